Source: an optimization exercise on an open RTL-to-GDS flow (aim: a short achievable clock period and few clock cycles per item). Production flows keep margins and buffers that such runs may drop. Function was checked by simulation only, so behaviour that the tests miss may differ from the original. Order is by start time. A run may have started before the one above it ended, and the first run may already hold edits. Some runs may be left out. An edit can pass the tests and still lose a function that they never use. The flow treats the clock pin as an ideal source, which a real chip does not have. No activity file was given, so power comes from the tool's default toggle rates.

`flow/constraint.sdc`:
```
create_clock -name core_clock -period 14.0 [get_ports {CLK}]
set_input_delay 2.8000 -clock core_clock [delete_from_list [all_inputs] [get_ports {CLK}]]
set_output_delay 2.8000 -clock core_clock [all_outputs]
set_load 0.01 [all_outputs]
```
`flow/config.mk`:
```
export PLATFORM = sky130hd
export DESIGN_NAME = risc_v
export DESIGN_NICKNAME = risc_v
export VERILOG_FILES = /design/flow/design.v
export SDC_FILE = /design/flow/constraint.sdc
export NUM_CORES = 8
export LEC_CHECK = 0
export CAP_MARGIN = 20
export CORE_MARGIN = 2
export CORE_UTILIZATION = 30
export SETUP_SLACK_MARGIN = 0.5
export SLEW_MARGIN = 20
```
`flow/design.v`:
```
module PC #(parameter width = 32 )
           (
            input wire [width-1 : 0] PCNext ,
            input wire CLK ,
	          input wire RST ,
	          output reg [width-1 : 0] PC 
    );
  always @(posedge CLK or negedge RST)
  begin
   if(!RST)
     begin
       PC <= 32'b0 ;
     end
   else
	    begin
		     PC <= PCNext ;
		  end
	 end	
endmodule
module PCPlus4 (PC, PCPlus4);
	input  wire  [31:0] PC;
	output wire  [31:0] PCPlus4 ;
	assign PCPlus4 = PC + 4;
endmodule
module PCTargt (PC,ImmExt ,PCTargt);
	input  wire  [31:0] PC;
  input  wire  [31:0] ImmExt;
	output wire  [31:0] PCTargt ;
	assign PCTargt = PC + ImmExt;
endmodule
 module alu
   (
   input     wire  [31:0]  SrcA,
   input     wire  [31:0]  SrcB,
   input     wire  [2:0]   ALUControl,
   output    reg   [31:0]  ALUResult,
   output    wire          Zero
   );
 always @(*)  
   begin
   case(ALUControl)
	 3'b000: begin   
           ALUResult = SrcA+SrcB; 
           end
	 3'b001: begin   
           ALUResult = SrcA-SrcB; 
           end
	 3'b010: begin   
           ALUResult = SrcA&SrcB;
           end
	 3'b011: begin   
           ALUResult = SrcA|SrcB; 
           end
	 3'b101: begin   
           if(SrcA < SrcB)
           begin
				   ALUResult = 32'b1;
           end 
				   else
           begin
				   ALUResult = 0;
           end
	         end
    default:begin
            ALUResult = 0;
            end         
    endcase	
  end
  assign Zero = (ALUResult == 0 ) ? 1'b1 :1'b0;  
endmodule
module ALU_Decoder 
 (
  input   wire    [2:0]     funct3,
  input   wire              funct7,
  input   wire    [1:0]     ALUOP,
  input   wire              OP,
  output  reg     [2:0]     ALUControl
 );
  localparam    [2:0]    add           = 3'b000,
                         sub           = 3'b001,
                         less_than     = 3'b101,
                         OR            = 3'b011,
                         AND           = 3'b010;
  always@(*)
  begin
    case(ALUOP)
      2'b00: begin
             ALUControl = add;
             end 
      2'b01: begin
             ALUControl = sub;
             end
      2'b10: begin
             if (funct3 == 3'b000)
             begin
             if( {OP,funct7} == 2'b11 )
             begin
             ALUControl = sub;
             end
             else
             begin
             ALUControl = add;
             end
             end
             else if (funct3 == 3'b010)
             begin
             ALUControl = less_than;
             end
             else if (funct3 == 3'b110)
             begin
             ALUControl = OR;
             end
             else  
             begin
             ALUControl = AND;
             end
             end
    default: begin
             ALUControl = add;
             end 
   endcase
 end     
endmodule
module control_decode  (
 input   wire     [6:0]       OP,
 output  reg                  Branch,
 output  reg                  Jump, 
 output  reg                  ALUSrc,
 output  reg                  RegWrite,
 output  reg                  MemWrite,
 output  reg      [1:0]       ResultSrc, 
 output  reg      [1:0]       ALUOp,
 output  reg      [1:0]       ImmSrc
);
parameter   [6:0]   lw    = 7'b0000011,
                    sw    = 7'b0100011,
					R     = 7'b0110011,
					I     = 7'b0010011,
					jal   = 7'b1101111,
                    beq   = 7'b1100011;
always @ (*)
begin
 case(OP)
  lw      : {RegWrite,ImmSrc,ALUSrc,MemWrite,ResultSrc,Branch,ALUOp,Jump} = 11'b 1_00_1_0_01_0_00_0;          
  sw      : {RegWrite,ImmSrc,ALUSrc,MemWrite,ResultSrc,Branch,ALUOp,Jump} = 11'b 0_01_1_1_00_0_00_0;
  R       : {RegWrite,ImmSrc,ALUSrc,MemWrite,ResultSrc,Branch,ALUOp,Jump} = 11'b 1_00_0_0_00_0_10_0;
  beq     : {RegWrite,ImmSrc,ALUSrc,MemWrite,ResultSrc,Branch,ALUOp,Jump} = 11'b 0_10_0_0_00_1_01_0;
  I       : {RegWrite,ImmSrc,ALUSrc,MemWrite,ResultSrc,Branch,ALUOp,Jump} = 11'b 1_00_1_0_00_0_10_0;
  jal     : {RegWrite,ImmSrc,ALUSrc,MemWrite,ResultSrc,Branch,ALUOp,Jump} = 11'b 1_11_0_0_10_0_00_1;
  default : {RegWrite,ImmSrc,ALUSrc,MemWrite,ResultSrc,Branch,ALUOp,Jump} = 11'b 0_00_0_0_00_0_00_0;
  endcase            
 end 
endmodule
module Control_Unit 
(
 input   wire     [6:0]        OP,
 input   wire                  Zero,
 input   wire     [2:0]        funct3,
 input   wire                  funct7,
 output  wire                  PCSrc,
 output  wire                  ALUSrc,
 output  wire                  RegWrite,
 output  wire                  MemWrite,
 output  wire      [1:0]       ResultSrc, 
 output  wire      [2:0]       ALUControl,
 output  wire      [1:0]       ImmSrc
);
wire                            Branch_c,Jump_c;
wire               [1:0]        ALUOp_c;  
control_decode  U0_control_decode(
  .OP(OP),
  .Branch(Branch_c),
  .Jump(Jump_c), 
  .ALUSrc(ALUSrc),
  .RegWrite(RegWrite),
  .MemWrite(MemWrite),
  .ResultSrc(ResultSrc), 
  .ALUOp(ALUOp_c),
  .ImmSrc(ImmSrc)
);
ALU_Decoder U0_ALU_Decoder(
  .funct3(funct3),
  .funct7(funct7),
  .ALUOP(ALUOp_c),
  .OP(OP[5]),
  .ALUControl(ALUControl)
);
assign PCSrc = ( ( Zero & Branch_c) | (Jump_c) ) ? 1'b1 : 1'b0 ;
endmodule
module Extend #(parameter width = 32)(
    input wire  [31 : 7] INSTR ,
	 input wire [1 : 0] IMMSrc ,
	 output reg [31 : 0] IMMExt
    );
	 always @(*)
	 begin
	   case(IMMSrc)
		  2'b00 : begin 
		         IMMExt = {{20{INSTR[31]}} , INSTR[31 : 20]} ;
		       end
		  2'b01 : begin 
		         IMMExt = {{20{INSTR[31]}} , INSTR[31 : 25] , INSTR[11 : 7]} ;
		       end
		  2'b10 : begin
		         IMMExt = {{20{INSTR[31]}}, INSTR[7], INSTR[30 : 25], INSTR[11 : 8], 1'b0} ;
		       end
		  2'b11 : begin 
		         IMMExt = {{12{INSTR[31]}}, INSTR[19 : 12], INSTR[20], INSTR[30 : 21], 1'b0} ;
		       end
                 default : IMMExt =32'b0;
		endcase
	 end
endmodule
module mux_2x1 #(parameter width = 32)
          (
            input  wire [width-1 : 0] RD2 ,
	          input  wire [width-1 : 0] ImmExt ,
	          input  wire ALUSrc ,
	          output wire [width-1 : 0] SrcB 
    );
  assign SrcB = ALUSrc ? ImmExt : RD2 ;
endmodule
module mux_3x1 #(parameter N =32 )
				(
					input [N-1:0] ALUResult,
					input [N-1:0] ReadData,
					input [N-1:0] PCPlus4,
					input [1:0] ResultSrc,
					output reg [N-1:0] Result
				);
				always @(*)
				 begin
					case (ResultSrc)
					 2'b00   : Result = ALUResult;
					 2'b01   : Result = ReadData;
					 2'b10   : Result = PCPlus4;
					 default : Result = 0;
					endcase
				 end
endmodule
module Register_File( 
    input  wire [4:0]    A1,
    input  wire [4:0]    A2,
    input  wire [4:0]    A3,
    input  wire [31:0]   WD3,
    input  wire          CLK,
    input  wire          RST,
    input  wire          WE3,
    output wire [31:0]   RD1,
    output wire [31:0]   RD2
  );
reg [31:0] MEM [31:0];
integer i ;
always@(posedge CLK or negedge RST)
begin
     if(!RST)
        begin
         for(i=0;i<=31;i=i+1)
          begin
            MEM[i] <= 0 ;
          end
        end
      else if(WE3)
        begin
         MEM[A3] <= WD3 ;     
        end
end 
assign RD1 = MEM[A1];
assign RD2 = MEM[A2];
endmodule
module risc_v  
(
 input   wire                        CLK,
 input   wire                        RST,
 output  wire     [31:0]             PC,
 input   wire     [31:0]             Instr,
 output  wire                        MemWrite,
 output  wire     [31:0]             DataAdr,
 output  wire     [31:0]             WriteData,
 input   wire     [31:0]             ReadData
);
 wire      [6:0]       OP_c;
 wire                  Zero_c;
 wire      [2:0]       funct3_c;
 wire                  funct7_c;
 wire                  PCSrc_c;
 wire                  ALUSrc_c;
 wire                  RegWrite_c;
 wire                  MemWrite_c;
 wire       [1:0]      ResultSrc_c;
 wire       [2:0]      ALUControl_c;
 wire       [1:0]      ImmSrc_c;
 wire       [31:0]     PC_c;
 wire       [31:0]     PCNext_c;
 wire       [31:0]     RD2_c;
 wire       [31:0]     ImmExt_c;
 wire       [31:0]     PCPlus_c;
 wire       [31:0]     PCTargt_c;
 wire       [31:0]     ALU_Result_c;   
 wire       [31:0]     Result_c; 
 wire       [31:0]     RD1_c;
 wire       [31:0]     SrcB_c;
Control_Unit U0_Control_Unit (
    .OP(Instr[6:0]),
    .Zero(Zero_c),
    .funct3(Instr[14:12]),
    .funct7(Instr[30]),
    .PCSrc(PCSrc_c),
    .ALUSrc(ALUSrc_c),
    .RegWrite(RegWrite_c),
    .MemWrite(MemWrite_c),
    .ResultSrc(ResultSrc_c),
    .ALUControl(ALUControl_c),
    .ImmSrc(ImmSrc_c)
);
PC U0_PC(
    .PCNext(PCNext_c),
    .CLK(CLK),
    .RST(RST),
    .PC(PC_c) 
);
PCPlus4 U0_PCPlus4(
    .PC(PC_c),
    .PCPlus4(PCPlus_c)
);
PCTargt U0_PCTargt(
    .PC(PC_c),
    .ImmExt(ImmExt_c),
    .PCTargt(PCTargt_c)
);
mux_2x1 U0_mux_2x1(
    .RD2(RD2_c),
    .ImmExt(ImmExt_c),
    .ALUSrc(ALUSrc_c),
    .SrcB(SrcB_c) 
);
mux_2x1 U1_mux_2x1(
    .RD2(PCPlus_c),
    .ImmExt(PCTargt_c),
    .ALUSrc(PCSrc_c),
    .SrcB(PCNext_c) 
);
assign PC = PC_c;
Register_File U0_Register_File( 
    .A1(Instr[19:15]),
    .A2(Instr[24:20]),
    .A3(Instr[11:7]),
    .WD3(Result_c),
    .CLK(CLK),
    .RST(RST),
    .WE3(RegWrite_c),
    .RD1(RD1_c),
    .RD2(RD2_c)   
);
mux_3x1 U0_mux_3x1(
    .ALUResult(ALU_Result_c),
    .ReadData(ReadData),
    .PCPlus4(PCPlus_c),
    .ResultSrc(ResultSrc_c),
    .Result(Result_c)
);
Extend U0_Extend(
    .INSTR(Instr[31:7]),
    .IMMSrc(ImmSrc_c),
    .IMMExt(ImmExt_c)
);
alu  U0_alu(
    .SrcA(RD1_c),
    .SrcB(SrcB_c),
    .ALUControl(ALUControl_c),
    .ALUResult(ALU_Result_c),
    .Zero(Zero_c)
);
assign MemWrite  = MemWrite_c;
assign DataAdr   = ALU_Result_c;
assign WriteData = RD2_c;
endmodule
```
`flow/run.sh`:
```
#!/bin/bash
# synth_recipe.tcl (not shown) runs the flow's synth.tcl, then flattens the netlist and writes it again
# the make line also repeats each setting of config.mk as NAME=value (left out here)
make -C /OpenROAD-flow-scripts/flow DESIGN_CONFIG=/design/flow/config.mk WORK_HOME=/design/flow/orfs CLKGATE_MAP_FILE= SYNTH_SCRIPT=/design/flow/synth_recipe.tcl finish
```
==> impl_metrics.json, run 1 <==
{
  "fp.dieW_um": 437,
  "grt_pass1_vias": 54300,
  "synth_area_leaders": "dfrtp_1, o21ai_0, a22oi_1",
  "routed_wl_um": 310000,
  "multi_input_area_mm2": 0.0286,
  "synth-seq-cells": 1056,
  "fin_crit_ps": 13390,
  "fp.coreArea_mm2": 0.187,
  "row_count": 159,
  "clockBufferDepth": 3,
  "pwr-share-seq_pct": 41.5,
  "hp-class": "reg -> reg",
  "intPower_w": 0.00561,
  "grt_usage_pct": 31.3,
  "path_delay_family": "compound AO/OA/AOI/OAI gates",
  "maxCapViolCount": 0,
  "crit_chain": "clkdlybuf4s50_1 > or3_1 > nor2_4 > buf_4 > a22o_1 > a221oi_1 > nand4_1 > o32a_1 > mux2i_1 > ha_1 > nand2_1 > o21ai_0 > o31ai_1 > buf_4 > a2111oi_1 > o211ai_1 > a2111oi_0 > o31a_1 > o41ai_1 > a22oi_1 > inv_1 > clkdlybuf4s50_1",
  "ctsResizeCount": 0,
  "cts_root_buf": "clkbuf_16",
  "grt_max_degree": 176,
  "slowest_stage": "clkdlybuf4s50_1",
  "drive_gt1_share_pct": 9.63,
  "cts_sinks": 1056,
  "clk_latency_ps": 820,
  "crit_buf_inv": 5,
  "overflow": 0,
  "path_clk_slew_ps": 60,
  "synth-edff-count": 0,
  "area_delta_synth_final_pct": 18.1,
  "cts_buffers": 118,
  "stdcell_count": 8893,
  "worstPathMaxFanout": 16,
  "cts_max_level": 3,
  "seqCellArea_mm2": 0.0264,
  "die-area_mm2": 0.191,
  "rsz0062_at_grt": "false",
  "io_buffers": 162,
  "wire_per_inst_um": 34.8,
  "arrival_ps": 10590,
  "start_util_pct": 30.1,
  "synth_cells": 6325,
  "setup_viol": 0,
  "holdBufCountCts": 0,
  "ys_warn_count": 8,
  "synth_flop_cell": "dfrtp_1",
  "final_common_cell": "dfrtp_1",
  "power_w": 0.00800,
  "antenna_left": 0,
  "mostFrequentLayoutCells": "dfrtp_1, nand2_1, o21ai_0",
  "comb_power_share_pct": 15.1,
  "ir_drop_mv": 0.100,
  "setup_ws_ps": 614,
  "synth_top_area_share_pct": 46.9,
  "final_area_mm2": 0.0665,
  "setup-tns-final_ps": 0,
  "gp_congestion": 1.03,
  "place_ws_ps": 956,
  "synth_area_mm2": 0.0563,
  "via_per_inst": 6.55,
  "power_leakage_nw": 28.3,
  "power_switching_w": 0.00240,
  "dpl.hpwl_um": 196000,
  "drv_slew": 0,
  "max_freq_mhz": 74.7,
  "crit_type": "in -> out",
  "grt_pass1_wl_um": 429000,
  "finalHoldViolations": 0,
  "max_stage_delay_ps": 790,
  "sw_frac_of_total_pct": 29.9,
  "yosys.area.top_type": "dfrtp_1",
  "synth.avg_cell_area_um2": 8.91,
  "fillers": 18900,
  "max_slew_margin_pct": 10.9,
  "dpl.cell_count": 8651,
  "outcome": "no timing/DRC/antenna violations",
  "worstSetupStartpointType": "input pin",
  "post-cts-setup-buffers": 0,
  "place_area_mm2": 0.0620,
  "route.detailed.drc": 0,
  "powerDensity_mw_per_mm2": 120,
  "first_pass_iters": 11,
  "cts_tree": "done",
  "critPathCaptureType": "output pin",
  "worst_pin_slew_ps": 1340,
  "die_h_um": 437,
  "ys_seq_area_share_pct": 46.9,
  "clkPwrFrac_pct": 43.4,
  "synthArstFlopShare_pct": 100,
  "io_pins": 163,
  "cp.required_ps": 11200,
  "vias": 58300,
  "fin_worst_skew_ps": 65.6,
  "grt_antenna_before_repair": 21,
  "min_period_over_period_pct": 95.6,
  "synth.distinct_cells": 80,
  "final_nets": 6481,
  "drt_iter0_drc": 10300
}
## routing by layer
layer  track usage [%]  up-vias  part of all wire [%]
li1                  -    23200                     -
met1              39.2    28000                    37
met2              44.4     5298                    40
met3              14.0     1740                    15
met4              17.8       26                   7.8
met5             0.857        -                  0.15
## worst register-to-register path, delay by kind of cell, from the launching register on
kind | cells | cell delay (ps)
fa+ha+maj | 1 | 260
flops | 1 | 410
compound gates | 7 | 3370
simple gates | 7 | 2190
mux | 2 | 680
buf+inv | 2 | 540
xor+xnor | 1 | 170
## power groups by stage
stage / logic [W] / registers, W / clock network (W)
global placement: 0.00115 / 0.00337 / 0
CTS: 0.00117 / 0.00331 / 0.00347
global route: 0.00129 / 0.00333 / 0.00359
finish: 0.00121 / 0.00332 / 0.00347
floorplan: 0.000636 / 0.00332 / 0
detailed placement: 0.00117 / 0.00337 / 0
## synthesized netlist by cell type (all sizes together), types with 32 or more instances
| cell | count |
|---|---|
| dfrtp | 1056 |
| nand2 | 778 |
| o21ai | 711 |
| nor2 | 577 |
| a21oi | 563 |
| clkbuf | 529 |
| a22oi | 458 |
| a221oi | 281 |
| a22o | 258 |
| nand3 | 147 |
| ha | 130 |
| inv | 108 |
| nand4 | 102 |
| xor2 | 43 |
| o21a | 42 |
| nor3 | 38 |
| mux2i | 37 |
| or4 | 36 |
| a21o | 35 |
| buf | 34 |
| xnor2 | 34 |
| o211ai | 32 |
| o32a | 32 |
## area by class of cell
type	instances	area share [%]
timing repair buffer	400	5.48
inverter	108	0.609
sequential	1056	39.7
clock buffer	162	5.06
clock inverter	59	1.39
antenna	15	0.0564
multi-input combinational	4598	43.0
tap	2495	4.69
## kinds of logic after synthesis
family,Yosys count,share of synthesized area (%)
flip-flops,1056,46.9
XOR/XNOR,77,1.20
AND/OR/NAND/NOR,1816,13.9
buffers and inverters,671,4.54
AO/OA/AOI/OAI,2522,29.5
adder cells (fa/ha/maj),133,2.99
multiplexers,50,0.944
## flip-flops by register name, summed over array words and instances (netlist names)
name and cells:
U0_PC.PC 32, U0_Register_File.MEM 1024
## worst paths after layout
kind	from	cells past startpoint	to	slack, ps
min in group asynchronous	RST	1	U0_PC.PC[3]$_DFF_PN0_	2040
min reg2reg	U0_Register_File.MEM[25][15]$_DFFE_PN0P_	2	U0_Register_File.MEM[25][15]$_DFFE_PN0P_	510
max in group asynchronous	RST	4	U0_Register_File.MEM[26][24]$_DFFE_PN0P_	9290
max	Instr[20]	22	DataAdr[31]	610
min	U0_Register_File.MEM[25][15]$_DFFE_PN0P_	2	U0_Register_File.MEM[25][15]$_DFFE_PN0P_	510
max reg2reg	U0_Register_File.MEM[22][1]$_DFFE_PN0P_	20	U0_PC.PC[26]$_DFF_PN0_	6290
## stage by stage
stage	utilization, %	hold WS [ps]
floorplan	-	467
global placement	33.1	487
detailed placement	33.1	495
CTS	35.4	508
global route	35.5	537
finish	35.5	510
Testbench counts, summed over its fixed seeds: cycles 70,638, instructions 70,638.
==> inputs of run 2 (changes only) <==
==> flow/design.v (replaced) <==
module risc_v
(
 input   wire                        CLK,
 input   wire                        RST,
 output  wire     [31:0]             PC,
 input   wire     [31:0]             Instr,
 output  wire                        MemWrite,
 output  wire     [31:0]             DataAdr,
 output  wire     [31:0]             WriteData,
 input   wire     [31:0]             ReadData
);
  reg  [31:0] pc_f;
  reg  [31:0] ir_d;
  reg  [31:0] pc_d;
  reg         v_d;
  reg  [31:0] a_e, b_e, imm_e, tgt_e;
  reg         we_e, lw_e, sw_e, br_e, bimm_e, sub_e;
  reg  [1:0]  rsel_e;             
  reg         fam_e, faw_e, fbm_e, fbw_e;
  reg  [4:0]  rd_e;
  reg  [31:0] res_m, wd_m;
  reg         we_m, lw_m, sw_m;
  reg  [4:0]  rd_m;
  reg  [31:0] val_w;
  reg         we_w;
  reg  [4:0]  rd_w;
  reg  [31:0] rf [0:31];
  wire [6:0] op_d  = ir_d[6:0];
  wire [4:0] rd_d  = ir_d[11:7];
  wire [2:0] f3_d  = ir_d[14:12];
  wire [4:0] rs1_d = ir_d[19:15];
  wire [4:0] rs2_d = ir_d[24:20];
  wire is_lw_d  = (op_d == 7'b0000011);
  wire is_sw_d  = (op_d == 7'b0100011);
  wire is_r_d   = (op_d == 7'b0110011);
  wire is_i_d   = (op_d == 7'b0010011);
  wire is_br_d  = (op_d == 7'b1100011);
  wire is_jal_d = (op_d == 7'b1101111);
  wire same_d   = (rs1_d == rs2_d);
  wire use1_d = is_lw_d | is_sw_d | is_r_d | is_i_d | (is_br_d & ~same_d);
  wire use2_d = is_sw_d | is_r_d | (is_br_d & ~same_d);
  wire wr_d   = is_lw_d | is_r_d | is_i_d | is_jal_d;
  wire [31:0] immI_d = {{20{ir_d[31]}}, ir_d[31:20]};
  wire [31:0] immS_d = {{20{ir_d[31]}}, ir_d[31:25], ir_d[11:7]};
  wire [31:0] immB_d = {{20{ir_d[31]}}, ir_d[7], ir_d[30:25], ir_d[11:8], 1'b0};
  wire [31:0] immJ_d = {{12{ir_d[31]}}, ir_d[19:12], ir_d[20], ir_d[30:21], 1'b0};
  wire [31:0] tgt_d = pc_d + (is_jal_d ? immJ_d : immB_d);
  wire [31:0] rf1_d = (we_w && rd_w == rs1_d) ? val_w : rf[rs1_d];
  wire [31:0] rf2_d = (we_w && rd_w == rs2_d) ? val_w : rf[rs2_d];
  wire [31:0] A  = fam_e ? res_m : faw_e ? val_w : a_e;
  wire [31:0] Bv = fbm_e ? res_m : fbw_e ? val_w : b_e;
  wire [31:0] B  = bimm_e ? imm_e : Bv;
  wire [31:0] Bx = B ^ {32{sub_e}};
  wire [32:0] sum_e = {1'b0, A} + {1'b0, Bx} + {32'b0, sub_e};
  reg  [31:0] res_e;
  always @(*) begin
    case (rsel_e)
      2'd0: res_e = sum_e[31:0];
      2'd1: res_e = {31'b0, ~sum_e[32]};
      2'd2: res_e = A | B;
      default: res_e = A & B;
    endcase
  end
  wire taken_e = br_e & (A == Bv);
  wire stall = v_d & lw_e &
               ((use1_d & (rs1_d == rd_e)) | (use2_d & (rs2_d == rd_e)));
  wire kill_d  = taken_e;
  wire redir_d = v_d & ~kill_d & (is_jal_d | (is_br_d & same_d));
  wire go_d    = v_d & ~kill_d & ~stall;
  assign PC = pc_f;
  always @(posedge CLK or negedge RST) begin
    if (!RST) begin
      pc_f <= 32'b0;
      ir_d <= 32'b0;
      pc_d <= 32'b0;
      v_d  <= 1'b0;
    end else begin
      if (taken_e)      pc_f <= tgt_e;
      else if (redir_d) pc_f <= tgt_d;
      else if (!stall)  pc_f <= pc_f + 32'd4;
      if (taken_e | redir_d) v_d <= 1'b0;
      else if (!stall) begin
        v_d  <= 1'b1;
        ir_d <= Instr;
        pc_d <= pc_f;
      end
    end
  end
  always @(posedge CLK or negedge RST) begin
    if (!RST) begin
      a_e <= 32'b0; b_e <= 32'b0; imm_e <= 32'b0; tgt_e <= 32'b0;
      we_e <= 1'b0; lw_e <= 1'b0; sw_e <= 1'b0; br_e <= 1'b0;
      bimm_e <= 1'b0; sub_e <= 1'b0; rsel_e <= 2'd0;
      fam_e <= 1'b0; faw_e <= 1'b0; fbm_e <= 1'b0; fbw_e <= 1'b0;
      rd_e <= 5'b0;
    end else begin
      a_e   <= is_jal_d ? pc_d : rf1_d;
      b_e   <= rf2_d;
      imm_e <= is_jal_d ? 32'd4 : is_sw_d ? immS_d : immI_d;
      tgt_e <= tgt_d;
      rd_e  <= rd_d;
      we_e  <= go_d & wr_d;
      lw_e  <= go_d & is_lw_d;
      sw_e  <= go_d & is_sw_d;
      br_e  <= go_d & is_br_d & ~same_d;
      bimm_e <= ~is_r_d;
      if ((is_r_d | is_i_d) && f3_d == 3'b000) begin
        sub_e  <= is_r_d & ir_d[30];
        rsel_e <= 2'd0;
      end else if ((is_r_d | is_i_d) && f3_d == 3'b010) begin
        sub_e  <= 1'b1;
        rsel_e <= 2'd1;
      end else if ((is_r_d | is_i_d) && f3_d == 3'b110) begin
        sub_e  <= 1'b0;
        rsel_e <= 2'd2;
      end else if (is_r_d | is_i_d) begin
        sub_e  <= 1'b0;
        rsel_e <= 2'd3;
      end else begin
        sub_e  <= 1'b0;
        rsel_e <= 2'd0;
      end
      fam_e <= use1_d & we_e & (rd_e == rs1_d);
      faw_e <= use1_d & ~(we_e & (rd_e == rs1_d)) & we_m & (rd_m == rs1_d);
      fbm_e <= use2_d & we_e & (rd_e == rs2_d);
      fbw_e <= use2_d & ~(we_e & (rd_e == rs2_d)) & we_m & (rd_m == rs2_d);
    end
  end
  always @(posedge CLK or negedge RST) begin
    if (!RST) begin
      res_m <= 32'b0; wd_m <= 32'b0;
      we_m <= 1'b0; lw_m <= 1'b0; sw_m <= 1'b0; rd_m <= 5'b0;
    end else begin
      res_m <= res_e;
      wd_m  <= Bv;
      we_m  <= we_e;
      lw_m  <= lw_e;
      sw_m  <= sw_e;
      rd_m  <= rd_e;
    end
  end
  assign MemWrite  = sw_m;
  assign DataAdr   = res_m;
  assign WriteData = wd_m;
  always @(posedge CLK or negedge RST) begin
    if (!RST) begin
      val_w <= 32'b0; we_w <= 1'b0; rd_w <= 5'b0;
    end else begin
      val_w <= lw_m ? ReadData : res_m;
      we_w  <= we_m;
      rd_w  <= rd_m;
    end
  end
  integer i;
  always @(posedge CLK or negedge RST) begin
    if (!RST) begin
      for (i = 0; i < 32; i = i + 1) rf[i] <= 32'b0;
    end else if (we_w) begin
      rf[rd_w] <= val_w;
    end
  end
endmodule
==> impl_metrics.json, run 2 <==
{
  "io_pins": 163,
  "synth_flop_cell": "dfrtp_1",
  "routed_wl_um": 320000,
  "max_slew_margin_pct": 15.8,
  "clkPwrFrac_pct": 41.5,
  "row_count": 175,
  "slowest_stage": "fa_1",
  "pwr-share-seq_pct": 45.8,
  "ys_warn_count": 2,
  "powerDensity_mw_per_mm2": 125,
  "clockBufferDepth": 3,
  "dpl.hpwl_um": 185000,
  "critPathCaptureType": "flip-flop",
  "grt_antenna_before_repair": 20,
  "worstPathMaxFanout": 32,
  "synth_commonest_cells": "dfrtp_1, mux2_2, clkbuf_1, a221oi_1, a22o_1",
  "power_leakage_nw": 35.7,
  "io_buffers": 162,
  "rsz0062_at_grt": "false",
  "reg2reg_depth": 16,
  "finalHoldViolations": 0,
  "drt_iter0_drc": 10900,
  "ir_drop_mv": 0.102,
  "grt_pass1_vias": 56400,
  "fin_worst_skew_ps": 60.5,
  "hold_ws_ps": 359,
  "antenna_left": 0,
  "outcome": "no timing/DRC/antenna violations",
  "die_h_um": 483,
  "final_nets": 5863,
  "fin_crit_ps": 5250,
  "cts_max_level": 4,
  "die-area_mm2": 0.233,
  "via_per_inst": 6.57,
  "final_common_cell": "dfrtp_1",
  "yosysMostFrequentCell": "dfrtp_1",
  "ctsResizeCount": 0,
  "fp.coreArea_mm2": 0.228,
  "path_clk_slew_ps": 60,
  "first_pass_iters": 11,
  "synth.avg_cell_area_um2": 11.9,
  "r2r_start": "fbw_e$_DFF_PN0_",
  "top_register": "rf",
  "hp-class": "reg -> reg",
  "r2r-end": "res_m[30]$_DFF_PN0_",
  "crit_chain": "buf_4 > mux2_2 > o21a_1 > o21ai_0 > nor2_1 > a21o_1 > fa_1 > a21oi_1 > o211a_1 > o31ai_1 > a31o_1 > a2111o_1 > o41ai_2 > o21ai_0 > xnor2_1 > o21ai_1",
  "vias": 58300,
  "clk_latency_ps": 850,
  "power_switching_w": 0.00283,
  "max_freq_mhz": 191,
  "synth_area_mm2": 0.0689,
  "synthArstFlopShare_pct": 100,
  "cp.required_ps": 14660,
  "area_delta_synth_final_pct": 15.1,
  "holdBufCountCts": 0,
  "synth_top_area_share_pct": 49.3,
  "synth_cells": 5784,
  "maxCapViolCount": 0,
  "whs_path_depth": 0,
  "synth_area_leaders": "dfrtp_1, mux2_2, a221oi_1",
  "cts_buffers": 151,
  "cts_sinks": 1356,
  "crit_path_frequent_cell": "o21ai_0",
  "min_period_over_period_pct": 37.5,
  "min_from": "sw_e$_DFF_PN0_",
  "drive_gt1_share_pct": 29.5,
  "synth.distinct_cells": 80,
  "max_stage_delay_ps": 470,
  "grt_usage_pct": 26.4,
  "intPower_w": 0.00705,
  "start_util_pct": 30.2,
  "cts_tree": "done",
  "gp_congestion": 0.955,
  "fillers": 22200,
  "min_to": "sw_m$_DFF_PN0_",
  "route.detailed.drc": 0,
  "wire_per_inst_um": 36.1,
  "cts_root_buf": "clkbuf_16",
  "rrSetupSlack_ps": 8750,
  "yosys.area.top_type": "dfrtp_1",
  "setup_viol": 0,
  "worst_pin_slew_ps": 1260,
  "synth-seq-cells": 1356,
  "drv_slew": 0,
  "grt_max_degree": 184,
  "fp.dieW_um": 483,
  "grt_pass1_wl_um": 442000,
  "synth-edff-count": 0,
  "comb_power_share_pct": 12.7,
  "setup-tns-final_ps": 0,
  "sw_frac_of_total_pct": 28.6,
  "ys_seq_area_share_pct": 49.3,
  "worstSetupStartpointType": "flip-flop",
  "mostFrequentLayoutCells": "dfrtp_1, mux2_2, a221oi_1",
  "largest_register_ffs": 1024,
  "post-cts-setup-buffers": 0,
  "overflow": 0,
  "crit_type": "reg -> reg",
  "arrival_ps": 5910
}
[run 2: critical path: cells and delay by family, from the launching register on]
kind	cells	cell delay [ps]
xor gates and xnor gates	1	180
and+or+nand+nor	1	140
muxes	1	430
buffers and inverters	1	460
DFF	1	340
adders and majority gates	1	470
AOI/OAI and AO/OA	11	3050
[run 2: cell type report]
type,instances,area (um^2),area share (%)
Timing Repair Buffer,344,3030,3.83
Clock inverter,39,528,0.667
Tap cell,3009,3760,4.75
Antenna cell,9,22.5,0.0284
Clock buffer,233,4530,5.72
Sequential cell,1356,34000,42.9
Inverter,92,345,0.436
Multi-Input combinational cell,3788,33000,41.7
[run 2: worst max path at each step]
| stage | depth (start not counted) | to | slack [ps] | startpoint |
|---|---|---|---|---|
| floorplan | 17 | pc_f[17]$_DFFE_PN0P_ | 9900 | ir_d[4]$_DFFE_PN0P_ |
| global placement | 4 | rf[8][18]$_DFFE_PN0P_ | 8080 | RST |
| detailed placement | 4 | rf[8][18]$_DFFE_PN0P_ | 7930 | RST |
| CTS | 15 | res_m[30]$_DFF_PN0_ | 8790 | val_w[0]$_DFF_PN0_ |
| global route | 4 | b_e[24]$_DFF_PN0_ | 8460 | RST |
| finish | 16 | res_m[30]$_DFF_PN0_ | 8750 | fbw_e$_DFF_PN0_ |
[run 2: kinds of logic (layout without fill, tap and decap cells)]
logic type                 Yosys count  after routing  synth area share, %
AOI/OAI and AO/OA                 1493           1493                 16.6
DFF                               1356           1356                 49.3
muxes                             1262           1262                 21.0
and+or+nand+nor                    765            765                 5.56
buffers and inverters              640            708                 3.77
xor gates and xnor gates           173            173                 2.20
adders and majority gates           95             95                 1.64
other                                0              9                    0
[run 2: stage by stage]
stage	setup slack [ps]	power (W)	utilization (%)	cells	area (um^2)
6_report	8750	0.00988	34.8	8870	79200
5_1_grt	8460	0.0102	34.8	8863	79200
4_1_cts	8790	0.00984	34.8	8861	79100
3_5_place_dp	7930	0.00579	32.5	8589	74100
3_3_place_gp	8080	0.00577	32.5	8589	74100
2_1_floorplan	9900	0.00516	-	5784	68900
[run 2: layer usage]
metal	up-vias	global-route usage [%]	part of all wire, %
li1	22000	-	-
met1	29500	33.9	38
met2	5224	35.9	39
met3	1564	11.6	15
met4	28	16.1	7.8
met5	-	0.776	0.10
[run 2: power by group through the flow]
stage,logic [W],clock network (W),registers [W]
finish,0.00125,0.00410,0.00453
global route,0.00133,0.00427,0.00455
CTS,0.00122,0.00411,0.00451
detailed placement,0.00121,0,0.00458
global placement,0.00120,0,0.00457
floorplan,0.000759,0,0.00440
Testbench counts for the RTL of run 2, summed over its fixed seeds: cycles 80,925, instructions 70,638.
==> inputs of run 3 (changes only) <==
==> flow/design.v (replaced) <==
module risc_v
(
 input   wire                        CLK,
 input   wire                        RST,
 output  wire     [31:0]             PC,
 input   wire     [31:0]             Instr,
 output  wire                        MemWrite,
 output  wire     [31:0]             DataAdr,
 output  wire     [31:0]             WriteData,
 input   wire     [31:0]             ReadData
);
  reg         rst_q;              
  reg  [31:0] pc_f;
  reg  [31:0] pc_o;               
  reg         v_d;
  reg  [31:0] pc_d;
  reg  [31:0] ir_d;
  reg  [31:0] rs1oh_d, rs2oh_d;
  reg  [31:0] immop_d;            
  reg         lw_d, sw_d, r_d, jal_d, brd_d, wr_d, use1_d, use2_d;
  reg         sub_d, ssum_d, slt_d, sor_d, sand_d;
  reg         stall;              
  reg  [31:0] a_e, b_e, bb_e, tgt_e;
  reg         we_e, lw_e, sw_e, br_e;
  reg         sub_e, ssum_e, slt_e, sor_e, sand_e;
  reg  [4:0]  rd_e;
  reg  [31:0] res_m, wd_m;
  reg  [31:0] res_o;              
  reg         we_m, lw_m, sw_m;
  reg  [4:0]  rd_m;
  reg  [31:0] val_w;
  reg         we_w;
  reg  [4:0]  rd_w;
  reg  [31:0] rfv;
  wire [1023:0] rf;               
  wire [6:0] op_f   = Instr[6:0];
  wire [2:0] f3_f   = Instr[14:12];
  wire [4:0] rs1_f  = Instr[19:15];
  wire [4:0] rs2_f  = Instr[24:20];
  wire lw_f   = (op_f == 7'b0000011);
  wire sw_f   = (op_f == 7'b0100011);
  wire r_f    = (op_f == 7'b0110011);
  wire i_f    = (op_f == 7'b0010011);
  wire br_f   = (op_f == 7'b1100011);
  wire jal_f  = (op_f == 7'b1101111);
  wire same_f = (rs1_f == rs2_f);
  wire alu_f  = r_f | i_f;
  wire brd_f  = br_f & ~same_f;
  wire beqs_f = br_f & same_f;
  wire use1_f = lw_f | sw_f | alu_f | brd_f;
  wire use2_f = sw_f | r_f | brd_f;
  wire wr_f   = lw_f | alu_f | jal_f;
  wire sub_f  = alu_f & ((f3_f == 3'b000) ? (r_f & Instr[30]) : (f3_f == 3'b010));
  wire ssum_f = ~alu_f | (f3_f == 3'b000);
  wire slt_f  = alu_f & (f3_f == 3'b010);
  wire sor_f  = alu_f & (f3_f == 3'b110);
  wire sand_f = alu_f & (f3_f != 3'b000) & (f3_f != 3'b010) & (f3_f != 3'b110);
  wire [31:0] immI_f  = {{20{Instr[31]}}, Instr[31:20]};
  wire [31:0] immS_f  = {{20{Instr[31]}}, Instr[31:25], Instr[11:7]};
  wire [31:0] immop_f = jal_f ? 32'd4 : sw_f ? immS_f : immI_f;
  wire [31:0] rs1oh_f = 32'b1 << rs1_f;
  wire [31:0] rs2oh_f = 32'b1 << rs2_f;
  wire [20:0] immJ_f = {Instr[31], Instr[19:12], Instr[20], Instr[30:21], 1'b0};
  wire [20:0] immB_f = {{9{Instr[31]}}, Instr[7], Instr[30:25], Instr[11:8], 1'b0};
  wire [10:0] hip_f, him_f;
  wire [21:0] loJ_f, loB_f;
  wire [31:0] p4_f;
  incdec11 u_hif (.a(pc_f[31:21]), .p(hip_f), .m(him_f));
  ksadd #(.N(21), .L(5)) u_tj (.a(pc_f[20:0]), .b(immJ_f), .ci(1'b0), .s(loJ_f));
  ksadd #(.N(21), .L(5)) u_tb (.a(pc_f[20:0]), .b(immB_f), .ci(1'b0), .s(loB_f));
  inc4     u_p4  (.a(pc_f), .s(p4_f));
  wire [4:0] rd_d  = ir_d[11:7];
  wire [4:0] rs1_d = ir_d[19:15];
  wire [4:0] rs2_d = ir_d[24:20];
  wire [31:0] immB_d = {{20{ir_d[31]}}, ir_d[7], ir_d[30:25], ir_d[11:8], 1'b0};
  wire [31:0] tgt_d;
  add32 u_tgtd (.a(pc_d), .b(immB_d), .s(tgt_d));
  wire [31:0] sel1_d = rs1oh_d & rfv;
  wire [31:0] sel2_d = rs2oh_d & rfv;
  reg  [31:0] rr1_d, rr2_d;
  integer k;
  always @(*) begin
    rr1_d = 32'b0;
    rr2_d = 32'b0;
    for (k = 0; k < 32; k = k + 1) begin
      rr1_d = rr1_d | ({32{sel1_d[k]}} & rf[32*k +: 32]);
      rr2_d = rr2_d | ({32{sel2_d[k]}} & rf[32*k +: 32]);
    end
  end
  wire [31:0] wv_m  = lw_m ? ReadData : res_m;
  wire [31:0] rf1_d = (we_m && rd_m == rs1_d) ? wv_m :
                      (we_w && rd_w == rs1_d) ? val_w : rr1_d;
  wire [31:0] rf2_d = (we_m && rd_m == rs2_d) ? wv_m :
                      (we_w && rd_w == rs2_d) ? val_w : rr2_d;
  wire fa_d = use1_d & we_e & (rd_e == rs1_d);
  wire fb_d = use2_d & we_e & (rd_e == rs2_d);
  wire [32:0] sum_e;
  add32c u_adde (.a(a_e), .b(bb_e), .ci(sub_e), .s(sum_e));
  wire [31:0] res_e, reso_e;
  resmux u_res  (.ssum(ssum_e), .sor(sor_e), .sand(sand_e), .slt(slt_e),
                 .sum(sum_e), .a(a_e), .b(bb_e), .r(res_e));
  resmux u_reso (.ssum(ssum_e), .sor(sor_e), .sand(sand_e), .slt(slt_e),
                 .sum(sum_e), .a(a_e), .b(bb_e), .r(reso_e));
  wire taken_e = br_e & (a_e == b_e);
  wire go_d    = v_d & ~taken_e & ~stall;
  wire stall_n = rst_q & go_d & lw_d &
                 ((use1_f & (rs1_f == rd_d)) | (use2_f & (rs2_f == rd_d)));
  assign PC = pc_o;
  wire [31:0] early_f = ~rst_q ? 32'b0 : taken_e ? tgt_e : stall ? pc_f : p4_f;
  wire        ok_f    = rst_q & ~taken_e & ~stall;
  wire [31:0] next_f, nexto_f;
  fsel u_fsel (.loJ(loJ_f[20:0]), .loB(loB_f[20:0]), .cJ(loJ_f[21]), .cB(loB_f[21]), .s(Instr[31]),
               .selj(ok_f & jal_f), .selb(ok_f & beqs_f),
               .hi0(pc_f[31:21]), .hip(hip_f), .him(him_f), .early(early_f), .nxt(next_f));
  fsel u_fselo (.loJ(loJ_f[20:0]), .loB(loB_f[20:0]), .cJ(loJ_f[21]), .cB(loB_f[21]), .s(Instr[31]),
                .selj(ok_f & jal_f), .selb(ok_f & beqs_f),
                .hi0(pc_f[31:21]), .hip(hip_f), .him(him_f), .early(early_f), .nxt(nexto_f));
  always @(posedge CLK or negedge RST) begin
    if (!RST) begin
      rst_q <= 1'b0;
      v_d   <= 1'b0;
      stall <= 1'b0;
    end else begin
      rst_q <= 1'b1;
      stall <= stall_n;
      if (!rst_q || taken_e) v_d <= 1'b0;
      else if (!stall)       v_d <= 1'b1;
    end
  end
  always @(posedge CLK) begin
    pc_f <= next_f;
    pc_o <= nexto_f;
    if (!stall) begin
      pc_d    <= pc_f;
      ir_d    <= Instr;
      rs1oh_d <= rs1oh_f;
      rs2oh_d <= rs2oh_f;
      immop_d <= immop_f;
      lw_d    <= lw_f;
      sw_d    <= sw_f;
      r_d     <= r_f;
      jal_d   <= jal_f;
      brd_d   <= brd_f;
      wr_d    <= wr_f;
      use1_d  <= use1_f;
      use2_d  <= use2_f;
      sub_d   <= sub_f;
      ssum_d  <= ssum_f;
      slt_d   <= slt_f;
      sor_d   <= sor_f;
      sand_d  <= sand_f;
    end
  end
  always @(posedge CLK or negedge RST) begin
    if (!RST) begin
      we_e <= 1'b0; lw_e <= 1'b0; sw_e <= 1'b0; br_e <= 1'b0;
    end else begin
      we_e  <= go_d & wr_d;
      lw_e  <= go_d & lw_d;
      sw_e  <= go_d & sw_d;
      br_e  <= go_d & brd_d;
    end
  end
  always @(posedge CLK) begin
    a_e    <= fa_d ? res_e : jal_d ? pc_d : rf1_d;
    b_e    <= fb_d ? res_e : rf2_d;
    bb_e   <= (r_d ? (fb_d ? res_e : rf2_d) : immop_d) ^ {32{sub_d}};
    tgt_e  <= tgt_d;
    rd_e   <= rd_d;
    sub_e  <= sub_d;
    ssum_e <= ssum_d;
    slt_e  <= slt_d;
    sor_e  <= sor_d;
    sand_e <= sand_d;
  end
  always @(posedge CLK or negedge RST) begin
    if (!RST) begin
      we_m <= 1'b0; lw_m <= 1'b0; sw_m <= 1'b0;
    end else begin
      we_m  <= we_e;
      lw_m  <= lw_e;
      sw_m  <= sw_e;
    end
  end
  always @(posedge CLK) begin
    res_m <= res_e;
    res_o <= reso_e;
    wd_m  <= b_e;
    rd_m  <= rd_e;
  end
  assign MemWrite  = sw_m;
  assign DataAdr   = res_o;
  assign WriteData = wd_m;
  always @(posedge CLK or negedge RST) begin
    if (!RST) we_w <= 1'b0;
    else      we_w <= we_m;
  end
  always @(posedge CLK) begin
    val_w <= wv_m;
    rd_w  <= rd_m;
  end
  genvar gi;
  generate
    for (gi = 0; gi < 32; gi = gi + 1) begin : x
      reg [31:0] q;
      always @(posedge CLK) begin
        if (we_w && rd_w == gi) q <= val_w;
      end
      assign rf[32*gi +: 32] = q;
    end
  endgenerate
  always @(posedge CLK or negedge RST) begin
    if (!RST)      rfv <= 32'b0;
    else if (we_w) rfv[rd_w] <= 1'b1;
  end
endmodule
module ksadd #(parameter N = 32, parameter L = 5)
(
  input  wire [N-1:0] a,
  input  wire [N-1:0] b,
  input  wire         ci,
  output wire [N:0]   s
);
  wire [N-1:0] p = a ^ b;
  wire [N-1:0] g = a & b;
  wire [N*(L+1)-1:0] G, P;
  assign G[N-1:0] = g;
  assign P[N-1:0] = p;
  genvar l, i;
  generate
    for (l = 0; l < L; l = l + 1) begin : lev
      for (i = 0; i < N; i = i + 1) begin : bit_
        if (i >= (1 << l)) begin : pr
          assign G[(l+1)*N+i] = G[l*N+i] | (P[l*N+i] & G[l*N+i-(1<<l)]);
          assign P[(l+1)*N+i] = P[l*N+i] & P[l*N+i-(1<<l)];
        end else begin : pa
          assign G[(l+1)*N+i] = G[l*N+i];
          assign P[(l+1)*N+i] = P[l*N+i];
        end
      end
    end
  endgenerate
  wire [N-1:0] GL = G[L*N+N-1:L*N];
  wire [N-1:0] PL = P[L*N+N-1:L*N];
  wire [N:0]   c  = {GL | (PL & {N{ci}}), ci};
  assign s = {c[N], p ^ c[N-1:0]};
endmodule
module add32c (input wire [31:0] a, input wire [31:0] b, input wire ci, output wire [32:0] s);
  ksadd #(.N(32), .L(5)) u (.a(a), .b(b), .ci(ci), .s(s));
endmodule
module add32 (input wire [31:0] a, input wire [31:0] b, output wire [31:0] s);
  wire [32:0] t;
  ksadd #(.N(32), .L(5)) u (.a(a), .b(b), .ci(1'b0), .s(t));
  assign s = t[31:0];
endmodule
module resmux
(
  input  wire        ssum,
  input  wire        sor,
  input  wire        sand,
  input  wire        slt,
  input  wire [32:0] sum,
  input  wire [31:0] a,
  input  wire [31:0] b,
  output wire [31:0] r
);
  assign r = ({32{ssum}} & sum[31:0]) |
             ({32{sor}}  & (a | b)) |
             ({32{sand}} & (a & b)) |
             {31'b0, slt & ~sum[32]};
endmodule
module inc4 (input wire [31:0] a, output wire [31:0] s);
  assign s = a + 32'd4;
endmodule
module incdec11 (input wire [10:0] a, output wire [10:0] p, output wire [10:0] m);
  assign p = a + 11'd1;
  assign m = a - 11'd1;
endmodule
module fsel
(
  input  wire [20:0] loJ,
  input  wire [20:0] loB,
  input  wire        cJ,
  input  wire        cB,
  input  wire        s,
  input  wire        selj,
  input  wire        selb,
  input  wire [10:0] hi0,
  input  wire [10:0] hip,
  input  wire [10:0] him,
  input  wire [31:0] early,
  output wire [31:0] nxt
);
  wire        ne   = ~selj & ~selb;
  wire [10:0] x1   = s ? hi0 : hip;
  wire [10:0] x0   = s ? him : hi0;
  wire [10:0] h0   = ne ? early[31:21] : x0;
  wire        cany = (selj & cJ) | (selb & cB);
  assign nxt[20:0]  = ({21{selj}} & loJ) | ({21{selb}} & loB) | ({21{ne}} & early[20:0]);
  assign nxt[31:21] = cany ? x1 : h0;
endmodule
==> flow/flow/run.sh (new file) <==
#!/bin/bash
# Layout flow: the standard ORFS flow (standard.sh), unchanged synthesis,
# with two changes to how the layout is made:
#  - the ports are buffered with sky130_fd_sc_hd__buf_8 instead of the default pick;
#  - timing repair (repair_timing after CTS and after global routing) asks for
#    SETUP_SLACK_MARGIN ns of setup slack, so that it works on paths well inside
#    the 14 ns clock. The clock, the SDC and every constraint stay the design's.
# Each step's full output goes to a log file in the folder this runs in; ORFS's
# own per-step logs are under orfs/logs/.
set -euo pipefail
bash standard.sh synth > synth.log 2>&1
bash standard.sh SETUP_SLACK_MARGIN=10 "BUFFER_PORTS_ARGS=-buffer_cell sky130_fd_sc_hd__buf_8" finish > layout.log 2>&1
==> flow/standard.sh (new file) <==
#!/bin/bash
# synth_recipe.tcl (not shown) runs the flow's synth.tcl, then flattens the netlist and writes it again
# the make line also repeats each setting of config.mk as NAME=value (left out here)
make -C /OpenROAD-flow-scripts/flow DESIGN_CONFIG=/design/flow/config.mk WORK_HOME=/design/flow/orfs CLKGATE_MAP_FILE= SYNTH_SCRIPT=/design/flow/synth_recipe.tcl "${@:-finish}"
--- a/flow/config.mk
+++ b/flow/config.mk
@@ -8,5 +8,6 @@
 export CAP_MARGIN = 20
 export CORE_MARGIN = 2
 export CORE_UTILIZATION = 30
-export SETUP_SLACK_MARGIN = 0.5
 export SLEW_MARGIN = 20
+export SYNTH_HIERARCHICAL = 1
+export SYNTH_MINIMUM_KEEP_SIZE = 0
removed: flow/run.sh
==> impl_metrics.json, run 3 <==
{
  "highest_layer": "met5",
  "power_leakage_nw": 29.0,
  "mostFrequentLayoutCells": "edfxtp_1, a22oi_1, a221oi_1",
  "synth_area_mm2": 0.0708,
  "rrSetupSlack_ps": 9900,
  "outcome": "no timing/DRC/antenna violations",
  "slowest_stage": "o211ai_2",
  "grt_antenna_before_repair": 15,
  "cp.required_ps": 14730,
  "route.detailed.drc": 0,
  "grt_usage_pct": 25.6,
  "cts_max_level": 4,
  "top_register": "x.q",
  "routed_wl_um": 321000,
  "crit_chain": "buf_16 > ha_4 > a21o_1 > a21o_1 > a211oi_2 > a21oi_2 > o211ai_2 > a31oi_4 > a21o_4 > a22oi_2 > buf_6 > clkbuf_16 > o21ai_1 > o22ai_1",
  "finalHoldViolations": 0,
  "max_stage_delay_ps": 260,
  "synth.avg_cell_area_um2": 12.6,
  "cts_sinks": 1550,
  "powerDensity_mw_per_mm2": 121,
  "worstSetupStartpointType": "input pin",
  "max_freq_mhz": 223,
  "area_delta_synth_final_pct": 17.3,
  "path_clk_slew_ps": 70,
  "final_area_mm2": 0.0830,
  "antenna_left": 0,
  "synth_cells": 5631,
  "maxCapViolCount": 0,
  "final_nets": 5864,
  "grt_max_degree": 89,
  "reg2reg_depth": 11,
  "drt_iter0_drc": 13800,
  "min_period_over_period_pct": 32.0,
  "clk_latency_ps": 850,
  "crit_path_frequent_cell": "a21o_1",
  "place_area_mm2": 0.0767,
  "clockBufferDepth": 3,
  "max_slew_margin_pct": 12.9,
  "vias": 58500,
  "dr_wl_met2_um": 125000,
  "cts_tree": "done",
  "rsz0062_at_grt": "true",
  "io_pins": 163,
  "gp_congestion": 0.965,
  "place_ws_ps": 7960,
  "power_w": 0.0101,
  "wirelength_met1_um": 118000,
  "min_to": "sand_e$_DFF_P_",
  "cts_buffers": 155,
  "route.met3.wl_um": 56300,
  "crit_type": "in -> reg",
  "fillers": 22600,
  "wire_per_inst_um": 35.8,
  "via_per_inst": 6.53,
  "seqCellArea_mm2": 0.0431,
  "worstPathMaxFanout": 20,
  "cts_root_buf": "clkbuf_16",
  "largest_register_ffs": 1024,
  "setup_ws_ps": 9530,
  "drive_gt1_share_pct": 18.4,
  "arrival_ps": 5200,
  "row_count": 178,
  "setup-tns-final_ps": 0,
  "die-area_mm2": 0.240,
  "final_common_cell": "edfxtp_1",
  "fin_crit_ps": 4470,
  "dpl.hpwl_um": 177000,
  "min_from": "sand_d$_DFFE_PN_",
  "whs_path_depth": 0,
  "grt_pass1_vias": 54000,
  "worst_pin_slew_ps": 1310,
  "drv_slew": 0,
  "start_util_pct": 30.1,
  "hp-class": "reg -> reg",
  "fp.dieW_um": 490,
  "die_h_um": 490,
  "fin_worst_skew_ps": 53.9,
  "first_pass_iters": 9,
  "r2r_start": "a_e[19]$_DFF_P_",
  "grt_pass1_wl_um": 433000,
  "io_buffers": 162,
  "overflow": 0,
  "fp.coreArea_mm2": 0.235,
  "setup_viol": 0,
  "r2r-end": "pc_o[29]$_DFF_P_",
  "multi_input_area_mm2": 0.0264,
  "ir_drop_mv": 0.0974,
  "ys_warn_count": 7,
  "critPathCaptureType": "flip-flop"
}
run 3: cell type report:
class / instances / area share [%]
tap: 3150 / 4.75
multi-input combinational: 3536 / 31.9
clock inverter: 104 / 1.40
clock buffer: 185 / 4.97
timing repair buffer: 314 / 4.56
sequential: 1550 / 51.9
inverter: 122 / 0.556
antenna: 2 / 0.00603
run 3: per-layer routing:
metal  up-vias  GRT usage [%]
met3      1433           11.2
met1     28500           34.2
met5         -              0
li1      22500              -
met4        14           13.3
met2      5996           34.7
run 3: worst max-delay path: cells and delay by family:
family          cells  cell delay (ps)
compound gates     10             1720
buf+inv             3              440
fa+ha+maj           1              230
run 3: repair_timing:
item	CTS	global route
cloned	5	1
pin swaps	17	23
buffers inserted	22	19
gates resized for setup	134	46
hold buffers	0	0
endpoints found under the setup margin	170	155
run 3: stage by stage:
step	hold slack, ps	instances	util [%]
2_1_floorplan	323	5642	-
3_3_place_gp	338	8625	32.6
3_5_place_dp	337	8625	32.6
4_1_cts	354	8941	35.2
5_1_grt	375	8961	35.3
6_report	348	8963	35.3
run 3: where the power goes:
group / internal, W / switching (W) / total (W)
logic: 0.000196 / 0.000288 / 0.000484
registers: 0.00502 / 0.000102 / 0.00513
clock network: 0.00248 / 0.00196 / 0.00444
total: 0.00770 / 0.00235 / 0.0101
run 3: how the worst max path moves through the flow:
stage                  endpoint  startpoint  slack, ps
6_report       pc_f[23]$_DFF_P_   Instr[31]       9530
5_1_grt        pc_f[28]$_DFF_P_   Instr[31]       9470
4_1_cts        pc_f[24]$_DFF_P_   Instr[20]       9680
3_5_place_dp   pc_f[31]$_DFF_P_   Instr[31]       7960
3_3_place_gp   pc_o[31]$_DFF_P_   Instr[31]       7990
2_1_floorplan  pc_f[22]$_DFF_P_   Instr[20]       9240
Testbench counts for the RTL of run 3, summed over its fixed seeds: cycles 75,646, instructions 70,638.
==> inputs of run 4 (changes only) <==
--- a/flow/design.v
+++ b/flow/design.v
@@ -19,12 +19,21 @@
   reg  [31:0] immop_d;            
   reg         lw_d, sw_d, r_d, jal_d, brd_d, wr_d, use1_d, use2_d;
   reg         sub_d, ssum_d, slt_d, sor_d, sand_d;
-  reg         stall;              
-  reg  [31:0] a_e, b_e, bb_e, tgt_e;
+  reg  [31:0] p4_d;               
+  reg         pt_d;               
+  reg  [63:0] bht;                
+  reg  [31:0] a_e, b_e, bb_e;
   reg         we_e, lw_e, sw_e, br_e;
-  reg         sub_e, ssum_e, slt_e, sor_e, sand_e;
+  reg         pt_e;
+  reg         stall;              
+  reg         xm_e, xl_e, ym_e, ymn_e, yl_e, bm_e, bl_e, am_e;
+  reg         ci_e, si_e, sltn_e;
+  reg  [31:0] rtgt_e;             
+  reg  [5:0]  idx_e;
+  reg         ssum_e, slt_e, sor_e, sand_e;
   reg  [4:0]  rd_e;
   reg  [31:0] res_m, wd_m;
+  reg  [31:0] res_mn;             
   reg  [31:0] res_o;              
   reg         we_m, lw_m, sw_m;
   reg  [4:0]  rd_m;
@@ -66,8 +75,8 @@
   wire [21:0] loJ_f, loB_f;
   wire [31:0] p4_f;
   incdec11 u_hif (.a(pc_f[31:21]), .p(hip_f), .m(him_f));
-  ksadd #(.N(21), .L(5)) u_tj (.a(pc_f[20:0]), .b(immJ_f), .ci(1'b0), .s(loJ_f));
-  ksadd #(.N(21), .L(5)) u_tb (.a(pc_f[20:0]), .b(immB_f), .ci(1'b0), .s(loB_f));
+  ksadd #(.N(21), .L(5)) u_tj (.a(pc_f[20:0]), .b(immJ_f), .ci(1'b0), .si(1'b0), .s(loJ_f));
+  ksadd #(.N(21), .L(5)) u_tb (.a(pc_f[20:0]), .b(immB_f), .ci(1'b0), .si(1'b0), .s(loB_f));
   inc4     u_p4  (.a(pc_f), .s(p4_f));
   wire [4:0] rd_d  = ir_d[11:7];
   wire [4:0] rs1_d = ir_d[19:15];
@@ -92,34 +101,52 @@
                       (we_w && rd_w == rs1_d) ? val_w : rr1_d;
   wire [31:0] rf2_d = (we_m && rd_m == rs2_d) ? wv_m :
                       (we_w && rd_w == rs2_d) ? val_w : rr2_d;
-  wire fa_d = use1_d & we_e & (rd_e == rs1_d);
-  wire fb_d = use2_d & we_e & (rd_e == rs2_d);
+  wire ealu_d = we_e & ~lw_e;
+  wire ma_d   = use1_d & ealu_d & (rd_e == rs1_d);
+  wire la_d   = use1_d & lw_e   & (rd_e == rs1_d);
+  wire mb_d   = use2_d & ealu_d & (rd_e == rs2_d);
+  wire lb_d   = use2_d & lw_e   & (rd_e == rs2_d);
+  wire mbY_d  = mb_d & r_d;                   
+  wire lbY_d  = lb_d & r_d;
+  wire inva_d = sub_d & lbY_d & ~la_d;        
+  wire zero_d = sub_d & lbY_d & la_d;         
+  wire invb_d = sub_d & ~lbY_d;               
+  wire [31:0] Xe_e = xm_e ? res_m : a_e;
+  wire [31:0] X_e  = xl_e ? ReadData : Xe_e;
+  wire [31:0] Ye_e = ymn_e ? res_mn : ym_e ? res_m : bb_e;
+  wire [31:0] Y_e  = yl_e ? ReadData : Ye_e;
+  wire [31:0] Bq_e = bm_e ? res_m : b_e;
+  wire [31:0] Bv_e = bl_e ? ReadData : Bq_e;
+  wire [31:0] Aq_e = am_e ? res_m : a_e;
   wire [32:0] sum_e;
-  add32c u_adde (.a(a_e), .b(bb_e), .ci(sub_e), .s(sum_e));
-  wire [31:0] res_e, reso_e;
-  resmux u_res  (.ssum(ssum_e), .sor(sor_e), .sand(sand_e), .slt(slt_e),
-                 .sum(sum_e), .a(a_e), .b(bb_e), .r(res_e));
-  resmux u_reso (.ssum(ssum_e), .sor(sor_e), .sand(sand_e), .slt(slt_e),
-                 .sum(sum_e), .a(a_e), .b(bb_e), .r(reso_e));
-  wire taken_e = br_e & (a_e == b_e);
+  add32c u_adde (.a(X_e), .b(Y_e), .ci(ci_e), .si(si_e), .s(sum_e));
+  wire [31:0] res_e, resn_e, reso_e;
+  resmux #(.INV(0)) u_res  (.ssum(ssum_e), .sor(sor_e), .sand(sand_e), .slt(slt_e), .sltn(sltn_e),
+                            .sum(sum_e), .a(X_e), .b(Y_e), .r(res_e));
+  resmux #(.INV(1)) u_resn (.ssum(ssum_e), .sor(sor_e), .sand(sand_e), .slt(slt_e), .sltn(sltn_e),
+                            .sum(sum_e), .a(X_e), .b(Y_e), .r(resn_e));
+  resmux #(.INV(0)) u_reso (.ssum(ssum_e), .sor(sor_e), .sand(sand_e), .slt(slt_e), .sltn(sltn_e),
+                            .sum(sum_e), .a(X_e), .b(Y_e), .r(reso_e));
+  wire eq_e    = (Aq_e == Bq_e);
+  wire taken_e = br_e & (eq_e ^ pt_e);    
   wire go_d    = v_d & ~taken_e & ~stall;
-  wire stall_n = rst_q & go_d & lw_d &
-                 ((use1_f & (rs1_f == rd_d)) | (use2_f & (rs2_f == rd_d)));
+  wire stall_n = rst_q & go_d & lw_d & brd_f & ((rs1_f == rd_d) | (rs2_f == rd_d));
   assign PC = pc_o;
-  wire [31:0] early_f = ~rst_q ? 32'b0 : taken_e ? tgt_e : stall ? pc_f : p4_f;
+  wire        pred_f  = bht[pc_f[7:2]];
+  wire [31:0] early_f = ~rst_q ? 32'b0 : taken_e ? rtgt_e : stall ? pc_f : p4_f;
   wire        ok_f    = rst_q & ~taken_e & ~stall;
   wire [31:0] next_f, nexto_f;
   fsel u_fsel (.loJ(loJ_f[20:0]), .loB(loB_f[20:0]), .cJ(loJ_f[21]), .cB(loB_f[21]), .s(Instr[31]),
-               .selj(ok_f & jal_f), .selb(ok_f & beqs_f),
+               .selj(ok_f & jal_f), .selb(ok_f & (beqs_f | (brd_f & pred_f))),
                .hi0(pc_f[31:21]), .hip(hip_f), .him(him_f), .early(early_f), .nxt(next_f));
   fsel u_fselo (.loJ(loJ_f[20:0]), .loB(loB_f[20:0]), .cJ(loJ_f[21]), .cB(loB_f[21]), .s(Instr[31]),
-                .selj(ok_f & jal_f), .selb(ok_f & beqs_f),
+                .selj(ok_f & jal_f), .selb(ok_f & (beqs_f | (brd_f & pred_f))),
                 .hi0(pc_f[31:21]), .hip(hip_f), .him(him_f), .early(early_f), .nxt(nexto_f));
   always @(posedge CLK or negedge RST) begin
     if (!RST) begin
       rst_q <= 1'b0;
-      v_d   <= 1'b0;
       stall <= 1'b0;
+      v_d   <= 1'b0;
     end else begin
       rst_q <= 1'b1;
       stall <= stall_n;
@@ -132,6 +159,8 @@
     pc_o <= nexto_f;
     if (!stall) begin
       pc_d    <= pc_f;
+      p4_d    <= p4_f;
+      pt_d    <= brd_f & pred_f;
       ir_d    <= Instr;
       rs1oh_d <= rs1oh_f;
       rs2oh_d <= rs2oh_f;
@@ -162,14 +191,26 @@
     end
   end
   always @(posedge CLK) begin
-    a_e    <= fa_d ? res_e : jal_d ? pc_d : rf1_d;
-    b_e    <= fb_d ? res_e : rf2_d;
-    bb_e   <= (r_d ? (fb_d ? res_e : rf2_d) : immop_d) ^ {32{sub_d}};
-    tgt_e  <= tgt_d;
+    a_e    <= jal_d ? pc_d : (rf1_d ^ {32{inva_d}});
+    b_e    <= rf2_d;
+    bb_e   <= (r_d ? rf2_d : immop_d) ^ {32{invb_d}};
+    rtgt_e <= pt_d ? p4_d : tgt_d;
+    xm_e   <= ma_d;               
+    xl_e   <= la_d;
+    ym_e   <= mbY_d & ~invb_d;
+    ymn_e  <= mbY_d & invb_d;
+    yl_e   <= lbY_d;
+    bm_e   <= mb_d;
+    bl_e   <= lb_d;
+    am_e   <= ma_d;
+    ci_e   <= invb_d;
+    si_e   <= inva_d;
+    sltn_e <= ~inva_d;
+    pt_e   <= pt_d;
+    idx_e  <= pc_d[7:2];
     rd_e   <= rd_d;
-    sub_e  <= sub_d;
-    ssum_e <= ssum_d;
-    slt_e  <= slt_d;
+    ssum_e <= ssum_d & ~zero_d;
+    slt_e  <= slt_d & ~zero_d;
     sor_e  <= sor_d;
     sand_e <= sand_d;
   end
@@ -184,8 +225,9 @@
   end
   always @(posedge CLK) begin
     res_m <= res_e;
+    res_mn <= resn_e;
     res_o <= reso_e;
-    wd_m  <= b_e;
+    wd_m  <= Bv_e;
     rd_m  <= rd_e;
   end
   assign MemWrite  = sw_m;
@@ -210,6 +252,10 @@
     end
   endgenerate
   always @(posedge CLK or negedge RST) begin
+    if (!RST)      bht <= 64'b0;
+    else if (br_e) bht[idx_e] <= eq_e;
+  end
+  always @(posedge CLK or negedge RST) begin
     if (!RST)      rfv <= 32'b0;
     else if (we_w) rfv[rd_w] <= 1'b1;
   end
@@ -219,6 +265,7 @@
   input  wire [N-1:0] a,
   input  wire [N-1:0] b,
   input  wire         ci,
+  input  wire         si,             
   output wire [N:0]   s
 );
   wire [N-1:0] p = a ^ b;
@@ -231,43 +278,64 @@
     for (l = 0; l < L; l = l + 1) begin : lev
       for (i = 0; i < N; i = i + 1) begin : bit_
         if (i >= (1 << l)) begin : pr
-          assign G[(l+1)*N+i] = G[l*N+i] | (P[l*N+i] & G[l*N+i-(1<<l)]);
-          assign P[(l+1)*N+i] = P[l*N+i] & P[l*N+i-(1<<l)];
+          if (l % 2 == 0) begin : a_
+            pg_aoi c (.g(G[l*N+i]), .p(P[l*N+i]), .gj(G[l*N+i-(1<<l)]), .pj(P[l*N+i-(1<<l)]),
+                      .gn(G[(l+1)*N+i]), .pn(P[(l+1)*N+i]));
+          end else begin : o_
+            pg_oai c (.gn(G[l*N+i]), .pn(P[l*N+i]), .gjn(G[l*N+i-(1<<l)]), .pjn(P[l*N+i-(1<<l)]),
+                      .g(G[(l+1)*N+i]), .p(P[(l+1)*N+i]));
+          end
         end else begin : pa
-          assign G[(l+1)*N+i] = G[l*N+i];
-          assign P[(l+1)*N+i] = P[l*N+i];
+          pg_inv c (.g(G[l*N+i]), .p(P[l*N+i]), .gn(G[(l+1)*N+i]), .pn(P[(l+1)*N+i]));
         end
       end
     end
   endgenerate
-  wire [N-1:0] GL = G[L*N+N-1:L*N];
-  wire [N-1:0] PL = P[L*N+N-1:L*N];
+  wire [N-1:0] GL = (L % 2 == 0) ? G[L*N+N-1:L*N] : ~G[L*N+N-1:L*N];
+  wire [N-1:0] PL = (L % 2 == 0) ? P[L*N+N-1:L*N] : ~P[L*N+N-1:L*N];
   wire [N:0]   c  = {GL | (PL & {N{ci}}), ci};
-  assign s = {c[N], p ^ c[N-1:0]};
+  assign s = {c[N], (p ^ {N{si}}) ^ c[N-1:0]};
+endmodule
+module pg_aoi (input wire g, input wire p, input wire gj, input wire pj,
+               output wire gn, output wire pn);
+  assign gn = ~(g | (p & gj));
+  assign pn = ~(p & pj);
+endmodule
+module pg_oai (input wire gn, input wire pn, input wire gjn, input wire pjn,
+               output wire g, output wire p);
+  assign g = ~(gn & (pn | gjn));
+  assign p = ~(pn | pjn);
+endmodule
+module pg_inv (input wire g, input wire p, output wire gn, output wire pn);
+  assign gn = ~g;
+  assign pn = ~p;
 endmodule
-module add32c (input wire [31:0] a, input wire [31:0] b, input wire ci, output wire [32:0] s);
-  ksadd #(.N(32), .L(5)) u (.a(a), .b(b), .ci(ci), .s(s));
+module add32c (input wire [31:0] a, input wire [31:0] b, input wire ci, input wire si,
+               output wire [32:0] s);
+  ksadd #(.N(32), .L(5)) u (.a(a), .b(b), .ci(ci), .si(si), .s(s));
 endmodule
 module add32 (input wire [31:0] a, input wire [31:0] b, output wire [31:0] s);
   wire [32:0] t;
-  ksadd #(.N(32), .L(5)) u (.a(a), .b(b), .ci(1'b0), .s(t));
+  ksadd #(.N(32), .L(5)) u (.a(a), .b(b), .ci(1'b0), .si(1'b0), .s(t));
   assign s = t[31:0];
 endmodule
-module resmux
+module resmux #(parameter INV = 0)
 (
   input  wire        ssum,
   input  wire        sor,
   input  wire        sand,
   input  wire        slt,
+  input  wire        sltn,
   input  wire [32:0] sum,
   input  wire [31:0] a,
   input  wire [31:0] b,
   output wire [31:0] r
 );
-  assign r = ({32{ssum}} & sum[31:0]) |
-             ({32{sor}}  & (a | b)) |
-             ({32{sand}} & (a & b)) |
-             {31'b0, slt & ~sum[32]};
+  wire [31:0] t = ({32{ssum}} & sum[31:0]) |
+                  ({32{sor}}  & (a | b)) |
+                  ({32{sand}} & (a & b)) |
+                  {31'b0, slt & (sum[32] ^ sltn)};
+  assign r = INV ? ~t : t;
 endmodule
 module inc4 (input wire [31:0] a, output wire [31:0] s);
   assign s = a + 32'd4;
==> impl_metrics.json, run 4 <==
{
  "outcome": "no timing/DRC/antenna violations",
  "grt_pass1_vias": 67100,
  "drv_slew": 0,
  "final_common_cell": "edfxtp_1",
  "grt_usage_pct": 25.3,
  "top_register": "x.q",
  "largestRegisters": "x.q: 1024 flops, bht: 64 flops",
  "fp.dieW_um": 533,
  "area_delta_synth_final_pct": 23.1,
  "grt_antenna_before_repair": 18,
  "fp.coreArea_mm2": 0.279,
  "io_pins": 163,
  "die-area_mm2": 0.284,
  "dpl.cell_count": 10900,
  "first_pass_iters": 9,
  "highest_layer": "met5",
  "max_freq_mhz": 234,
  "synth.avg_cell_area_um2": 11.4,
  "slowest_stage": "dfrtp_2",
  "route.met3.wl_um": 57200,
  "path_clk_slew_ps": 60,
  "final_nets": 7711,
  "critPathCaptureType": "output pin",
  "grt_pass1_wl_um": 517000,
  "fin_crit_ps": 4270,
  "crit_type": "reg -> out",
  "largest_register_ffs": 1024,
  "dpl.hpwl_um": 218000,
  "crit_chain": "buf_8",
  "maxCapViolCount": 0,
  "routed_wl_um": 378000,
  "synth_cells": 7362,
  "cts_root_buf": "clkbuf_16",
  "overflow": 0,
  "antenna_left": 0,
  "path_delay_family": "flip-flops",
  "wirelength_met1_um": 142000,
  "route.detailed.drc": 0,
  "cp.required_ps": 11200,
  "cts_sinks": 1695,
  "max_stage_delay_ps": 480,
  "powerDensity_mw_per_mm2": 110,
  "rsz0062_at_grt": "true",
  "clockBufferDepth": 3,
  "worstPathMaxFanout": 1,
  "fin_worst_skew_ps": 85.4,
  "start_util_pct": 30.1,
  "finalHoldViolations": 0,
  "ys_warn_count": 7,
  "cts_tree": "done",
  "setup_ws_ps": 9730,
  "gp_congestion": 0.967,
  "crit_buf_inv": 1,
  "setup-tns-final_ps": 0,
  "vias": 71000,
  "cts_buffers": 175,
  "io_buffers": 162,
  "worst_pin_slew_ps": 1440,
  "hp-class": "reg -> reg",
  "cts_max_level": 4,
  "row_count": 194,
  "dr_wl_met2_um": 152000,
  "via_per_inst": 6.22,
  "die_h_um": 533,
  "place_area_mm2": 0.0917,
  "power_leakage_nw": 35.7,
  "min_period_over_period_pct": 30.5,
  "clk_latency_ps": 880,
  "holdBufCountCts": 0,
  "max_slew_margin_pct": 3.17,
  "drive_gt1_share_pct": 28.4,
  "worstSetupStartpointType": "flip-flop",
  "arrival_ps": 1470,
  "grt_max_degree": 176,
  "wire_per_inst_um": 33.1,
  "mostFrequentLayoutCells": "edfxtp_1, a22oi_1, nand2_1",
  "drt_iter0_drc": 13800,
  "place_ws_ps": 7990,
  "final_area_mm2": 0.103,
  "ir_drop_mv": 0.117,
  "stdcell_count": 11400,
  "setup_viol": 0,
  "synth_area_mm2": 0.0840
}
==> run 4: path summary, 6_finish.rpt <==
path,startpoint,to,slack (ps),cells after the start
setup / recovery,sw_m$_DFF_PN0_,MemWrite,9730,1
hold / removal,sw_e$_DFF_PN0_,sw_m$_DFF_PN0_,330,0
setup reg to reg,rd_w[3]$_DFF_P_,a_e[3]$_DFF_P_,9870,9
hold reg to reg,sw_e$_DFF_PN0_,sw_m$_DFF_PN0_,330,0
max in group asynchronous,RST,lw_m$_DFF_PN0_,11270,1
min in group asynchronous,RST,bht[22]$_DFFE_PN0P_,2010,1
==> run 4: cell type report <==
cell class,count,area (um^2)
diodes,7,17.5
clock buffers,222,4710
clock inverters,107,1320
fillers,26600,175000
inverters,375,1510
multi-input cells,4782,38900
flip-flops and latches,1695,46600
well taps,3724,4660
repair buffers,497,5690
==> run 4: per-stage QoR <==
stage | hold WS [ps] | utilization [%] | total power, W
after floorplan | 323 | - | 0.00608
after global placement | 332 | 32.9 | 0.00638
after detailed placement | 327 | 32.9 | 0.00640
after CTS | 329 | 36.2 | 0.0113
after global routing | 348 | 37.1 | 0.0117
final | 330 | 37.1 | 0.0114
==> run 4: repair_timing <==
| item | CTS | global route |
|---|---|---|
| pin swaps | 111 | 175 |
| cloned | 13 | 5 |
| setup endpoints to repair | 311 | 276 |
| gates resized for setup | 479 | 376 |
| setup buffers | 118 | 58 |
==> run 4: routing by layer <==
metal | global-route usage [%] | vias up
li1 | - | 28300
met1 | 33.5 | 34700
met2 | 35.5 | 6418
met3 | 9.31 | 1526
met4 | 13.8 | 4
met5 | 0.0833 | -
==> run 4: power breakdown <==
part	internal, W	leakage [nW]	switching (W)
Clock	0.00282	2.93	0.00216
Combinational	0.000339	16.7	0.000530
Sequential	0.00546	16.0	0.000112
Testbench counts for the RTL of run 4, summed over its fixed seeds: cycles 73,725, instructions 70,638.
==> inputs of run 5 (changes only) <==
--- a/flow/design.v
+++ b/flow/design.v
@@ -18,6 +18,8 @@
   reg  [31:0] rs1oh_d, rs2oh_d;
   reg  [31:0] immop_d;            
   reg         lw_d, sw_d, r_d, jal_d, brd_d, wr_d, use1_d, use2_d;
+  reg         fe1_d, fe2_d, fm1_d, fm2_d, fw1_d, fw2_d;
+  reg         vsel_d;             
   reg         sub_d, ssum_d, slt_d, sor_d, sand_d;
   reg  [31:0] p4_d;               
   reg         pt_d;               
@@ -25,6 +27,7 @@
   reg  [31:0] a_e, b_e, bb_e;
   reg         we_e, lw_e, sw_e, br_e;
   reg         pt_e;
+  reg         upd_e, out_e;       
   reg         stall;              
   reg         xm_e, xl_e, ym_e, ymn_e, yl_e, bm_e, bl_e, am_e;
   reg         ci_e, si_e, sltn_e;
@@ -97,51 +100,93 @@
     end
   end
   wire [31:0] wv_m  = lw_m ? ReadData : res_m;
-  wire [31:0] rf1_d = (we_m && rd_m == rs1_d) ? wv_m :
-                      (we_w && rd_w == rs1_d) ? val_w : rr1_d;
-  wire [31:0] rf2_d = (we_m && rd_m == rs2_d) ? wv_m :
-                      (we_w && rd_w == rs2_d) ? val_w : rr2_d;
-  wire ealu_d = we_e & ~lw_e;
-  wire ma_d   = use1_d & ealu_d & (rd_e == rs1_d);
-  wire la_d   = use1_d & lw_e   & (rd_e == rs1_d);
-  wire mb_d   = use2_d & ealu_d & (rd_e == rs2_d);
-  wire lb_d   = use2_d & lw_e   & (rd_e == rs2_d);
+  wire [31:0] rf1_d = fm1_d ? wv_m : fw1_d ? val_w : rr1_d;
+  wire [31:0] rf2_d = fm2_d ? wv_m : fw2_d ? val_w : rr2_d;
+  wire ma_d   = use1_d & ~lw_e & fe1_d;
+  wire la_d   = use1_d & lw_e  & fe1_d;
+  wire mb_d   = use2_d & ~lw_e & fe2_d;
+  wire lb_d   = use2_d & lw_e  & fe2_d;
   wire mbY_d  = mb_d & r_d;                   
   wire lbY_d  = lb_d & r_d;
   wire inva_d = sub_d & lbY_d & ~la_d;        
   wire zero_d = sub_d & lbY_d & la_d;         
   wire invb_d = sub_d & ~lbY_d;               
   wire [31:0] Xe_e = xm_e ? res_m : a_e;
-  wire [31:0] X_e  = xl_e ? ReadData : Xe_e;
+  wire [31:0] X_e, xa_e, xb_e;
+  nandv u_xa (.a(ReadData), .b({32{xl_e}}), .y(xa_e));
+  nandv u_xb (.a(Xe_e), .b({32{~xl_e}}), .y(xb_e));
+  nandv u_xc (.a(xa_e), .b(xb_e), .y(X_e));
   wire [31:0] Ye_e = ymn_e ? res_mn : ym_e ? res_m : bb_e;
-  wire [31:0] Y_e  = yl_e ? ReadData : Ye_e;
+  wire [31:0] Y_e, ya_e, yb_e;
+  nandv u_ya (.a(ReadData), .b({32{yl_e}}), .y(ya_e));
+  nandv u_yb (.a(Ye_e), .b({32{~yl_e}}), .y(yb_e));
+  nandv u_yc (.a(ya_e), .b(yb_e), .y(Y_e));
   wire [31:0] Bq_e = bm_e ? res_m : b_e;
   wire [31:0] Bv_e = bl_e ? ReadData : Bq_e;
   wire [31:0] Aq_e = am_e ? res_m : a_e;
   wire [32:0] sum_e;
-  add32c u_adde (.a(X_e), .b(Y_e), .ci(ci_e), .si(si_e), .s(sum_e));
+  wire [31:0] po_e;
+  wire [32:0] co_e;
+  add32c u_adde (.a(X_e), .b(Y_e), .ci(ci_e), .si(si_e), .s(sum_e), .po(po_e), .co(co_e));
   wire [31:0] res_e, resn_e, reso_e;
   resmux #(.INV(0)) u_res  (.ssum(ssum_e), .sor(sor_e), .sand(sand_e), .slt(slt_e), .sltn(sltn_e),
-                            .sum(sum_e), .a(X_e), .b(Y_e), .r(res_e));
+                            .po(po_e), .c(co_e), .a(X_e), .b(Y_e), .r(res_e));
   resmux #(.INV(1)) u_resn (.ssum(ssum_e), .sor(sor_e), .sand(sand_e), .slt(slt_e), .sltn(sltn_e),
-                            .sum(sum_e), .a(X_e), .b(Y_e), .r(resn_e));
+                            .po(po_e), .c(co_e), .a(X_e), .b(Y_e), .r(resn_e));
   resmux #(.INV(0)) u_reso (.ssum(ssum_e), .sor(sor_e), .sand(sand_e), .slt(slt_e), .sltn(sltn_e),
-                            .sum(sum_e), .a(X_e), .b(Y_e), .r(reso_e));
+                            .po(po_e), .c(co_e), .a(X_e), .b(Y_e), .r(reso_e));
   wire eq_e    = (Aq_e == Bq_e);
   wire taken_e = br_e & (eq_e ^ pt_e);    
+  wire        e1_d   = fe1_d;
+  wire        e2_d   = fe2_d;
+  wire        efast  = ~lw_e & ~xl_e & ~yl_e & (ssum_e | sor_e | sand_e);
+  wire        ok1_d  = e1_d ? efast : fm1_d ? ~lw_m : fw1_d;
+  wire        ok2_d  = e2_d ? efast : fm2_d ? ~lw_m : fw2_d;
+  wire        dres_d = ok1_d & ok2_d;
+  wire        ee_d   = e1_d | e2_d;                
+  wire [31:0] vE_d   = vsel_d ? res_m : val_w;     
+  wire        eqR_d  = (fm1_d == fm2_d) | (res_m == val_w);
+  wire        eqE_d;
+  fasteq u_feq (.x(Xe_e), .y(Ye_e), .ci(ci_e), .ssum(ssum_e), .sor(sor_e), .sand(sand_e),
+                .v(vE_d), .eq(eqE_d));
+  wire        eq_d   = ee_d ? eqE_d : eqR_d;
+  wire [31:0] rtgt_d = pt_d ? p4_d : tgt_d;
   wire go_d    = v_d & ~taken_e & ~stall;
+  wire mie_d   = go_d & brd_d & dres_d & ~pt_d;            
+  wire min_d   = go_d & brd_d & dres_d & pt_d;             
+  wire misR_d  = eqR_d ? mie_d : min_d;
+  wire mieX_d  = ee_d ? mie_d : misR_d;
+  wire minX_d  = ee_d ? min_d : misR_d;
+  wire mis_d   = eqE_d ? mieX_d : minX_d;
   wire stall_n = rst_q & go_d & lw_d & brd_f & ((rs1_f == rd_d) | (rs2_f == rd_d));
+  wire [4:0] rs1_n = stall ? rs1_d : rs1_f;
+  wire [4:0] rs2_n = stall ? rs2_d : rs2_f;
+  wire fe1_n = go_d & wr_d & (rd_d == rs1_f);
+  wire fe2_n = go_d & wr_d & (rd_d == rs2_f);
+  wire fm1_n = we_e & (rd_e == rs1_n);
+  wire fm2_n = we_e & (rd_e == rs2_n);
+  wire fw1_n = we_m & (rd_m == rs1_n);
+  wire fw2_n = we_m & (rd_m == rs2_n);
+  wire vsel_n = fe1_n ? fm2_n : fm1_n;
   assign PC = pc_o;
   wire        pred_f  = bht[pc_f[7:2]];
   wire [31:0] early_f = ~rst_q ? 32'b0 : taken_e ? rtgt_e : stall ? pc_f : p4_f;
-  wire        ok_f    = rst_q & ~taken_e & ~stall;
+  wire        sj0_f   = rst_q & ~stall & jal_f;
+  wire        sb0_f   = rst_q & ~stall & (beqs_f | (brd_f & pred_f));
+  wire        selj_f  = sj0_f & ~taken_e;
+  wire        selb_f  = sb0_f & ~taken_e;
   wire [31:0] next_f, nexto_f;
+  wire        eqE1_d, eqE2_d;
+  fasteq u_feq1 (.x(Xe_e), .y(Ye_e), .ci(ci_e), .ssum(ssum_e), .sor(sor_e), .sand(sand_e),
+                 .v(vE_d), .eq(eqE1_d));
+  fasteq u_feq2 (.x(Xe_e), .y(Ye_e), .ci(ci_e), .ssum(ssum_e), .sor(sor_e), .sand(sand_e),
+                 .v(vE_d), .eq(eqE2_d));
   fsel u_fsel (.loJ(loJ_f[20:0]), .loB(loB_f[20:0]), .cJ(loJ_f[21]), .cB(loB_f[21]), .s(Instr[31]),
-               .selj(ok_f & jal_f), .selb(ok_f & (beqs_f | (brd_f & pred_f))),
-               .hi0(pc_f[31:21]), .hip(hip_f), .him(him_f), .early(early_f), .nxt(next_f));
+               .selj0(selj_f), .selb0(selb_f), .eq(eqE1_d), .mie(mieX_d), .min(minX_d), .rt(rtgt_d),
+               .hi0(pc_f[31:21]), .hip(hip_f), .him(him_f), .early0(early_f), .nxt(next_f));
   fsel u_fselo (.loJ(loJ_f[20:0]), .loB(loB_f[20:0]), .cJ(loJ_f[21]), .cB(loB_f[21]), .s(Instr[31]),
-                .selj(ok_f & jal_f), .selb(ok_f & (beqs_f | (brd_f & pred_f))),
-                .hi0(pc_f[31:21]), .hip(hip_f), .him(him_f), .early(early_f), .nxt(nexto_f));
+                .selj0(selj_f), .selb0(selb_f), .eq(eqE2_d), .mie(mieX_d), .min(minX_d), .rt(rtgt_d),
+                .hi0(pc_f[31:21]), .hip(hip_f), .him(him_f), .early0(early_f), .nxt(nexto_f));
   always @(posedge CLK or negedge RST) begin
     if (!RST) begin
       rst_q <= 1'b0;
@@ -150,11 +195,18 @@
     end else begin
       rst_q <= 1'b1;
       stall <= stall_n;
-      if (!rst_q || taken_e) v_d <= 1'b0;
+      if (!rst_q || taken_e || mis_d) v_d <= 1'b0;
       else if (!stall)       v_d <= 1'b1;
     end
   end
   always @(posedge CLK) begin
+    fe1_d <= fe1_n;
+    fe2_d <= fe2_n;
+    fm1_d <= fm1_n;
+    fm2_d <= fm2_n;
+    fw1_d <= fw1_n;
+    fw2_d <= fw2_n;
+    vsel_d <= vsel_n;
     pc_f <= next_f;
     pc_o <= nexto_f;
     if (!stall) begin
@@ -182,19 +234,21 @@
   end
   always @(posedge CLK or negedge RST) begin
     if (!RST) begin
-      we_e <= 1'b0; lw_e <= 1'b0; sw_e <= 1'b0; br_e <= 1'b0;
+      we_e <= 1'b0; lw_e <= 1'b0; sw_e <= 1'b0; br_e <= 1'b0; upd_e <= 1'b0;
     end else begin
       we_e  <= go_d & wr_d;
       lw_e  <= go_d & lw_d;
       sw_e  <= go_d & sw_d;
-      br_e  <= go_d & brd_d;
+      br_e  <= go_d & brd_d & ~dres_d;
+      upd_e <= go_d & brd_d & dres_d;
     end
   end
   always @(posedge CLK) begin
     a_e    <= jal_d ? pc_d : (rf1_d ^ {32{inva_d}});
     b_e    <= rf2_d;
     bb_e   <= (r_d ? rf2_d : immop_d) ^ {32{invb_d}};
-    rtgt_e <= pt_d ? p4_d : tgt_d;
+    rtgt_e <= rtgt_d;
+    out_e  <= eq_d;
     xm_e   <= ma_d;               
     xl_e   <= la_d;
     ym_e   <= mbY_d & ~invb_d;
@@ -216,14 +270,16 @@
   end
   always @(posedge CLK or negedge RST) begin
     if (!RST) begin
-      we_m <= 1'b0; lw_m <= 1'b0; sw_m <= 1'b0;
+      we_m <= 1'b0; lw_m <= 1'b0;
     end else begin
       we_m  <= we_e;
       lw_m  <= lw_e;
-      sw_m  <= sw_e;
     end
   end
   always @(posedge CLK) begin
+    sw_m <= sw_e & rst_q;
+  end
+  always @(posedge CLK) begin
     res_m <= res_e;
     res_mn <= resn_e;
     res_o <= reso_e;
@@ -254,6 +310,7 @@
   always @(posedge CLK or negedge RST) begin
     if (!RST)      bht <= 64'b0;
     else if (br_e) bht[idx_e] <= eq_e;
+    else if (upd_e) bht[idx_e] <= out_e;
   end
   always @(posedge CLK or negedge RST) begin
     if (!RST)      rfv <= 32'b0;
@@ -266,35 +323,51 @@
   input  wire [N-1:0] b,
   input  wire         ci,
   input  wire         si,             
-  output wire [N:0]   s
+  output wire [N:0]   s,
+  output wire [N-1:0] po,             
+  output wire [N:0]   co              
 );
-  wire [N-1:0] p = a ^ b;
-  wire [N-1:0] g = a & b;
-  wire [N*(L+1)-1:0] G, P;
-  assign G[N-1:0] = g;
-  assign P[N-1:0] = p;
+  wire [N-1:0] p, gn, tn;
+  xorv #(.N(N)) ux (.a(a), .b(b), .y(p));
+  gtn  #(.N(N)) ug (.a(a), .b(b), .gn(gn), .tn(tn));
+  wire [N*(L+1)-1:0] G, T;
+  assign G[N-1:0] = gn;
+  assign T[N-1:0] = tn;
   genvar l, i;
   generate
     for (l = 0; l < L; l = l + 1) begin : lev
       for (i = 0; i < N; i = i + 1) begin : bit_
         if (i >= (1 << l)) begin : pr
-          if (l % 2 == 0) begin : a_
-            pg_aoi c (.g(G[l*N+i]), .p(P[l*N+i]), .gj(G[l*N+i-(1<<l)]), .pj(P[l*N+i-(1<<l)]),
-                      .gn(G[(l+1)*N+i]), .pn(P[(l+1)*N+i]));
-          end else begin : o_
-            pg_oai c (.gn(G[l*N+i]), .pn(P[l*N+i]), .gjn(G[l*N+i-(1<<l)]), .pjn(P[l*N+i-(1<<l)]),
-                      .g(G[(l+1)*N+i]), .p(P[(l+1)*N+i]));
+          if (l % 2 == 0) begin : o_
+            pg_oai c (.gn(G[l*N+i]), .pn(T[l*N+i]), .gjn(G[l*N+i-(1<<l)]), .pjn(T[l*N+i-(1<<l)]),
+                      .g(G[(l+1)*N+i]), .p(T[(l+1)*N+i]));
+          end else begin : a_
+            pg_aoi c (.g(G[l*N+i]), .p(T[l*N+i]), .gj(G[l*N+i-(1<<l)]), .pj(T[l*N+i-(1<<l)]),
+                      .gn(G[(l+1)*N+i]), .pn(T[(l+1)*N+i]));
           end
         end else begin : pa
-          pg_inv c (.g(G[l*N+i]), .p(P[l*N+i]), .gn(G[(l+1)*N+i]), .pn(P[(l+1)*N+i]));
+          pg_inv c (.g(G[l*N+i]), .p(T[l*N+i]), .gn(G[(l+1)*N+i]), .pn(T[(l+1)*N+i]));
         end
       end
     end
   endgenerate
-  wire [N-1:0] GL = (L % 2 == 0) ? G[L*N+N-1:L*N] : ~G[L*N+N-1:L*N];
-  wire [N-1:0] PL = (L % 2 == 0) ? P[L*N+N-1:L*N] : ~P[L*N+N-1:L*N];
-  wire [N:0]   c  = {GL | (PL & {N{ci}}), ci};
-  assign s = {c[N], (p ^ {N{si}}) ^ c[N-1:0]};
+  wire [N-1:0] GL = (L % 2 == 1) ? G[L*N+N-1:L*N] : ~G[L*N+N-1:L*N];
+  wire [N-1:0] TL = (L % 2 == 1) ? T[L*N+N-1:L*N] : ~T[L*N+N-1:L*N];
+  wire [N:0]   c  = {GL | (TL & {N{ci}}), ci};
+  assign po = p ^ {N{si}};
+  assign co = c;
+  assign s  = {c[N], po ^ c[N-1:0]};
+endmodule
+module xorv #(parameter N = 32) (input wire [N-1:0] a, input wire [N-1:0] b, output wire [N-1:0] y);
+  assign y = a ^ b;
+endmodule
+module gtn #(parameter N = 32) (input wire [N-1:0] a, input wire [N-1:0] b,
+                                output wire [N-1:0] gn, output wire [N-1:0] tn);
+  assign gn = ~(a & b);
+  assign tn = ~(a | b);
+endmodule
+module nandv #(parameter N = 32) (input wire [N-1:0] a, input wire [N-1:0] b, output wire [N-1:0] y);
+  assign y = ~(a & b);
 endmodule
 module pg_aoi (input wire g, input wire p, input wire gj, input wire pj,
                output wire gn, output wire pn);
@@ -311,14 +384,66 @@
   assign pn = ~p;
 endmodule
 module add32c (input wire [31:0] a, input wire [31:0] b, input wire ci, input wire si,
-               output wire [32:0] s);
-  ksadd #(.N(32), .L(5)) u (.a(a), .b(b), .ci(ci), .si(si), .s(s));
+               output wire [32:0] s, output wire [31:0] po, output wire [32:0] co);
+  ksadd #(.N(32), .L(5)) u (.a(a), .b(b), .ci(ci), .si(si), .s(s), .po(po), .co(co));
 endmodule
 module add32 (input wire [31:0] a, input wire [31:0] b, output wire [31:0] s);
   wire [32:0] t;
   ksadd #(.N(32), .L(5)) u (.a(a), .b(b), .ci(1'b0), .si(1'b0), .s(t));
   assign s = t[31:0];
 endmodule
+module fasteq
+(
+  input  wire [31:0] x,
+  input  wire [31:0] y,
+  input  wire        ci,
+  input  wire        ssum,
+  input  wire        sor,
+  input  wire        sand,
+  input  wire [31:0] v,
+  output wire        eq
+);
+  wire [31:0] p, g, o, gn, tn;
+  xorv u_p (.a(x), .b(y), .y(p));
+  gtn  u_g (.a(x), .b(y), .gn(gn), .tn(tn));
+  assign g = ~gn;
+  assign o = ~tn;
+  wire [31:0] z   = p ^ v;                                    
+  wire [31:0] k   = {g[30:0] | (p[30:0] & ~v[30:0]), ci};     
+  wire [31:0] b   = ({32{ssum}} & (z ~^ k)) | ({32{sor}} & (o ~^ v)) | ({32{sand}} & (g ~^ v));
+  and32 u_and (.a(b), .y(eq));
+endmodule
+module and32 (input wire [31:0] a, output wire y);
+  wire [15:0] n1;
+  wire [7:0]  n2;
+  wire [3:0]  n3;
+  wire [1:0]  n4;
+  genvar i;
+  generate
+    for (i = 0; i < 16; i = i + 1) begin : l1
+      nand2m c (.a(a[2*i+1:2*i]), .y(n1[i]));
+    end
+    for (i = 0; i < 8; i = i + 1) begin : l2
+      nor2m c (.a(n1[2*i+1:2*i]), .y(n2[i]));
+    end
+    for (i = 0; i < 4; i = i + 1) begin : l3
+      nand2m c (.a(n2[2*i+1:2*i]), .y(n3[i]));
+    end
+    for (i = 0; i < 2; i = i + 1) begin : l4
+      nor2m c (.a(n3[2*i+1:2*i]), .y(n4[i]));
+    end
+  endgenerate
+  and2m c5 (.a(n4), .y(y));
+endmodule
+module nand2m (input wire [1:0] a, output wire y);
+  assign y = ~&a;
+endmodule
+module nor2m (input wire [1:0] a, output wire y);
+  assign y = ~|a;
+endmodule
+module and2m (input wire [1:0] a, output wire y);
+  assign y = &a;
+endmodule
 module resmux #(parameter INV = 0)
 (
   input  wire        ssum,
@@ -326,20 +451,34 @@
   input  wire        sand,
   input  wire        slt,
   input  wire        sltn,
-  input  wire [32:0] sum,
+  input  wire [31:0] po,
+  input  wire [32:0] c,
   input  wire [31:0] a,
   input  wire [31:0] b,
   output wire [31:0] r
 );
-  wire [31:0] t = ({32{ssum}} & sum[31:0]) |
-                  ({32{sor}}  & (a | b)) |
-                  ({32{sand}} & (a & b)) |
-                  {31'b0, slt & (sum[32] ^ sltn)};
-  assign r = INV ? ~t : t;
+  wire [31:0] rest = ({32{sor}} & (a | b)) | ({32{sand}} & (a & b));
+  wire [31:0] d1, d0, sel;
+  assign d1[31:1]  = ssum ? ~po[31:1] : rest[31:1];
+  assign d0[31:1]  = ssum ?  po[31:1] : rest[31:1];
+  assign sel[31:1] = c[31:1];
+  wire   r0 = rest[0] | (ssum & (po[0] ^ c[0]));
+  assign d1[0]  = r0 | (slt & ~sltn);
+  assign d0[0]  = r0 | (slt & sltn);
+  assign sel[0] = c[32];
+  genvar i;
+  generate
+    for (i = 0; i < 32; i = i + 1) begin : b_
+      mux1 m (.s(sel[i]), .a(INV ? ~d1[i] : d1[i]), .b(INV ? ~d0[i] : d0[i]), .y(r[i]));
+    end
+  endgenerate
 endmodule
 module inc4 (input wire [31:0] a, output wire [31:0] s);
   assign s = a + 32'd4;
 endmodule
+module mux1 (input wire s, input wire a, input wire b, output wire y);
+  assign y = s ? a : b;
+endmodule
 module incdec11 (input wire [10:0] a, output wire [10:0] p, output wire [10:0] m);
   assign p = a + 11'd1;
   assign m = a - 11'd1;
@@ -351,19 +490,33 @@
   input  wire        cJ,
   input  wire        cB,
   input  wire        s,
-  input  wire        selj,
-  input  wire        selb,
+  input  wire        selj0,
+  input  wire        selb0,
+  input  wire        eq,
+  input  wire        mie,
+  input  wire        min,
+  input  wire [31:0] rt,
   input  wire [10:0] hi0,
   input  wire [10:0] hip,
   input  wire [10:0] him,
-  input  wire [31:0] early,
+  input  wire [31:0] early0,
   output wire [31:0] nxt
 );
-  wire        ne   = ~selj & ~selb;
+  wire        misl, mish;
+  mux1 u_ml (.s(eq), .a(mie), .b(min), .y(misl));
+  mux1 u_mh (.s(eq), .a(mie), .b(min), .y(mish));
+  wire        seljl = selj0 & ~misl;
+  wire        selbl = selb0 & ~misl;
+  wire        nel   = ~seljl & ~selbl;
+  wire        seljh = selj0 & ~mish;
+  wire        selbh = selb0 & ~mish;
+  wire        neh   = ~seljh & ~selbh;
+  wire [20:0] earlyl = misl ? rt[20:0] : early0[20:0];
+  wire [10:0] earlyh = mish ? rt[31:21] : early0[31:21];
   wire [10:0] x1   = s ? hi0 : hip;
   wire [10:0] x0   = s ? him : hi0;
-  wire [10:0] h0   = ne ? early[31:21] : x0;
-  wire        cany = (selj & cJ) | (selb & cB);
-  assign nxt[20:0]  = ({21{selj}} & loJ) | ({21{selb}} & loB) | ({21{ne}} & early[20:0]);
+  wire [10:0] h0   = neh ? earlyh : x0;
+  wire        cany = (seljh & cJ) | (selbh & cB);
+  assign nxt[20:0]  = ({21{seljl}} & loJ) | ({21{selbl}} & loB) | ({21{nel}} & earlyl);
   assign nxt[31:21] = cany ? x1 : h0;
 endmodule
--- a/flow/config.mk
+++ b/flow/config.mk
@@ -7,7 +7,7 @@
 export LEC_CHECK = 0
 export CAP_MARGIN = 20
 export CORE_MARGIN = 2
-export CORE_UTILIZATION = 30
+export CORE_UTILIZATION = 55
 export SLEW_MARGIN = 20
 export SYNTH_HIERARCHICAL = 1
 export SYNTH_MINIMUM_KEEP_SIZE = 0
==> impl_metrics.json, run 5 <==
{
  "cts_tree": "done",
  "fp.dieW_um": 427,
  "cts_sinks": 1704,
  "die_h_um": 427,
  "ir_drop_mv": 0.115,
  "arrival_ps": 1380,
  "gp_congestion": 1.01,
  "area_delta_synth_final_pct": 16.0,
  "fp.coreArea_mm2": 0.178,
  "grt_antenna_before_repair": 13,
  "mostFrequentLayoutCells": "edfxtp_1, nand2_1, xor2_1",
  "final_nets": 9518,
  "io_buffers": 162,
  "drive_gt1_share_pct": 26.2,
  "via_per_inst": 7.10,
  "io_pins": 163,
  "fin_worst_skew_ps": 68.3,
  "worstSetupStartpointType": "flip-flop",
  "routed_wl_um": 426000,
  "clk_latency_ps": 880,
  "start_util_pct": 55.2,
  "grt_usage_pct": 45.0,
  "max_slew_margin_pct": 12.7,
  "crit_cells": 1,
  "rsz0062_at_grt": "true",
  "overflow": 0,
  "ys_warn_count": 7,
  "dpl.hpwl_um": 259000,
  "vias": 84300,
  "crit_chain": "buf_8",
  "holdBufCountCts": 0,
  "max_stage_delay_ps": 400,
  "cts_buffers": 182,
  "first_pass_iters": 15,
  "setup_viol": 0,
  "hp-class": "reg -> reg",
  "critPathCaptureType": "output pin",
  "reg2reg_depth": 9,
  "outcome": "no timing/DRC/antenna violations",
  "route.detailed.drc": 0,
  "clockBufferDepth": 3,
  "place_ws_ps": 8300,
  "drv_slew": 0,
  "powerDensity_mw_per_mm2": 104,
  "worst_pin_slew_ps": 1300,
  "synth_area_mm2": 0.0983,
  "crit_buf_inv": 1,
  "fin_crit_ps": 4180,
  "final_common_cell": "edfxtp_1",
  "grt_max_degree": 180,
  "synth_cells": 9179,
  "finalHoldViolations": 0,
  "top_register": "x.q",
  "maxCapViolCount": 0,
  "path_delay_family": "flip-flops",
  "largest_register_ffs": 1024,
  "worstPathMaxFanout": 1,
  "min_period_over_period_pct": 29.9,
  "power_leakage_nw": 44.0,
  "max_freq_mhz": 239,
  "grt_pass1_vias": 78400,
  "whs_path_depth": 0,
  "path_clk_slew_ps": 70,
  "cts_root_buf": "clkbuf_16",
  "slowest_stage": "dfxtp_4",
  "setup_ws_ps": 9820,
  "cts_max_level": 4,
  "drt_iter0_drc": 15900,
  "wire_per_inst_um": 35.9,
  "grt_pass1_wl_um": 579000,
  "row_count": 155,
  "largestRegisters": "x.q: 1024 flops, bht: 64 flops",
  "cp.required_ps": 11200,
  "crit_type": "reg -> out",
  "hold_ws_ps": 386,
  "antenna_left": 0,
  "setup-tns-final_ps": 0,
  "synth.avg_cell_area_um2": 10.7,
  "die-area_mm2": 0.182
}
==> run 5: power breakdown <==
| group | leakage, nW | internal (W) | switching [W] |
|---|---|---|---|
| combinational | 24.9 | 0.000478 | 0.000766 |
| sequential | 16.1 | 0.00548 | 0.0000855 |
| clock | 3.00 | 0.00288 | 0.00217 |
==> run 5: final cells by class <==
| class | instances | area, um^2 |
|---|---|---|
| antenna | 14 | 35.0 |
| clock buffer | 228 | 4880 |
| clock inverter | 112 | 1280 |
| fill | 14100 | 63900 |
| inverter | 470 | 1770 |
| multi-input combinational | 6448 | 50400 |
| sequential | 1704 | 46900 |
| tap | 2355 | 2950 |
| timing repair buffer | 538 | 5940 |
| timing repair inverter | 1 | 5.00 |
==> run 5: timing repair <==
action / 4_1_cts / 5_1_grt
pin swaps: 15 / 99
setup endpoints to repair: 238 / 283
gates cloned: 12 / 18
setup buffers: 22 / 111
resized for setup: 224 / 289
==> run 5: per-layer routing <==
metal  wire, um  part of all wire [%]  track usage, %
met1     150000                    35            56.6
met3      65400                    15            17.9
met4      34900                   8.2            27.6
met5        244                 0.057           0.317
met2     176000                    41            64.6
==> run 5: worst paths after layout <==
check                                   start                  to  slack [ps]
max                           pc_o[3]$_DFF_P_               PC[3]        9820
min in group asynchronous                 RST  rfv[4]$_DFFE_PN0P_        1990
max reg2reg                rfv[9]$_DFFE_PN0P_      a_e[5]$_DFF_P_        9860
max in group asynchronous                 RST      lw_m$_DFF_PN0_       11370
min reg2reg                   rd_m[3]$_DFF_P_     rd_w[3]$_DFF_P_         390
min                           rd_m[3]$_DFF_P_     rd_w[3]$_DFF_P_         390
==> run 5: stage by stage <==
stage	power (W)	utilization [%]	cell area, um^2	instances
5_1_grt	0.0121	64.1	114000	11900
4_1_cts	0.0118	62.8	112000	11700
2_1_floorplan	0.00641	-	99800	9198
3_3_place_gp	0.00680	58.7	104000	11400
3_5_place_dp	0.00682	58.7	104000	11400
6_report	0.0119	64.1	114000	11900
Testbench counts for the RTL of run 5, summed over its fixed seeds: cycles 73,139, instructions 70,638.
==> inputs of run 6 (changes only) <==
--- a/flow/design.v
+++ b/flow/design.v
@@ -15,11 +15,12 @@
   reg         v_d;
   reg  [31:0] pc_d;
   reg  [31:0] ir_d;
-  reg  [31:0] rs1oh_d, rs2oh_d;
+  reg  [31:0] erv1_d, erv2_d;     
   reg  [31:0] immop_d;            
   reg         lw_d, sw_d, r_d, jal_d, brd_d, wr_d, use1_d, use2_d;
-  reg         fe1_d, fe2_d, fm1_d, fm2_d, fw1_d, fw2_d;
-  reg         vsel_d;             
+  reg         fe1_d, fe2_d, fm1_d, fm2_d, fw1_d, fw2_d, fx1_d, fx2_d, fy1_d, fy2_d;
+  reg         vm_d, vw_d, vx_d, vr1_d, vr2_d;
+  reg  [12:0] pr_d;
   reg         sub_d, ssum_d, slt_d, sor_d, sand_d;
   reg  [31:0] p4_d;               
   reg         pt_d;               
@@ -43,6 +44,10 @@
   reg  [31:0] val_w;
   reg         we_w;
   reg  [4:0]  rd_w;
+  reg  [31:0] val_x;
+  reg         we_x;
+  reg  [4:0]  rd_x;
+  reg  [31:0] val_y;
   reg  [31:0] rfv;
   wire [1023:0] rf;               
   wire [6:0] op_f   = Instr[6:0];
@@ -70,8 +75,6 @@
   wire [31:0] immI_f  = {{20{Instr[31]}}, Instr[31:20]};
   wire [31:0] immS_f  = {{20{Instr[31]}}, Instr[31:25], Instr[11:7]};
   wire [31:0] immop_f = jal_f ? 32'd4 : sw_f ? immS_f : immI_f;
-  wire [31:0] rs1oh_f = 32'b1 << rs1_f;
-  wire [31:0] rs2oh_f = 32'b1 << rs2_f;
   wire [20:0] immJ_f = {Instr[31], Instr[19:12], Instr[20], Instr[30:21], 1'b0};
   wire [20:0] immB_f = {{9{Instr[31]}}, Instr[7], Instr[30:25], Instr[11:8], 1'b0};
   wire [10:0] hip_f, him_f;
@@ -87,21 +90,9 @@
   wire [31:0] immB_d = {{20{ir_d[31]}}, ir_d[7], ir_d[30:25], ir_d[11:8], 1'b0};
   wire [31:0] tgt_d;
   add32 u_tgtd (.a(pc_d), .b(immB_d), .s(tgt_d));
-  wire [31:0] sel1_d = rs1oh_d & rfv;
-  wire [31:0] sel2_d = rs2oh_d & rfv;
-  reg  [31:0] rr1_d, rr2_d;
-  integer k;
-  always @(*) begin
-    rr1_d = 32'b0;
-    rr2_d = 32'b0;
-    for (k = 0; k < 32; k = k + 1) begin
-      rr1_d = rr1_d | ({32{sel1_d[k]}} & rf[32*k +: 32]);
-      rr2_d = rr2_d | ({32{sel2_d[k]}} & rf[32*k +: 32]);
-    end
-  end
   wire [31:0] wv_m  = lw_m ? ReadData : res_m;
-  wire [31:0] rf1_d = fm1_d ? wv_m : fw1_d ? val_w : rr1_d;
-  wire [31:0] rf2_d = fm2_d ? wv_m : fw2_d ? val_w : rr2_d;
+  wire [31:0] rf1_d = fm1_d ? wv_m : fw1_d ? val_w : fx1_d ? val_x : fy1_d ? val_y : erv1_d;
+  wire [31:0] rf2_d = fm2_d ? wv_m : fw2_d ? val_w : fx2_d ? val_x : fy2_d ? val_y : erv2_d;
   wire ma_d   = use1_d & ~lw_e & fe1_d;
   wire la_d   = use1_d & lw_e  & fe1_d;
   wire mb_d   = use2_d & ~lw_e & fe2_d;
@@ -140,12 +131,27 @@
   wire        e1_d   = fe1_d;
   wire        e2_d   = fe2_d;
   wire        efast  = ~lw_e & ~xl_e & ~yl_e & (ssum_e | sor_e | sand_e);
-  wire        ok1_d  = e1_d ? efast : fm1_d ? ~lw_m : fw1_d;
-  wire        ok2_d  = e2_d ? efast : fm2_d ? ~lw_m : fw2_d;
+  wire        ok1_d  = e1_d ? efast : ~(fm1_d & lw_m) & ~fy1_d;
+  wire        ok2_d  = e2_d ? efast : ~(fm2_d & lw_m) & ~fy2_d;
   wire        dres_d = ok1_d & ok2_d;
   wire        ee_d   = e1_d | e2_d;                
-  wire [31:0] vE_d   = vsel_d ? res_m : val_w;     
-  wire        eqR_d  = (fm1_d == fm2_d) | (res_m == val_w);
+  wire [31:0] vE_d   = ({32{vm_d}} & res_m) | ({32{vw_d}} & val_w) | ({32{vx_d}} & val_x) |
+                       ({32{vr1_d}} & erv1_d) | ({32{vr2_d}} & erv2_d);
+  wire [12:0] peq_d;
+  eq32 u_e0  (.a(res_m),  .b(val_w),  .eq(peq_d[0]));     
+  eq32 u_e1  (.a(res_m),  .b(val_x),  .eq(peq_d[1]));     
+  eq32 u_e2  (.a(res_m),  .b(erv2_d), .eq(peq_d[2]));     
+  eq32 u_e3  (.a(val_w),  .b(res_m),  .eq(peq_d[3]));     
+  eq32 u_e4  (.a(val_w),  .b(val_x),  .eq(peq_d[4]));     
+  eq32 u_e5  (.a(val_w),  .b(erv2_d), .eq(peq_d[5]));     
+  eq32 u_e6  (.a(val_x),  .b(res_m),  .eq(peq_d[6]));     
+  eq32 u_e7  (.a(val_x),  .b(val_w),  .eq(peq_d[7]));     
+  eq32 u_e8  (.a(val_x),  .b(erv2_d), .eq(peq_d[8]));     
+  eq32 u_e9  (.a(erv1_d), .b(res_m),  .eq(peq_d[9]));     
+  eq32 u_e10 (.a(erv1_d), .b(val_w),  .eq(peq_d[10]));    
+  eq32 u_e11 (.a(erv1_d), .b(val_x),  .eq(peq_d[11]));    
+  eq32 u_e12 (.a(erv1_d), .b(erv2_d), .eq(peq_d[12]));    
+  wire        eqR_d  = |(pr_d & peq_d);
   wire        eqE_d;
   fasteq u_feq (.x(Xe_e), .y(Ye_e), .ci(ci_e), .ssum(ssum_e), .sor(sor_e), .sand(sand_e),
                 .v(vE_d), .eq(eqE_d));
@@ -167,7 +173,34 @@
   wire fm2_n = we_e & (rd_e == rs2_n);
   wire fw1_n = we_m & (rd_m == rs1_n);
   wire fw2_n = we_m & (rd_m == rs2_n);
-  wire vsel_n = fe1_n ? fm2_n : fm1_n;
+  wire fx1_n = we_w & (rd_w == rs1_n);
+  wire fx2_n = we_w & (rd_w == rs2_n);
+  wire fy1_n = stall & we_x & (rd_x == rs1_d);
+  wire fy2_n = stall & we_x & (rd_x == rs2_d);
+  wire s1m_n = fm1_n;
+  wire s1w_n = ~fm1_n & fw1_n;
+  wire s1x_n = ~fm1_n & ~fw1_n & fx1_n;
+  wire s1r_n = ~fm1_n & ~fw1_n & ~fx1_n & ~fy1_n;
+  wire s2m_n = fm2_n;
+  wire s2w_n = ~fm2_n & fw2_n;
+  wire s2x_n = ~fm2_n & ~fw2_n & fx2_n;
+  wire s2r_n = ~fm2_n & ~fw2_n & ~fx2_n & ~fy2_n;
+  wire [12:0] pr_n = {s1r_n & s2r_n, s1r_n & s2x_n, s1r_n & s2w_n, s1r_n & s2m_n,
+                      s1x_n & s2r_n, s1x_n & s2w_n, s1x_n & s2m_n,
+                      s1w_n & s2r_n, s1w_n & s2x_n, s1w_n & s2m_n,
+                      s1m_n & s2r_n, s1m_n & s2x_n, s1m_n & s2w_n};
+  wire om_n = fe1_n ? fm2_n : fm1_n;
+  wire ow_n = fe1_n ? fw2_n : fw1_n;
+  wire ox_n = fe1_n ? fx2_n : fx1_n;
+  wire vm_n  = om_n;
+  wire vw_n  = ~om_n & ow_n;
+  wire vx_n  = ~om_n & ~ow_n & ox_n;
+  wire vr_n  = ~om_n & ~ow_n & ~ox_n;    
+  wire [31:0] sel1_n = (32'b1 << rs1_f) & rfv;
+  wire [31:0] sel2_n = (32'b1 << rs2_f) & rfv;
+  wire [31:0] rr1_n, rr2_n;
+  rfread u_rr1 (.sel(sel1_n), .rf(rf), .y(rr1_n));
+  rfread u_rr2 (.sel(sel2_n), .rf(rf), .y(rr2_n));
   assign PC = pc_o;
   wire        pred_f  = bht[pc_f[7:2]];
   wire [31:0] early_f = ~rst_q ? 32'b0 : taken_e ? rtgt_e : stall ? pc_f : p4_f;
@@ -206,16 +239,25 @@
     fm2_d <= fm2_n;
     fw1_d <= fw1_n;
     fw2_d <= fw2_n;
-    vsel_d <= vsel_n;
+    fx1_d <= fx1_n;
+    fx2_d <= fx2_n;
+    fy1_d <= fy1_n;
+    fy2_d <= fy2_n;
+    pr_d  <= pr_n;
+    vm_d  <= vm_n;
+    vw_d  <= vw_n;
+    vx_d  <= vx_n;
+    vr1_d <= vr_n & ~fe1_n;
+    vr2_d <= vr_n & fe1_n;
     pc_f <= next_f;
     pc_o <= nexto_f;
     if (!stall) begin
+      erv1_d  <= rr1_n;
+      erv2_d  <= rr2_n;
       pc_d    <= pc_f;
       p4_d    <= p4_f;
       pt_d    <= brd_f & pred_f;
       ir_d    <= Instr;
-      rs1oh_d <= rs1oh_f;
-      rs2oh_d <= rs2oh_f;
       immop_d <= immop_f;
       lw_d    <= lw_f;
       sw_d    <= sw_f;
@@ -290,8 +332,17 @@
   assign DataAdr   = res_o;
   assign WriteData = wd_m;
   always @(posedge CLK or negedge RST) begin
-    if (!RST) we_w <= 1'b0;
-    else      we_w <= we_m;
+    if (!RST) begin
+      we_w <= 1'b0; we_x <= 1'b0;
+    end else begin
+      we_w <= we_m;
+      we_x <= we_w;
+    end
+  end
+  always @(posedge CLK) begin
+    val_x <= val_w;
+    rd_x  <= rd_w;
+    val_y <= val_x;
   end
   always @(posedge CLK) begin
     val_w <= wv_m;
@@ -476,6 +527,46 @@
 module inc4 (input wire [31:0] a, output wire [31:0] s);
   assign s = a + 32'd4;
 endmodule
+module eq32 (input wire [31:0] a, input wire [31:0] b, output wire eq);
+  wire [31:0] x;
+  xnorv u_x (.a(a), .b(b), .y(x));
+  and32 u_a (.a(x), .y(eq));
+endmodule
+module xnorv (input wire [31:0] a, input wire [31:0] b, output wire [31:0] y);
+  assign y = a ~^ b;
+endmodule
+module rfread (input wire [31:0] sel, input wire [1023:0] rf, output wire [31:0] y);
+  wire [32*16-1:0] t1;
+  wire [32*8-1:0]  t2;
+  wire [32*4-1:0]  t3;
+  wire [32*2-1:0]  t4;
+  wire [31:0]      t5;
+  genvar j;
+  generate
+    for (j = 0; j < 16; j = j + 1) begin : l1
+      aoi22w c (.s0(sel[2*j]), .a0(rf[32*(2*j) +: 32]), .s1(sel[2*j+1]), .a1(rf[32*(2*j+1) +: 32]),
+                .y(t1[32*j +: 32]));
+    end
+    for (j = 0; j < 8; j = j + 1) begin : l2
+      nandv c (.a(t1[32*(2*j) +: 32]), .b(t1[32*(2*j+1) +: 32]), .y(t2[32*j +: 32]));
+    end
+    for (j = 0; j < 4; j = j + 1) begin : l3
+      norv c (.a(t2[32*(2*j) +: 32]), .b(t2[32*(2*j+1) +: 32]), .y(t3[32*j +: 32]));
+    end
+    for (j = 0; j < 2; j = j + 1) begin : l4
+      nandv c (.a(t3[32*(2*j) +: 32]), .b(t3[32*(2*j+1) +: 32]), .y(t4[32*j +: 32]));
+    end
+  endgenerate
+  norv c5 (.a(t4[31:0]), .b(t4[63:32]), .y(t5));
+  assign y = ~t5;
+endmodule
+module aoi22w (input wire s0, input wire [31:0] a0, input wire s1, input wire [31:0] a1,
+               output wire [31:0] y);
+  assign y = ~(({32{s0}} & a0) | ({32{s1}} & a1));
+endmodule
+module norv #(parameter N = 32) (input wire [N-1:0] a, input wire [N-1:0] b, output wire [N-1:0] y);
+  assign y = ~(a | b);
+endmodule
 module mux1 (input wire s, input wire a, input wire b, output wire y);
   assign y = s ? a : b;
 endmodule
==> impl_metrics.json, run 6 <==
{
  "hp-class": "reg -> reg",
  "area_delta_synth_final_pct": 17.9,
  "fp.coreArea_mm2": 0.197,
  "grt_pass1_wl_um": 614000,
  "largestRegisters": "x.q: 1024 flops, bht: 64 flops",
  "via_per_inst": 6.67,
  "final_area_mm2": 0.128,
  "grt_max_degree": 176,
  "finalCoreUtilization_pct": 65.1,
  "max_freq_mhz": 235,
  "min_period_over_period_pct": 30.4,
  "start_util_pct": 55.2,
  "r2r_start": "am_e$_DFF_P_",
  "multi_input_area_mm2": 0.0604,
  "synth.avg_cell_area_um2": 9.83,
  "cp.required_ps": 14640,
  "overflow": 0,
  "max_stage_delay_ps": 280,
  "holdBufCountCts": 0,
  "outcome": "no timing/DRC/antenna violations",
  "reg2reg_depth": 16,
  "crit_buf_inv": 4,
  "ir_drop_mv": 0.120,
  "clockBufferDepth": 3,
  "path_clk_slew_ps": 70,
  "gp_congestion": 0.973,
  "crit_type": "in -> reg",
  "vias": 94800,
  "cts_max_level": 4,
  "die-area_mm2": 0.201,
  "hold_ws_ps": 340,
  "fin_crit_ps": 4260,
  "rsz0062_at_grt": "true",
  "grt_usage_pct": 41.8,
  "setup-tns-final_ps": 0,
  "seqCellArea_mm2": 0.0488,
  "finalHoldViolations": 0,
  "drive_gt1_share_pct": 25.2,
  "setup.worst_path.start": "Instr[16]",
  "dpl.hpwl_um": 267000,
  "grt_antenna_before_repair": 37,
  "cts_buffers": 193,
  "setup_viol": 0,
  "powerDensity_mw_per_mm2": 99.5,
  "io_buffers": 162,
  "crit_chain": "buf_12 > nor2b_4 > buf_8 > and3_4 > buf_12 > a22oi_1 > nand2_1 > nor2_4 > nand2_1 > nor2_4 > inv_1",
  "path_delay_family": "simple AND/OR/NAND/NOR gates",
  "ys_warn_count": 7,
  "maxCapViolCount": 0,
  "critPathCapture": "erv1_d[19]$_DFFE_PN_",
  "io_pins": 163,
  "crit_cells": 11,
  "antenna_left": 0,
  "worst_pin_slew_ps": 1120,
  "route.detailed.drc": 0,
  "fin_worst_skew_ps": 75.6,
  "clk_latency_ps": 880,
  "synth_cells": 11100,
  "cts_tree": "done",
  "fillers": 15600,
  "place_area_mm2": 0.115,
  "r2r-end": "pc_o[30]$_DFF_P_",
  "final_nets": 11500,
  "max_slew_margin_pct": 25.1,
  "fp.dieW_um": 449,
  "final_common_cell": "nand2_1",
  "rrSetupSlack_ps": 9750,
  "critPathCaptureType": "flip-flop",
  "mostFrequentLayoutCells": "nand2_1, edfxtp_1, a22oi_1",
  "grt_pass1_vias": 87500,
  "first_pass_iters": 17,
  "worstPathMaxFanout": 11,
  "row_count": 163,
  "largest_register_ffs": 1024,
  "routed_wl_um": 456000,
  "power_leakage_nw": 50.7,
  "drv_slew": 0,
  "drt_iter0_drc": 15200,
  "cts_sinks": 1795,
  "die_h_um": 449,
  "cts_root_buf": "clkbuf_16",
  "wire_per_inst_um": 32.1,
  "worstSetupStartpointType": "input pin",
  "top_register": "x.q",
  "arrival_ps": 4910,
  "synth_area_mm2": 0.109,
  "slowest_stage": "nor2_4"
}
## run 6: where the power goes
group	switching [W]	total, W	internal, W
registers	0.000216	0.00598	0.00576
clock network	0.00230	0.00542	0.00312
logic	0.000827	0.00136	0.000538
## run 6: cell type report
type,count,area share (%)
antenna,26,0.0507
clock buffer,257,4.13
clock inverter,104,1.05
inverter,512,1.50
multi-input combinational,8296,47.1
sequential,1795,38.1
tap,2640,2.58
timing repair buffer,578,5.54
## run 6: through the flow
| step | cells | total power (W) | worst slack, ps |
|---|---|---|---|
| 6_report | 14200 | 0.0128 | 9740 |
| 4_1_cts | 14000 | 0.0127 | 9760 |
| 2_1_floorplan | 11100 | 0.00684 | 9330 |
| 3_5_place_dp | 13500 | 0.00729 | 7770 |
| 5_1_grt | 14200 | 0.0131 | 9720 |
| 3_3_place_gp | 13500 | 0.00726 | 7860 |
## run 6: worst min path at each step
stage                                start              to  cells after the start  slack, ps
final                      sor_d$_DFFE_PN_   sor_e$_DFF_P_                      0        340
after global routing       sor_d$_DFFE_PN_   sor_e$_DFF_P_                      0        340
after CTS                  sor_d$_DFFE_PN_   sor_e$_DFF_P_                      0        340
after detailed placement  sand_d$_DFFE_PN_  sand_e$_DFF_P_                      0        330
after global placement    sand_d$_DFFE_PN_  sand_e$_DFF_P_                      0        330
after floorplan           sand_d$_DFFE_PN_  sand_e$_DFF_P_                      0        320
## run 6: worst reg2reg max path, delay by kind of cell (launching register included)
kind,cells,cell delay (ps)
xor+xnor,1,310
flops,1,460
simple gates,4,850
mux,4,1150
compound gates,2,500
buf+inv,5,880
## run 6: timing repair
item                                    CTS  global route
resized for setup                       442           433
buffers inserted                         79           160
pin swaps                                21           136
cloned                                   68            41
endpoints found under the setup margin  318           286
## run 6: routing by layer
| layer | share of wire [%] | global-route usage, % | vias up |
|---|---|---|---|
| li1 | - | - | 40000 |
| met3 | 14 | 15.7 | 1770 |
| met2 | 42 | 61.9 | 6835 |
| met4 | 6.8 | 22.3 | 42 |
| met5 | 0.21 | 1.33 | - |
| met1 | 37 | 52.8 | 46200 |
Testbench counts for the RTL of run 6, summed over its fixed seeds: cycles 72,408, instructions 70,638.
==> inputs of run 7 (changes only) <==
--- a/flow/design.v
+++ b/flow/design.v
@@ -18,7 +18,9 @@
   reg  [31:0] erv1_d, erv2_d;     
   reg  [31:0] immop_d;            
   reg         lw_d, sw_d, r_d, jal_d, brd_d, wr_d, use1_d, use2_d;
-  reg         fe1_d, fe2_d, fm1_d, fm2_d, fw1_d, fw2_d, fx1_d, fx2_d, fy1_d, fy2_d;
+  reg         fe1_d, fe2_d, fm1_d, fm2_d, fw1_d, fw2_d, fx1_d, fx2_d;
+  reg  [31:0] hold1_d, hold2_d;   
+  reg         stq;                
   reg         vm_d, vw_d, vx_d, vr1_d, vr2_d;
   reg  [12:0] pr_d;
   reg         sub_d, ssum_d, slt_d, sor_d, sand_d;
@@ -47,7 +49,6 @@
   reg  [31:0] val_x;
   reg         we_x;
   reg  [4:0]  rd_x;
-  reg  [31:0] val_y;
   reg  [31:0] rfv;
   wire [1023:0] rf;               
   wire [6:0] op_f   = Instr[6:0];
@@ -91,8 +92,10 @@
   wire [31:0] tgt_d;
   add32 u_tgtd (.a(pc_d), .b(immB_d), .s(tgt_d));
   wire [31:0] wv_m  = lw_m ? ReadData : res_m;
-  wire [31:0] rf1_d = fm1_d ? wv_m : fw1_d ? val_w : fx1_d ? val_x : fy1_d ? val_y : erv1_d;
-  wire [31:0] rf2_d = fm2_d ? wv_m : fw2_d ? val_w : fx2_d ? val_x : fy2_d ? val_y : erv2_d;
+  wire [31:0] base1_d = stq ? hold1_d : erv1_d;
+  wire [31:0] base2_d = stq ? hold2_d : erv2_d;
+  wire [31:0] rf1_d = fm1_d ? wv_m : fw1_d ? val_w : fx1_d ? val_x : base1_d;
+  wire [31:0] rf2_d = fm2_d ? wv_m : fw2_d ? val_w : fx2_d ? val_x : base2_d;
   wire ma_d   = use1_d & ~lw_e & fe1_d;
   wire la_d   = use1_d & lw_e  & fe1_d;
   wire mb_d   = use2_d & ~lw_e & fe2_d;
@@ -102,12 +105,15 @@
   wire inva_d = sub_d & lbY_d & ~la_d;        
   wire zero_d = sub_d & lbY_d & la_d;         
   wire invb_d = sub_d & ~lbY_d;               
-  wire [31:0] Xe_e = xm_e ? res_m : a_e;
+  wire [31:0] Xe_e, Ye_e, Xf_e, Yf_e;
+  omux2 u_xe (.s0(xm_e), .a0(res_m), .b(a_e), .y(Xe_e));
+  omux u_ye (.s1(ymn_e), .a1(res_mn), .s0(ym_e), .a0(res_m), .b(bb_e), .y(Ye_e));
+  omux2 u_xf (.s0(xm_e), .a0(res_m), .b(a_e), .y(Xf_e));
+  omux u_yf (.s1(ymn_e), .a1(res_mn), .s0(ym_e), .a0(res_m), .b(bb_e), .y(Yf_e));
   wire [31:0] X_e, xa_e, xb_e;
   nandv u_xa (.a(ReadData), .b({32{xl_e}}), .y(xa_e));
   nandv u_xb (.a(Xe_e), .b({32{~xl_e}}), .y(xb_e));
   nandv u_xc (.a(xa_e), .b(xb_e), .y(X_e));
-  wire [31:0] Ye_e = ymn_e ? res_mn : ym_e ? res_m : bb_e;
   wire [31:0] Y_e, ya_e, yb_e;
   nandv u_ya (.a(ReadData), .b({32{yl_e}}), .y(ya_e));
   nandv u_yb (.a(Ye_e), .b({32{~yl_e}}), .y(yb_e));
@@ -126,14 +132,18 @@
                             .po(po_e), .c(co_e), .a(X_e), .b(Y_e), .r(resn_e));
   resmux #(.INV(0)) u_reso (.ssum(ssum_e), .sor(sor_e), .sand(sand_e), .slt(slt_e), .sltn(sltn_e),
                             .po(po_e), .c(co_e), .a(X_e), .b(Y_e), .r(reso_e));
-  wire eq_e    = (Aq_e == Bq_e);
+  wire eq_ab, eq_mb, eq_am;
+  eq32 u_qab (.a(a_e),   .b(b_e),   .eq(eq_ab));
+  eq32 u_qmb (.a(res_m), .b(b_e),   .eq(eq_mb));
+  eq32 u_qam (.a(a_e),   .b(res_m), .eq(eq_am));
+  wire eq_e    = am_e ? (bm_e | eq_mb) : (bm_e ? eq_am : eq_ab);
   wire taken_e = br_e & (eq_e ^ pt_e);    
   wire        e1_d   = fe1_d;
   wire        e2_d   = fe2_d;
   wire        efast  = ~lw_e & ~xl_e & ~yl_e & (ssum_e | sor_e | sand_e);
-  wire        ok1_d  = e1_d ? efast : ~(fm1_d & lw_m) & ~fy1_d;
-  wire        ok2_d  = e2_d ? efast : ~(fm2_d & lw_m) & ~fy2_d;
-  wire        dres_d = ok1_d & ok2_d;
+  wire        ok1_d  = e1_d ? efast : ~(fm1_d & lw_m);
+  wire        ok2_d  = e2_d ? efast : ~(fm2_d & lw_m);
+  wire        dres_d = ok1_d & ok2_d & ~stq;
   wire        ee_d   = e1_d | e2_d;                
   wire [31:0] vE_d   = ({32{vm_d}} & res_m) | ({32{vw_d}} & val_w) | ({32{vx_d}} & val_x) |
                        ({32{vr1_d}} & erv1_d) | ({32{vr2_d}} & erv2_d);
@@ -153,7 +163,7 @@
   eq32 u_e12 (.a(erv1_d), .b(erv2_d), .eq(peq_d[12]));    
   wire        eqR_d  = |(pr_d & peq_d);
   wire        eqE_d;
-  fasteq u_feq (.x(Xe_e), .y(Ye_e), .ci(ci_e), .ssum(ssum_e), .sor(sor_e), .sand(sand_e),
+  fasteq u_feq (.x(Xf_e), .y(Yf_e), .ci(ci_e), .ssum(ssum_e), .sor(sor_e), .sand(sand_e),
                 .v(vE_d), .eq(eqE_d));
   wire        eq_d   = ee_d ? eqE_d : eqR_d;
   wire [31:0] rtgt_d = pt_d ? p4_d : tgt_d;
@@ -171,20 +181,18 @@
   wire fe2_n = go_d & wr_d & (rd_d == rs2_f);
   wire fm1_n = we_e & (rd_e == rs1_n);
   wire fm2_n = we_e & (rd_e == rs2_n);
-  wire fw1_n = we_m & (rd_m == rs1_n);
-  wire fw2_n = we_m & (rd_m == rs2_n);
-  wire fx1_n = we_w & (rd_w == rs1_n);
-  wire fx2_n = we_w & (rd_w == rs2_n);
-  wire fy1_n = stall & we_x & (rd_x == rs1_d);
-  wire fy2_n = stall & we_x & (rd_x == rs2_d);
+  wire fw1_n = ~stall & we_m & (rd_m == rs1_n);
+  wire fw2_n = ~stall & we_m & (rd_m == rs2_n);
+  wire fx1_n = ~stall & we_w & (rd_w == rs1_n);
+  wire fx2_n = ~stall & we_w & (rd_w == rs2_n);
   wire s1m_n = fm1_n;
   wire s1w_n = ~fm1_n & fw1_n;
   wire s1x_n = ~fm1_n & ~fw1_n & fx1_n;
-  wire s1r_n = ~fm1_n & ~fw1_n & ~fx1_n & ~fy1_n;
+  wire s1r_n = ~fm1_n & ~fw1_n & ~fx1_n;
   wire s2m_n = fm2_n;
   wire s2w_n = ~fm2_n & fw2_n;
   wire s2x_n = ~fm2_n & ~fw2_n & fx2_n;
-  wire s2r_n = ~fm2_n & ~fw2_n & ~fx2_n & ~fy2_n;
+  wire s2r_n = ~fm2_n & ~fw2_n & ~fx2_n;
   wire [12:0] pr_n = {s1r_n & s2r_n, s1r_n & s2x_n, s1r_n & s2w_n, s1r_n & s2m_n,
                       s1x_n & s2r_n, s1x_n & s2w_n, s1x_n & s2m_n,
                       s1w_n & s2r_n, s1w_n & s2x_n, s1w_n & s2m_n,
@@ -195,30 +203,31 @@
   wire vm_n  = om_n;
   wire vw_n  = ~om_n & ow_n;
   wire vx_n  = ~om_n & ~ow_n & ox_n;
-  wire vr_n  = ~om_n & ~ow_n & ~ox_n;    
-  wire [31:0] sel1_n = (32'b1 << rs1_f) & rfv;
-  wire [31:0] sel2_n = (32'b1 << rs2_f) & rfv;
+  wire vr_n  = ~om_n & ~ow_n & ~ox_n;
   wire [31:0] rr1_n, rr2_n;
-  rfread u_rr1 (.sel(sel1_n), .rf(rf), .y(rr1_n));
-  rfread u_rr2 (.sel(sel2_n), .rf(rf), .y(rr2_n));
+  rfport u_rr1 (.rs(rs1_f), .rfv(rfv), .rf(rf), .y(rr1_n));
+  rfport u_rr2 (.rs(rs2_f), .rfv(rfv), .rf(rf), .y(rr2_n));
   assign PC = pc_o;
   wire        pred_f  = bht[pc_f[7:2]];
-  wire [31:0] early_f = ~rst_q ? 32'b0 : taken_e ? rtgt_e : stall ? pc_f : p4_f;
-  wire        sj0_f   = rst_q & ~stall & jal_f;
-  wire        sb0_f   = rst_q & ~stall & (beqs_f | (brd_f & pred_f));
-  wire        selj_f  = sj0_f & ~taken_e;
-  wire        selb_f  = sb0_f & ~taken_e;
+  wire [31:0] early_f = ~rst_q ? 32'b0 : stall ? pc_f : p4_f;
+  wire        mieF_d  = taken_e | mieX_d;
+  wire        minF_d  = taken_e | minX_d;
+  wire [31:0] rtF_d   = taken_e ? rtgt_e : rtgt_d;
+  wire        ok_f    = rst_q & ~stall;
+  wire        selj_f, selb_f;
+  fdec u_fdec (.op(op_f), .rs1(rs1_f), .rs2(rs2_f), .ok(ok_f), .pred(pred_f),
+               .selj(selj_f), .selb(selb_f));
   wire [31:0] next_f, nexto_f;
   wire        eqE1_d, eqE2_d;
-  fasteq u_feq1 (.x(Xe_e), .y(Ye_e), .ci(ci_e), .ssum(ssum_e), .sor(sor_e), .sand(sand_e),
+  fasteq u_feq1 (.x(Xf_e), .y(Yf_e), .ci(ci_e), .ssum(ssum_e), .sor(sor_e), .sand(sand_e),
                  .v(vE_d), .eq(eqE1_d));
-  fasteq u_feq2 (.x(Xe_e), .y(Ye_e), .ci(ci_e), .ssum(ssum_e), .sor(sor_e), .sand(sand_e),
+  fasteq u_feq2 (.x(Xf_e), .y(Yf_e), .ci(ci_e), .ssum(ssum_e), .sor(sor_e), .sand(sand_e),
                  .v(vE_d), .eq(eqE2_d));
   fsel u_fsel (.loJ(loJ_f[20:0]), .loB(loB_f[20:0]), .cJ(loJ_f[21]), .cB(loB_f[21]), .s(Instr[31]),
-               .selj0(selj_f), .selb0(selb_f), .eq(eqE1_d), .mie(mieX_d), .min(minX_d), .rt(rtgt_d),
+               .selj0(selj_f), .selb0(selb_f), .eq(eqE1_d), .mie(mieF_d), .min(minF_d), .rt(rtF_d),
                .hi0(pc_f[31:21]), .hip(hip_f), .him(him_f), .early0(early_f), .nxt(next_f));
   fsel u_fselo (.loJ(loJ_f[20:0]), .loB(loB_f[20:0]), .cJ(loJ_f[21]), .cB(loB_f[21]), .s(Instr[31]),
-                .selj0(selj_f), .selb0(selb_f), .eq(eqE2_d), .mie(mieX_d), .min(minX_d), .rt(rtgt_d),
+                .selj0(selj_f), .selb0(selb_f), .eq(eqE2_d), .mie(mieF_d), .min(minF_d), .rt(rtF_d),
                 .hi0(pc_f[31:21]), .hip(hip_f), .him(him_f), .early0(early_f), .nxt(nexto_f));
   always @(posedge CLK or negedge RST) begin
     if (!RST) begin
@@ -241,8 +250,11 @@
     fw2_d <= fw2_n;
     fx1_d <= fx1_n;
     fx2_d <= fx2_n;
-    fy1_d <= fy1_n;
-    fy2_d <= fy2_n;
+    hold1_d <= rf1_d;
+    hold2_d <= rf2_d;
+    stq   <= stall;
+    erv1_d  <= rr1_n;
+    erv2_d  <= rr2_n;
     pr_d  <= pr_n;
     vm_d  <= vm_n;
     vw_d  <= vw_n;
@@ -252,8 +264,6 @@
     pc_f <= next_f;
     pc_o <= nexto_f;
     if (!stall) begin
-      erv1_d  <= rr1_n;
-      erv2_d  <= rr2_n;
       pc_d    <= pc_f;
       p4_d    <= p4_f;
       pt_d    <= brd_f & pred_f;
@@ -342,7 +352,6 @@
   always @(posedge CLK) begin
     val_x <= val_w;
     rd_x  <= rd_w;
-    val_y <= val_x;
   end
   always @(posedge CLK) begin
     val_w <= wv_m;
@@ -535,38 +544,117 @@
 module xnorv (input wire [31:0] a, input wire [31:0] b, output wire [31:0] y);
   assign y = a ~^ b;
 endmodule
-module rfread (input wire [31:0] sel, input wire [1023:0] rf, output wire [31:0] y);
-  wire [32*16-1:0] t1;
-  wire [32*8-1:0]  t2;
-  wire [32*4-1:0]  t3;
-  wire [32*2-1:0]  t4;
-  wire [31:0]      t5;
+module rfport (input wire [4:0] rs, input wire [31:0] rfv, input wire [1023:0] rf,
+               output wire [31:0] y);
+  wire vn;
+  rfvld u_v (.rs(rs), .rfv(rfv), .vn(vn));
+  genvar q;
+  generate
+    for (q = 0; q < 4; q = q + 1) begin : sl
+      wire [31:0] sel;
+      dec5 u_d (.a(rs), .y(sel));
+      rfread #(.OFF(8*q)) u_r (.sel(sel), .rf(rf), .vn(vn), .y(y[8*q +: 8]));
+    end
+  endgenerate
+endmodule
+module rfvld (input wire [4:0] rs, input wire [31:0] rfv, output wire vn);
+  assign vn = ~rfv[rs];
+endmodule
+module dec5 (input wire [4:0] a, output wire [31:0] y);
+  assign y = 32'b1 << a;
+endmodule
+module rfread #(parameter OFF = 0)
+(
+  input  wire [31:0]   sel,
+  input  wire [1023:0] rf,
+  input  wire          vn,
+  output wire [7:0]    y
+);
+  wire [8*16-1:0] t1;
+  wire [8*8-1:0]  t2;
+  wire [8*4-1:0]  t3;
+  wire [8*2-1:0]  t4;
+  wire [7:0]      t5;
   genvar j;
   generate
     for (j = 0; j < 16; j = j + 1) begin : l1
-      aoi22w c (.s0(sel[2*j]), .a0(rf[32*(2*j) +: 32]), .s1(sel[2*j+1]), .a1(rf[32*(2*j+1) +: 32]),
-                .y(t1[32*j +: 32]));
+      aoi22w c (.s0(sel[2*j]), .a0(rf[32*(2*j)+OFF +: 8]), .s1(sel[2*j+1]), .a1(rf[32*(2*j+1)+OFF +: 8]),
+                .y(t1[8*j +: 8]));
     end
     for (j = 0; j < 8; j = j + 1) begin : l2
-      nandv c (.a(t1[32*(2*j) +: 32]), .b(t1[32*(2*j+1) +: 32]), .y(t2[32*j +: 32]));
+      nandv #(.N(8)) c (.a(t1[8*(2*j) +: 8]), .b(t1[8*(2*j+1) +: 8]), .y(t2[8*j +: 8]));
     end
     for (j = 0; j < 4; j = j + 1) begin : l3
-      norv c (.a(t2[32*(2*j) +: 32]), .b(t2[32*(2*j+1) +: 32]), .y(t3[32*j +: 32]));
+      norv #(.N(8)) c (.a(t2[8*(2*j) +: 8]), .b(t2[8*(2*j+1) +: 8]), .y(t3[8*j +: 8]));
     end
     for (j = 0; j < 2; j = j + 1) begin : l4
-      nandv c (.a(t3[32*(2*j) +: 32]), .b(t3[32*(2*j+1) +: 32]), .y(t4[32*j +: 32]));
+      nandv #(.N(8)) c (.a(t3[8*(2*j) +: 8]), .b(t3[8*(2*j+1) +: 8]), .y(t4[8*j +: 8]));
     end
   endgenerate
-  norv c5 (.a(t4[31:0]), .b(t4[63:32]), .y(t5));
-  assign y = ~t5;
+  norv #(.N(8)) c5 (.a(t4[7:0]), .b(t4[15:8]), .y(t5));
+  norv #(.N(8)) c6 (.a(t5), .b({8{vn}}), .y(y));
 endmodule
-module aoi22w (input wire s0, input wire [31:0] a0, input wire s1, input wire [31:0] a1,
-               output wire [31:0] y);
-  assign y = ~(({32{s0}} & a0) | ({32{s1}} & a1));
+module aoi22w (input wire s0, input wire [7:0] a0, input wire s1, input wire [7:0] a1,
+               output wire [7:0] y);
+  assign y = ~(({8{s0}} & a0) | ({8{s1}} & a1));
 endmodule
 module norv #(parameter N = 32) (input wire [N-1:0] a, input wire [N-1:0] b, output wire [N-1:0] y);
   assign y = ~(a | b);
 endmodule
+module fdec
+(
+  input  wire [6:0] op,
+  input  wire [4:0] rs1,
+  input  wire [4:0] rs2,
+  input  wire       ok,
+  input  wire       pred,
+  output wire       selj,
+  output wire       selb
+);
+  wire cn, jn, bz, jb, bb, sm;
+  nand4s u_c (.a(op[6]), .b(op[5]), .c(op[1]), .d(op[0]), .y(cn));
+  nand2s u_j (.a(op[3]), .b(op[2]), .y(jn));
+  nor3s  u_b (.a(op[4]), .b(op[3]), .c(op[2]), .y(bz));
+  eq5    u_s (.a(rs1), .b(rs2), .eq(sm));
+  assign selj = ok & ~cn & ~jn & ~op[4];
+  assign selb = ok & ~cn & bz & (sm | pred);
+endmodule
+module nand4s (input wire a, input wire b, input wire c, input wire d, output wire y);
+  assign y = ~(a & b & c & d);
+endmodule
+module nand2s (input wire a, input wire b, output wire y);
+  assign y = ~(a & b);
+endmodule
+module nor3s (input wire a, input wire b, input wire c, output wire y);
+  assign y = ~(a | b | c);
+endmodule
+module eq5 (input wire [4:0] a, input wire [4:0] b, output wire eq);
+  assign eq = &(a ~^ b);
+endmodule
+module fsello #(parameter W = 11)
+(
+  input  wire         mis,
+  input  wire         selj0,
+  input  wire         selb0,
+  input  wire [W-1:0] loJ,
+  input  wire [W-1:0] loB,
+  input  wire [W-1:0] rt,
+  input  wire [W-1:0] early0,
+  output wire [W-1:0] y
+);
+  wire         selj  = selj0 & ~mis;
+  wire         selb  = selb0 & ~mis;
+  wire         ne    = ~selj & ~selb;
+  wire [W-1:0] early = mis ? rt : early0;
+  assign y = ({W{selj}} & loJ) | ({W{selb}} & loB) | ({W{ne}} & early);
+endmodule
+module omux (input wire s1, input wire [31:0] a1, input wire s0, input wire [31:0] a0,
+             input wire [31:0] b, output wire [31:0] y);
+  assign y = s1 ? a1 : s0 ? a0 : b;
+endmodule
+module omux2 (input wire s0, input wire [31:0] a0, input wire [31:0] b, output wire [31:0] y);
+  assign y = s0 ? a0 : b;
+endmodule
 module mux1 (input wire s, input wire a, input wire b, output wire y);
   assign y = s ? a : b;
 endmodule
@@ -593,21 +681,23 @@
   input  wire [31:0] early0,
   output wire [31:0] nxt
 );
-  wire        misl, mish;
-  mux1 u_ml (.s(eq), .a(mie), .b(min), .y(misl));
+  wire        misa, misb, mish;
+  mux1 u_ma (.s(eq), .a(mie), .b(min), .y(misa));
+  mux1 u_mb (.s(eq), .a(mie), .b(min), .y(misb));
   mux1 u_mh (.s(eq), .a(mie), .b(min), .y(mish));
-  wire        seljl = selj0 & ~misl;
-  wire        selbl = selb0 & ~misl;
-  wire        nel   = ~seljl & ~selbl;
+  wire [10:0] lo_a, lo_b;
+  fsello #(.W(11)) u_la (.mis(misa), .selj0(selj0), .selb0(selb0), .loJ(loJ[10:0]), .loB(loB[10:0]),
+                         .rt(rt[10:0]), .early0(early0[10:0]), .y(lo_a));
+  fsello #(.W(10)) u_lb (.mis(misb), .selj0(selj0), .selb0(selb0), .loJ(loJ[20:11]), .loB(loB[20:11]),
+                         .rt(rt[20:11]), .early0(early0[20:11]), .y(lo_b));
   wire        seljh = selj0 & ~mish;
   wire        selbh = selb0 & ~mish;
   wire        neh   = ~seljh & ~selbh;
-  wire [20:0] earlyl = misl ? rt[20:0] : early0[20:0];
   wire [10:0] earlyh = mish ? rt[31:21] : early0[31:21];
   wire [10:0] x1   = s ? hi0 : hip;
   wire [10:0] x0   = s ? him : hi0;
   wire [10:0] h0   = neh ? earlyh : x0;
   wire        cany = (seljh & cJ) | (selbh & cB);
-  assign nxt[20:0]  = ({21{seljl}} & loJ) | ({21{selbl}} & loB) | ({21{nel}} & earlyl);
+  assign nxt[20:0]  = {lo_b, lo_a};
   assign nxt[31:21] = cany ? x1 : h0;
 endmodule
==> impl_metrics.json, run 7 <==
{
  "outcome": "no timing/DRC/antenna violations",
  "rsz0062_at_grt": "true",
  "io_pins": 163,
  "final_area_mm2": 0.139,
  "r2r_start": "am_e$_DFF_P_",
  "rrSetupSlack_ps": 9860,
  "final_nets": 12000,
  "r2r-end": "pc_o[3]$_DFF_P_",
  "cts_max_level": 4,
  "whs_path_depth": 0,
  "overflow": 0,
  "wire_per_inst_um": 28.8,
  "drv_slew": 0,
  "setup_viol": 0,
  "drt_iter0_drc": 10400,
  "synth.avg_cell_area_um2": 10.3,
  "min_from": "sor_d$_DFFE_PN_",
  "crit_buf_inv": 1,
  "worst_pin_slew_ps": 1140,
  "synth_cells": 11600,
  "largest_register_ffs": 1024,
  "setup-tns-final_ps": 0,
  "grt_max_degree": 198,
  "cts_tree": "done",
  "grt_pass1_wl_um": 602000,
  "max_slew_margin_pct": 23.3,
  "place_ws_ps": 7840,
  "first_pass_iters": 9,
  "place_area_mm2": 0.124,
  "fin_crit_ps": 4220,
  "fp.coreArea_mm2": 0.217,
  "grt_antenna_before_repair": 14,
  "route.detailed.drc": 0,
  "cts_root_buf": "clkbuf_16",
  "crit_chain": "buf_8",
  "critPathCaptureType": "output pin",
  "ys_warn_count": 8,
  "start_util_pct": 55.2,
  "hp-class": "reg -> reg",
  "cts_buffers": 200,
  "worstSetupStartpointType": "flip-flop",
  "fp.dieW_um": 471,
  "max_stage_delay_ps": 430,
  "via_per_inst": 6.29,
  "cts_sinks": 1788,
  "drive_gt1_share_pct": 33.8,
  "min_to": "sor_e$_DFF_P_",
  "grt_pass1_vias": 89600,
  "clockBufferDepth": 3,
  "die_h_um": 471,
  "power_leakage_nw": 54.1,
  "fin_worst_skew_ps": 63.5,
  "grt_usage_pct": 36.3,
  "min_period_over_period_pct": 30.1,
  "setup_ws_ps": 9780,
  "row_count": 171,
  "slowest_stage": "dfxtp_4",
  "top_register": "x.q",
  "finalCoreUtilization_pct": 63.9,
  "worstPathMaxFanout": 1,
  "die-area_mm2": 0.222,
  "arrival_ps": 1420,
  "io_buffers": 162,
  "gp_congestion": 0.938,
  "ir_drop_mv": 0.138,
  "max_freq_mhz": 237,
  "path_clk_slew_ps": 60,
  "largestRegisters": "x.q: 1024 flops, bht: 64 flops",
  "finalHoldViolations": 0,
  "crit_type": "reg -> out",
  "path_delay_family": "flip-flops",
  "powerDensity_mw_per_mm2": 113,
  "clk_latency_ps": 880,
  "antenna_left": 0,
  "cp.required_ps": 11200,
  "final_common_cell": "nand2_1",
  "routed_wl_um": 429000,
  "vias": 93500,
  "maxCapViolCount": 0,
  "area_delta_synth_final_pct": 15.8,
  "synth_area_mm2": 0.120,
  "mostFrequentLayoutCells": "nand2_1, edfxtp_1, nor2_1",
  "dpl.hpwl_um": 284000,
  "reg2reg_depth": 19
}
-- run 7: what timing repair did --
action,4_1_cts,5_1_grt
setup endpoints to repair,290,281
resized for setup,799,351
pin swaps,19,117
hold buffers,0,0
cloned,18,21
setup buffers,88,199
-- run 7: worst max-delay path by stage --
stage | startpoint | to | slack (ps) | cells after the start
finish | wd_m[7]$_DFF_P_ | WriteData[7] | 9780 | 1
global route | wd_m[7]$_DFF_P_ | WriteData[7] | 9760 | 1
CTS | wd_m[7]$_DFF_P_ | WriteData[7] | 9780 | 1
detailed placement | Instr[19] | pc_o[31]$_DFF_P_ | 7840 | 11
global placement | Instr[19] | pc_o[29]$_DFF_P_ | 7870 | 11
floorplan | Instr[16] | erv1_d[0]$_DFF_P_ | 9550 | 8
-- run 7: power breakdown --
| part | switching [W] | total [W] | internal [W] |
|---|---|---|---|
| clock | 0.00237 | 0.00568 | 0.00331 |
| sequential | 0.000569 | 0.00656 | 0.00599 |
| combinational | 0.00197 | 0.00347 | 0.00150 |
-- run 7: per-layer routing --
layer	wire, um	part of all wire [%]	vias to the layer above	GRT usage, %
li1	-	-	41600	-
met1	178000	41	46500	50.5
met2	191000	44	4507	55.9
met3	38200	8.9	808	6.01
met4	22000	5.1	4	15.4
met5	267	0.062	-	0.260
-- run 7: per-stage QoR --
stage          instances  hold WS [ps]  total power, W
3_3_place_gp       14200           325         0.00951
5_1_grt            14900           360          0.0162
2_1_floorplan      11700           323         0.00851
4_1_cts            14600           341          0.0154
6_report           14900           340          0.0157
3_5_place_dp       14200           328         0.00959
-- run 7: cell type report --
type,instances,area (um^2)
antenna,8,20.0
clock buffer,259,5600
clock inverter,119,1500
fill,17400,78200
inverter,464,1750
multi-input combinational,8793,70600
sequential,1788,48200
tap,2854,3570
timing repair buffer,581,7500
Testbench counts for the RTL of run 7, summed over its fixed seeds: cycles 72,408, instructions 70,638.
==> inputs of run 8 (changes only) <==
--- a/flow/design.v
+++ b/flow/design.v
@@ -35,6 +35,8 @@
   reg         xm_e, xl_e, ym_e, ymn_e, yl_e, bm_e, bl_e, am_e;
   reg         ci_e, si_e, sltn_e;
   reg  [31:0] rtgt_e;             
+  reg         tk_q;               
+  reg  [31:0] rt_q;               
   reg  [5:0]  idx_e;
   reg         ssum_e, slt_e, sor_e, sand_e;
   reg  [4:0]  rd_e;
@@ -82,8 +84,8 @@
   wire [21:0] loJ_f, loB_f;
   wire [31:0] p4_f;
   incdec11 u_hif (.a(pc_f[31:21]), .p(hip_f), .m(him_f));
-  ksadd #(.N(21), .L(5)) u_tj (.a(pc_f[20:0]), .b(immJ_f), .ci(1'b0), .si(1'b0), .s(loJ_f));
-  ksadd #(.N(21), .L(5)) u_tb (.a(pc_f[20:0]), .b(immB_f), .ci(1'b0), .si(1'b0), .s(loB_f));
+  ksadd #(.N(21), .L(5), .CI(0)) u_tj (.a(pc_f[20:0]), .b(immJ_f), .ci(1'b0), .si(1'b0), .s(loJ_f));
+  ksadd #(.N(21), .L(5), .CI(0)) u_tb (.a(pc_f[20:0]), .b(immB_f), .ci(1'b0), .si(1'b0), .s(loB_f));
   inc4     u_p4  (.a(pc_f), .s(p4_f));
   wire [4:0] rd_d  = ir_d[11:7];
   wire [4:0] rs1_d = ir_d[19:15];
@@ -137,7 +139,7 @@
   eq32 u_qmb (.a(res_m), .b(b_e),   .eq(eq_mb));
   eq32 u_qam (.a(a_e),   .b(res_m), .eq(eq_am));
   wire eq_e    = am_e ? (bm_e | eq_mb) : (bm_e ? eq_am : eq_ab);
-  wire taken_e = br_e & (eq_e ^ pt_e);    
+  wire taken_e = br_e & ~tk_q & (eq_e ^ pt_e);    
   wire        e1_d   = fe1_d;
   wire        e2_d   = fe2_d;
   wire        efast  = ~lw_e & ~xl_e & ~yl_e & (ssum_e | sor_e | sand_e);
@@ -145,8 +147,13 @@
   wire        ok2_d  = e2_d ? efast : ~(fm2_d & lw_m);
   wire        dres_d = ok1_d & ok2_d & ~stq;
   wire        ee_d   = e1_d | e2_d;                
-  wire [31:0] vE_d   = ({32{vm_d}} & res_m) | ({32{vw_d}} & val_w) | ({32{vx_d}} & val_x) |
-                       ({32{vr1_d}} & erv1_d) | ({32{vr2_d}} & erv2_d);
+  wire [31:0] vE_d, vE1_d, vE2_d;
+  vsel u_v0 (.vm(vm_d), .vw(vw_d), .vx(vx_d), .vr1(vr1_d), .vr2(vr2_d), .m(res_m), .w(val_w),
+             .x(val_x), .r1(erv1_d), .r2(erv2_d), .y(vE_d));
+  vsel u_v1 (.vm(vm_d), .vw(vw_d), .vx(vx_d), .vr1(vr1_d), .vr2(vr2_d), .m(res_m), .w(val_w),
+             .x(val_x), .r1(erv1_d), .r2(erv2_d), .y(vE1_d));
+  vsel u_v2 (.vm(vm_d), .vw(vw_d), .vx(vx_d), .vr1(vr1_d), .vr2(vr2_d), .m(res_m), .w(val_w),
+             .x(val_x), .r1(erv1_d), .r2(erv2_d), .y(vE2_d));
   wire [12:0] peq_d;
   eq32 u_e0  (.a(res_m),  .b(val_w),  .eq(peq_d[0]));     
   eq32 u_e1  (.a(res_m),  .b(val_x),  .eq(peq_d[1]));     
@@ -167,7 +174,7 @@
                 .v(vE_d), .eq(eqE_d));
   wire        eq_d   = ee_d ? eqE_d : eqR_d;
   wire [31:0] rtgt_d = pt_d ? p4_d : tgt_d;
-  wire go_d    = v_d & ~taken_e & ~stall;
+  wire go_d    = v_d & ~tk_q & ~stall;
   wire mie_d   = go_d & brd_d & dres_d & ~pt_d;            
   wire min_d   = go_d & brd_d & dres_d & pt_d;             
   wire misR_d  = eqR_d ? mie_d : min_d;
@@ -210,24 +217,26 @@
   assign PC = pc_o;
   wire        pred_f  = bht[pc_f[7:2]];
   wire [31:0] early_f = ~rst_q ? 32'b0 : stall ? pc_f : p4_f;
-  wire        mieF_d  = taken_e | mieX_d;
-  wire        minF_d  = taken_e | minX_d;
-  wire [31:0] rtF_d   = taken_e ? rtgt_e : rtgt_d;
+  wire        mieF_d  = tk_q | mieX_d;
+  wire        minF_d  = tk_q | minX_d;
+  wire [31:0] rtF_d   = tk_q ? rt_q : rtgt_d;
   wire        ok_f    = rst_q & ~stall;
-  wire        selj_f, selb_f;
+  wire        selj_f, selb_f, seljo_f, selbo_f;
   fdec u_fdec (.op(op_f), .rs1(rs1_f), .rs2(rs2_f), .ok(ok_f), .pred(pred_f),
                .selj(selj_f), .selb(selb_f));
+  fdec u_fdeco (.op(op_f), .rs1(rs1_f), .rs2(rs2_f), .ok(ok_f), .pred(pred_f),
+                .selj(seljo_f), .selb(selbo_f));
   wire [31:0] next_f, nexto_f;
   wire        eqE1_d, eqE2_d;
   fasteq u_feq1 (.x(Xf_e), .y(Yf_e), .ci(ci_e), .ssum(ssum_e), .sor(sor_e), .sand(sand_e),
-                 .v(vE_d), .eq(eqE1_d));
+                 .v(vE1_d), .eq(eqE1_d));
   fasteq u_feq2 (.x(Xf_e), .y(Yf_e), .ci(ci_e), .ssum(ssum_e), .sor(sor_e), .sand(sand_e),
-                 .v(vE_d), .eq(eqE2_d));
+                 .v(vE2_d), .eq(eqE2_d));
   fsel u_fsel (.loJ(loJ_f[20:0]), .loB(loB_f[20:0]), .cJ(loJ_f[21]), .cB(loB_f[21]), .s(Instr[31]),
                .selj0(selj_f), .selb0(selb_f), .eq(eqE1_d), .mie(mieF_d), .min(minF_d), .rt(rtF_d),
                .hi0(pc_f[31:21]), .hip(hip_f), .him(him_f), .early0(early_f), .nxt(next_f));
   fsel u_fselo (.loJ(loJ_f[20:0]), .loB(loB_f[20:0]), .cJ(loJ_f[21]), .cB(loB_f[21]), .s(Instr[31]),
-                .selj0(selj_f), .selb0(selb_f), .eq(eqE2_d), .mie(mieF_d), .min(minF_d), .rt(rtF_d),
+                .selj0(seljo_f), .selb0(selbo_f), .eq(eqE2_d), .mie(mieF_d), .min(minF_d), .rt(rtF_d),
                 .hi0(pc_f[31:21]), .hip(hip_f), .him(him_f), .early0(early_f), .nxt(nexto_f));
   always @(posedge CLK or negedge RST) begin
     if (!RST) begin
@@ -237,7 +246,7 @@
     end else begin
       rst_q <= 1'b1;
       stall <= stall_n;
-      if (!rst_q || taken_e || mis_d) v_d <= 1'b0;
+      if (!rst_q || tk_q || mis_d) v_d <= 1'b0;
       else if (!stall)       v_d <= 1'b1;
     end
   end
@@ -286,13 +295,14 @@
   end
   always @(posedge CLK or negedge RST) begin
     if (!RST) begin
-      we_e <= 1'b0; lw_e <= 1'b0; sw_e <= 1'b0; br_e <= 1'b0; upd_e <= 1'b0;
+      we_e <= 1'b0; lw_e <= 1'b0; sw_e <= 1'b0; br_e <= 1'b0; upd_e <= 1'b0; tk_q <= 1'b0;
     end else begin
       we_e  <= go_d & wr_d;
       lw_e  <= go_d & lw_d;
       sw_e  <= go_d & sw_d;
       br_e  <= go_d & brd_d & ~dres_d;
       upd_e <= go_d & brd_d & dres_d;
+      tk_q  <= taken_e;
     end
   end
   always @(posedge CLK) begin
@@ -300,6 +310,7 @@
     b_e    <= rf2_d;
     bb_e   <= (r_d ? rf2_d : immop_d) ^ {32{invb_d}};
     rtgt_e <= rtgt_d;
+    rt_q   <= rtgt_e;
     out_e  <= eq_d;
     xm_e   <= ma_d;               
     xl_e   <= la_d;
@@ -324,12 +335,12 @@
     if (!RST) begin
       we_m <= 1'b0; lw_m <= 1'b0;
     end else begin
-      we_m  <= we_e;
-      lw_m  <= lw_e;
+      we_m  <= we_e & ~tk_q;         
+      lw_m  <= lw_e & ~tk_q;         
     end
   end
   always @(posedge CLK) begin
-    sw_m <= sw_e & rst_q;
+    sw_m <= sw_e & rst_q & ~tk_q;
   end
   always @(posedge CLK) begin
     res_m <= res_e;
@@ -369,15 +380,15 @@
   endgenerate
   always @(posedge CLK or negedge RST) begin
     if (!RST)      bht <= 64'b0;
-    else if (br_e) bht[idx_e] <= eq_e;
-    else if (upd_e) bht[idx_e] <= out_e;
+    else if (br_e & ~tk_q) bht[idx_e] <= eq_e;
+    else if (upd_e & ~tk_q) bht[idx_e] <= out_e;
   end
   always @(posedge CLK or negedge RST) begin
     if (!RST)      rfv <= 32'b0;
     else if (we_w) rfv[rd_w] <= 1'b1;
   end
 endmodule
-module ksadd #(parameter N = 32, parameter L = 5)
+module ksadd #(parameter N = 32, parameter L = 5, parameter CI = 1)
 (
   input  wire [N-1:0] a,
   input  wire [N-1:0] b,
@@ -413,8 +424,8 @@
   endgenerate
   wire [N-1:0] GL = (L % 2 == 1) ? G[L*N+N-1:L*N] : ~G[L*N+N-1:L*N];
   wire [N-1:0] TL = (L % 2 == 1) ? T[L*N+N-1:L*N] : ~T[L*N+N-1:L*N];
-  wire [N:0]   c  = {GL | (TL & {N{ci}}), ci};
-  assign po = p ^ {N{si}};
+  wire [N:0]   c  = CI ? {GL | (TL & {N{ci}}), ci} : {GL, 1'b0};
+  assign po = CI ? p ^ {N{si}} : p;
   assign co = c;
   assign s  = {c[N], po ^ c[N-1:0]};
 endmodule
@@ -449,7 +460,7 @@
 endmodule
 module add32 (input wire [31:0] a, input wire [31:0] b, output wire [31:0] s);
   wire [32:0] t;
-  ksadd #(.N(32), .L(5)) u (.a(a), .b(b), .ci(1'b0), .si(1'b0), .s(t));
+  ksadd #(.N(32), .L(5), .CI(0)) u (.a(a), .b(b), .ci(1'b0), .si(1'b0), .s(t));
   assign s = t[31:0];
 endmodule
 module fasteq
@@ -646,7 +657,20 @@
   wire         selb  = selb0 & ~mis;
   wire         ne    = ~selj & ~selb;
   wire [W-1:0] early = mis ? rt : early0;
-  assign y = ({W{selj}} & loJ) | ({W{selb}} & loB) | ({W{ne}} & early);
+  wire [W-1:0] nj, nb, ne_;
+  nandv #(.N(W)) u_j (.a({W{selj}}), .b(loJ), .y(nj));
+  nandv #(.N(W)) u_b (.a({W{selb}}), .b(loB), .y(nb));
+  nandv #(.N(W)) u_e (.a({W{ne}}), .b(early), .y(ne_));
+  nand3v #(.N(W)) u_y (.a(nj), .b(nb), .c(ne_), .y(y));
+endmodule
+module nand3v #(parameter N = 32) (input wire [N-1:0] a, input wire [N-1:0] b, input wire [N-1:0] c,
+                                   output wire [N-1:0] y);
+  assign y = ~(a & b & c);
+endmodule
+module vsel (input wire vm, input wire vw, input wire vx, input wire vr1, input wire vr2,
+             input wire [31:0] m, input wire [31:0] w, input wire [31:0] x,
+             input wire [31:0] r1, input wire [31:0] r2, output wire [31:0] y);
+  assign y = ({32{vm}} & m) | ({32{vw}} & w) | ({32{vx}} & x) | ({32{vr1}} & r1) | ({32{vr2}} & r2);
 endmodule
 module omux (input wire s1, input wire [31:0] a1, input wire s0, input wire [31:0] a0,
              input wire [31:0] b, output wire [31:0] y);
--- a/flow/config.mk
+++ b/flow/config.mk
@@ -8,6 +8,8 @@
 export CAP_MARGIN = 20
 export CORE_MARGIN = 2
 export CORE_UTILIZATION = 55
+export CTS_CLUSTER_DIAMETER = 100
+export CTS_CLUSTER_SIZE = 22
 export SLEW_MARGIN = 20
 export SYNTH_HIERARCHICAL = 1
 export SYNTH_MINIMUM_KEEP_SIZE = 0
==> impl_metrics.json, run 8 <==
{
  "die-area_mm2": 0.222,
  "rsz0062_at_grt": "true",
  "worstSetupStartpointType": "flip-flop",
  "setup-tns-final_ps": 0,
  "area_delta_synth_final_pct": 11.4,
  "clkPwrFrac_pct": 25.8,
  "place_area_mm2": 0.124,
  "via_per_inst": 6.41,
  "power_leakage_nw": 51.0,
  "gp_congestion": 0.941,
  "sw_frac_of_total_pct": 33.1,
  "cts_max_level": 3,
  "cts_sinks": 1821,
  "hp-class": "reg -> reg",
  "finalHoldViolations": 0,
  "multi_input_area_mm2": 0.0700,
  "clockBufferDepth": 3,
  "setup.worst_path.start": "pc_o[9]$_DFF_P_",
  "max_slew_margin_pct": 20.7,
  "grt_usage_pct": 34.9,
  "fin_worst_skew_ps": 65.7,
  "final_area_mm2": 0.134,
  "critPathCapture": "PC[9]",
  "setup_viol": 0,
  "io_pins": 163,
  "top_register": "x.q",
  "worst_pin_slew_ps": 1190,
  "crit_buf_inv": 1,
  "drt_iter0_drc": 11000,
  "crit_type": "reg -> out",
  "setup_ws_ps": 9910,
  "first_pass_iters": 11,
  "vias": 93400,
  "drv_slew": 0,
  "reg2reg_depth": 16,
  "mostFrequentLayoutCells": "nand2_1, edfxtp_1, a22oi_2",
  "slowest_stage": "dfxtp_2",
  "maxCapViolCount": 0,
  "routed_wl_um": 421000,
  "fillers": 17800,
  "max_freq_mhz": 245,
  "r2r-end": "pc_o[23]$_DFF_P_",
  "die_h_um": 471,
  "final_nets": 11800,
  "fin_crit_ps": 4090,
  "cts_buffers": 102,
  "crit_cells": 1,
  "antenna_left": 0,
  "seqCellArea_mm2": 0.0488,
  "start_util_pct": 55.3,
  "grt_max_degree": 109,
  "holdBufCountCts": 0,
  "clk_latency_ps": 820,
  "arrival_ps": 1290,
  "rrSetupSlack_ps": 9990,
  "critPathCaptureType": "output pin",
  "overflow": 0,
  "row_count": 171,
  "r2r_start": "erv1_d[18]$_DFF_P_",
  "fp.coreArea_mm2": 0.217,
  "final_common_cell": "nand2_1",
  "cp.required_ps": 11200,
  "worstPathMaxFanout": 1,
  "wire_per_inst_um": 28.9,
  "synth.avg_cell_area_um2": 10.3,
  "min_period_over_period_pct": 29.2,
  "power_w": 0.0134,
  "crit_chain": "buf_8",
  "cts_tree": "done",
  "dpl.hpwl_um": 281000,
  "synth_area_mm2": 0.120,
  "ys_warn_count": 8,
  "pwr-share-seq_pct": 49.3,
  "path_clk_slew_ps": 100,
  "comb_power_share_pct": 24.8,
  "grt_pass1_wl_um": 586000,
  "fp.dieW_um": 471,
  "max_stage_delay_ps": 380,
  "synth_cells": 11600,
  "largest_register_ffs": 1024,
  "route.detailed.drc": 0,
  "place_ws_ps": 8350,
  "grt_pass1_vias": 88300,
  "powerDensity_mw_per_mm2": 100,
  "cts_root_buf": "clkbuf_16",
  "drive_gt1_share_pct": 30.6,
  "power_switching_w": 0.00443,
  "io_buffers": 162,
  "path_delay_family": "flip-flops",
  "intPower_w": 0.00895,
  "grt_antenna_before_repair": 17,
  "largestRegisters": "x.q: 1024 flops, bht: 64 flops",
  "ir_drop_mv": 0.111,
  "outcome": "no timing/DRC/antenna violations"
}
[run 8: cell count changes in the layout (fill, tap and decap cells not counted), moves of 43 or more]
cell / change
a21o_1: -70
xor2_2: -54
a21oi_1: -84
nand3_1: +43
nand2_1: +134
buf_4: -81
and2_1: +68
nor2_2: -49
o31a_1: +53
a222oi_1: +64
nor2_1: -64
clkbuf_16: -100
inv_1: -80
[run 8: worst min-delay path by stage]
stage	startpoint	to	slack [ps]	cells past startpoint
global placement	rtgt_e[24]$_DFF_P_	rt_q[24]$_DFF_P_	310	0
floorplan	rtgt_e[0]$_DFF_P_	rt_q[0]$_DFF_P_	310	0
finish	rtgt_e[17]$_DFF_P_	rt_q[17]$_DFF_P_	330	0
detailed placement	rtgt_e[23]$_DFF_P_	rt_q[23]$_DFF_P_	310	0
global route	rtgt_e[12]$_DFF_P_	rt_q[12]$_DFF_P_	340	0
CTS	rtgt_e[12]$_DFF_P_	rt_q[12]$_DFF_P_	330	0
[run 8: per-layer routing]
| metal | global-route usage [%] | routed length, um | vias to the layer above |
|---|---|---|---|
| li1 | - | - | 41400 |
| met1 | 50.0 | 177000 | 46400 |
| met2 | 53.3 | 184000 | 4720 |
| met3 | 4.88 | 38600 | 878 |
| met4 | 13.9 | 21200 | 2 |
| met5 | 0 | 8 | - |
[run 8: area by class of cell]
type                    instances  area share, %
diodes                         18         0.0337
clock buffers                 167           2.12
clock inverters                27          0.340
inverters                     388           1.10
multi-input cells            8803           52.3
flip-flops and latches       1821           36.5
well taps                    2854           2.67
repair buffers                481           4.87
[run 8: metrics by stage]
step                      hold WS [ps]  util (%)  std cells
after floorplan                    310         -      11600
after global placement             312      57.2      14100
after detailed placement           312      57.2      14200
after CTS                          333      60.2      14400
after global routing               336      61.6      14500
final                              326      61.6      14600
[run 8: power by group through the flow]
stage / combinational [W] / clock, W / sequential (W)
2_1_floorplan: 0.00196 / 0 / 0.00661
3_3_place_gp: 0.00285 / 0 / 0.00673
3_5_place_dp: 0.00291 / 0 / 0.00674
4_1_cts: 0.00303 / 0.00351 / 0.00661
5_1_grt: 0.00355 / 0.00368 / 0.00662
6_report: 0.00333 / 0.00346 / 0.00660
[run 8: worst register-to-register path: stages (launching register included)]
cell and delay [ps]:
dfxtp_1 660, xnor2_1 180, nand2_1 70, nor2_1 130, nand2_1 70, nor2_1 480
and2_1 250, a222oi_1 80, nand3_2 150, o21ai_1 110, xnor2_1 140, a21o_1 340
mux2_4 390, o21bai_4 220, buf_4 180, mux2_4 290, mux2i_2 190
[run 8: timing repair]
item	in CTS	in global routing
cloned	10	28
setup buffers	55	102
resized for setup	713	356
endpoints found under the setup margin	284	279
pin swaps	13	52
Testbench counts for the RTL of run 8, summed over its fixed seeds: cycles 72,425, instructions 70,638.
==> inputs of run 9 (changes only) <==
==> flow/flow/run.sh (replaced) <==
#!/bin/bash
# Layout flow: the standard ORFS flow (standard.sh), unchanged synthesis,
# with three changes to how the layout is made:
#  - the ports are buffered with sky130_fd_sc_hd__buf_8 instead of the default pick;
#  - timing repair (repair_timing after CTS and after global routing) asks for
#    SETUP_SLACK_MARGIN ns of setup slack, so that it works on paths well inside
#    the 14 ns clock. The clock, the SDC and every constraint stay the design's;
#  - after CTS, flow/post_cts.tcl upsizes the cells of the register file read
#    ports (see that file).
# Each step's full output goes to a log file in the folder this runs in; ORFS's
# own per-step logs are under orfs/logs/.
set -euo pipefail
bash standard.sh synth > synth.log 2>&1
bash standard.sh SETUP_SLACK_MARGIN=10 "BUFFER_PORTS_ARGS=-buffer_cell sky130_fd_sc_hd__buf_8" \
  "POST_CTS_TCL=$(pwd)/flow/post_cts.tcl" finish > layout.log 2>&1
==> flow/flow/post_cts.tcl (new file) <==
# After CTS (and its timing repair): upsize the cells of the register file read
# ports in F (the drivers of the nets u_rr*.sl*.sel* and u_rr*.sl*.u_r.t*, and
# the gates feeding the select drivers). Their routed wires come out longer
# than the estimates that repair works from. Then legalize the placement.
proc my_upsize {inst} {
  set m [[$inst getMaster] getName]
  if {![regexp {^(sky130_fd_sc_hd__[a-z0-9]+)_([0-9]+)$} $m -> base sz]} { return 0 }
  if {$sz >= 4} { return 0 }
  foreach t {4 2} {
    if {$t > $sz && [llength [get_lib_cells -quiet */${base}_$t]] > 0} {
      replace_cell [get_cells [$inst getName]] ${base}_$t
      return 1
    }
  }
  return 0
}
set my_n 0
set my_done [dict create]
foreach net [[ord::get_db_block] getNets] {
  set nm [$net getName]
  if {![string match {u_rr*.sl*} $nm]} { continue }
  foreach it [$net getITerms] {
    if {![$it isOutputSignal]} { continue }
    set inst [$it getInst]
    if {[dict exists $my_done [$inst getName]]} { continue }
    dict set my_done [$inst getName] 1
    incr my_n [my_upsize $inst]
    if {[string match {*.sel*} $nm]} {
      # the predecode gates that feed the select driver
      foreach in [$inst getITerms] {
        if {![$in isInputSignal]} { continue }
        set n2 [$in getNet]
        if {$n2 == "NULL"} { continue }
        foreach it2 [$n2 getITerms] {
          if {![$it2 isOutputSignal]} { continue }
          set i2 [$it2 getInst]
          if {[dict exists $my_done [$i2 getName]]} { continue }
          dict set my_done [$i2 getName] 1
          incr my_n [my_upsize $i2]
        }
      }
    }
  }
}
puts "post_cts: upsized $my_n cells of the register file read ports"
detailed_placement
check_placement -verbose
==> impl_metrics.json, run 9 <==
{
  "synth.avg_cell_area_um2": 10.3,
  "fp.coreArea_mm2": 0.217,
  "finalHoldViolations": 0,
  "intPower_w": 0.00909,
  "pwr-share-seq_pct": 48.2,
  "mostFrequentLayoutCells": "nand2_1, edfxtp_1, a22oi_4",
  "clk_latency_ps": 830,
  "path_clk_slew_ps": 100,
  "top_register": "x.q",
  "outcome": "no timing/DRC/antenna violations",
  "synth_area_mm2": 0.120,
  "fp.dieW_um": 471,
  "wire_per_inst_um": 30.4,
  "overflow": 0,
  "drive_gt1_share_pct": 39.4,
  "dpl.cell_count": 14200,
  "dpl.hpwl_um": 281000,
  "start_util_pct": 55.3,
  "path_delay_family": "flip-flops",
  "final_nets": 11800,
  "setup-tns-final_ps": 0,
  "final_common_cell": "nand2_1",
  "powerDensity_mw_per_mm2": 91.5,
  "drt_iter0_drc": 11300,
  "hp-class": "reg -> reg",
  "max_freq_mhz": 245,
  "grt_pass1_vias": 91600,
  "fin_worst_skew_ps": 73.4,
  "max_stage_delay_ps": 380,
  "final_area_mm2": 0.150,
  "place_ws_ps": 8350,
  "cp.required_ps": 11200,
  "arrival_ps": 1290,
  "via_per_inst": 6.53,
  "grt_usage_pct": 36.7,
  "io_pins": 163,
  "grt_pass1_wl_um": 617000,
  "max_slew_margin_pct": 21.2,
  "sw_frac_of_total_pct": 33.7,
  "ys_warn_count": 8,
  "setup_viol": 0,
  "io_buffers": 162,
  "first_pass_iters": 13,
  "power_leakage_nw": 67.1,
  "largestRegisters": "x.q: 1024 flops, bht: 64 flops",
  "stdcell_count": 14600,
  "min_period_over_period_pct": 29.2,
  "ir_drop_mv": 0.115,
  "maxCapViolCount": 0,
  "rsz0062_at_grt": "true",
  "worstPathMaxFanout": 1,
  "fillers": 15300,
  "die_h_um": 471,
  "cts_tree": "done",
  "worstSetupStartpointType": "flip-flop",
  "setup_ws_ps": 9910,
  "worst_pin_slew_ps": 1180,
  "grt_max_degree": 109,
  "crit_buf_inv": 1,
  "gp_congestion": 0.941,
  "clkPwrFrac_pct": 25.4,
  "synth_cells": 11600,
  "grt_antenna_before_repair": 16,
  "routed_wl_um": 443000,
  "drv_slew": 0,
  "row_count": 171,
  "fin_crit_ps": 4090,
  "place_area_mm2": 0.124,
  "area_delta_synth_final_pct": 25.0,
  "largest_register_ffs": 1024,
  "slowest_stage": "dfxtp_2",
  "power_switching_w": 0.00462,
  "cts_sinks": 1821,
  "route.detailed.drc": 0,
  "hold_ws_ps": 325,
  "antenna_left": 0,
  "die-area_mm2": 0.222,
  "crit_type": "reg -> out",
  "comb_power_share_pct": 26.4,
  "crit_chain": "buf_8",
  "vias": 95100,
  "critPathCaptureType": "output pin"
}
run 9: changes by cell type in the layout (fill, tap and decap cells not counted), moves of 10 or more:
cell,previous run,this run
nand2_1,1922,1282
nand2b_4,8,18
or3b_1,21,1
nor2_2,109,59
a22oi_2,900,4
or3b_4,4,24
nand3b_1,27,6
a22oi_4,128,1024
diode_2,18,6
nand2_4,72,717
nand3b_4,0,21
nor2_4,303,675
nor2_1,863,541
nand2b_2,10,0
run 9: area by class of cell:
type / count / area, um^2 / area share [%]
Multi-Input combinational cell: 8803 / 85900 / 57.3
Sequential cell: 1821 / 48800 / 32.6
Timing Repair Buffer: 499 / 6830 / 4.56
Tap cell: 2854 / 3570 / 2.38
Clock buffer: 167 / 2840 / 1.89
Inverter: 388 / 1460 / 0.976
Clock inverter: 27 / 454 / 0.303
Antenna cell: 6 / 15.0 / 0.0100
run 9: through the flow:
stage               utilization [%]  power (W)
global placement               57.2    0.00958
global route                   69.1     0.0141
detailed placement             57.2    0.00966
finish                         69.1     0.0137
floorplan                         -    0.00857
run 9: final timing paths:
kind	slack, ps	to	from	cells after the start
setup / recovery	9910	PC[5]	pc_o[5]$_DFF_P_	1
hold reg to reg	320	rt_q[17]$_DFF_P_	rtgt_e[17]$_DFF_P_	0
setup reg to reg	10020	pc_o[23]$_DFF_P_	val_w[28]$_DFF_P_	17
min in group asynchronous	2010	bht[16]$_DFFE_PN0P_	RST	1
hold / removal	320	rt_q[17]$_DFF_P_	rtgt_e[17]$_DFF_P_	0
max in group asynchronous	11210	stall$_DFF_PN0_	RST	1
run 9: power groups by stage:
stage	Clock, W	Combinational (W)	Sequential (W)
final	0.00348	0.00362	0.00661
after global routing	0.00368	0.00384	0.00662
after detailed placement	0	0.00291	0.00674
after global placement	0	0.00285	0.00673
after floorplan	0	0.00196	0.00661
run 9: metal layers:
layer	global-route usage [%]	vias up	part of all wire, %
met5	0	-	0.023
met4	15.2	10	5.5
met3	5.02	990	8.5
met2	57.0	4754	44
met1	51.6	47800	41
li1	-	41500	-
run 9: worst register-to-register path, delay by kind of cell (launching register included):
| family | cells | cell delay (ps) |
|---|---|---|
| compound gates | 3 | 920 |
| xor+xnor | 2 | 190 |
| buf+inv | 2 | 380 |
| flops | 1 | 470 |
| mux | 3 | 830 |
| simple gates | 7 | 1120 |

-- afterwards: timing with drivers on the ports --
Ports are ideal in the flow. The routed layouts listed here were re-timed in OpenROAD. Step 1 assumes that a clkbuf_16 drives the clock port and a buf_2 every other input. Step 2, shift: input delay + t, output delay - t, t = (earliest + latest rising clock arrival at the registers) / 2. This alone moves slack from input paths to output paths. Three values: ideal, step 1, step 2; two values: the first two.
run | shift t [ns] | setup WS [ns] | worst setup path at the end | cell pins on the clock port's net
run 1 | 0.876 | 0.614 / 0.586 / 0.586 | input to output | 1
run 2 | 0.898 | 8.753 / 8.753 / 7.966 | input, reset recovery | 1
run 3 | 0.895 | 9.526 / 9.458 / 8.563 | input to register | 1
run 4 | 0.924 | 9.733 / 9.645 / 8.832 | input to register | 1
run 5 | 0.942 | 9.821 / 9.729 / 9.034 | input to register | 1
run 6 | 0.934 | 9.738 / 9.704 / 8.770 | input to register | 1
run 7 | 0.948 | 9.784 / 9.687 / 8.760 | input to register | 1
run 8 | 0.881 | 9.913 / 9.573 / 8.692 | input to register | 1
run 9 | 0.886 | 9.913 / 9.561 / 8.675 | input to register | 1
After both steps every run listed still meets setup and hold. For run 9, which loses most, drivers alone change the setup slack by -0.352 ns; drivers and shift together by -1.238 ns. The worst setup slack also covers recovery checks on asynchronous resets.
